Context: an optimization exercise on an open-source flow, tuned for small area, a short achievable clock period and few clock cycles per item. The choices shown serve that exercise and are no tape-out recipe.
The RTL was checked by simulation tests, not by an equivalence proof against the original design.
The runs stand in the order in which they began. Some may have run side by side, so a run need not build on the results above it, and the first need not be the original design.
Not every run is shown, and edits may drop behaviour that the tests do not exercise.

[run.sh]
#!/bin/bash
# synth_recipe.tcl (not shown) runs the flow's synth.tcl, then flattens the netlist and writes it again
# the make line also repeats each setting of config.mk as NAME=value (left out here)
make -C /OpenROAD-flow-scripts/flow DESIGN_CONFIG=/design/flow/config.mk WORK_HOME=/design/flow/orfs CLKGATE_MAP_FILE= SYNTH_SCRIPT=/design/flow/synth_recipe.tcl finish
[config.mk]
export PLATFORM = sky130hd
export DESIGN_NAME = Multiplier
export DESIGN_NICKNAME = Multiplier
export VERILOG_FILES = /design/flow/design.v
export SDC_FILE = /design/flow/constraint.sdc
export NUM_CORES = 4
export LEC_CHECK = 0
export CAP_MARGIN = 20
export CORE_MARGIN = 2
export CORE_UTILIZATION = 40
export SLEW_MARGIN = 20
[constraint.sdc]
create_clock -name core_clock -period 5.0 [get_ports {Clock}]
set_input_delay 1.0000 -clock core_clock [delete_from_list [all_inputs] [get_ports {Clock}]]
set_output_delay 1.0000 -clock core_clock [all_outputs]
set_load 0.01 [all_outputs]
[design.v]
module DataPath
(
	input wire b_sel,
	input wire a_sel,
	input wire add_sel,
	input wire prod_sel,
	input wire [31:0]Data_A,
	input wire [31:0]Data_B,
	input wire Shift_Enable,
	input wire Clock,
	input wire Reset,
	output reg [63:0]Prod,
	output wire oB_LSB
);
wire [31:0]Mux_B_Out;
wire [31:0]Reg_B_Out;
wire [31:0]Shifted_B;
assign	oB_LSB= Reg_B_Out[0];
assign  Shifted_B = Reg_B_Out >>1;
MUX #(32) Mux_B
(
	.Select(b_sel),
	.Data_A(Shifted_B),
	.Data_B(Data_B),
	.Out(Mux_B_Out)
);
FFD #(32) Reg_B
(
	.Clock(Clock),
	.Reset(Reset),
	.Enable(1'b1),
	.D(Mux_B_Out),
	.Q(Reg_B_Out)
);
wire [63:0]Mux_A_Out;
wire [63:0]Reg_A_Out;
wire [63:0]Shifted_A;
wire [63:0]A_64_Bits;
assign  Shifted_A = {32'b0,Reg_A_Out} <<1;
assign  A_64_Bits = {32'b0,Data_A} ;
MUX #(64) Mux_A
(
	.Select(a_sel),
	.Data_A(Shifted_A),
	.Data_B(A_64_Bits),
	.Out(Mux_A_Out)
);
FFD #(64) Reg_A
(
	.Clock(Clock),
	.Reset(Reset),
	.Enable(1'b1),
	.D(Mux_A_Out),
	.Q(Reg_A_Out)
);
wire [63:0]Mux_Prod_Out;
wire [63:0]Add_Out;
wire [63:0]Sum_Prod;
MUX #(64) Mux_Prod1
(
	.Select(prod_sel),
	.Data_A(Sum_Prod),
	.Data_B(64'b0),
	.Out(Mux_Prod_Out)
);
wire [63:0]Product;
always @ (Product)
	Prod=Product;
FFD #(64) Reg_Prod
(
	.Clock(Clock),
	.Reset(Reset),
	.Enable(1'b1),
	.D(Mux_Prod_Out),
	.Q(Product)
);
ADDER Adder_Prod
(
	.Data_A(Reg_A_Out),
	.Data_B(Product),
	.Result(Add_Out)
);
MUX #(64) Mux_Prod0
(
	.Select(add_sel),
	.Data_A(Add_Out),
	.Data_B(Product),
	.Out(Sum_Prod)
);
endmodule
module MUX #(parameter SIZE=32)
(
	input wire Select,
	input wire [SIZE-1:0]Data_B,
	input wire [SIZE-1:0]Data_A,
	output reg [SIZE-1:0] Out
);
always @(*)
	begin
		if(Select==1)
			Out=Data_A;
		else
			Out=Data_B;
	end
endmodule
module FFD # ( parameter SIZE=32 )
(
	input wire				Clock,
	input wire				Reset,
	input wire				Enable,
	input wire [SIZE-1:0]	D,
	output reg [SIZE-1:0]	Q
);
always @ (posedge Clock) 
begin
	if ( Reset )
		Q <= 0;
	else
	begin	
		if (Enable) 
			Q <= D; 
	end	
end
endmodule
module ADDER
(
	input wire [63:0]Data_A,
	input wire [63:0]Data_B,
	output reg [63:0]Result
);
	always @(*)
		begin
			Result = Data_B + Data_A;
		end
endmodule
module control_Machine
  (
    input wire Clock,
    input wire Reset,
    input wire iLSB,
    input wire iValid_Data,
    input wire iAck,
    output reg oShift,
    output reg oA_Sel,
    output reg oB_Sel,
    output reg oProduct_Sel,
    output reg oAdd_Sel,
    output wire oReady,
    output wire oDone
  );
  reg [5:0] rCounter;
  reg [1:0] rCurrentState;
  reg [1:0] rNextState;
  reg rCountReset;
  assign oReady = (rCurrentState == 0);
  assign oDone  = (rCurrentState == 2);
  always @ ( posedge Clock )
    if (Reset)
      begin
        rCurrentState <= 0;
        rCounter <= 6'd0;
      end
    else
      begin
        rCurrentState <= rNextState;
        if (rCountReset)
          rCounter <= 6'd0;
        else
          rCounter <= rCounter + 6'd1;
      end
  always @ ( * )
    begin
      rNextState = rCurrentState;
      rCountReset = 1'b1;
      oShift = 1'b0;
      oA_Sel = 1'b0;
      oB_Sel = 1'b0;
      oProduct_Sel = 1'b0;
      oAdd_Sel = 1'b0;
      case (rCurrentState)
        0:
          begin
            if (iValid_Data)
              begin
                rNextState = 1;
                rCountReset = 1'b0;
              end
          end
        1:
          begin
            oA_Sel = 1'b1;
            oB_Sel = 1'b1;
            oProduct_Sel = 1'b1;
            oShift = 1'b1;
            oAdd_Sel = iLSB;
            if (rCounter < 6'd32)
              rCountReset = 1'b0;
            else
              rNextState = 2;
          end
        2:
          begin
            oA_Sel = 1'b1;
            oB_Sel = 1'b1;
            oProduct_Sel = 1'b1;
            if (iAck)
              rNextState = 0;
          end
        default:
          begin
            rNextState = 0;
          end
      endcase
    end
endmodule
module Multiplier
(
	input wire Clock,
	input wire Reset,
	input wire iValid_Data,
	input wire iAck,
	input wire [31:0] Data_A,
	input wire [31:0] Data_B,
	output wire oReady,
	output wire oDone,
	output wire [63:0] Prod
);
wire oShift, oA_Sel, oB_Sel, oProduct_Sel, oAdd_Sel, wiLSB;
control_Machine control1(.Clock(Clock), .Reset(Reset), .iLSB(wiLSB),
	.iValid_Data(iValid_Data), .iAck(iAck), .oShift(oShift), .oA_Sel(oA_Sel),
	.oB_Sel(oB_Sel), .oProduct_Sel(oProduct_Sel), .oAdd_Sel(oAdd_Sel),
	.oReady(oReady), .oDone(oDone));
DataPath data1(.add_sel(oAdd_Sel), .b_sel(oB_Sel), .a_sel(oA_Sel),
	.prod_sel(oProduct_Sel), .Data_A(Data_A), .Data_B(Data_B),
	.Shift_Enable(oShift), .Clock(Clock), .Reset(Reset), .Prod(Prod),
	.oB_LSB(wiLSB));
endmodule
==> metrics.cfg, run 1 <==
[clocking]
cts_buffers = 17
path_clk_slew_ps = 70
clock_sinks = 168
cts_resized = 0
cts_tree = done
htreeDepth = 4
clk_latency_ps = 440
clk_path_buf_depth = 2
cts_root_buffer = clkbuf_16
ctsHoldBuffers = 0
post_cts_buffers = 0

[synth]
yosysWarnings = 7
synth_area_leaders = dfxtp_1 35%, ha_1 8.8%, mux2i_1 6.8%
syn_inst = 1156
yosys_register_bits = 168
syn_nets = 1292
syn_area_um2 = 9510
ys_types = 66
synth_ff_type = dfxtp_1
yosysTopAreaCellShare_pct = 35.4
synth_top_area_cell = dfxtp_1
synth_edf_count = 0
yosysSeqAreaShare_pct = 35.4
ys_async_sr_fraction_pct = 0
syn_area_per_cell_um2 = 8.22

[run_status]
status = no timing/DRC/antenna violations

[global_route]
grt_usage_pct = 20.6
grt_pass1_wl_um = 41100
grt_pass1_vias = 8195
groute.layer.met1.usage_pct = 27.6
grt-ovfl-total = 0
grt_max_degree = 58
met3_usage_pct = 5.78
top_usage_layer = met2
grt_antenna_before_repair = 2
grt_use_met2_pct = 32.4

[sta]
hold_viol = 0
worst_pin_slew_ps = 964
rsz0062_at_grt = false
max_slew_margin_pct = 35.7
setup_viol = 0
fin_crit_ps = 3400
hold_ws_ps = 451
fmaxAchievable_mhz = 294
fin_crit_sh_pct = 68.1
finalSetupTns_ps = 0
slew_viol_final = 0
finClkSkew_ps = 11.7

[job]
cap_violations = 0

[worst_setup_path]
path_cells = ha_1 > fa_1 > a21o_1 > and4_1 > o2111ai_1 > a211oi_1 > a211oi_1 > o21ai_0 > a31oi_1 > xor2_1 > o21ai_0
critPathMaxFanout = 3
crit_arrival_ps = 3730
rr_worst_depth = 11
worst-r2r-setup-slack_ps = 1600
r2r-start = data1.Reg_Prod.Q[0]
r2r-end = data1.Reg_Prod.Q[56]
max_stage_delay_ps = 560
critPathSlowestCell = a211oi_1
end_kind = flop
critical_path_class = reg -> reg
critPathTopFamily = compound AO/OA/AOI/OAI gates
cp-start-kind = flop
critPathRequiredTime_ps = 5330
crit_buf_inv = 0

[worst_hold_path]
hold_depth = 1
min_path_type = reg -> reg
min_to = control1.rCounter[0]
min_from = control1.rCounter[0]

[route]
vias = 8383
via_per_inst = 5.27
drt_iter0_drc = 457
antenna_left = 0
wl_um = 25100
post_drt_wl_per_cell_um = 15.8
first_pass_iters = 6
drc = 0

[die]
coreArea_um2 = 23400
die-area_um2 = 25000
die_w_um = 158
pin_count = 134
die_height_um = 158
start_util_pct = 40.6
core.rowCount = 56

[pwr]
total_power_mw = 4.16
leakagePower_nw = 4.63
vdd_ir_drop_max_mv = 0.214
p_per_area_nw_per_um2 = 355

[finish]
fillers = 2308
final_cell_mix = 168 x dfxtp_1, 144 x nand2_1, 132 x clkdlybuf4s50_1
drive_gt1_share_pct = 4.41
mostFrequentLayoutCell = dfxtp_1
postLayoutCoreUtil_pct = 50.0
final_nets = 1392
synthToLayoutAreaGrowth_pct = 23.0
design_area_um2 = 11700

[place]
portBuffers = 133
place_area_um2 = 11100
dp_hpwl_um = 18600
gp_congestion = 0.884

[cells in the mapped netlist (12+ instances only)]
cell type,count
xor2_1,25
clkbuf_1,36
dfxtp_1,168
nor3_1,13
o21bai_1,18
nor2_1,132
xnor2_1,28
inv_1,26
nand2_1,144
nand4_1,21
o21ai_0,57
buf_2,12
a211oi_1,16
ha_1,67
mux2i_1,65
and2_1,38
nand3_1,21
a21oi_1,126
a21o_1,25
[cells by family after synthesis]
| family | share of synthesized area (%) |
|---|---|
| muxes | 6.84 |
| buffers and inverters | 3.65 |
| and+or+nand+nor | 19.7 |
| xor gates and xnor gates | 4.88 |
| DFF | 35.4 |
| adders and majority gates | 9.03 |
| AOI/OAI and AO/OA | 20.5 |
[sequential cells by signal, indices dropped and copies added, names as in the netlist]
| signal | flops |
|---|---|
| data1.Reg_B.Q | 32 |
| control1.rCurrentState | 2 |
| data1.Reg_Prod.Q | 64 |
| control1.rCounter | 6 |
| data1.Reg_A.Q | 64 |
[metal layers]
metal	share of wire (%)	wire (µm)	vias to the layer above
met5	0	0	-
met4	1.3	319	0
met3	6.7	1680	22
met2	44	11000	198
met1	48	12100	3858
li1	-	-	4305
[stage by stage]
stage | setup slack, ps | instances
finish | 1600 | 1590
detailed placement | 1610 | 1556
global placement | 1660 | 1556
floorplan | 2170 | 1156
global route | 1380 | 1588
CTS | 1570 | 1588
[area by class of cell]
cell class / count / area (µm²) / share of cell area (%)
diodes: 2 / 5.00 / 0.0428
clock buffers: 17 / 425 / 3.64
clock inverters: 15 / 200 / 1.71
inverters: 26 / 97.6 / 0.834
multi-input cells: 901 / 5810 / 49.7
flip-flops and latches: 168 / 3360 / 28.8
well taps: 319 / 399 / 3.41
repair buffers: 142 / 1390 / 11.9
[power breakdown]
part	internal [mW]	switching, mW
logic	0.516	0.686
registers	1.49	0.0746
clock network	0.730	0.656
total	2.74	1.42
[worst max-delay path by stage]
stage / cells after the start / slack (ps) / to / startpoint
after floorplan: 11 / 2170 / data1.Reg_Prod.Q[56] / data1.Reg_Prod.Q[0]
after global placement: 11 / 1660 / data1.Reg_Prod.Q[56] / data1.Reg_Prod.Q[0]
after detailed placement: 11 / 1610 / data1.Reg_Prod.Q[56] / data1.Reg_Prod.Q[0]
after CTS: 11 / 1570 / data1.Reg_Prod.Q[56] / data1.Reg_Prod.Q[0]
after global routing: 11 / 1380 / data1.Reg_Prod.Q[56] / data1.Reg_Prod.Q[0]
final: 11 / 1600 / data1.Reg_Prod.Q[56] / data1.Reg_Prod.Q[0]
Testbench counts, summed over its fixed seeds: cycles 54,400, items 1,600.
## Run 2: large edit since run 1, in outline
design.v: 237 -> 4771 lines; modules unchanged: 0
  DataPath: edited, 90 -> 4685 lines, shown in part
  FullAdder: new, 4 lines
  HalfAdder: new, 4 lines
  HalfAdderX: new, 4 lines
  Aoi21: new, 3 lines
  Oai21: new, 3 lines
  Nand2: new, 3 lines
  Nor2: new, 3 lines
  Xor2: new, 3 lines
  Xnor2: new, 3 lines
  BoothEnc: new, 4 lines
  BoothSel: new, 5 lines
  BoothAoi: new, 3 lines
  BoothXor: new, 3 lines
  control_Machine: edited, 80 -> 22 lines
  Multiplier: edited, 22 -> 19 lines
  removed: MUX, FFD, ADDER
==> module DataPath, changes in run 2, first 106 of 4771 lines <==
@@ -1,90 +1,4685 @@
 module DataPath
 (
-	input wire b_sel,
-	input wire a_sel,
-	input wire add_sel,
-	input wire prod_sel,
-	input wire [31:0]Data_A,
-	input wire [31:0]Data_B,
-	input wire Shift_Enable,
 	input wire Clock,
-	input wire Reset,
-	output reg [63:0]Prod,
-	output wire oB_LSB
-);
-wire [31:0]Mux_B_Out;
-wire [31:0]Reg_B_Out;
-wire [31:0]Shifted_B;
-assign	oB_LSB= Reg_B_Out[0];
-assign  Shifted_B = Reg_B_Out >>1;
-MUX #(32) Mux_B
-(
-	.Select(b_sel),
-	.Data_A(Shifted_B),
-	.Data_B(Data_B),
-	.Out(Mux_B_Out)
-);
-FFD #(32) Reg_B
-(
-	.Clock(Clock),
-	.Reset(Reset),
-	.Enable(1'b1),
-	.D(Mux_B_Out),
-	.Q(Reg_B_Out)
-);
-wire [63:0]Mux_A_Out;
-wire [63:0]Reg_A_Out;
-wire [63:0]Shifted_A;
-wire [63:0]A_64_Bits;
-assign  Shifted_A = {32'b0,Reg_A_Out} <<1;
-assign  A_64_Bits = {32'b0,Data_A} ;
-MUX #(64) Mux_A
-(
-	.Select(a_sel),
-	.Data_A(Shifted_A),
-	.Data_B(A_64_Bits),
-	.Out(Mux_A_Out)
-);
-FFD #(64) Reg_A
-(
-	.Clock(Clock),
-	.Reset(Reset),
-	.Enable(1'b1),
-	.D(Mux_A_Out),
-	.Q(Reg_A_Out)
-);
-wire [63:0]Mux_Prod_Out;
-wire [63:0]Add_Out;
-wire [63:0]Sum_Prod;
-MUX #(64) Mux_Prod1
-(
-	.Select(prod_sel),
-	.Data_A(Sum_Prod),
-	.Data_B(64'b0),
-	.Out(Mux_Prod_Out)
-);
-wire [63:0]Product;
-always @ (Product)
-	Prod=Product;
-FFD #(64) Reg_Prod
-(
-	.Clock(Clock),
-	.Reset(Reset),
-	.Enable(1'b1),
-	.D(Mux_Prod_Out),
-	.Q(Product)
-);
-ADDER Adder_Prod
-(
-	.Data_A(Reg_A_Out),
-	.Data_B(Product),
-	.Result(Add_Out)
-);
-MUX #(64) Mux_Prod0
-(
-	.Select(add_sel),
-	.Data_A(Add_Out),
-	.Data_B(Product),
-	.Out(Sum_Prod)
+	input wire Load,
+	input wire [31:0] Data_A,
+	input wire [31:0] Data_B,
+	output wire [63:0] Prod
 );
+wire bo1;
+wire bt1;
+wire bo2;
+wire bt2;
+wire pp1;
+wire pp2;
+wire pp3;
+wire pp4;
+wire pp5;
+wire pp6;
+wire pp7;
+wire pp8;
==> module FullAdder as of run 2 <==
module FullAdder (input wire iA, input wire iB, input wire iC, output wire oS, output wire oC);
assign oS = iA ^ iB ^ iC;
assign oC = (iA & iB) | (iA & iC) | (iB & iC);
endmodule
==> module HalfAdder as of run 2 <==
module HalfAdder (input wire iA, input wire iB, output wire oS, output wire oC);
assign oS = iA ^ iB;
assign oC = iA & iB;
endmodule
==> module HalfAdderX as of run 2 <==
module HalfAdderX (input wire iA, input wire iB, output wire oS, output wire oC);
assign oS = ~(iA ^ iB);
assign oC = iA | iB;
endmodule
==> module Aoi21 as of run 2 <==
module Aoi21 (input wire iA1, input wire iA2, input wire iB1, output wire oY);
assign oY = ~(iB1 | (iA1 & iA2));
endmodule
==> module Oai21 as of run 2 <==
module Oai21 (input wire iA1, input wire iA2, input wire iB1, output wire oY);
assign oY = ~(iB1 & (iA1 | iA2));
endmodule
==> module Nand2 as of run 2 <==
module Nand2 (input wire iA, input wire iB, output wire oY);
assign oY = ~(iA & iB);
endmodule
==> module Nor2 as of run 2 <==
module Nor2 (input wire iA, input wire iB, output wire oY);
assign oY = ~(iA | iB);
endmodule
==> module Xor2 as of run 2 <==
module Xor2 (input wire iA, input wire iB, output wire oY);
assign oY = iA ^ iB;
endmodule
==> module Xnor2 as of run 2 <==
module Xnor2 (input wire iA, input wire iB, output wire oY);
assign oY = ~(iA ^ iB);
endmodule
==> module BoothEnc as of run 2 <==
module BoothEnc (input wire iB2, input wire iB1, input wire iB0, output wire oOne, output wire oTwo);
assign oOne = iB1 ^ iB0;
assign oTwo = (iB2 & ~iB1 & ~iB0) | (~iB2 & iB1 & iB0);
endmodule
==> module BoothSel as of run 2 <==
module BoothSel (input wire iOne, input wire iTwo, input wire iNeg, input wire iA1, input wire iA0, output wire oP);
wire wSelN;
BoothAoi u_aoi (.iOne(iOne), .iTwo(iTwo), .iA1(iA1), .iA0(iA0), .oN(wSelN));
BoothXor u_xor (.iN(wSelN), .iNeg(iNeg), .oP(oP));
endmodule
==> module BoothAoi as of run 2 <==
module BoothAoi (input wire iOne, input wire iTwo, input wire iA1, input wire iA0, output wire oN);
assign oN = (iOne & iA1) | (iTwo & iA0);
endmodule
==> module BoothXor as of run 2 <==
module BoothXor (input wire iN, input wire iNeg, output wire oP);
assign oP = iN ^ iNeg;
endmodule
==> module control_Machine as of run 2 <==
module control_Machine
  (
    input wire Clock,
    input wire Reset,
    input wire iValid_Data,
    input wire iAck,
    output wire oLoad,
    output wire oReady,
    output wire oDone
  );
  reg rFull;
  assign oDone  = rFull;
  assign oReady = ~rFull | iAck;
  assign oLoad  = iValid_Data & oReady & ~Reset;
  always @ ( posedge Clock )
    if (Reset)
      rFull <= 1'b0;
    else if (oLoad)
      rFull <= 1'b1;
    else if (iAck)
      rFull <= 1'b0;
endmodule
==> module Multiplier as of run 2 <==
module Multiplier
(
	input wire Clock,
	input wire Reset,
	input wire iValid_Data,
	input wire iAck,
	input wire [31:0] Data_A,
	input wire [31:0] Data_B,
	output wire oReady,
	output wire oDone,
	output wire [63:0] Prod
);
wire wLoad;
control_Machine control1(.Clock(Clock), .Reset(Reset),
	.iValid_Data(iValid_Data), .iAck(iAck), .oLoad(wLoad),
	.oReady(oReady), .oDone(oDone));
DataPath data1(.Clock(Clock), .Load(wLoad), .Data_A(Data_A), .Data_B(Data_B),
	.Prod(Prod));
endmodule
removed: run.sh
==> flow/run.sh (new file) <==
#!/bin/bash
# The standard layout (standard.sh, standard synthesis included), except that the
# port buffers ORFS inserts at global placement are buf_2 cells instead of its default
# delay-cell choice, so the resizer can size them like any other buffer.
set -euo pipefail
bash standard.sh "BUFFER_PORTS_ARGS=-buffer_cell sky130_fd_sc_hd__buf_2" finish > flow_make.log 2>&1
==> standard.sh (new file) <==
#!/bin/bash
# synth_recipe.tcl (not shown) runs the flow's synth.tcl, then flattens the netlist and writes it again
# the make line also repeats each setting of config.mk as NAME=value (left out here)
make -C /OpenROAD-flow-scripts/flow DESIGN_CONFIG=/design/flow/config.mk WORK_HOME=/design/flow/orfs CLKGATE_MAP_FILE= SYNTH_SCRIPT=/design/flow/synth_recipe.tcl "${@:-finish}"
--- a/config.mk
+++ b/config.mk
@@ -7,5 +7,8 @@
 export LEC_CHECK = 0
 export CAP_MARGIN = 20
 export CORE_MARGIN = 2
-export CORE_UTILIZATION = 40
+export CORE_UTILIZATION = 55
+export SETUP_SLACK_MARGIN = 0.5
 export SLEW_MARGIN = 20
+export SYNTH_HIERARCHICAL = 1
+export SYNTH_MINIMUM_KEEP_SIZE = 0
==> run 2 against run 1 <==
  * Register-to-register slack better by 1600 ps
  * Global-route usage is 18 points higher
  * Setup slack worse by 1100 ps
  * Critical path type is now reg -> out
==> metrics.cfg, run 2 <==
[finish]
fillers = 4526  ; was 2308
final_cell_mix = 540 x xor2_1, 496 x a22o_1, 454 x fa_1  ; was 168 x dfxtp_1, 144 x nand2_1, 132 x clkdlybuf4s50_1
final_nets = 3717  ; was 1392
design_area_um2 = 35400  ; was 11700 µm²
antenna_cells_inserted = 0  ; was 2
drive_gt1_share_pct = 23.9  ; was 4.41%
synthToLayoutAreaGrowth_pct = 15.7  ; was 23.0%
seq_area_um2 = 4670  ; was 3360 µm²
multi_input_comb_area_um2 = 26100  ; was 5810 µm²
postLayoutCoreUtil_pct = 64.3  ; was 50.0%
mostFrequentLayoutCell = xor2_1  ; was dfxtp_1

[synth]
yosysSeqAreaShare_pct = 15.3  ; was 35.4%
ys_async_sr_fraction_pct = 0  ; unchanged
synth_area_leaders = fa_1 30%, xor2_1 16%, edfxtp_1 15%  ; was dfxtp_1 35%, ha_1 8.8%, mux2i_1 6.8%
syn_area_um2 = 30600  ; was 9510 µm²
ys_types = 25  ; was 66
synth_ff_type = edfxtp_1  ; was dfxtp_1
syn_nets = 3448  ; was 1292
synth_top_area_cell = fa_1  ; was dfxtp_1
synth_edf_count = 155  ; was 0
yosysWarnings = 8  ; was 7
syn_inst = 2774  ; was 1156
synth_commonest_cells = 568 x xor2_1, 496 x a22o_1, 463 x fa_1, 208 x nand2_1, 166 x a21oi_2  ; was 168 x dfxtp_1, 144 x nand2_1, 132 x nor2_1, 126 x a21oi_1, 67 x ha_1
yosysTopAreaCellShare_pct = 30.3  ; was 35.4%
synth.most_common_cell = xor2_1  ; was dfxtp_1
yosys_register_bits = 156  ; was 168
syn_area_per_cell_um2 = 11.0  ; was 8.22 µm²

[die]
die_height_um = 240  ; was 158 µm
core.rowCount = 86  ; was 56
pin_count = 134  ; unchanged
coreArea_um2 = 55100  ; was 23400 µm²
die_w_um = 240  ; was 158 µm
start_util_pct = 55.6  ; was 40.6%
die-area_um2 = 57600  ; was 25000 µm²

[global_route]
grt_antenna_before_repair = 2  ; unchanged
grt_usage_pct = 38.4  ; was 20.6%
grt-ovfl-total = 0  ; unchanged
grt_max_degree = 63  ; was 58
grt_pass1_vias = 26500  ; was 8195
grt_pass1_wl_um = 164000  ; was 41100 µm

[sta]
fin_crit_sh_pct = 90.7  ; was 68.1%
finClkSkew_ps = 5.90  ; was 11.7 ps
fmaxAchievable_mhz = 220  ; was 294 MHz
setup_viol = 0  ; unchanged
fin_crit_ps = 4540  ; was 3400 ps
slew_viol_final = 0  ; unchanged
hold_viol = 0  ; unchanged
max_slew_margin_pct = 40.4  ; was 35.7%
worst_pin_slew_ps = 893  ; was 964 ps
rsz0062_at_grt = true  ; was false

[clocking]
cts_root_buffer = clkbuf_16  ; unchanged
htreeDepth = 4  ; unchanged
clk_latency_ps = 440  ; about the same
cts_buffers = 17  ; unchanged
cts_tree = done  ; unchanged
path_clk_slew_ps = 60  ; was 70 ps
ctsHoldBuffers = 0  ; unchanged
clock_sinks = 156  ; was 168
clk_path_buf_depth = 2  ; unchanged

[worst_setup_path]
critPathMaxFanout = 4  ; was 3
cp-start-kind = flop  ; unchanged
crit_arrival_ps = 3540  ; was 3730 ps
critical_path_class = reg -> out  ; was reg -> reg
critPathRequiredTime_ps = 4000  ; was 5330 ps
worst-r2r-setup-slack_ps = 3210  ; was 1600 ps
end_kind = primary output  ; was flop

[run_status]
status = no timing/DRC/antenna violations  ; unchanged

[route]
drc = 0  ; unchanged
vias = 25100  ; was 8383
post_drt_wl_per_cell_um = 28.6  ; was 15.8 µm
first_pass_iters = 6  ; unchanged
drt_iter0_drc = 2812  ; was 457
wl_um = 109000  ; was 25100 µm
via_per_inst = 6.60  ; was 5.27
antenna_left = 0  ; unchanged

[job]
cap_violations = 0  ; unchanged

[worst_hold_path]
min_path_type = reg -> reg  ; unchanged

[place]
gp_congestion = 0.987  ; was 0.884
dp_hpwl_um = 83000  ; was 18600 µm
place_area_um2 = 33600  ; was 11100 µm²
portBuffers = 133  ; unchanged

## run 2: cells by family (layout without fill, tap and decap cells)
kind of cell,after synthesis,in the layout,share of synthesized area [%]
simple gates,380,380,5.24
buf+inv,171,453,3.03
fa+ha+maj,606,606,36.1
xor+xnor,620,620,17.7
flops,156,156,15.3
compound gates,841,841,22.6
## run 2: worst paths after layout
| check | startpoint | end | depth (start not counted) |
|---|---|---|---|
| max | data1.r0_32 | Prod[52] | 11 |
| min | control1.rFull | control1.rFull | 2 |
| max reg2reg | control1.rFull | data1.r0_24 | 4 |
| min reg2reg | control1.rFull | control1.rFull | 2 |
## run 2: final cells by class
type	count	share of cell area [%]
multi-input cells	2447	73.7
well taps	748	2.64
inverters	99	1.05
flip-flops and latches	156	13.2
clock buffers	17	1.20
clock inverters	15	0.498
repair buffers	322	7.66
## run 2: per-layer routing
layer  share of wire, %  vias to the layer above  wire, µm  track usage, %
met1                 40                    12700     43500            53.3
li1                   -                    10400         -               -
met3                 12                      340     12800            9.39
met4                4.1                        2      4460            13.9
met5              0.012                        -        13               0
met2                 44                     1703     48100            58.9
## run 2: through the flow
| step | setup TNS [ps] | cells | hold slack [ps] | worst slack, ps |
|---|---|---|---|---|
| 2_1_floorplan | -80490 | 2774 | 545 | -519 |
| 3_3_place_gp | -206 | 3757 | 489 | -134 |
| 3_5_place_dp | -3.52 | 3758 | 520 | -3.52 |
| 4_1_cts | 0 | 3797 | 529 | 481 |
| 5_1_grt | 0 | 3804 | 543 | 353 |
| 6_report | 0 | 3804 | 520 | 463 |
## run 2: critical path: stages, from the launching register on
cell      delay, ps
edfxtp_1        400
fa_1            560
fa_1            460
ha_4            350
nand2_1         170
nor2_4          180
nand2_1         170
o21ai_2         250
a21oi_2          70
o21ai_1         120
xor2_1          210
buf_2           160
## run 2: timing repair
| item | 4_1_cts | 5_1_grt |
|---|---|---|
| pin swaps | 30 | 25 |
| cloned | 0 | 0 |
| gates resized for setup | 130 | 117 |
| setup buffers | 7 | 7 |
| endpoints found under the setup margin | 36 | 72 |
## run 2: modules after synthesis, one instance, submodules excluded, excerpt
module	flip-flops and latches	area [µm²]
Nand2	0	3.75
HalfAdder	0	12.5
control_Machine	1	55.1
BoothAoi	0	8.76
FullAdder	0	20.0
Xor2	0	8.76
HalfAdderX	0	27.5
BoothEnc	0	31.3
Oai21	0	5.00
Testbench counts for the RTL of run 2, summed over its fixed seeds: cycles 1,608, items 1,600.
Power of run 2 is not shown: the default activity estimate is doubtful for this run.
## Run 3: large edit since run 2, in outline
design.v: 4771 -> 4869 lines; modules unchanged: 15
  DataPath: edited, 4685 -> 4783 lines, shown in part
==> module DataPath, changes in run 3, first 144 of 1443 lines <==
@@ -10,6 +10,10 @@
 wire bt1;
 wire bo2;
 wire bt2;
+wire bo3;
+wire bt3;
+wire bo4;
+wire bt4;
 wire pp1;
 wire pp2;
 wire pp3;
@@ -43,10 +47,14 @@
 wire pp31;
 wire pp32;
 wire pp33;
-wire bo3;
-wire bt3;
-wire bo4;
-wire bt4;
+wire bo5;
+wire bt5;
+wire bo6;
+wire bt6;
+wire bo7;
+wire bt7;
+wire bo8;
+wire bt8;
 wire pp34;
 wire pp35;
 wire pp36;
@@ -80,10 +88,14 @@
 wire pp64;
 wire pp65;
 wire pp66;
-wire bo5;
-wire bt5;
-wire bo6;
-wire bt6;
+wire bo9;
+wire bt9;
+wire bo10;
+wire bt10;
+wire bo11;
+wire bt11;
+wire bo12;
+wire bt12;
 wire pp67;
 wire pp68;
 wire pp69;
@@ -117,10 +129,14 @@
 wire pp97;
 wire pp98;
 wire pp99;
-wire bo7;
-wire bt7;
-wire bo8;
-wire bt8;
+wire bo13;
+wire bt13;
+wire bo14;
+wire bt14;
+wire bo15;
+wire bt15;
+wire bo16;
+wire bt16;
 wire pp100;
 wire pp101;
 wire pp102;
@@ -154,10 +170,14 @@
 wire pp130;
 wire pp131;
 wire pp132;
-wire bo9;
-wire bt9;
-wire bo10;
-wire bt10;
+wire bo17;
+wire bt17;
+wire bo18;
+wire bt18;
+wire bo19;
+wire bt19;
+wire bo20;
+wire bt20;
 wire pp133;
 wire pp134;
 wire pp135;
@@ -191,10 +211,14 @@
 wire pp163;
 wire pp164;
 wire pp165;
-wire bo11;
-wire bt11;
-wire bo12;
-wire bt12;
+wire bo21;
+wire bt21;
+wire bo22;
+wire bt22;
+wire bo23;
+wire bt23;
+wire bo24;
+wire bt24;
 wire pp166;
 wire pp167;
 wire pp168;
@@ -228,10 +252,14 @@
 wire pp196;
 wire pp197;
 wire pp198;
-wire bo13;
-wire bt13;
-wire bo14;
-wire bt14;
+wire bo25;
+wire bt25;
+wire bo26;
+wire bt26;
+wire bo27;
+wire bt27;
+wire bo28;
+wire bt28;
 wire pp199;
 wire pp200;
 wire pp201;
@@ -265,10 +293,14 @@
 wire pp229;
 wire pp230;
 wire pp231;
-wire bo15;
-wire bt15;
-wire bo16;
-wire bt16;
+wire bo29;
+wire bt29;
+wire bo30;
+wire bt30;
+wire bo31;
+wire bt31;
+wire bo32;
+wire bt32;
 wire pp232;
 wire pp233;
 wire pp234;
--- a/config.mk
+++ b/config.mk
@@ -7,7 +7,7 @@
 export LEC_CHECK = 0
 export CAP_MARGIN = 20
 export CORE_MARGIN = 2
-export CORE_UTILIZATION = 55
+export CORE_UTILIZATION = 65
 export SETUP_SLACK_MARGIN = 0.5
 export SLEW_MARGIN = 20
 export SYNTH_HIERARCHICAL = 1
==> run 3 against run 2 <==
  * Count of clock-buffer cells in the layout up 1
  * Still clean
  * Synthesized cell count up 4.3%
  * Largest cell class unchanged
  * Final cell count up 0.42%
  * Setup slack worse by 60 ps
  * Clock skew up 2.8 ps
  * Wire length down 0.12%
==> metrics.cfg, run 3 <==
[clocking]
cts_buffers = 17  ; unchanged
cts_tree = done  ; unchanged
clock_sinks = 156  ; unchanged
path_clk_slew_ps = 70  ; was 60 ps
htreeDepth = 4  ; unchanged
clk_latency_ps = 450  ; was 440 ps
clk_path_buf_depth = 2  ; unchanged
cts_root_buffer = clkbuf_16  ; unchanged

[sta]
hold_viol = 0  ; unchanged
fin_crit_ps = 4600  ; was 4540 ps
setup_slack_ps = 403  ; was 463 ps
fin_crit_sh_pct = 91.9  ; was 90.7%
max_slew_margin_pct = 33.9  ; was 40.4%
setup_viol = 0  ; unchanged
worst_pin_slew_ps = 991  ; was 893 ps
finClkSkew_ps = 8.73  ; was 5.90 ps
slew_viol_final = 0  ; unchanged
fmaxAchievable_mhz = 218  ; was 220 MHz
rsz0062_at_grt = true  ; unchanged

[place]
pre_cts_ws_ps = -16.3  ; was -3.52 ps
dp_hpwl_um = 84900  ; was 83000 µm
portBuffers = 133  ; unchanged
gp_congestion = 1.04  ; was 0.987

[synth]
yosys_register_bits = 156  ; unchanged
syn_area_um2 = 31600  ; was 30600 µm²
synth_commonest_cells = 598 x xor2_1, 496 x a22o_1, 463 x fa_1, 238 x nand2_1, 166 x a21oi_2  ; was 568 x xor2_1, 496 x a22o_1, 463 x fa_1, 208 x nand2_1, 166 x a21oi_2
ys_async_sr_fraction_pct = 0  ; unchanged
yosysWarnings = 8  ; unchanged
yosysSeqAreaShare_pct = 14.8  ; was 15.3%
yosysTopAreaCellShare_pct = 29.4  ; was 30.3%
ys_types = 25  ; unchanged
syn_nets = 3568  ; was 3448
synth_top_area_cell = fa_1  ; unchanged
syn_area_per_cell_um2 = 10.9  ; was 11.0 µm²
syn_inst = 2894  ; was 2774
synth_area_leaders = fa_1 29%, xor2_1 17%, edfxtp_1 15%  ; was fa_1 30%, xor2_1 16%, edfxtp_1 15%
synth_ff_type = edfxtp_1  ; unchanged
synth_edf_count = 155  ; unchanged
synth.most_common_cell = xor2_1  ; unchanged

[worst_setup_path]
crit_arrival_ps = 3600  ; was 3540 ps
crit_start = data1.r0_41  ; was data1.r0_32
worst-r2r-setup-slack_ps = 2930  ; was 3210 ps
critPathCapture = Prod[56]  ; was Prod[52]
r2r-start = control1.rFull  ; unchanged
rr_worst_depth = 3  ; was 4
critPathRequiredTime_ps = 4000  ; about the same
r2r-end = data1.r1_53  ; was data1.r0_24
cp-start-kind = flop  ; unchanged
end_kind = primary output  ; unchanged
critPathMaxFanout = 4  ; unchanged
critical_path_class = reg -> out  ; unchanged

[die]
die_height_um = 224  ; was 240 µm
pin_count = 134  ; unchanged
core.rowCount = 80  ; was 86
die-area_um2 = 50300  ; was 57600 µm²
start_util_pct = 65.9  ; was 55.6%
die_w_um = 224  ; was 240 µm
coreArea_um2 = 47800  ; was 55100 µm²

[finish]
synthToLayoutAreaGrowth_pct = 15.7  ; about the same
final_nets = 3867  ; was 3717
mostFrequentLayoutCell = xor2_1  ; unchanged
antenna_cells_inserted = 0  ; unchanged
fillers = 3200  ; was 4526
drive_gt1_share_pct = 25.7  ; was 23.9%
final_cell_mix = 572 x xor2_1, 496 x a22o_1, 456 x fa_1  ; was 540 x xor2_1, 496 x a22o_1, 454 x fa_1

[route]
post_drt_wl_per_cell_um = 28.5  ; was 28.6 µm
vias = 26400  ; was 25100
drt_iter0_drc = 3537  ; was 2812
first_pass_iters = 8  ; was 6
drc = 0  ; unchanged
via_per_inst = 6.90  ; was 6.60
antenna_left = 0  ; unchanged
wl_um = 109000  ; about the same

[global_route]
grt-ovfl-total = 0  ; unchanged
grt_antenna_before_repair = 2  ; unchanged
grt_max_degree = 73  ; was 63
grt_pass1_vias = 26700  ; was 26500
grt_pass1_wl_um = 160000  ; was 164000 µm
grt_usage_pct = 42.7  ; was 38.4%

[worst_hold_path]
min_path_type = reg -> reg  ; unchanged

[job]
cap_violations = 0  ; unchanged

[run_status]
status = no timing/DRC/antenna violations  ; unchanged

run 3: cell types whose count changed after synthesis:
cell      change
nand2_1      +30
nand2b_1     +30
o22ai_2      +30
xor2_1       +30
run 3: per-module statistics from Yosys, one instance, submodules excluded, a selection:
module / area [µm²] / times used
BoothEnc: 31.3 / 60
control_Machine: 55.1 / 1
Nor2: 3.75 / 106
Xnor2: 8.76 / 21
HalfAdderX: 27.5 / 16
Xor2: 8.76 / 42
BoothXor: 8.76 / 496
DataPath: 5940 / 1
Oai21: 5.00 / 147
BoothAoi: 8.76 / 496
Aoi21: 8.76 / 166
FullAdder: 20.0 / 463
HalfAdder: 12.5 / 127
Nand2: 3.75 / 148
run 3: worst min-delay path by stage:
stage,start,end,slack (ps),depth (start not counted)
floorplan,control1.rFull,control1.rFull,540,2
global placement,control1.rFull,control1.rFull,490,2
detailed placement,control1.rFull,control1.rFull,500,2
CTS,control1.rFull,control1.rFull,510,2
global route,control1.rFull,control1.rFull,530,2
finish,control1.rFull,control1.rFull,510,2
run 3: metal layers:
layer	vias up	part of all wire, %	track usage (%)
met5	-	0.096	0
met4	4	4.6	16.2
met3	351	13	10.9
met2	2046	44	65.6
met1	13100	38	58.8
li1	10900	-	-
run 3: timing repair:
item / in CTS / in global routing
endpoints found under the setup margin: 43 / 93
gates cloned: 0 / 2
pin swaps: 17 / 40
gates resized for setup: 145 / 179
endpoints found under the hold margin: 0 / 0
hold buffers: 0 / 0
setup buffers: 2 / 21
run 3: worst max-delay path: stages (launching register included):
cell and delay (ps):
edfxtp_1 400, fa_1 580, fa_1 480, ha_4 340, nand2_2 130, nor2_4 160, nand2_1 180, nor2_2 190
nand2_1 90, o21ai_2 220, xor2_1 220, buf_2 170
run 3: cell type report:
cell class,instances,area (µm²),share of cell area (%)
inverters,99,372,1.02
repair buffers,352,2720,7.46
multi-input cells,2567,27400,75.0
flip-flops and latches,156,4670,12.8
clock buffers,18,429,1.18
well taps,615,769,2.11
clock inverters,13,166,0.456
run 3: per-stage QoR:
stage / hold WS [ps] / std cells / TNS [ps] / util, % / instance area [µm²]
after global placement: 488 / 3764 / 0 / 71.6 / 34200
final: 507 / 3820 / 0 / 76.3 / 36500
after CTS: 511 / 3797 / 0 / 74.0 / 35400
after detailed placement: 502 / 3764 / -16.3 / 71.6 / 34200
after global routing: 534 / 3820 / 0 / 76.3 / 36500
after floorplan: 545 / 2894 / -80490 / - / 31600
run 3: cell families (layout without fill, tap and decap cells):
group | count (synthesis) | after routing | share of synthesized area [%]
AOI/OAI and AO/OA | 871 | 871 | 23.1
xor gates and xnor gates | 650 | 650 | 18.0
adders and majority gates | 606 | 606 | 35.0
buffers and inverters | 171 | 482 | 2.94
DFF | 156 | 156 | 14.8
and+or+nand+nor | 440 | 440 | 6.04
Testbench counts for the RTL of run 3, summed over its fixed seeds: cycles 1,608, items 1,600.
Power of run 3 is not shown: the default activity estimate is doubtful for this run.
--- run 4: outline of the changes from run 3 ---
design.v: 4869 -> 4334 lines; modules unchanged: 12
  DataPath: edited, 4783 -> 4248 lines, shown in part
  BoothEncN: new, 4 lines
  BoothSel: edited, 5 -> 5 lines
  BoothOai: new, 3 lines
  removed: BoothEnc, BoothAoi
==> module DataPath, changes in run 4, first 145 of 5817 lines <==
@@ -6,14 +6,42 @@
 	input wire [31:0] Data_B,
 	output wire [63:0] Prod
 );
+wire an1;
+wire an2;
+wire an3;
+wire an4;
+wire an5;
+wire an6;
+wire an7;
+wire an8;
+wire an9;
+wire an10;
+wire an11;
+wire an12;
+wire an13;
+wire an14;
+wire an15;
+wire an16;
+wire an17;
+wire an18;
+wire an19;
+wire an20;
+wire an21;
+wire an22;
+wire an23;
+wire an24;
+wire an25;
+wire an26;
+wire an27;
+wire an28;
+wire an29;
+wire an30;
+wire an31;
+wire an32;
 wire bo1;
 wire bt1;
 wire bo2;
 wire bt2;
-wire bo3;
-wire bt3;
-wire bo4;
-wire bt4;
 wire pp1;
 wire pp2;
 wire pp3;
@@ -47,14 +75,10 @@
 wire pp31;
 wire pp32;
 wire pp33;
-wire bo5;
-wire bt5;
-wire bo6;
-wire bt6;
-wire bo7;
-wire bt7;
-wire bo8;
-wire bt8;
+wire bo3;
+wire bt3;
+wire bo4;
+wire bt4;
 wire pp34;
 wire pp35;
 wire pp36;
@@ -88,14 +112,10 @@
 wire pp64;
 wire pp65;
 wire pp66;
-wire bo9;
-wire bt9;
-wire bo10;
-wire bt10;
-wire bo11;
-wire bt11;
-wire bo12;
-wire bt12;
+wire bo5;
+wire bt5;
+wire bo6;
+wire bt6;
 wire pp67;
 wire pp68;
 wire pp69;
@@ -129,14 +149,10 @@
 wire pp97;
 wire pp98;
 wire pp99;
-wire bo13;
-wire bt13;
-wire bo14;
-wire bt14;
-wire bo15;
-wire bt15;
-wire bo16;
-wire bt16;
+wire bo7;
+wire bt7;
+wire bo8;
+wire bt8;
 wire pp100;
 wire pp101;
 wire pp102;
@@ -170,14 +186,10 @@
 wire pp130;
 wire pp131;
 wire pp132;
-wire bo17;
-wire bt17;
-wire bo18;
-wire bt18;
-wire bo19;
-wire bt19;
-wire bo20;
-wire bt20;
+wire bo9;
+wire bt9;
+wire bo10;
+wire bt10;
 wire pp133;
 wire pp134;
 wire pp135;
@@ -211,14 +223,10 @@
 wire pp163;
 wire pp164;
 wire pp165;
-wire bo21;
-wire bt21;
-wire bo22;
-wire bt22;
-wire bo23;
-wire bt23;
-wire bo24;
-wire bt24;
+wire bo11;
+wire bt11;
+wire bo12;
+wire bt12;
 wire pp166;
 wire pp167;
 wire pp168;
@@ -252,14 +260,10 @@
 wire pp196;
 wire pp197;
==> module BoothEncN as of run 4 <==
module BoothEncN (input wire iB2, input wire iB1, input wire iB0, output wire oOneN, output wire oTwoN);
assign oOneN = ~(iB1 ^ iB0);
assign oTwoN = ~((iB2 & ~iB1 & ~iB0) | (~iB2 & iB1 & iB0));
endmodule
==> module BoothSel as of run 4 <==
module BoothSel (input wire iOneN, input wire iTwoN, input wire iNeg, input wire iA1N, input wire iA0N, output wire oP);
wire wSel;
BoothOai u_oai (.iOneN(iOneN), .iTwoN(iTwoN), .iA1N(iA1N), .iA0N(iA0N), .oY(wSel));
BoothXor u_xor (.iN(wSel), .iNeg(iNeg), .oP(oP));
endmodule
==> module BoothOai as of run 4 <==
module BoothOai (input wire iOneN, input wire iTwoN, input wire iA1N, input wire iA0N, output wire oY);
assign oY = ~((iOneN | iA1N) & (iTwoN | iA0N));
endmodule
--- a/config.mk
+++ b/config.mk
@@ -7,7 +7,7 @@
 export LEC_CHECK = 0
 export CAP_MARGIN = 20
 export CORE_MARGIN = 2
-export CORE_UTILIZATION = 65
+export CORE_UTILIZATION = 55
 export SETUP_SLACK_MARGIN = 0.5
 export SLEW_MARGIN = 20
 export SYNTH_HIERARCHICAL = 1
==> run 4 against run 3 <==
  * Count of clock-buffer cells in the layout is 1 higher
  * Synthesized area is 8.5% lower
  * Fmax is 2.7% higher
  * Clock skew is 2.8 ps higher
  * Synthesized cell count is 12% lower
  * Largest cell class unchanged
  * Highest routed layer is now met4
  * Utilization is 13 points lower
  * Still clean
==> metrics.cfg, run 4 <==
[route]
wl_um = 105000  ; was 109000 µm
vias = 23500  ; was 26400
drt_iter0_drc = 2997  ; was 3537
drc = 0  ; unchanged
antenna_left = 0  ; unchanged
post_drt_wl_per_cell_um = 29.7  ; was 28.5 µm
via_per_inst = 6.67  ; was 6.90
first_pass_iters = 6  ; was 8

[global_route]
grt_pass1_vias = 24000  ; was 26700
grt_max_degree = 98  ; was 73
grt_pass1_wl_um = 156000  ; was 160000 µm
grt-ovfl-total = 0  ; unchanged
grt_usage_pct = 39.3  ; was 42.7%
grt_antenna_before_repair = 2  ; unchanged

[synth]
syn_inst = 2560  ; was 2894
synth_commonest_cells = 517 x xor2_1, 496 x o22ai_1, 464 x fa_1, 187 x edfxtp_1, 143 x a21oi_2  ; was 598 x xor2_1, 496 x a22o_1, 463 x fa_1, 238 x nand2_1, 166 x a21oi_2
yosysSeqAreaShare_pct = 19.5  ; was 14.8%
syn_area_per_cell_um2 = 11.3  ; was 10.9 µm²
yosysWarnings = 8  ; unchanged
synth_ff_type = edfxtp_1  ; unchanged
syn_area_um2 = 28900  ; was 31600 µm²
yosysTopAreaCellShare_pct = 32.2  ; was 29.4%
ys_async_sr_fraction_pct = 0  ; unchanged
synth_area_leaders = fa_1 32%, edfxtp_1 19%, xor2_1 16%  ; was fa_1 29%, xor2_1 17%, edfxtp_1 15%
synth_top_area_cell = fa_1  ; unchanged
synth.most_common_cell = xor2_1  ; unchanged
yosys_register_bits = 188  ; was 156
ys_types = 22  ; was 25
syn_nets = 3217  ; was 3568
synth_edf_count = 187  ; was 155

[clocking]
path_clk_slew_ps = 70  ; about the same
clk_latency_ps = 490  ; was 450 ps
cts_root_buffer = clkbuf_16  ; unchanged
clk_path_buf_depth = 2  ; unchanged
cts_tree = done  ; unchanged
clock_sinks = 188  ; was 156
cts_buffers = 17  ; unchanged
htreeDepth = 4  ; unchanged

[die]
coreArea_um2 = 51600  ; was 47800 µm²
die_w_um = 233  ; was 224 µm
die-area_um2 = 54300  ; was 50300 µm²
die_height_um = 233  ; was 224 µm
pin_count = 134  ; unchanged
core.rowCount = 83  ; was 80
start_util_pct = 55.9  ; was 65.9%

[worst_setup_path]
critical_path_class = in -> reg  ; was reg -> out
r2r-start = control1.rFull  ; unchanged
critPathRequiredTime_ps = 5190  ; was 4000 ps
end_kind = flop  ; was primary output
critPathMaxFanout = 11  ; was 4
crit_start = Data_B[23]  ; was data1.r0_41
cp-start-kind = input pin  ; was flop
crit_arrival_ps = 4670  ; was 3600 ps

[sta]
hold_viol = 0  ; unchanged
slew_viol_final = 0  ; unchanged
fin_crit_sh_pct = 89.6  ; was 91.9%
finClkSkew_ps = 11.6  ; was 8.73 ps
fmaxAchievable_mhz = 223  ; was 218 MHz
max_slew_margin_pct = 34.6  ; was 33.9%
setup_viol = 0  ; unchanged
rsz0062_at_grt = true  ; unchanged
fin_crit_ps = 4480  ; was 4600 ps
worst_pin_slew_ps = 981  ; was 991 ps

[place]
gp_congestion = 0.990  ; was 1.04
dp_hpwl_um = 81600  ; was 84900 µm
place_area_um2 = 31400  ; was 34200 µm²
portBuffers = 133  ; unchanged

[job]
cap_violations = 0  ; unchanged

[worst_hold_path]
min_path_type = reg -> reg  ; unchanged
min_from = control1.rFull  ; unchanged

[run_status]
status = no timing/DRC/antenna violations  ; unchanged

[finish]
synthToLayoutAreaGrowth_pct = 14.0  ; was 15.7%
design_area_um2 = 32900  ; was 36500 µm²
final_nets = 3489  ; was 3867
mostFrequentLayoutCell = xor2_1  ; unchanged
drive_gt1_share_pct = 22.2  ; was 25.7%
final_cell_mix = 515 x xor2_1, 496 x o22ai_1, 462 x fa_1  ; was 572 x xor2_1, 496 x a22o_1, 456 x fa_1

==> run 4: cell type report <==
class | count | area (µm²)
Fill cell | 4193 | 18700
Inverter | 130 | 492
Clock inverter | 12 | 139
Multi-Input combinational cell | 2173 | 23100
Tap cell | 680 | 851
Sequential cell | 188 | 5640
Antenna cell | 1 | 2.50
Clock buffer | 19 | 433
Timing Repair Buffer | 322 | 2210
==> run 4: worst max-delay path: stages <==
cell and delay [ps]:
buf_2 200, xnor2_2 630, buf_4 290, nor2b_1 70, xnor2_1 460, fa_1 520, fa_1 510, fa_1 430
fa_1 540
==> run 4: metrics by stage <==
step,worst slack [ps],util (%),cells,hold WS [ps],setup TNS [ps]
final,522,63.8,3525,517,0
after global routing,469,63.8,3525,542,0
after CTS,408,62.5,3519,519,0
after detailed placement,-2.52,60.8,3484,508,-2.52
after global placement,82.6,60.8,3484,489,0
after floorplan,-1320,-,2560,545,-247450
==> run 4: logic make-up after synthesis <==
kind of cell	Yosys count	synth area share, %
flip-flops	188	19.5
buffers and inverters	199	3.49
adder cells (fa/ha/maj)	589	37.6
XOR/XNOR	620	18.8
AO/OA/AOI/OAI	713	16.4
AND/OR/NAND/NOR	251	4.18
==> run 4: modules after synthesis, one instance, submodules excluded, excerpt <==
module	area, µm²	flops+latches	copies in the design	cells
Aoi21	8.76	0	113	1
BoothEncN	30.0	0	30	4
BoothOai	6.26	0	496	1
BoothXor	8.76	0	496	1
FullAdder	20.0	0	464	1
HalfAdder	12.5	0	109	1
HalfAdderX	27.5	0	16	5
Nor2	3.75	0	52	1
Oai21	5.00	0	72	1
Xnor2	8.76	0	42	1
Xor2	8.76	0	21	1
control_Machine	55.1	1	1	5
==> run 4: final timing paths <==
| path | endpoint | slack, ps | cells past startpoint |
|---|---|---|---|
| setup / recovery | data1.r1_26 | 520 | 9 |
| hold / removal | control1.rFull | 520 | 2 |
| setup reg to reg | data1.r0_43 | 3380 | 3 |
| hold reg to reg | control1.rFull | 520 | 2 |
==> run 4: repair_timing <==
action	in CTS	in global routing
buffers inserted	4	5
endpoints found under the setup margin	36	54
gates resized for setup	60	116
hold buffers	0	0
pin swaps	2	21
==> run 4: per-layer routing <==
metal / up-vias / track usage, % / share of wire [%]
met1: 11900 / 55.1 / 39
met3: 273 / 11.1 / 13
met4: 0 / 15.2 / 4.3
met2: 1722 / 57.9 / 43
met5: - / 0 / 0
li1: 9653 / - / -
Testbench counts for the RTL of run 4, summed over its fixed seeds: cycles 1,608, items 1,600.
Power of run 4 is not shown: the default activity estimate is doubtful for this run.
==> run 5: changes to the inputs <==
--- a/config.mk
+++ b/config.mk
@@ -8,7 +8,7 @@
 export CAP_MARGIN = 20
 export CORE_MARGIN = 2
 export CORE_UTILIZATION = 55
-export SETUP_SLACK_MARGIN = 0.5
+export SETUP_SLACK_MARGIN = 0.25
 export SLEW_MARGIN = 20
 export SYNTH_HIERARCHICAL = 1
 export SYNTH_MINIMUM_KEEP_SIZE = 0
==> run 5 against run 4 <==
  * Sequential cell count stayed put
  * Critical path depth is 2 higher
  * Final cell count is 0.11% higher
  * Global-route usage is 0.065 points higher
  * Register-to-register slack worse by 320 ps
  * Utilization is 1.6 points lower
  * Sequential share of layout area is 0.44 points higher
  * Worst hold slack worse by 3.2 ps
  * Synthesized cell count stayed put
==> metrics.cfg, run 5 <==
[route]
wl_um = 104000  ; was 105000 µm
routed-wl-met2_um = 45900  ; was 45400 µm
highest_layer = met5  ; was met4
drt_iter0_drc = 2741  ; was 2997
drc = 0  ; unchanged
first_pass_iters = 6  ; unchanged
antenna_left = 0  ; unchanged
drt-met1-wl_um = 41600  ; was 41100 µm
vias = 23500  ; about the same
post_drt_wl_per_cell_um = 29.6  ; was 29.7 µm
via_per_inst = 6.65  ; was 6.67
routed-wl-met3_um = 12300  ; was 13600 µm

[finish]
drive_gt1_share_pct = 18.6  ; was 22.2%
synthToLayoutAreaGrowth_pct = 11.2  ; was 14.0%
final_cell_mix = 517 x xor2_1, 496 x o22ai_1, 464 x fa_1  ; was 515 x xor2_1, 496 x o22ai_1, 462 x fa_1
mostFrequentLayoutCell = xor2_1  ; unchanged
final_nets = 3492  ; was 3489

[sta]
fin_crit_sh_pct = 93.7  ; was 89.6%
fin_crit_ps = 4680  ; was 4480 ps
finalSetupTns_ps = 0  ; unchanged
hold_viol = 0  ; unchanged
finClkSkew_ps = 13.8  ; was 11.6 ps
setup_slack_ps = 315  ; was 522 ps
worst_pin_slew_ps = 998  ; was 981 ps
max_slew_margin_pct = 33.5  ; was 34.6%
setup_viol = 0  ; unchanged
slew_viol_final = 0  ; unchanged
rsz0062_at_grt = true  ; unchanged
fmaxAchievable_mhz = 213  ; was 223 MHz

[clocking]
cts_root_buffer = clkbuf_16  ; unchanged
clk_path_buf_depth = 2  ; unchanged
cts_tree = done  ; unchanged
cts_buffers = 17  ; unchanged
clk_latency_ps = 510  ; was 490 ps
htreeDepth = 4  ; unchanged
path_clk_slew_ps = 90  ; was 70 ps
ctsHoldBuffers = 0  ; unchanged
clock_sinks = 188  ; unchanged

[worst_setup_path]
rr_worst_depth = 3  ; unchanged
crit_arrival_ps = 3680  ; was 4670 ps
worst-r2r-setup-slack_ps = 3060  ; was 3380 ps
end_kind = primary output  ; was flop
critPathMaxFanout = 3  ; was 11
cp-start-kind = flop  ; was input pin
critPathRequiredTime_ps = 4000  ; was 5190 ps
critical_path_class = reg -> out  ; was in -> reg

[synth]
syn_area_per_cell_um2 = 11.3  ; unchanged
syn_nets = 3217  ; unchanged
syn_area_um2 = 28900  ; unchanged
synthMuxAreaShare_pct = 0  ; unchanged
ys_types = 22  ; unchanged
synthAdderAreaFrac_pct = 37.6  ; unchanged
synth_edf_count = 187  ; unchanged
syn_inst = 2560  ; unchanged
synth_commonest_cells = 517 x xor2_1, 496 x o22ai_1, 464 x fa_1, 187 x edfxtp_1, 143 x a21oi_2  ; unchanged
synth_top_area_cell = fa_1  ; unchanged
synth_ff_type = edfxtp_1  ; unchanged
yosysTopAreaCellShare_pct = 32.2  ; unchanged
synth_area_leaders = fa_1 32%, edfxtp_1 19%, xor2_1 16%  ; unchanged
synth_compound_area_share_pct = 16.4  ; unchanged
yosysWarnings = 8  ; unchanged
ys_async_sr_fraction_pct = 0  ; unchanged
synth_top_family_by_area = adder cells  ; unchanged
synth.most_common_cell = xor2_1  ; unchanged
yosys_register_bits = 188  ; unchanged
yosys.area_share.simple_pct = 4.18  ; unchanged
yosysSeqAreaShare_pct = 19.5  ; unchanged
synth_xor_area_share_pct = 18.8  ; unchanged

[die]
coreArea_um2 = 51600  ; unchanged
die_height_um = 233  ; unchanged
core.rowCount = 83  ; unchanged
start_util_pct = 55.9  ; unchanged
die_w_um = 233  ; unchanged
die-area_um2 = 54300  ; unchanged
pin_count = 134  ; unchanged

[global_route]
grt-ovfl-total = 0  ; unchanged
grt_usage_pct = 39.3  ; about the same
grt_pass1_vias = 23800  ; was 24000
grt_pass1_wl_um = 154000  ; was 156000 µm
grt_antenna_before_repair = 2  ; unchanged
grt_max_degree = 90  ; was 98

[place]
gp_congestion = 1.02  ; was 0.990
dp_hpwl_um = 80900  ; was 81600 µm
portBuffers = 133  ; unchanged
pre_cts_ws_ps = 93.2  ; was -2.52 ps

[worst_hold_path]
min_path_type = reg -> reg  ; unchanged
hold_depth = 2  ; unchanged

[job]
cap_violations = 0  ; unchanged

[run_status]
status = no timing/DRC/antenna violations  ; unchanged

[run 5: cell counts after synthesis]
No cell type changed its count.
[run 5: kinds of logic after synthesis]
group,count (synthesis)
and+or+nand+nor,251
xor gates and xnor gates,620
AOI/OAI and AO/OA,713
adders and majority gates,589
DFF,188
buffers and inverters,199
[run 5: metrics by stage]
stage | hold slack (ps) | std cells | utilization, % | cell area [µm²]
2_1_floorplan | 545 | 2560 | - | 28900
3_3_place_gp | 488 | 3495 | 60.8 | 31400
3_5_place_dp | 509 | 3495 | 60.8 | 31400
4_1_cts | 520 | 3527 | 62.0 | 32000
5_1_grt | 535 | 3529 | 62.2 | 32100
6_report | 514 | 3529 | 62.2 | 32100
[run 5: critical path, cell delays in order (launching register included)]
cell and delay, ps:
edfxtp_1 440, fa_1 540, ha_1 370, nand2_1 210, nor2_2 250, nand2_1 120
nor2_1 230, nand2_1 100, o21ai_2 300, a21oi_2 100, xnor2_1 310, buf_2 200
[run 5: Yosys stat by module, one instance, submodules excluded, a selection]
| module | copies in the design | cells inside | flops+latches |
|---|---|---|---|
| Aoi21 | 113 | 1 | 0 |
| BoothEncN | 30 | 4 | 0 |
| BoothOai | 496 | 1 | 0 |
| BoothXor | 496 | 1 | 0 |
| FullAdder | 464 | 1 | 0 |
| HalfAdder | 109 | 1 | 0 |
| HalfAdderX | 16 | 5 | 0 |
| Nand2 | 73 | 1 | 0 |
| Nor2 | 52 | 1 | 0 |
| Oai21 | 72 | 1 | 0 |
| Xnor2 | 42 | 1 | 0 |
| Xor2 | 21 | 1 | 0 |
| control_Machine | 1 | 5 | 1 |
[run 5: layout make-up]
type | count | area (µm²)
clock inverters | 11 | 136
repair buffers | 325 | 2180
inverters | 130 | 488
well taps | 680 | 851
flip-flops and latches | 188 | 5640
multi-input cells | 2173 | 22300
diodes | 1 | 2.50
clock buffers | 21 | 450
fillers | 4276 | 19500
[run 5: per-layer routing]
| metal | track usage [%] | vias up |
|---|---|---|
| li1 | - | 9686 |
| met5 | 1.75 | - |
| met1 | 54.3 | 11800 |
| met2 | 59.2 | 1650 |
| met3 | 10.3 | 305 |
| met4 | 15.7 | 4 |
[run 5: final timing paths]
kind	start	to
max	data1.r0_23	Prod[39]
min	control1.rFull	control1.rFull
max reg2reg	control1.rFull	data1.r0_41
min reg2reg	control1.rFull	control1.rFull
[run 5: timing repair]
action / CTS / global route
gates resized for setup: 9 / 18
buffers inserted: 0 / 1
setup endpoints to repair: 9 / 28
pin swaps: 0 / 0
Power of run 5 is not shown: the default activity estimate is doubtful for this run.
## Run 6: large edit since run 5, in outline
design.v: 4334 -> 4321 lines; modules unchanged: 15
  DataPath: edited, 4248 -> 4235 lines, shown in part
==> module DataPath, changes in run 6, first 150 of 2420 lines <==
@@ -710,126 +710,86 @@
 wire fc15;
 wire fs16;
 wire fc16;
-wire iv1;
-wire xs1;
-wire xc1;
+wire hs9;
+wire hc9;
 wire fs17;
 wire fc17;
 wire fs18;
 wire fc18;
 wire fs19;
 wire fc19;
-wire hs9;
-wire hc9;
-wire xs2;
-wire xc2;
 wire fs20;
 wire fc20;
+wire hs10;
+wire hc10;
 wire fs21;
 wire fc21;
 wire fs22;
 wire fc22;
-wire hs10;
-wire hc10;
-wire iv2;
 wire fs23;
 wire fc23;
 wire fs24;
 wire fc24;
 wire fs25;
 wire fc25;
+wire hs11;
+wire hc11;
 wire fs26;
 wire fc26;
-wire xs3;
-wire xc3;
 wire fs27;
 wire fc27;
 wire fs28;
 wire fc28;
-wire hs11;
-wire hc11;
-wire iv3;
 wire fs29;
 wire fc29;
 wire fs30;
 wire fc30;
+wire hs12;
+wire hc12;
 wire fs31;
 wire fc31;
-wire xs4;
-wire xc4;
 wire fs32;
 wire fc32;
-wire hs12;
-wire hc12;
-wire iv4;
 wire fs33;
 wire fc33;
 wire fs34;
 wire fc34;
-wire xs5;
-wire xc5;
-wire hs13;
-wire hc13;
-wire iv5;
 wire fs35;
 wire fc35;
-wire hs14;
-wire hc14;
-wire iv6;
-wire iv7;
-wire iv8;
-wire iv9;
-wire iv10;
-wire iv11;
-wire iv12;
-wire iv13;
-wire iv14;
-wire iv15;
-wire iv16;
-wire hs15;
-wire hc15;
-wire hs16;
-wire hc16;
 wire fs36;
 wire fc36;
-wire hs17;
-wire hc17;
+wire hs13;
+wire hc13;
 wire fs37;
 wire fc37;
-wire hs18;
-wire hc18;
 wire fs38;
 wire fc38;
 wire fs39;
 wire fc39;
-wire hs19;
-wire hc19;
 wire fs40;
 wire fc40;
 wire fs41;
 wire fc41;
-wire hs20;
-wire hc20;
 wire fs42;
 wire fc42;
+wire hs14;
+wire hc14;
 wire fs43;
 wire fc43;
 wire fs44;
 wire fc44;
-wire hs21;
-wire hc21;
 wire fs45;
 wire fc45;
 wire fs46;
 wire fc46;
 wire fs47;
 wire fc47;
-wire hs22;
-wire hc22;
 wire fs48;
 wire fc48;
 wire fs49;
 wire fc49;
+wire hs15;
+wire hc15;
 wire fs50;
 wire fc50;
 wire fs51;
@@ -844,6 +804,8 @@
 wire fc55;
 wire fs56;
 wire fc56;
+wire hs16;
+wire hc16;
 wire fs57;
 wire fc57;
 wire fs58;
--- a/config.mk
+++ b/config.mk
@@ -8,7 +8,7 @@
 export CAP_MARGIN = 20
 export CORE_MARGIN = 2
 export CORE_UTILIZATION = 55
-export SETUP_SLACK_MARGIN = 0.25
+export SETUP_SLACK_MARGIN = 0.5
 export SLEW_MARGIN = 20
 export SYNTH_HIERARCHICAL = 1
 export SYNTH_MINIMUM_KEEP_SIZE = 0
==> run 6 against run 5 <==
  * Still clean on timing, DRC and antenna
  * Final cell count down 0.51%
  * Via count rose by 0.86%
  * Die area decreased by 2.6%
  * Utilization up 3.8 points
  * Sequential cell count is 32 lower
  * Sequential share of layout area decreased by 3.5 points
  * Synthesized area fell by 2.6%
  * Fmax up 0.98%
  * Final area increased by 3.4%
  * Critical path depth increased by 4
  * Synthesized cell count is 0.59% lower
  * Non-clock buffer count rose by 6
==> metrics.cfg, run 6 <==
[place]
place_area_um2 = 31200  ; was 31400 µm²
gp_congestion = 0.972  ; was 1.02
portBuffers = 133  ; unchanged
dp_hpwl_um = 77200  ; was 80900 µm

[route]
antenna_left = 0  ; unchanged
routed-wl-met2_um = 44800  ; was 45900 µm
post_drt_wl_per_cell_um = 30.3  ; was 29.6 µm
routed-wl-met3_um = 17000  ; was 12300 µm
drc = 0  ; unchanged
first_pass_iters = 7  ; was 6
vias = 23700  ; was 23500
wl_um = 106000  ; was 104000 µm
highest_layer = met5  ; unchanged
drt_iter0_drc = 3219  ; was 2741
via_per_inst = 6.74  ; was 6.65
drt-met1-wl_um = 40000  ; was 41600 µm

[sta]
worst_pin_slew_ps = 834  ; was 998 ps
max_slew_margin_pct = 44.3  ; was 33.5%
setup_viol = 0  ; unchanged
finClkSkew_ps = 14.1  ; was 13.8 ps
hold_ws_ps = 506  ; was 514 ps
hold_viol = 0  ; unchanged
fmaxAchievable_mhz = 216  ; was 213 MHz
finalSetupTns_ps = 0  ; unchanged
slew_viol_final = 0  ; unchanged
fin_crit_ps = 4640  ; was 4680 ps
rsz0062_at_grt = true  ; unchanged
fin_crit_sh_pct = 92.8  ; was 93.7%

[worst_setup_path]
crit_arrival_ps = 3640  ; was 3680 ps
critical_path_class = reg -> out  ; unchanged
end_kind = primary output  ; unchanged
critPathMaxFanout = 3  ; unchanged
cp-start-kind = flop  ; unchanged
critPathRequiredTime_ps = 4000  ; about the same

[finish]
postLayoutCoreUtil_pct = 66.0  ; was 62.2%
final_cell_mix = 514 x xor2_1, 496 x o22ai_1, 443 x fa_1  ; was 517 x xor2_1, 496 x o22ai_1, 464 x fa_1
design_area_um2 = 33200  ; was 32100 µm²
antenna_cells_inserted = 0  ; was 1
drive_gt1_share_pct = 24.0  ; was 18.6%
final_nets = 3500  ; was 3492
mostFrequentLayoutCell = xor2_1  ; unchanged
synthToLayoutAreaGrowth_pct = 18.0  ; was 11.2%

[clocking]
clk_latency_ps = 470  ; was 510 ps
clk_path_buf_depth = 2  ; unchanged
path_clk_slew_ps = 70  ; was 90 ps
cts_buffers = 17  ; unchanged
htreeDepth = 4  ; unchanged
cts_root_buffer = clkbuf_16  ; unchanged
clock_sinks = 156  ; was 188
cts_tree = done  ; unchanged
ctsHoldBuffers = 0  ; unchanged

[die]
die_height_um = 230  ; was 233 µm
core.rowCount = 82  ; was 83
start_util_pct = 55.9  ; about the same
die_w_um = 230  ; was 233 µm
coreArea_um2 = 50300  ; was 51600 µm²
pin_count = 134  ; unchanged
die-area_um2 = 52900  ; was 54300 µm²

[synth]
yosysTopAreaCellShare_pct = 33.0  ; was 32.2%
synth_ff_type = edfxtp_1  ; unchanged
synth_top_area_cell = fa_1  ; unchanged
syn_inst = 2545  ; was 2560
syn_nets = 3219  ; was 3217
ys_types = 22  ; unchanged
synth.most_common_cell = xor2_1  ; unchanged
ys_async_sr_fraction_pct = 0  ; unchanged
yosys_register_bits = 156  ; was 188
yosysWarnings = 8  ; unchanged
synth_area_leaders = fa_1 33%, edfxtp_1 17%, xor2_1 16%  ; was fa_1 32%, edfxtp_1 19%, xor2_1 16%
syn_area_per_cell_um2 = 11.0  ; was 11.3 µm²
synth_edf_count = 155  ; was 187
synth_commonest_cells = 517 x xor2_1, 496 x o22ai_1, 463 x fa_1, 155 x edfxtp_1  ; was 517 x xor2_1, 496 x o22ai_1, 464 x fa_1, 187 x edfxtp_1, 143 x a21oi_2
syn_area_um2 = 28100  ; was 28900 µm²
yosysSeqAreaShare_pct = 16.6  ; was 19.5%

[global_route]
grt_usage_pct = 40.6  ; was 39.3%
grt_max_degree = 82  ; was 90
grt-ovfl-total = 0  ; unchanged
grt_pass1_wl_um = 158000  ; was 154000 µm
grt_pass1_vias = 24400  ; was 23800
grt_antenna_before_repair = 1  ; was 2

[job]
cap_violations = 0  ; unchanged

[run_status]
status = no timing/DRC/antenna violations  ; unchanged

[worst_hold_path]
min_path_type = reg -> reg  ; unchanged

-- run 6: cell types whose count changed in the layout (fill, tap and decap cells not counted), sizes merged --
cell,before,now
bufinv,2,0
edfxtp,187,155
diode,1,0
clkinv,2,6
ha,125,143
inv,133,134
buf,325,328
fa,464,463
-- run 6: worst max-delay path: stages, from the launching register on --
cell	delay, ps
edfxtp_1	380
ha_2	210
ha_4	160
fa_2	580
ha_4	230
a21oi_4	160
buf_12	140
buf_6	100
o21ai_4	70
a21oi_4	210
o21ai_4	110
a21oi_4	250
inv_2	70
a21oi_2	170
xnor2_2	150
buf_2	170
-- run 6: repair_timing --
item,in CTS,in global routing
setup endpoints to repair,39,63
pin swaps,45,75
gates resized for setup,151,86
buffers inserted,18,12
-- run 6: Yosys stat by module (local to each module, per instance), excerpt --
module      flops+latches  cells inside
BoothEncN               0             4
BoothOai                0             1
BoothXor                0             1
DataPath              155           385
FullAdder               0             1
HalfAdderX              0             5
Nand2                   0             1
Nor2                    0             1
Oai21                   0             1
Xnor2                   0             1
Xor2                    0             1
-- run 6: area by class of cell --
class                      instances  area (µm²)
multi-input combinational       2190       23700
fill                            3942       17100
sequential                       156        4670
timing repair buffer             331        2850
tap                              672         841
inverter                         130         499
clock buffer                      18         439
clock inverter                    14         130
-- run 6: metal layers --
layer,up-vias,GRT usage (%)
li1,9613,-
met1,11700,55.2
met2,1956,58.4
met3,357,16.7
met4,4,14.4
met5,-,0.919
-- run 6: logic make-up (layout without fill, tap and decap cells) --
| logic type | count (synthesis) | in the layout | share of synthesized area [%] |
|---|---|---|---|
| flip-flops | 156 | 156 | 16.6 |
| AO/OA/AOI/OAI | 713 | 713 | 16.8 |
| buffers and inverters | 199 | 493 | 3.58 |
| XOR/XNOR | 620 | 620 | 19.3 |
| AND/OR/NAND/NOR | 251 | 251 | 4.29 |
| adder cells (fa/ha/maj) | 606 | 606 | 39.4 |
-- run 6: per-stage QoR --
stage	cells	worst slack [ps]
after global placement	3449	-14.2
after floorplan	2545	-519
after detailed placement	3449	-7.95
final	3511	361
after CTS	3499	393
after global routing	3511	262
-- run 6: final timing paths --
kind	endpoint	slack (ps)	start	depth (start not counted)
worst max-delay path	Prod[29]	360	data1.r1_23	15
worst min-delay path	control1.rFull	510	control1.rFull	2
worst max register to register	data1.r0_49	3010	control1.rFull	3
worst min register to register	control1.rFull	510	control1.rFull	2
Testbench counts for the RTL of run 6, summed over its fixed seeds: cycles 1,608, items 1,600.
Power of run 6 is not shown: the default activity estimate is doubtful for this run.
## Run 7: large edit since run 6, in outline
design.v: 4321 -> 4285 lines; modules unchanged: 15
  DataPath: edited, 4235 -> 4199 lines, shown in part
==> module DataPath, changes in run 7, first 140 of 3701 lines <==
@@ -40,8 +40,6 @@
 wire an32;
 wire bo1;
 wire bt1;
-wire bo2;
-wire bt2;
 wire pp1;
 wire pp2;
 wire pp3;
@@ -75,10 +73,8 @@
 wire pp31;
 wire pp32;
 wire pp33;
-wire bo3;
-wire bt3;
-wire bo4;
-wire bt4;
+wire bo2;
+wire bt2;
 wire pp34;
 wire pp35;
 wire pp36;
@@ -112,10 +108,8 @@
 wire pp64;
 wire pp65;
 wire pp66;
-wire bo5;
-wire bt5;
-wire bo6;
-wire bt6;
+wire bo3;
+wire bt3;
 wire pp67;
 wire pp68;
 wire pp69;
@@ -149,10 +143,8 @@
 wire pp97;
 wire pp98;
 wire pp99;
-wire bo7;
-wire bt7;
-wire bo8;
-wire bt8;
+wire bo4;
+wire bt4;
 wire pp100;
 wire pp101;
 wire pp102;
@@ -186,10 +178,8 @@
 wire pp130;
 wire pp131;
 wire pp132;
-wire bo9;
-wire bt9;
-wire bo10;
-wire bt10;
+wire bo5;
+wire bt5;
 wire pp133;
 wire pp134;
 wire pp135;
@@ -223,10 +213,8 @@
 wire pp163;
 wire pp164;
 wire pp165;
-wire bo11;
-wire bt11;
-wire bo12;
-wire bt12;
+wire bo6;
+wire bt6;
 wire pp166;
 wire pp167;
 wire pp168;
@@ -260,10 +248,8 @@
 wire pp196;
 wire pp197;
 wire pp198;
-wire bo13;
-wire bt13;
-wire bo14;
-wire bt14;
+wire bo7;
+wire bt7;
 wire pp199;
 wire pp200;
 wire pp201;
@@ -297,10 +283,8 @@
 wire pp229;
 wire pp230;
 wire pp231;
-wire bo15;
-wire bt15;
-wire bo16;
-wire bt16;
+wire bo8;
+wire bt8;
 wire pp232;
 wire pp233;
 wire pp234;
@@ -334,10 +318,8 @@
 wire pp262;
 wire pp263;
 wire pp264;
-wire bo17;
-wire bt17;
-wire bo18;
-wire bt18;
+wire bo9;
+wire bt9;
 wire pp265;
 wire pp266;
 wire pp267;
@@ -371,10 +353,8 @@
 wire pp295;
 wire pp296;
 wire pp297;
-wire bo19;
-wire bt19;
-wire bo20;
-wire bt20;
+wire bo10;
+wire bt10;
 wire pp298;
 wire pp299;
 wire pp300;
@@ -408,10 +388,8 @@
 wire pp328;
 wire pp329;
 wire pp330;
-wire bo21;
-wire bt21;
-wire bo22;
-wire bt22;
+wire bo11;
+wire bt11;
 wire pp331;
 wire pp332;
 wire pp333;
@@ -445,10 +423,8 @@
==> run 7 against run 6 <==
  * Still clean
  * Die area is 1.1% higher
  * Sequential cell count increased by 32
  * Sequential share of layout area increased by 3.0 points
  * Via count fell by 1.0%
  * Clock skew fell by 1.3 ps
  * Utilization is 1.6 points lower
  * Synthesized area increased by 1.1%
  * Register-to-register slack lost 30 ps
  * Final area fell by 0.60%
  * Wire length increased by 3.2%
  * Final cell count is 1.4% lower
  * Critical path type unchanged
  * Largest cell class unchanged
==> metrics.cfg, run 7 <==
[run_status]
status = no timing/DRC/antenna violations  ; unchanged

[synth]
synth_edf_count = 187  ; was 155
yosys.area_share.simple_pct = 3.59  ; was 4.29%
synth_area_leaders = fa_1 33%, edfxtp_1 20%, xor2_1 16%  ; was fa_1 33%, edfxtp_1 17%, xor2_1 16%
syn_area_um2 = 28400  ; was 28100 µm²
synth_top_area_cell = fa_1  ; unchanged
yosysWarnings = 8  ; unchanged
synthMuxAreaShare_pct = 0  ; unchanged
synth_ff_type = edfxtp_1  ; unchanged
synth_xor_area_share_pct = 18.7  ; was 19.3%
synth_top_family_by_area = adder cells  ; unchanged
syn_area_per_cell_um2 = 11.4  ; was 11.0 µm²
yosys_register_bits = 188  ; was 156
ys_types = 22  ; unchanged
yosysTopAreaCellShare_pct = 32.7  ; was 33.0%
syn_inst = 2500  ; was 2545
syn_nets = 3157  ; was 3219
synth.most_common_cell = xor2_1  ; unchanged
synth_compound_area_share_pct = 16.2  ; was 16.8%
yosysSeqAreaShare_pct = 19.8  ; was 16.6%
ys_async_sr_fraction_pct = 0  ; unchanged
synthAdderAreaFrac_pct = 38.2  ; was 39.4%
synth_commonest_cells = 517 x xor2_1, 496 x o22ai_1, 464 x fa_1, 187 x edfxtp_1, 129 x inv_1  ; was 517 x xor2_1, 496 x o22ai_1, 463 x fa_1, 155 x edfxtp_1

[worst_setup_path]
critPathMaxFanout = 3  ; unchanged
worst-r2r-setup-slack_ps = 2980  ; was 3010 ps
crit_arrival_ps = 3480  ; was 3640 ps
critical_path_class = reg -> out  ; unchanged
critPathRequiredTime_ps = 4000  ; about the same
rr_worst_depth = 4  ; was 3
cp-start-kind = flop  ; unchanged
end_kind = primary output  ; unchanged

[route]
vias = 23400  ; was 23700
first_pass_iters = 9  ; was 7
via_per_inst = 6.77  ; was 6.74
antenna_left = 0  ; unchanged
drc = 0  ; unchanged
drt_iter0_drc = 3063  ; was 3219
post_drt_wl_per_cell_um = 31.7  ; was 30.3 µm
wl_um = 110000  ; was 106000 µm

[finish]
layoutNonFillerInstCount = 3462  ; was 3511
synthToLayoutAreaGrowth_pct = 16.1  ; was 18.0%
drive_gt1_share_pct = 21.9  ; was 24.0%
final_nets = 3423  ; was 3500
mostFrequentLayoutCell = xor2_1  ; unchanged
final_cell_mix = 517 x xor2_1, 493 x o22ai_1, 460 x fa_1  ; was 514 x xor2_1, 496 x o22ai_1, 443 x fa_1

[sta]
slew_viol_final = 0  ; unchanged
fin_crit_sh_pct = 89.6  ; was 92.8%
fmaxAchievable_mhz = 223  ; was 216 MHz
hold_ws_ps = 510  ; was 506 ps
max_slew_margin_pct = 32.0  ; was 44.3%
rsz0062_at_grt = true  ; unchanged
hold_viol = 0  ; unchanged
finClkSkew_ps = 12.9  ; was 14.1 ps
fin_crit_ps = 4480  ; was 4640 ps
worst_pin_slew_ps = 1020  ; was 834 ps
setup_viol = 0  ; unchanged

[place]
gp_congestion = 0.951  ; was 0.972
placed_cells = 3406  ; was 3449
dp_hpwl_um = 78000  ; was 77200 µm
portBuffers = 133  ; unchanged

[global_route]
grt_max_degree = 188  ; was 82
grt_antenna_before_repair = 9  ; was 1
grt_pass1_vias = 24400  ; about the same
grt_usage_pct = 41.6  ; was 40.6%
grt_pass1_wl_um = 160000  ; was 158000 µm
grt-ovfl-total = 0  ; unchanged

[clocking]
clock_sinks = 188  ; was 156
clk_path_buf_depth = 2  ; unchanged
cts_root_buffer = clkbuf_16  ; unchanged
htreeDepth = 4  ; unchanged
clk_latency_ps = 500  ; was 470 ps
path_clk_slew_ps = 90  ; was 70 ps
cts_tree = done  ; unchanged
cts_buffers = 17  ; unchanged

[die]
pin_count = 134  ; unchanged
die-area_um2 = 53500  ; was 52900 µm²
start_util_pct = 55.5  ; was 55.9%
coreArea_um2 = 51200  ; was 50300 µm²
core.rowCount = 83  ; was 82
die_w_um = 231  ; was 230 µm
die_height_um = 231  ; was 230 µm

[worst_hold_path]
min_path_type = reg -> reg  ; unchanged
hold_depth = 2  ; unchanged

[job]
cap_violations = 0  ; unchanged

## run 7: cell types whose count changed after synthesis, sizes merged
cell    before  now
a21oi      145  130
and3b       30   15
edfxtp     155  187
fa         463  464
ha         143  125
nor2       114   99
xnor2      103   88
## run 7: kinds of logic (layout without fill, tap and decap cells)
kind of cell,after synthesis,after routing
DFF,188,188
adders and majority gates,589,589
AOI/OAI and AO/OA,698,698
and+or+nand+nor,221,221
buffers and inverters,199,478
other,0,3
xor gates and xnor gates,605,605
## run 7: worst paths after layout
kind,start,to
max,data1.r1_25,Prod[43]
min,control1.rFull,control1.rFull
max reg2reg,control1.rFull,data1.r2_44
min reg2reg,control1.rFull,control1.rFull
## run 7: per-module statistics from Yosys (local to each module, per instance), a selection
module      cells  copies in the design  cell area (µm²)  flops+latches
DataPath      417                     1             6990            187
BoothEncN       4                    15             30.0              0
HalfAdderX      5                    16             27.5              0
FullAdder       1                   464             20.0              0
HalfAdder       1                   109             12.5              0
BoothXor        1                   496             8.76              0
Aoi21           1                   113             8.76              0
Xor2            1                    21             8.76              0
Xnor2           1                    42             8.76              0
BoothOai        1                   496             6.26              0
Oai21           1                    72             5.00              0
Nand2           1                    73             3.75              0
Nor2            1                    52             3.75              0
## run 7: timing repair
item,CTS,global route
setup buffers,12,8
endpoints found under the setup margin,41,36
hold buffers,0,0
gates resized for setup,73,83
gates cloned,0,0
pin swaps,8,7
## run 7: worst max-delay path, stage by stage, from the launching register on
cell      delay (ps)
edfxtp_1         490
fa_1             500
ha_1             410
nand2_2          150
nor2_4           180
nand2_1          150
nor2_2           190
nand2_1           80
o21ai_1          140
buf_4            220
a21oi_2           90
xnor2_1          200
buf_2            170
## run 7: layout make-up
type	instances	area, µm²
Tap cell	680	851
Inverter	130	492
Clock inverter	14	165
Timing Repair Buffer	316	2550
Sequential cell	188	5640
Antenna cell	3	7.51
Clock buffer	18	439
Fill cell	4056	18200
Multi-Input combinational cell	2113	22800
## run 7: through the flow
| step | util (%) | setup slack, ps | TNS, ps | instance area, µm² |
|---|---|---|---|---|
| finish | 64.4 | 521 | 0 | 33000 |
| global route | 64.4 | 426 | 0 | 33000 |
| CTS | 63.4 | 468 | 0 | 32400 |
| detailed placement | 61.3 | -59.6 | -59.6 | 31400 |
| global placement | 61.3 | 68.7 | 0 | 31400 |
| floorplan | - | -1320 | -247450 | 28800 |
## run 7: layer usage
| metal | up-vias | share of wire (%) | GRT usage, % |
|---|---|---|---|
| li1 | 9451 | - | - |
| met1 | 11800 | 38 | 55.9 |
| met2 | 1849 | 44 | 61.6 |
| met3 | 342 | 13 | 12.2 |
| met4 | 2 | 5.0 | 20.6 |
| met5 | - | 0.045 | 0.735 |
Testbench counts for the RTL of run 7, summed over its fixed seeds: cycles 1,608, items 1,600.
Power of run 7 is not shown: the default activity estimate is doubtful for this run.
==> run 8: changes to the inputs <==
--- a/config.mk
+++ b/config.mk
@@ -7,7 +7,7 @@
 export LEC_CHECK = 0
 export CAP_MARGIN = 20
 export CORE_MARGIN = 2
-export CORE_UTILIZATION = 55
+export CORE_UTILIZATION = 68
 export SETUP_SLACK_MARGIN = 0.5
 export SLEW_MARGIN = 20
 export SYNTH_HIERARCHICAL = 1
==> run 8 against run 7 <==
  * Largest cell class unchanged
  * Highest routed layer unchanged
  * Synthesized cell count did not move
  * Setup slack got worse by 380 ps
  * Critical path type unchanged
  * Worst hold slack improved by 39 ps
==> metrics.cfg, run 8 <==
[worst_setup_path]
max_stage_delay_ps = 500  ; about the same
critPathRequiredTime_ps = 4000  ; about the same
cp-start-kind = flop  ; unchanged
path_cells = fa_1 > ha_1 > nand2_1 > nor2_2 > nand2_1 > nor2_1 > nand2_1 > o21ai_4 > a21oi_2 > xnor2_1 > buf_2  ; was fa_1 > ha_1 > nand2_2 > nor2_4 > nand2_1 > nor2_2 > nand2_1 > o21ai_1 > buf_4 > a21oi_2 > xnor2_1 > buf_2
crit_arrival_ps = 3850  ; was 3480 ps
critical_path.most_common_cell = nand2_1  ; unchanged
critPathSlowestCell = fa_1  ; unchanged
critPathMaxFanout = 3  ; unchanged
critical_path_class = reg -> out  ; unchanged
end_kind = primary output  ; unchanged

[job]
cap_violations = 0  ; unchanged

[synth]
yosysTopAreaCellShare_pct = 32.7  ; unchanged
yosysSeqAreaShare_pct = 19.8  ; unchanged
syn_area_per_cell_um2 = 11.4  ; unchanged
yosysWarnings = 8  ; unchanged
synth_top_area_cell = fa_1  ; unchanged
synth_edf_count = 187  ; unchanged
synth_ff_type = edfxtp_1  ; unchanged
synth_area_leaders = fa_1 33%, edfxtp_1 20%, xor2_1 16%  ; unchanged
ys_async_sr_fraction_pct = 0  ; unchanged
syn_inst = 2500  ; unchanged
synth_commonest_cells = 517 x xor2_1, 496 x o22ai_1, 464 x fa_1, 187 x edfxtp_1, 129 x inv_1  ; unchanged
syn_area_um2 = 28400  ; unchanged
ys_types = 22  ; unchanged
synth.most_common_cell = xor2_1  ; unchanged
yosys_register_bits = 188  ; unchanged
syn_nets = 3157  ; unchanged

[die]
die-area_um2 = 43400  ; was 53500 µm²
pin_count = 134  ; unchanged
coreArea_um2 = 41000  ; was 51200 µm²
core.rowCount = 74  ; was 83
die_height_um = 208  ; was 231 µm
start_util_pct = 69.3  ; was 55.5%
die_w_um = 208  ; was 231 µm

[place]
placed_cells = 3262  ; was 3406
gp_congestion = 1.00  ; was 0.951
dp_hpwl_um = 78400  ; was 78000 µm
portBuffers = 133  ; unchanged

[route]
drt_iter0_drc = 5008  ; was 3063
via_per_inst = 7.79  ; was 6.77
vias = 25900  ; was 23400
wl_um = 118000  ; was 110000 µm
post_drt_wl_per_cell_um = 35.3  ; was 31.7 µm
first_pass_iters = 14  ; was 9
antenna_left = 0  ; unchanged
drc = 0  ; unchanged

[worst_hold_path]
min_path_type = reg -> reg  ; unchanged

[clocking]
clock_sinks = 188  ; unchanged
htreeDepth = 4  ; unchanged
cts_buffers = 17  ; unchanged
clk_latency_ps = 500  ; about the same
clk_path_buf_depth = 2  ; unchanged
path_clk_slew_ps = 80  ; was 90 ps
cts_tree = done  ; unchanged
cts_root_buffer = clkbuf_16  ; unchanged
ctsHoldBuffers = 0  ; unchanged

[finish]
synthToLayoutAreaGrowth_pct = 15.6  ; was 16.1%
drive_gt1_share_pct = 22.2  ; was 21.9%
mostFrequentLayoutCell = xor2_1  ; unchanged
final_nets = 3431  ; was 3423
layoutNonFillerInstCount = 3328  ; was 3462
final_cell_mix = 517 x xor2_1, 493 x o22ai_1, 462 x fa_1  ; was 517 x xor2_1, 493 x o22ai_1, 460 x fa_1
fillers = 2399  ; was 4056

[global_route]
grt_usage_pct = 52.3  ; was 41.6%
grt_max_degree = 71  ; was 188
grt_pass1_vias = 26600  ; was 24400
grt_antenna_before_repair = 7  ; was 9
grt-ovfl-total = 0  ; unchanged
grt_pass1_wl_um = 166000  ; was 160000 µm

[sta]
setup_viol = 0  ; unchanged
finClkSkew_ps = 12.7  ; was 12.9 ps
worst_pin_slew_ps = 1040  ; was 1020 ps
fin_crit_ps = 4850  ; was 4480 ps
fmaxAchievable_mhz = 206  ; was 223 MHz
max_slew_margin_pct = 30.5  ; was 32.0%
hold_viol = 0  ; unchanged
fin_crit_sh_pct = 97.1  ; was 89.6%
rsz0062_at_grt = true  ; unchanged
slew_viol_final = 0  ; unchanged

[run_status]
status = no timing/DRC/antenna violations  ; unchanged

## run 8: changes by cell type in the layout (fill, tap and decap cells not counted), sizes merged
cell,change
clkbuf,+2
buf,+4
xnor2,+1
bufinv,+1
diode,+6
## run 8: cell families (layout without fill, tap and decap cells)
| family | after synthesis | after routing | share of synthesized area, % |
|---|---|---|---|
| adder cells (fa/ha/maj) | 589 | 589 | 38.2 |
| AND/OR/NAND/NOR | 221 | 221 | 3.59 |
| other | 0 | 9 | 0 |
| AO/OA/AOI/OAI | 698 | 698 | 16.2 |
| buffers and inverters | 199 | 485 | 3.54 |
| XOR/XNOR | 605 | 606 | 18.7 |
| flip-flops | 188 | 188 | 19.8 |
## run 8: layer usage
metal | vias to the layer above | part of all wire [%] | global-route usage, %
li1 | 9464 | - | -
met1 | 12200 | 30 | 63.8
met2 | 3157 | 41 | 75.0
met3 | 1099 | 18 | 22.6
met4 | 4 | 10 | 36.1
met5 | - | 0.043 | 0.556
## run 8: path summary, 6_finish.rpt
kind                   from             end  slack, ps  depth (start not counted)
max             data1.r0_47        Prod[51]        150                         11
min          control1.rFull  control1.rFull        550                          2
max reg2reg  control1.rFull     data1.r0_42       2870                          3
min reg2reg  control1.rFull  control1.rFull        550                          2
## run 8: final cells by class
cell class / instances / area, µm² / area share, %
multi-input cells: 2114 / 22900 / 69.9
flip-flops and latches: 188 / 5640 / 17.2
repair buffers: 323 / 2470 / 7.52
well taps: 532 / 666 / 2.03
inverters: 130 / 492 / 1.50
clock buffers: 17 / 425 / 1.30
clock inverters: 15 / 179 / 0.545
diodes: 9 / 22.5 / 0.0686
## run 8: critical path: cells and delay by family (launching register included)
| family | cells | cell delay, ps |
|---|---|---|
| and+or+nand+nor | 5 | 1230 |
| adders and majority gates | 2 | 870 |
| AOI/OAI and AO/OA | 2 | 430 |
| DFF | 1 | 420 |
| xor gates and xnor gates | 1 | 230 |
| buffers and inverters | 1 | 170 |
## run 8: modules after synthesis, one instance, submodules excluded, a selection
module           cell area [µm²]  copies in the design
HalfAdder                   12.5                   109
BoothOai                    6.26                   496
Oai21                       5.00                    72
Nor2                        3.75                    52
Xnor2                       8.76                    42
BoothXor                    8.76                   496
Aoi21                       8.76                   113
control_Machine             55.1                     1
Xor2                        8.76                    21
BoothEncN                   30.0                    15
DataPath                    6990                     1
Nand2                       3.75                    73
HalfAdderX                  27.5                    16
FullAdder                   20.0                   464
## run 8: repair_timing
item,CTS,global route
gates cloned,0,3
gates resized for setup,52,124
pin swaps,0,16
setup buffers,5,17
setup endpoints to repair,35,60
## run 8: stage by stage
step	utilization [%]	hold slack [ps]	worst slack (ps)	TNS [ps]	instance area, µm²
6_report	80.1	548	146	0	32800
5_1_grt	80.0	550	89.0	0	32800
3_3_place_gp	75.8	484	83.6	0	31100
2_1_floorplan	-	545	-1320	-247450	28800
4_1_cts	77.9	534	457	0	32000
3_5_place_dp	75.8	513	-4.32	-4.32	31100
Power of run 8 is not shown: the default activity estimate is doubtful for this run.
==> run 9: changes to the inputs <==
--- a/config.mk
+++ b/config.mk
@@ -7,8 +7,8 @@
 export LEC_CHECK = 0
 export CAP_MARGIN = 20
 export CORE_MARGIN = 2
-export CORE_UTILIZATION = 68
-export SETUP_SLACK_MARGIN = 0.5
+export CORE_UTILIZATION = 55
+export SETUP_SLACK_MARGIN = 0.35
 export SLEW_MARGIN = 20
 export SYNTH_HIERARCHICAL = 1
 export SYNTH_MINIMUM_KEEP_SIZE = 0
==> run 9 against run 8 <==
  * Sequential share of layout area rose by 0.32 points
  * Sequential cell count unchanged
  * Final area is 1.8% lower
  * Fmax up 6.0%
  * Global-route usage down 10 points
  * Non-clock buffer count down 35
  * Synthesized area unchanged
  * Final cell count rose by 3.2%
  * Worst hold slack worse by 16 ps
  * Count of clock-buffer cells in the layout increased by 1
  * Register-to-register slack better by 390 ps
  * Synthesized cell count is the same
==> metrics.cfg, run 9 <==
[route]
via_per_inst = 6.86  ; was 7.79
wl_um = 110000  ; was 118000 µm
drc = 0  ; unchanged
first_pass_iters = 6  ; was 14
antenna_left = 0  ; unchanged
post_drt_wl_per_cell_um = 31.9  ; was 35.3 µm
vias = 23600  ; was 25900
drt_iter0_drc = 3059  ; was 5008

[synth]
synth_top_area_cell = fa_1  ; unchanged
yosysSeqAreaShare_pct = 19.8  ; unchanged
yosysTopAreaCellShare_pct = 32.7  ; unchanged
yosysWarnings = 8  ; unchanged
yosys_register_bits = 188  ; unchanged
synth_edf_count = 187  ; unchanged
syn_area_per_cell_um2 = 11.4  ; unchanged
synth_commonest_cells = 517 x xor2_1, 496 x o22ai_1, 464 x fa_1, 187 x edfxtp_1, 129 x inv_1  ; unchanged
synth.most_common_cell = xor2_1  ; unchanged
syn_inst = 2500  ; unchanged
ys_async_sr_fraction_pct = 0  ; unchanged
syn_area_um2 = 28400  ; unchanged
synth_ff_type = edfxtp_1  ; unchanged
synth_area_leaders = fa_1 33%, edfxtp_1 20%, xor2_1 16%  ; unchanged
ys_types = 22  ; unchanged
syn_nets = 3157  ; unchanged

[global_route]
grt_pass1_wl_um = 162000  ; was 166000 µm
grt_usage_pct = 42.0  ; was 52.3%
top_usage_layer = met2  ; unchanged
grt_max_degree = 89  ; was 71
grt_pass1_vias = 24600  ; was 26600
groute.layer.met1.usage_pct = 55.9  ; was 63.8%
met3_usage_pct = 13.7  ; was 22.6%
grt-ovfl-total = 0  ; unchanged
grt_antenna_before_repair = 6  ; was 7
grt_use_met2_pct = 62.7  ; was 75.0%

[sta]
worst_pin_slew_ps = 822  ; was 1040 ps
max_slew_margin_pct = 45.2  ; was 30.5%
setup_viol = 0  ; unchanged
finClkSkew_ps = 12.8  ; was 12.7 ps
hold_viol = 0  ; unchanged
fin_crit_ps = 4580  ; was 4850 ps
slew_viol_final = 0  ; unchanged
setup_slack_ps = 422  ; was 146 ps
fmaxAchievable_mhz = 218  ; was 206 MHz
fin_crit_sh_pct = 91.6  ; was 97.1%
rsz0062_at_grt = true  ; unchanged

[finish]
fillers = 4183  ; was 2399
mostFrequentLayoutCell = xor2_1  ; unchanged
layoutNonFillerInstCount = 3435  ; was 3328
synthToLayoutAreaGrowth_pct = 13.5  ; was 15.6%
final_cell_mix = 517 x xor2_1, 496 x o22ai_1, 464 x fa_1  ; was 517 x xor2_1, 493 x o22ai_1, 462 x fa_1
multi_input_comb_area_um2 = 22300  ; was 22900 µm²
drive_gt1_share_pct = 19.3  ; was 22.2%
final_nets = 3395  ; was 3431
seq_area_um2 = 5640  ; unchanged

[clocking]
ctsHoldBuffers = 0  ; unchanged
clk_path_buf_depth = 2  ; unchanged
cts_tree = done  ; unchanged
htreeDepth = 4  ; unchanged
path_clk_slew_ps = 80  ; about the same
cts_root_buffer = clkbuf_16  ; unchanged
cts_buffers = 17  ; unchanged
clock_sinks = 188  ; unchanged
clk_latency_ps = 520  ; was 500 ps

[worst_setup_path]
critical_path_class = reg -> out  ; unchanged
r2r-end = data1.r0_37  ; was data1.r0_42
cp-start-kind = flop  ; unchanged
rr_worst_depth = 3  ; unchanged
worst-r2r-setup-slack_ps = 3260  ; was 2870 ps
end_kind = primary output  ; unchanged
crit_arrival_ps = 3580  ; was 3850 ps
r2r-start = control1.rFull  ; unchanged
critPathMaxFanout = 3  ; unchanged
critPathRequiredTime_ps = 4000  ; about the same

[die]
coreArea_um2 = 51200  ; was 41000 µm²
pin_count = 134  ; unchanged
core.rowCount = 83  ; was 74
die-area_um2 = 53500  ; was 43400 µm²
start_util_pct = 55.5  ; was 69.3%
die_w_um = 231  ; was 208 µm
die_height_um = 231  ; was 208 µm

[place]
placed_cells = 3395  ; was 3262
dp_hpwl_um = 76800  ; was 78400 µm
gp_congestion = 0.974  ; was 1.00
portBuffers = 133  ; unchanged
pre_cts_ws_ps = 108  ; was -4.32 ps

[worst_hold_path]
min_from = control1.rFull  ; unchanged
hold_depth = 2  ; unchanged
min_to = control1.rFull  ; unchanged
min_path_type = reg -> reg  ; unchanged

[run_status]
status = no timing/DRC/antenna violations  ; unchanged

[job]
cap_violations = 0  ; unchanged

## run 9: worst max path at each step
stage	from	end	slack (ps)
6_report	data1.r0_41	Prod[43]	420
5_1_grt	data1.r0_41	Prod[43]	310
4_1_cts	data1.r0_25	Prod[43]	340
3_5_place_dp	Data_B[17]	data1.r2_33	110
3_3_place_gp	Data_B[17]	data1.r2_31	140
2_1_floorplan	iAck	data1.r0_0	-1320
## run 9: what timing repair did
| item | 4_1_cts | 5_1_grt |
|---|---|---|
| setup endpoints to repair | 27 | 32 |
| pin swaps | 1 | 3 |
| buffers inserted | 0 | 4 |
| resized for setup | 28 | 58 |
## run 9: cells by family after synthesis
family	count (synthesis)	share of synthesized area, %
AOI/OAI and AO/OA	698	16.2
xor gates and xnor gates	605	18.7
adders and majority gates	589	38.2
buffers and inverters	199	3.54
DFF	188	19.8
and+or+nand+nor	221	3.59
## run 9: worst max-delay path: stages (launching register included)
cell and delay [ps]:
edfxtp_1 400, fa_1 590, ha_2 340, a21oi_4 400, o21ai_2 160, a21oi_2 180
o21ai_2 100, a21oi_2 100, o21ai_1 80, buf_4 190, a21oi_2 180, xnor2_2 160
buf_2 170
## run 9: through the flow
stage               setup TNS, ps  utilization (%)  instance area (µm²)  hold slack, ps
floorplan                 -247450                -                28600             545
global placement                0             61.0                31200             485
detailed placement              0             61.0                31200             523
CTS                             0             62.4                31900             534
global route                    0             63.0                32200             547
finish                          0             63.0                32200             532
## run 9: cell type report
cell class | instances | area share, %
Inverter | 130 | 1.52
Multi-Input combinational cell | 2113 | 69.2
Clock buffer | 18 | 1.36
Clock inverter | 14 | 0.497
Sequential cell | 188 | 17.5
Tap cell | 680 | 2.64
Antenna cell | 4 | 0.0310
Timing Repair Buffer | 288 | 7.23
## run 9: modules after synthesis (local to each module, per instance), excerpt
module / times used / cells inside / area, µm² / flip-flops and latches
Aoi21: 113 / 1 / 8.76 / 0
BoothEncN: 15 / 4 / 30.0 / 0
BoothOai: 496 / 1 / 6.26 / 0
BoothXor: 496 / 1 / 8.76 / 0
FullAdder: 464 / 1 / 20.0 / 0
HalfAdder: 109 / 1 / 12.5 / 0
HalfAdderX: 16 / 5 / 27.5 / 0
Nand2: 73 / 1 / 3.75 / 0
Nor2: 52 / 1 / 3.75 / 0
Oai21: 72 / 1 / 5.00 / 0
Xnor2: 42 / 1 / 8.76 / 0
Xor2: 21 / 1 / 8.76 / 0
control_Machine: 1 / 5 / 55.1 / 1
## run 9: routing by layer
layer,up-vias,wire length [µm],share of wire [%]
li1,9397,-,-
met5,-,0,0
met3,389,14900,14
met2,1942,48200,44
met1,11800,40700,37
met4,0,5790,5.3
Power of run 9 is not shown: the default activity estimate is doubtful for this run.
==> run 10: changes to the inputs <==
--- a/config.mk
+++ b/config.mk
@@ -7,7 +7,7 @@
 export LEC_CHECK = 0
 export CAP_MARGIN = 20
 export CORE_MARGIN = 2
-export CORE_UTILIZATION = 55
+export CORE_UTILIZATION = 45
 export SETUP_SLACK_MARGIN = 0.35
 export SLEW_MARGIN = 20
 export SYNTH_HIERARCHICAL = 1
==> run 10 against run 9 <==
  * Still clean on timing, DRC and antenna
  * Synthesized area unchanged
  * Count of clock-buffer cells in the layout down 1
  * First-iteration DRC count down 10%
  * Via count down 0.39%
  * Register-to-register slack worse by 180 ps
  * Clock skew down 0.81 ps
  * Critical path type unchanged
  * Largest cell class unchanged
==> metrics.cfg, run 10 <==
[route]
vias = 23500  ; was 23600
antenna_left = 0  ; unchanged
drt_iter0_drc = 2752  ; was 3059
via_per_inst = 6.48  ; was 6.86
first_pass_iters = 6  ; unchanged
drc = 0  ; unchanged
post_drt_wl_per_cell_um = 30.2  ; was 31.9 µm
wl_um = 109000  ; was 110000 µm

[die]
die_height_um = 255  ; was 231 µm
coreArea_um2 = 62700  ; was 51200 µm²
core.rowCount = 92  ; was 83
start_util_pct = 45.3  ; was 55.5%
pin_count = 134  ; unchanged
die-area_um2 = 65200  ; was 53500 µm²
die_w_um = 255  ; was 231 µm

[sta]
setup_slack_ps = 383  ; was 422 ps
rsz0062_at_grt = true  ; unchanged
max_slew_margin_pct = 18.8  ; was 45.2%
worst_pin_slew_ps = 1210  ; was 822 ps
slew_viol_final = 0  ; unchanged
finalSetupTns_ps = 0  ; unchanged
hold_viol = 0  ; unchanged
finClkSkew_ps = 12.0  ; was 12.8 ps
fmaxAchievable_mhz = 217  ; was 218 MHz
fin_crit_ps = 4620  ; was 4580 ps
fin_crit_sh_pct = 92.3  ; was 91.6%
setup_viol = 0  ; unchanged

[worst_hold_path]
min_path_type = reg -> reg  ; unchanged

[clocking]
path_clk_slew_ps = 80  ; about the same
cts_buffers = 17  ; unchanged
cts_root_buffer = clkbuf_16  ; unchanged
ctsHoldBuffers = 0  ; unchanged
cts_tree = done  ; unchanged
clk_path_buf_depth = 2  ; unchanged
clk_latency_ps = 520  ; about the same
clock_sinks = 188  ; unchanged
htreeDepth = 4  ; unchanged

[finish]
drive_gt1_share_pct = 20.2  ; was 19.3%
seq_area_um2 = 5640  ; unchanged
fillers = 5592  ; was 4183
mostFrequentLayoutCell = xor2_1  ; unchanged
synthToLayoutAreaGrowth_pct = 14.3  ; was 13.5%
final_nets = 3420  ; was 3395
multi_input_comb_area_um2 = 22400  ; was 22300 µm²
final_cell_mix = 516 x xor2_1, 496 x o22ai_1, 464 x fa_1  ; was 517 x xor2_1, 496 x o22ai_1, 464 x fa_1

[global_route]
grt_pass1_wl_um = 162000  ; about the same
grt_usage_pct = 34.4  ; was 42.0%
grt_max_degree = 104  ; was 89
grt_pass1_vias = 24700  ; was 24600
grt-ovfl-total = 0  ; unchanged
grt_antenna_before_repair = 5  ; was 6

[place]
portBuffers = 133  ; unchanged
dp_hpwl_um = 80100  ; was 76800 µm
pre_cts_ws_ps = -203  ; was 108 ps
gp_congestion = 0.993  ; was 0.974

[synth]
synth_commonest_cells = 517 x xor2_1, 496 x o22ai_1, 464 x fa_1, 187 x edfxtp_1, 129 x inv_1  ; unchanged
syn_nets = 3157  ; unchanged
synth_top_area_cell = fa_1  ; unchanged
yosysTopAreaCellShare_pct = 32.7  ; unchanged
syn_inst = 2500  ; unchanged
syn_area_um2 = 28400  ; unchanged
synth_area_leaders = fa_1 33%, edfxtp_1 20%, xor2_1 16%  ; unchanged
syn_area_per_cell_um2 = 11.4  ; unchanged
ys_types = 22  ; unchanged
yosys_register_bits = 188  ; unchanged
synth_edf_count = 187  ; unchanged
synth_ff_type = edfxtp_1  ; unchanged
synth.most_common_cell = xor2_1  ; unchanged
ys_async_sr_fraction_pct = 0  ; unchanged
yosysWarnings = 8  ; unchanged
yosysSeqAreaShare_pct = 19.8  ; unchanged

[job]
cap_violations = 0  ; unchanged

[worst_setup_path]
end_kind = primary output  ; unchanged
critPathRequiredTime_ps = 4000  ; about the same
critPathMaxFanout = 3  ; unchanged
crit_arrival_ps = 3620  ; was 3580 ps
cp-start-kind = flop  ; unchanged
critical_path_class = reg -> out  ; unchanged

[run_status]
status = no timing/DRC/antenna violations  ; unchanged

==> run 10: cell types whose count changed in the layout (fill, tap and decap cells not counted), moves of 3 or more <==
cell / delta
buf_4: +42
buf_12: -17
nor2_2: +6
nor2_1: -4
clkinv_4: -3
clkinv_8: +3
inv_8: -3
o21ai_4: +3
==> run 10: final cells by class <==
cell class / count / area share [%]
Clock inverter: 15 / 0.582
Inverter: 130 / 1.51
Multi-Input combinational cell: 2113 / 68.9
Clock buffer: 17 / 1.31
Timing Repair Buffer: 313 / 7.10
Antenna cell: 2 / 0.0154
Tap cell: 846 / 3.26
Sequential cell: 188 / 17.4
==> run 10: final timing paths <==
check,from,endpoint,slack [ps],cells past startpoint
setup / recovery,data1.r0_17,Prod[35],380,11
hold reg to reg,control1.rFull,control1.rFull,510,2
setup reg to reg,control1.rFull,data1.r2_43,3080,3
hold / removal,control1.rFull,control1.rFull,510,2
==> run 10: worst max-delay path, cell delays in order, from the launching register on <==
cell	delay, ps
edfxtp_1	410
fa_1	500
ha_1	360
nand2_1	250
nor2_2	250
nand2_1	120
nor2_1	230
nand2_1	130
o21ai_4	240
a21oi_2	110
xnor2_2	310
buf_2	200
==> run 10: cell families (layout without fill, tap and decap cells) <==
group | count (synthesis) | in the layout | synth area share (%)
flops | 188 | 188 | 19.8
compound gates | 698 | 698 | 16.2
simple gates | 221 | 221 | 3.59
other cells | 0 | 2 | 0
buf+inv | 199 | 475 | 3.54
fa+ha+maj | 589 | 589 | 38.2
xor+xnor | 605 | 605 | 18.7
==> run 10: per-module statistics from Yosys (local to each module, per instance), excerpt <==
module           cells inside  times used  cell area (µm²)
BoothOai                    1         496             6.26
HalfAdder                   1         109             12.5
Nand2                       1          73             3.75
BoothXor                    1         496             8.76
Xor2                        1          21             8.76
control_Machine             5           1             55.1
Oai21                       1          72             5.00
Xnor2                       1          42             8.76
BoothEncN                   4          15             30.0
Nor2                        1          52             3.75
HalfAdderX                  5          16             27.5
FullAdder                   1         464             20.0
Aoi21                       1         113             8.76
DataPath                  417           1             6990
==> run 10: repair_timing <==
action / 4_1_cts / 5_1_grt
pin swaps: 0 / 6
gates resized for setup: 32 / 57
endpoints found under the hold margin: 0 / 0
setup buffers: 2 / 6
setup endpoints to repair: 25 / 37
==> run 10: metrics by stage <==
step | hold slack, ps | util [%] | instances | cell area [µm²]
5_1_grt | 542 | 51.7 | 3623 | 32500
2_1_floorplan | 545 | - | 2500 | 28600
4_1_cts | 510 | 51.2 | 3616 | 32100
3_5_place_dp | 498 | 49.9 | 3582 | 31300
3_3_place_gp | 485 | 49.9 | 3582 | 31300
6_report | 513 | 51.7 | 3624 | 32500
==> run 10: layer usage <==
layer  track usage [%]  share of wire (%)  up-vias  routed length [µm]
met5                 0             0.0064        -                   7
met4              19.2                6.2        2                6830
met3              10.1                 12      415               13200
met2              51.4                 44     1795               48100
met1              44.8                 38    11800               41300
li1                  -                  -     9449                   -
Power of run 10 is not shown: the default activity estimate is doubtful for this run.
==> run 11: changes to the inputs <==
--- a/design.v
+++ b/design.v
@@ -1824,11 +1824,13 @@
 wire cg62;
 wire cp63;
 wire cg63;
+wire ci1;
 wire cs1;
+wire ci2;
 wire ca1;
 wire cq1;
 wire cs2;
-wire ci1;
+wire ci3;
 wire cx1;
 wire cs3;
 wire cx2;
@@ -1843,7 +1845,7 @@
 wire cq4;
 wire cx7;
 wire cs6;
-wire ci2;
+wire ci4;
 wire cx8;
 wire cs7;
 wire cx9;
@@ -1852,7 +1854,7 @@
 wire cq6;
 wire cx11;
 wire cs8;
-wire ci3;
+wire ci5;
 wire cx12;
 wire cs9;
 wire cx13;
@@ -1871,7 +1873,7 @@
 wire cq11;
 wire cx20;
 wire cq12;
-wire ci4;
+wire ci6;
 wire cx21;
 wire cs12;
 wire cx22;
@@ -1906,7 +1908,7 @@
 wire cq22;
 wire cx37;
 wire cs18;
-wire ci5;
+wire ci7;
 wire cx38;
 wire cs19;
 wire cx39;
@@ -1919,7 +1921,7 @@
 wire cq26;
 wire cx43;
 wire cs20;
-wire ci6;
+wire ci8;
 wire cx44;
 wire cs21;
 wire cx45;
@@ -1932,7 +1934,7 @@
 wire cq30;
 wire cx49;
 wire cs22;
-wire ci7;
+wire ci9;
 wire cx50;
 wire cs23;
 wire cx51;
@@ -1945,7 +1947,7 @@
 wire cq34;
 wire cx55;
 wire cs24;
-wire ci8;
+wire ci10;
 wire cx56;
 wire cs25;
 wire cx57;
@@ -1958,7 +1960,7 @@
 wire cq38;
 wire cx61;
 wire cs26;
-wire ci9;
+wire ci11;
 wire cx62;
 wire cs27;
 wire cx63;
@@ -1971,7 +1973,7 @@
 wire cq42;
 wire cx67;
 wire cs28;
-wire ci10;
+wire ci12;
 wire cx68;
 wire cs29;
 wire cx69;
@@ -1984,7 +1986,7 @@
 wire cq46;
 wire cx73;
 wire cs30;
-wire ci11;
+wire ci13;
 wire cx74;
 wire cs31;
 wire cx75;
@@ -1997,7 +1999,7 @@
 wire cq50;
 wire cx79;
 wire cs32;
-wire ci12;
+wire ci14;
 wire cx80;
 wire cs33;
 wire cx81;
@@ -2066,7 +2068,7 @@
 wire cq74;
 wire cx113;
 wire cq75;
-wire ci13;
+wire ci15;
 wire cx114;
 wire cs42;
 wire cx115;
@@ -2081,7 +2083,7 @@
 wire cq79;
 wire cx120;
 wire cq80;
-wire ci14;
+wire ci16;
 wire cx121;
 wire cs44;
 wire cx122;
@@ -2096,7 +2098,7 @@
 wire cq84;
 wire cx127;
 wire cq85;
-wire ci15;
+wire ci17;
 wire cx128;
 wire cs46;
 wire cx129;
@@ -2111,7 +2113,7 @@
 wire cq89;
 wire cx134;
 wire cq90;
-wire ci16;
+wire ci18;
 wire cx135;
 wire cs48;
 wire cx136;
@@ -2515,22 +2517,24 @@
 assign iv14 = ~Data_B[27];
 assign iv15 = ~Data_B[29];
 assign iv16 = ~Data_B[31];
-assign ci1 = ~ca1;
-assign ci2 = ~cx7;
-assign ci3 = ~cx11;
-assign ci4 = ~cx3;
-assign ci5 = ~cx37;
-assign ci6 = ~cx43;
-assign ci7 = ~cx49;
-assign ci8 = ~cx55;
-assign ci9 = ~cx61;
-assign ci10 = ~cx67;
-assign ci11 = ~cx73;
-assign ci12 = ~cx79;
-assign ci13 = ~cx16;
-assign ci14 = ~cx21;
-assign ci15 = ~cx26;
-assign ci16 = ~cx31;
+assign ci1 = ~cp1;
+assign ci2 = ~r0_1;
+assign ci3 = ~ca1;
+assign ci4 = ~cx7;
+assign ci5 = ~cx11;
+assign ci6 = ~cx3;
+assign ci7 = ~cx37;
+assign ci8 = ~cx43;
+assign ci9 = ~cx49;
+assign ci10 = ~cx55;
+assign ci11 = ~cx61;
+assign ci12 = ~cx67;
+assign ci13 = ~cx73;
+assign ci14 = ~cx79;
+assign ci15 = ~cx16;
+assign ci16 = ~cx21;
+assign ci17 = ~cx26;
+assign ci18 = ~cx31;
 BoothSel u_pp2 (.iOneN(bo1), .iTwoN(bt1), .iNeg(Data_B[1]), .iA1N(an2), .iA0N(an1), .oP(pp2));
 BoothSel u_pp3 (.iOneN(bo1), .iTwoN(bt1), .iNeg(Data_B[1]), .iA1N(an3), .iA0N(an2), .oP(pp3));
 BoothSel u_pp4 (.iOneN(bo1), .iTwoN(bt1), .iNeg(Data_B[1]), .iA1N(an4), .iA0N(an3), .oP(pp4));
@@ -3568,442 +3572,505 @@
 FullAdder u_fs463 (.iA(r0_61), .iB(r1_61), .iC(r2_61), .oS(fs463), .oC(fc463));
 HalfAdderX u_xs16 (.iA(r0_62), .iB(r1_62), .oS(xs16), .oC(xc16));
 FullAdder u_fs464 (.iA(r0_63), .iB(r1_63), .iC(r2_63), .oS(fs464), .oC(fc464));
-HalfAdder u_cp1 (.iA(r0_0), .iB(r1_0), .oS(cp1), .oC(cg1));
-HalfAdder u_cp2 (.iA(r2_2), .iB(hs45), .oS(cp2), .oC(cg2));
-HalfAdder u_cp3 (.iA(hc45), .iB(hs46), .oS(cp3), .oC(cg3));
-HalfAdder u_cp4 (.iA(hc46), .iB(fs406), .oS(cp4), .oC(cg4));
-HalfAdder u_cp5 (.iA(fc406), .iB(fs407), .oS(cp5), .oC(cg5));
-HalfAdder u_cp6 (.iA(fc407), .iB(fs408), .oS(cp6), .oC(cg6));
-HalfAdder u_cp7 (.iA(fc408), .iB(fs409), .oS(cp7), .oC(cg7));
-HalfAdder u_cp8 (.iA(fc409), .iB(fs410), .oS(cp8), .oC(cg8));
-HalfAdder u_cp9 (.iA(fc410), .iB(fs411), .oS(cp9), .oC(cg9));
-HalfAdder u_cp10 (.iA(fc411), .iB(fs412), .oS(cp10), .oC(cg10));
-HalfAdder u_cp11 (.iA(fc412), .iB(fs413), .oS(cp11), .oC(cg11));
-HalfAdder u_cp12 (.iA(fc413), .iB(fs414), .oS(cp12), .oC(cg12));
-HalfAdder u_cp13 (.iA(fc414), .iB(fs415), .oS(cp13), .oC(cg13));
-HalfAdder u_cp14 (.iA(fc415), .iB(fs416), .oS(cp14), .oC(cg14));
-HalfAdder u_cp15 (.iA(fc416), .iB(fs417), .oS(cp15), .oC(cg15));
-HalfAdder u_cp16 (.iA(fc417), .iB(fs418), .oS(cp16), .oC(cg16));
-HalfAdder u_cp17 (.iA(fc418), .iB(fs419), .oS(cp17), .oC(cg17));
-HalfAdder u_cp18 (.iA(fc419), .iB(fs420), .oS(cp18), .oC(cg18));
-HalfAdder u_cp19 (.iA(fc420), .iB(fs421), .oS(cp19), .oC(cg19));
-HalfAdder u_cp20 (.iA(fc421), .iB(fs422), .oS(cp20), .oC(cg20));
-HalfAdder u_cp21 (.iA(fc422), .iB(fs423), .oS(cp21), .oC(cg21));
-HalfAdder u_cp22 (.iA(fc423), .iB(fs424), .oS(cp22), .oC(cg22));
-HalfAdder u_cp23 (.iA(fc424), .iB(fs425), .oS(cp23), .oC(cg23));
-HalfAdder u_cp24 (.iA(fc425), .iB(fs426), .oS(cp24), .oC(cg24));
-HalfAdder u_cp25 (.iA(fc426), .iB(fs427), .oS(cp25), .oC(cg25));
-HalfAdder u_cp26 (.iA(fc427), .iB(fs428), .oS(cp26), .oC(cg26));
-HalfAdder u_cp27 (.iA(fc428), .iB(fs429), .oS(cp27), .oC(cg27));
-HalfAdder u_cp28 (.iA(fc429), .iB(fs430), .oS(cp28), .oC(cg28));
-HalfAdder u_cp29 (.iA(fc430), .iB(fs431), .oS(cp29), .oC(cg29));
-HalfAdder u_cp30 (.iA(fc431), .iB(fs432), .oS(cp30), .oC(cg30));
-HalfAdder u_cp31 (.iA(fc432), .iB(fs433), .oS(cp31), .oC(cg31));
-HalfAdder u_cp32 (.iA(fc433), .iB(fs434), .oS(cp32), .oC(cg32));
-HalfAdder u_cp33 (.iA(fc434), .iB(fs435), .oS(cp33), .oC(cg33));
-HalfAdder u_cp34 (.iA(fc435), .iB(fs436), .oS(cp34), .oC(cg34));
-HalfAdder u_cp35 (.iA(fc436), .iB(fs437), .oS(cp35), .oC(cg35));
-HalfAdder u_cp36 (.iA(fc437), .iB(fs438), .oS(cp36), .oC(cg36));
-HalfAdder u_cp37 (.iA(fc438), .iB(fs439), .oS(cp37), .oC(cg37));
-HalfAdder u_cp38 (.iA(fc439), .iB(fs440), .oS(cp38), .oC(cg38));
-HalfAdder u_cp39 (.iA(fc440), .iB(fs441), .oS(cp39), .oC(cg39));
-HalfAdder u_cp40 (.iA(fc441), .iB(fs442), .oS(cp40), .oC(cg40));
-HalfAdder u_cp41 (.iA(fc442), .iB(fs443), .oS(cp41), .oC(cg41));
-HalfAdder u_cp42 (.iA(fc443), .iB(fs444), .oS(cp42), .oC(cg42));
-HalfAdder u_cp43 (.iA(fc444), .iB(fs445), .oS(cp43), .oC(cg43));
-HalfAdder u_cp44 (.iA(fc445), .iB(fs446), .oS(cp44), .oC(cg44));
-HalfAdder u_cp45 (.iA(fc446), .iB(fs447), .oS(cp45), .oC(cg45));
-HalfAdder u_cp46 (.iA(fc447), .iB(fs448), .oS(cp46), .oC(cg46));
-HalfAdder u_cp47 (.iA(fc448), .iB(fs449), .oS(cp47), .oC(cg47));
-HalfAdder u_cp48 (.iA(fc449), .iB(fs450), .oS(cp48), .oC(cg48));
-HalfAdder u_cp49 (.iA(fc450), .iB(fs451), .oS(cp49), .oC(cg49));
-HalfAdder u_cp50 (.iA(fc451), .iB(fs452), .oS(cp50), .oC(cg50));
-HalfAdder u_cp51 (.iA(fc452), .iB(fs453), .oS(cp51), .oC(cg51));
-HalfAdder u_cp52 (.iA(fc453), .iB(fs454), .oS(cp52), .oC(cg52));
-HalfAdder u_cp53 (.iA(fc454), .iB(fs455), .oS(cp53), .oC(cg53));
-HalfAdder u_cp54 (.iA(fc455), .iB(fs456), .oS(cp54), .oC(cg54));
-HalfAdder u_cp55 (.iA(fc456), .iB(fs457), .oS(cp55), .oC(cg55));
-HalfAdder u_cp56 (.iA(fc457), .iB(fs458), .oS(cp56), .oC(cg56));
-HalfAdder u_cp57 (.iA(fc458), .iB(fs459), .oS(cp57), .oC(cg57));
-HalfAdder u_cp58 (.iA(fc459), .iB(fs460), .oS(cp58), .oC(cg58));
-HalfAdder u_cp59 (.iA(fc460), .iB(fs461), .oS(cp59), .oC(cg59));
-HalfAdder u_cp60 (.iA(fc461), .iB(fs462), .oS(cp60), .oC(cg60));
-HalfAdder u_cp61 (.iA(fc462), .iB(fs463), .oS(cp61), .oC(cg61));
-HalfAdder u_cp62 (.iA(xs16), .iB(fc463), .oS(cp62), .oC(cg62));
-HalfAdder u_cp63 (.iA(xc16), .iB(fs464), .oS(cp63), .oC(cg63));
-Xor2 u_cs1 (.iA(r0_1), .iB(cg1), .oY(cs1));
-Nand2 u_ca1 (.iA(r0_1), .iB(cg1), .oY(ca1));
-Nand2 u_cq1 (.iA(r0_1), .iB(cp1), .oY(cq1));
+Xnor2 u_cp1 (.iA(r0_0), .iB(r1_0), .oY(cp1));
+Nand2 u_cg1 (.iA(r0_0), .iB(r1_0), .oY(cg1));
+Xnor2 u_cp2 (.iA(r2_2), .iB(hs45), .oY(cp2));
+Nand2 u_cg2 (.iA(r2_2), .iB(hs45), .oY(cg2));
+Xnor2 u_cp3 (.iA(hc45), .iB(hs46), .oY(cp3));
+Nand2 u_cg3 (.iA(hc45), .iB(hs46), .oY(cg3));
+Xnor2 u_cp4 (.iA(hc46), .iB(fs406), .oY(cp4));
+Nand2 u_cg4 (.iA(hc46), .iB(fs406), .oY(cg4));
+Xnor2 u_cp5 (.iA(fc406), .iB(fs407), .oY(cp5));
+Nand2 u_cg5 (.iA(fc406), .iB(fs407), .oY(cg5));
+Xnor2 u_cp6 (.iA(fc407), .iB(fs408), .oY(cp6));
+Nand2 u_cg6 (.iA(fc407), .iB(fs408), .oY(cg6));
+Xnor2 u_cp7 (.iA(fc408), .iB(fs409), .oY(cp7));
+Nand2 u_cg7 (.iA(fc408), .iB(fs409), .oY(cg7));
+Xnor2 u_cp8 (.iA(fc409), .iB(fs410), .oY(cp8));
+Nand2 u_cg8 (.iA(fc409), .iB(fs410), .oY(cg8));
+Xnor2 u_cp9 (.iA(fc410), .iB(fs411), .oY(cp9));
+Nand2 u_cg9 (.iA(fc410), .iB(fs411), .oY(cg9));
+Xnor2 u_cp10 (.iA(fc411), .iB(fs412), .oY(cp10));
+Nand2 u_cg10 (.iA(fc411), .iB(fs412), .oY(cg10));
+Xnor2 u_cp11 (.iA(fc412), .iB(fs413), .oY(cp11));
+Nand2 u_cg11 (.iA(fc412), .iB(fs413), .oY(cg11));
+Xnor2 u_cp12 (.iA(fc413), .iB(fs414), .oY(cp12));
+Nand2 u_cg12 (.iA(fc413), .iB(fs414), .oY(cg12));
+Xnor2 u_cp13 (.iA(fc414), .iB(fs415), .oY(cp13));
+Nand2 u_cg13 (.iA(fc414), .iB(fs415), .oY(cg13));
+Xnor2 u_cp14 (.iA(fc415), .iB(fs416), .oY(cp14));
+Nand2 u_cg14 (.iA(fc415), .iB(fs416), .oY(cg14));
+Xnor2 u_cp15 (.iA(fc416), .iB(fs417), .oY(cp15));
+Nand2 u_cg15 (.iA(fc416), .iB(fs417), .oY(cg15));
+Xnor2 u_cp16 (.iA(fc417), .iB(fs418), .oY(cp16));
+Nand2 u_cg16 (.iA(fc417), .iB(fs418), .oY(cg16));
+Xnor2 u_cp17 (.iA(fc418), .iB(fs419), .oY(cp17));
+Nand2 u_cg17 (.iA(fc418), .iB(fs419), .oY(cg17));
+Xnor2 u_cp18 (.iA(fc419), .iB(fs420), .oY(cp18));
+Nand2 u_cg18 (.iA(fc419), .iB(fs420), .oY(cg18));
+Xnor2 u_cp19 (.iA(fc420), .iB(fs421), .oY(cp19));
+Nand2 u_cg19 (.iA(fc420), .iB(fs421), .oY(cg19));
+Xnor2 u_cp20 (.iA(fc421), .iB(fs422), .oY(cp20));
+Nand2 u_cg20 (.iA(fc421), .iB(fs422), .oY(cg20));
+Xnor2 u_cp21 (.iA(fc422), .iB(fs423), .oY(cp21));
+Nand2 u_cg21 (.iA(fc422), .iB(fs423), .oY(cg21));
+Xnor2 u_cp22 (.iA(fc423), .iB(fs424), .oY(cp22));
+Nand2 u_cg22 (.iA(fc423), .iB(fs424), .oY(cg22));
+Xnor2 u_cp23 (.iA(fc424), .iB(fs425), .oY(cp23));
+Nand2 u_cg23 (.iA(fc424), .iB(fs425), .oY(cg23));
+Xnor2 u_cp24 (.iA(fc425), .iB(fs426), .oY(cp24));
+Nand2 u_cg24 (.iA(fc425), .iB(fs426), .oY(cg24));
+Xnor2 u_cp25 (.iA(fc426), .iB(fs427), .oY(cp25));
+Nand2 u_cg25 (.iA(fc426), .iB(fs427), .oY(cg25));
+Xnor2 u_cp26 (.iA(fc427), .iB(fs428), .oY(cp26));
+Nand2 u_cg26 (.iA(fc427), .iB(fs428), .oY(cg26));
+Xnor2 u_cp27 (.iA(fc428), .iB(fs429), .oY(cp27));
+Nand2 u_cg27 (.iA(fc428), .iB(fs429), .oY(cg27));
+Xnor2 u_cp28 (.iA(fc429), .iB(fs430), .oY(cp28));
+Nand2 u_cg28 (.iA(fc429), .iB(fs430), .oY(cg28));
+Xnor2 u_cp29 (.iA(fc430), .iB(fs431), .oY(cp29));
+Nand2 u_cg29 (.iA(fc430), .iB(fs431), .oY(cg29));
+Xnor2 u_cp30 (.iA(fc431), .iB(fs432), .oY(cp30));
+Nand2 u_cg30 (.iA(fc431), .iB(fs432), .oY(cg30));
+Xnor2 u_cp31 (.iA(fc432), .iB(fs433), .oY(cp31));
+Nand2 u_cg31 (.iA(fc432), .iB(fs433), .oY(cg31));
+Xnor2 u_cp32 (.iA(fc433), .iB(fs434), .oY(cp32));
+Nand2 u_cg32 (.iA(fc433), .iB(fs434), .oY(cg32));
+Xnor2 u_cp33 (.iA(fc434), .iB(fs435), .oY(cp33));
+Nand2 u_cg33 (.iA(fc434), .iB(fs435), .oY(cg33));
+Xnor2 u_cp34 (.iA(fc435), .iB(fs436), .oY(cp34));
+Nand2 u_cg34 (.iA(fc435), .iB(fs436), .oY(cg34));
+Xnor2 u_cp35 (.iA(fc436), .iB(fs437), .oY(cp35));
+Nand2 u_cg35 (.iA(fc436), .iB(fs437), .oY(cg35));
+Xnor2 u_cp36 (.iA(fc437), .iB(fs438), .oY(cp36));
+Nand2 u_cg36 (.iA(fc437), .iB(fs438), .oY(cg36));
+Xnor2 u_cp37 (.iA(fc438), .iB(fs439), .oY(cp37));
+Nand2 u_cg37 (.iA(fc438), .iB(fs439), .oY(cg37));
+Xnor2 u_cp38 (.iA(fc439), .iB(fs440), .oY(cp38));
+Nand2 u_cg38 (.iA(fc439), .iB(fs440), .oY(cg38));
+Xnor2 u_cp39 (.iA(fc440), .iB(fs441), .oY(cp39));
+Nand2 u_cg39 (.iA(fc440), .iB(fs441), .oY(cg39));
+Xnor2 u_cp40 (.iA(fc441), .iB(fs442), .oY(cp40));
+Nand2 u_cg40 (.iA(fc441), .iB(fs442), .oY(cg40));
+Xnor2 u_cp41 (.iA(fc442), .iB(fs443), .oY(cp41));
+Nand2 u_cg41 (.iA(fc442), .iB(fs443), .oY(cg41));
+Xnor2 u_cp42 (.iA(fc443), .iB(fs444), .oY(cp42));
+Nand2 u_cg42 (.iA(fc443), .iB(fs444), .oY(cg42));
+Xnor2 u_cp43 (.iA(fc444), .iB(fs445), .oY(cp43));
+Nand2 u_cg43 (.iA(fc444), .iB(fs445), .oY(cg43));
+Xnor2 u_cp44 (.iA(fc445), .iB(fs446), .oY(cp44));
+Nand2 u_cg44 (.iA(fc445), .iB(fs446), .oY(cg44));
+Xnor2 u_cp45 (.iA(fc446), .iB(fs447), .oY(cp45));
+Nand2 u_cg45 (.iA(fc446), .iB(fs447), .oY(cg45));
+Xnor2 u_cp46 (.iA(fc447), .iB(fs448), .oY(cp46));
+Nand2 u_cg46 (.iA(fc447), .iB(fs448), .oY(cg46));
+Xnor2 u_cp47 (.iA(fc448), .iB(fs449), .oY(cp47));
+Nand2 u_cg47 (.iA(fc448), .iB(fs449), .oY(cg47));
+Xnor2 u_cp48 (.iA(fc449), .iB(fs450), .oY(cp48));
+Nand2 u_cg48 (.iA(fc449), .iB(fs450), .oY(cg48));
+Xnor2 u_cp49 (.iA(fc450), .iB(fs451), .oY(cp49));
+Nand2 u_cg49 (.iA(fc450), .iB(fs451), .oY(cg49));
+Xnor2 u_cp50 (.iA(fc451), .iB(fs452), .oY(cp50));
+Nand2 u_cg50 (.iA(fc451), .iB(fs452), .oY(cg50));
+Xnor2 u_cp51 (.iA(fc452), .iB(fs453), .oY(cp51));
+Nand2 u_cg51 (.iA(fc452), .iB(fs453), .oY(cg51));
+Xnor2 u_cp52 (.iA(fc453), .iB(fs454), .oY(cp52));
+Nand2 u_cg52 (.iA(fc453), .iB(fs454), .oY(cg52));
+Xnor2 u_cp53 (.iA(fc454), .iB(fs455), .oY(cp53));
+Nand2 u_cg53 (.iA(fc454), .iB(fs455), .oY(cg53));
+Xnor2 u_cp54 (.iA(fc455), .iB(fs456), .oY(cp54));
+Nand2 u_cg54 (.iA(fc455), .iB(fs456), .oY(cg54));
+Xnor2 u_cp55 (.iA(fc456), .iB(fs457), .oY(cp55));
+Nand2 u_cg55 (.iA(fc456), .iB(fs457), .oY(cg55));
+Xnor2 u_cp56 (.iA(fc457), .iB(fs458), .oY(cp56));
+Nand2 u_cg56 (.iA(fc457), .iB(fs458), .oY(cg56));
+Xnor2 u_cp57 (.iA(fc458), .iB(fs459), .oY(cp57));
+Nand2 u_cg57 (.iA(fc458), .iB(fs459), .oY(cg57));
+Xnor2 u_cp58 (.iA(fc459), .iB(fs460), .oY(cp58));
+Nand2 u_cg58 (.iA(fc459), .iB(fs460), .oY(cg58));
+Xnor2 u_cp59 (.iA(fc460), .iB(fs461), .oY(cp59));
+Nand2 u_cg59 (.iA(fc460), .iB(fs461), .oY(cg59));
+Xnor2 u_cp60 (.iA(fc461), .iB(fs462), .oY(cp60));
+Nand2 u_cg60 (.iA(fc461), .iB(fs462), .oY(cg60));
+Xnor2 u_cp61 (.iA(fc462), .iB(fs463), .oY(cp61));
+Nand2 u_cg61 (.iA(fc462), .iB(fs463), .oY(cg61));
+Xnor2 u_cp62 (.iA(xs16), .iB(fc463), .oY(cp62));
+Nand2 u_cg62 (.iA(xs16), .iB(fc463), .oY(cg62));
+Xnor2 u_cp63 (.iA(xc16), .iB(fs464), .oY(cp63));
+Nand2 u_cg63 (.iA(xc16), .iB(fs464), .oY(cg63));
+Xnor2 u_cs1 (.iA(r0_1), .iB(cg1), .oY(cs1));
+Nor2 u_ca1 (.iA(ci2), .iB(cg1), .oY(ca1));
+Nor2 u_cq1 (.iA(ci2), .iB(cp1), .oY(cq1));
 Xnor2 u_cs2 (.iA(cp2), .iB(ca1), .oY(cs2));
-Aoi21 u_cx1 (.iA1(cp2), .iA2(ci1), .iB1(cg2), .oY(cx1));
+Oai21 u_cx1 (.iA1(cp2), .iA2(ci3), .iB1(cg2), .oY(cx1));
 Xnor2 u_cs3 (.iA(cp3), .iB(cx1), .oY(cs3));
-Aoi21 u_cx2 (.iA1(cp3), .iA2(cg2), .iB1(cg3), .oY(cx2));
-Nand2 u_cq2 (.iA(cp3), .iB(cp2), .oY(cq2));
-Oai21 u_cx3 (.iA1(cq2), .iA2(ca1), .iB1(cx2), .oY(cx3));
+Oai21 u_cx2 (.iA1(cp3), .iA2(cg2), .iB1(cg3), .oY(cx2));
+Nor2 u_cq2 (.iA(cp3), .iB(cp2), .oY(cq2));
+Aoi21 u_cx3 (.iA1(cq2), .iA2(ca1), .iB1(cx2), .oY(cx3));
 Xor2 u_cs4 (.iA(cp4), .iB(cx3), .oY(cs4));
-Aoi21 u_cx4 (.iA1(cp4), .iA2(cx3), .iB1(cg4), .oY(cx4));
+Oai21 u_cx4 (.iA1(cp4), .iA2(cx3), .iB1(cg4), .oY(cx4));
 Xnor2 u_cs5 (.iA(cp5), .iB(cx4), .oY(cs5));
-Aoi21 u_cx5 (.iA1(cp5), .iA2(cg4), .iB1(cg5), .oY(cx5));
-Nand2 u_cq3 (.iA(cp5), .iB(cp4), .oY(cq3));
-Oai21 u_cx6 (.iA1(cq3), .iA2(cx2), .iB1(cx5), .oY(cx6));
-Nor2 u_cq4 (.iA(cq3), .iB(cq2), .oY(cq4));
-Aoi21 u_cx7 (.iA1(cq4), .iA2(ci1), .iB1(cx6), .oY(cx7));
+Oai21 u_cx5 (.iA1(cp5), .iA2(cg4), .iB1(cg5), .oY(cx5));
+Nor2 u_cq3 (.iA(cp5), .iB(cp4), .oY(cq3));
+Aoi21 u_cx6 (.iA1(cq3), .iA2(cx2), .iB1(cx5), .oY(cx6));
+Nand2 u_cq4 (.iA(cq3), .iB(cq2), .oY(cq4));
+Oai21 u_cx7 (.iA1(cq4), .iA2(ci3), .iB1(cx6), .oY(cx7));
 Xnor2 u_cs6 (.iA(cp6), .iB(cx7), .oY(cs6));
-Aoi21 u_cx8 (.iA1(cp6), .iA2(ci2), .iB1(cg6), .oY(cx8));
+Oai21 u_cx8 (.iA1(cp6), .iA2(ci4), .iB1(cg6), .oY(cx8));
 Xnor2 u_cs7 (.iA(cp7), .iB(cx8), .oY(cs7));
-Aoi21 u_cx9 (.iA1(cp7), .iA2(cg6), .iB1(cg7), .oY(cx9));
-Nand2 u_cq5 (.iA(cp7), .iB(cp6), .oY(cq5));
-Oai21 u_cx10 (.iA1(cq5), .iA2(cx5), .iB1(cx9), .oY(cx10));
-Nor2 u_cq6 (.iA(cq5), .iB(cq3), .oY(cq6));
-Aoi21 u_cx11 (.iA1(cq6), .iA2(cx3), .iB1(cx10), .oY(cx11));
+Oai21 u_cx9 (.iA1(cp7), .iA2(cg6), .iB1(cg7), .oY(cx9));
+Nor2 u_cq5 (.iA(cp7), .iB(cp6), .oY(cq5));
+Aoi21 u_cx10 (.iA1(cq5), .iA2(cx5), .iB1(cx9), .oY(cx10));
+Nand2 u_cq6 (.iA(cq5), .iB(cq3), .oY(cq6));
+Oai21 u_cx11 (.iA1(cq6), .iA2(cx3), .iB1(cx10), .oY(cx11));
 Xnor2 u_cs8 (.iA(cp8), .iB(cx11), .oY(cs8));
-Aoi21 u_cx12 (.iA1(cp8), .iA2(ci3), .iB1(cg8), .oY(cx12));
+Oai21 u_cx12 (.iA1(cp8), .iA2(ci5), .iB1(cg8), .oY(cx12));
 Xnor2 u_cs9 (.iA(cp9), .iB(cx12), .oY(cs9));
-Aoi21 u_cx13 (.iA1(cp9), .iA2(cg8), .iB1(cg9), .oY(cx13));
-Nand2 u_cq7 (.iA(cp9), .iB(cp8), .oY(cq7));
-Oai21 u_cx14 (.iA1(cq7), .iA2(cx9), .iB1(cx13), .oY(cx14));
-Nor2 u_cq8 (.iA(cq7), .iB(cq5), .oY(cq8));
-Aoi21 u_cx15 (.iA1(cq8), .iA2(cx6), .iB1(cx14), .oY(cx15));
-Nand2 u_cq9 (.iA(cq8), .iB(cq4), .oY(cq9));
-Oai21 u_cx16 (.iA1(cq9), .iA2(ca1), .iB1(cx15), .oY(cx16));
+Oai21 u_cx13 (.iA1(cp9), .iA2(cg8), .iB1(cg9), .oY(cx13));
+Nor2 u_cq7 (.iA(cp9), .iB(cp8), .oY(cq7));
+Aoi21 u_cx14 (.iA1(cq7), .iA2(cx9), .iB1(cx13), .oY(cx14));
+Nand2 u_cq8 (.iA(cq7), .iB(cq5), .oY(cq8));
+Oai21 u_cx15 (.iA1(cq8), .iA2(cx6), .iB1(cx14), .oY(cx15));
+Nor2 u_cq9 (.iA(cq8), .iB(cq4), .oY(cq9));
+Aoi21 u_cx16 (.iA1(cq9), .iA2(ca1), .iB1(cx15), .oY(cx16));
 Xor2 u_cs10 (.iA(cp10), .iB(cx16), .oY(cs10));
-Aoi21 u_cx17 (.iA1(cp10), .iA2(cx16), .iB1(cg10), .oY(cx17));
+Oai21 u_cx17 (.iA1(cp10), .iA2(cx16), .iB1(cg10), .oY(cx17));
 Xnor2 u_cs11 (.iA(cp11), .iB(cx17), .oY(cs11));
-Aoi21 u_cx18 (.iA1(cp11), .iA2(cg10), .iB1(cg11), .oY(cx18));
-Nand2 u_cq10 (.iA(cp11), .iB(cp10), .oY(cq10));
-Oai21 u_cx19 (.iA1(cq10), .iA2(cx13), .iB1(cx18), .oY(cx19));
-Nor2 u_cq11 (.iA(cq10), .iB(cq7), .oY(cq11));
-Aoi21 u_cx20 (.iA1(cq11), .iA2(cx10), .iB1(cx19), .oY(cx20));
-Nand2 u_cq12 (.iA(cq11), .iB(cq6), .oY(cq12));
-Oai21 u_cx21 (.iA1(cq12), .iA2(ci4), .iB1(cx20), .oY(cx21));
+Oai21 u_cx18 (.iA1(cp11), .iA2(cg10), .iB1(cg11), .oY(cx18));
+Nor2 u_cq10 (.iA(cp11), .iB(cp10), .oY(cq10));
+Aoi21 u_cx19 (.iA1(cq10), .iA2(cx13), .iB1(cx18), .oY(cx19));
+Nand2 u_cq11 (.iA(cq10), .iB(cq7), .oY(cq11));
+Oai21 u_cx20 (.iA1(cq11), .iA2(cx10), .iB1(cx19), .oY(cx20));
+Nor2 u_cq12 (.iA(cq11), .iB(cq6), .oY(cq12));
+Aoi21 u_cx21 (.iA1(cq12), .iA2(ci6), .iB1(cx20), .oY(cx21));
 Xor2 u_cs12 (.iA(cp12), .iB(cx21), .oY(cs12));
-Aoi21 u_cx22 (.iA1(cp12), .iA2(cx21), .iB1(cg12), .oY(cx22));
+Oai21 u_cx22 (.iA1(cp12), .iA2(cx21), .iB1(cg12), .oY(cx22));
 Xnor2 u_cs13 (.iA(cp13), .iB(cx22), .oY(cs13));
-Aoi21 u_cx23 (.iA1(cp13), .iA2(cg12), .iB1(cg13), .oY(cx23));
-Nand2 u_cq13 (.iA(cp13), .iB(cp12), .oY(cq13));
-Oai21 u_cx24 (.iA1(cq13), .iA2(cx18), .iB1(cx23), .oY(cx24));
-Nor2 u_cq14 (.iA(cq13), .iB(cq10), .oY(cq14));
-Aoi21 u_cx25 (.iA1(cq14), .iA2(cx14), .iB1(cx24), .oY(cx25));
-Nand2 u_cq15 (.iA(cq14), .iB(cq8), .oY(cq15));
-Oai21 u_cx26 (.iA1(cq15), .iA2(cx7), .iB1(cx25), .oY(cx26));
+Oai21 u_cx23 (.iA1(cp13), .iA2(cg12), .iB1(cg13), .oY(cx23));
+Nor2 u_cq13 (.iA(cp13), .iB(cp12), .oY(cq13));
+Aoi21 u_cx24 (.iA1(cq13), .iA2(cx18), .iB1(cx23), .oY(cx24));
+Nand2 u_cq14 (.iA(cq13), .iB(cq10), .oY(cq14));
+Oai21 u_cx25 (.iA1(cq14), .iA2(cx14), .iB1(cx24), .oY(cx25));
+Nor2 u_cq15 (.iA(cq14), .iB(cq8), .oY(cq15));
+Aoi21 u_cx26 (.iA1(cq15), .iA2(cx7), .iB1(cx25), .oY(cx26));
 Xor2 u_cs14 (.iA(cp14), .iB(cx26), .oY(cs14));
-Aoi21 u_cx27 (.iA1(cp14), .iA2(cx26), .iB1(cg14), .oY(cx27));
+Oai21 u_cx27 (.iA1(cp14), .iA2(cx26), .iB1(cg14), .oY(cx27));
 Xnor2 u_cs15 (.iA(cp15), .iB(cx27), .oY(cs15));
-Aoi21 u_cx28 (.iA1(cp15), .iA2(cg14), .iB1(cg15), .oY(cx28));
-Nand2 u_cq16 (.iA(cp15), .iB(cp14), .oY(cq16));
-Oai21 u_cx29 (.iA1(cq16), .iA2(cx23), .iB1(cx28), .oY(cx29));
-Nor2 u_cq17 (.iA(cq16), .iB(cq13), .oY(cq17));
-Aoi21 u_cx30 (.iA1(cq17), .iA2(cx19), .iB1(cx29), .oY(cx30));
-Nand2 u_cq18 (.iA(cq17), .iB(cq11), .oY(cq18));
-Oai21 u_cx31 (.iA1(cq18), .iA2(cx11), .iB1(cx30), .oY(cx31));
+Oai21 u_cx28 (.iA1(cp15), .iA2(cg14), .iB1(cg15), .oY(cx28));
+Nor2 u_cq16 (.iA(cp15), .iB(cp14), .oY(cq16));
+Aoi21 u_cx29 (.iA1(cq16), .iA2(cx23), .iB1(cx28), .oY(cx29));
+Nand2 u_cq17 (.iA(cq16), .iB(cq13), .oY(cq17));
+Oai21 u_cx30 (.iA1(cq17), .iA2(cx19), .iB1(cx29), .oY(cx30));
+Nor2 u_cq18 (.iA(cq17), .iB(cq11), .oY(cq18));
+Aoi21 u_cx31 (.iA1(cq18), .iA2(cx11), .iB1(cx30), .oY(cx31));
 Xor2 u_cs16 (.iA(cp16), .iB(cx31), .oY(cs16));
-Aoi21 u_cx32 (.iA1(cp16), .iA2(cx31), .iB1(cg16), .oY(cx32));
+Oai21 u_cx32 (.iA1(cp16), .iA2(cx31), .iB1(cg16), .oY(cx32));
 Xnor2 u_cs17 (.iA(cp17), .iB(cx32), .oY(cs17));
-Aoi21 u_cx33 (.iA1(cp17), .iA2(cg16), .iB1(cg17), .oY(cx33));
-Nand2 u_cq19 (.iA(cp17), .iB(cp16), .oY(cq19));
-Oai21 u_cx34 (.iA1(cq19), .iA2(cx28), .iB1(cx33), .oY(cx34));
-Nor2 u_cq20 (.iA(cq19), .iB(cq16), .oY(cq20));
-Aoi21 u_cx35 (.iA1(cq20), .iA2(cx24), .iB1(cx34), .oY(cx35));
-Nand2 u_cq21 (.iA(cq20), .iB(cq14), .oY(cq21));
-Oai21 u_cx36 (.iA1(cq21), .iA2(cx15), .iB1(cx35), .oY(cx36));
-Nor2 u_cq22 (.iA(cq21), .iB(cq9), .oY(cq22));
-Aoi21 u_cx37 (.iA1(cq22), .iA2(ci1), .iB1(cx36), .oY(cx37));
+Oai21 u_cx33 (.iA1(cp17), .iA2(cg16), .iB1(cg17), .oY(cx33));
+Nor2 u_cq19 (.iA(cp17), .iB(cp16), .oY(cq19));
+Aoi21 u_cx34 (.iA1(cq19), .iA2(cx28), .iB1(cx33), .oY(cx34));
+Nand2 u_cq20 (.iA(cq19), .iB(cq16), .oY(cq20));
+Oai21 u_cx35 (.iA1(cq20), .iA2(cx24), .iB1(cx34), .oY(cx35));
+Nor2 u_cq21 (.iA(cq20), .iB(cq14), .oY(cq21));
+Aoi21 u_cx36 (.iA1(cq21), .iA2(cx15), .iB1(cx35), .oY(cx36));
+Nand2 u_cq22 (.iA(cq21), .iB(cq9), .oY(cq22));
+Oai21 u_cx37 (.iA1(cq22), .iA2(ci3), .iB1(cx36), .oY(cx37));
 Xnor2 u_cs18 (.iA(cp18), .iB(cx37), .oY(cs18));
-Aoi21 u_cx38 (.iA1(cp18), .iA2(ci5), .iB1(cg18), .oY(cx38));
+Oai21 u_cx38 (.iA1(cp18), .iA2(ci7), .iB1(cg18), .oY(cx38));
 Xnor2 u_cs19 (.iA(cp19), .iB(cx38), .oY(cs19));
-Aoi21 u_cx39 (.iA1(cp19), .iA2(cg18), .iB1(cg19), .oY(cx39));
-Nand2 u_cq23 (.iA(cp19), .iB(cp18), .oY(cq23));
-Oai21 u_cx40 (.iA1(cq23), .iA2(cx33), .iB1(cx39), .oY(cx40));
-Nor2 u_cq24 (.iA(cq23), .iB(cq19), .oY(cq24));
-Aoi21 u_cx41 (.iA1(cq24), .iA2(cx29), .iB1(cx40), .oY(cx41));
-Nand2 u_cq25 (.iA(cq24), .iB(cq17), .oY(cq25));
-Oai21 u_cx42 (.iA1(cq25), .iA2(cx20), .iB1(cx41), .oY(cx42));
-Nor2 u_cq26 (.iA(cq25), .iB(cq12), .oY(cq26));
-Aoi21 u_cx43 (.iA1(cq26), .iA2(cx3), .iB1(cx42), .oY(cx43));
+Oai21 u_cx39 (.iA1(cp19), .iA2(cg18), .iB1(cg19), .oY(cx39));
+Nor2 u_cq23 (.iA(cp19), .iB(cp18), .oY(cq23));
+Aoi21 u_cx40 (.iA1(cq23), .iA2(cx33), .iB1(cx39), .oY(cx40));
+Nand2 u_cq24 (.iA(cq23), .iB(cq19), .oY(cq24));
+Oai21 u_cx41 (.iA1(cq24), .iA2(cx29), .iB1(cx40), .oY(cx41));
+Nor2 u_cq25 (.iA(cq24), .iB(cq17), .oY(cq25));
+Aoi21 u_cx42 (.iA1(cq25), .iA2(cx20), .iB1(cx41), .oY(cx42));
+Nand2 u_cq26 (.iA(cq25), .iB(cq12), .oY(cq26));
+Oai21 u_cx43 (.iA1(cq26), .iA2(cx3), .iB1(cx42), .oY(cx43));
 Xnor2 u_cs20 (.iA(cp20), .iB(cx43), .oY(cs20));
-Aoi21 u_cx44 (.iA1(cp20), .iA2(ci6), .iB1(cg20), .oY(cx44));
+Oai21 u_cx44 (.iA1(cp20), .iA2(ci8), .iB1(cg20), .oY(cx44));
 Xnor2 u_cs21 (.iA(cp21), .iB(cx44), .oY(cs21));
-Aoi21 u_cx45 (.iA1(cp21), .iA2(cg20), .iB1(cg21), .oY(cx45));
-Nand2 u_cq27 (.iA(cp21), .iB(cp20), .oY(cq27));
-Oai21 u_cx46 (.iA1(cq27), .iA2(cx39), .iB1(cx45), .oY(cx46));
-Nor2 u_cq28 (.iA(cq27), .iB(cq23), .oY(cq28));
-Aoi21 u_cx47 (.iA1(cq28), .iA2(cx34), .iB1(cx46), .oY(cx47));
-Nand2 u_cq29 (.iA(cq28), .iB(cq20), .oY(cq29));
-Oai21 u_cx48 (.iA1(cq29), .iA2(cx25), .iB1(cx47), .oY(cx48));
-Nor2 u_cq30 (.iA(cq29), .iB(cq15), .oY(cq30));
-Aoi21 u_cx49 (.iA1(cq30), .iA2(ci2), .iB1(cx48), .oY(cx49));
+Oai21 u_cx45 (.iA1(cp21), .iA2(cg20), .iB1(cg21), .oY(cx45));
+Nor2 u_cq27 (.iA(cp21), .iB(cp20), .oY(cq27));
+Aoi21 u_cx46 (.iA1(cq27), .iA2(cx39), .iB1(cx45), .oY(cx46));
+Nand2 u_cq28 (.iA(cq27), .iB(cq23), .oY(cq28));
+Oai21 u_cx47 (.iA1(cq28), .iA2(cx34), .iB1(cx46), .oY(cx47));
+Nor2 u_cq29 (.iA(cq28), .iB(cq20), .oY(cq29));
+Aoi21 u_cx48 (.iA1(cq29), .iA2(cx25), .iB1(cx47), .oY(cx48));
+Nand2 u_cq30 (.iA(cq29), .iB(cq15), .oY(cq30));
+Oai21 u_cx49 (.iA1(cq30), .iA2(ci4), .iB1(cx48), .oY(cx49));
 Xnor2 u_cs22 (.iA(cp22), .iB(cx49), .oY(cs22));
-Aoi21 u_cx50 (.iA1(cp22), .iA2(ci7), .iB1(cg22), .oY(cx50));
+Oai21 u_cx50 (.iA1(cp22), .iA2(ci9), .iB1(cg22), .oY(cx50));
 Xnor2 u_cs23 (.iA(cp23), .iB(cx50), .oY(cs23));
-Aoi21 u_cx51 (.iA1(cp23), .iA2(cg22), .iB1(cg23), .oY(cx51));
-Nand2 u_cq31 (.iA(cp23), .iB(cp22), .oY(cq31));
-Oai21 u_cx52 (.iA1(cq31), .iA2(cx45), .iB1(cx51), .oY(cx52));
-Nor2 u_cq32 (.iA(cq31), .iB(cq27), .oY(cq32));
-Aoi21 u_cx53 (.iA1(cq32), .iA2(cx40), .iB1(cx52), .oY(cx53));
-Nand2 u_cq33 (.iA(cq32), .iB(cq24), .oY(cq33));
-Oai21 u_cx54 (.iA1(cq33), .iA2(cx30), .iB1(cx53), .oY(cx54));
-Nor2 u_cq34 (.iA(cq33), .iB(cq18), .oY(cq34));
-Aoi21 u_cx55 (.iA1(cq34), .iA2(ci3), .iB1(cx54), .oY(cx55));
+Oai21 u_cx51 (.iA1(cp23), .iA2(cg22), .iB1(cg23), .oY(cx51));
+Nor2 u_cq31 (.iA(cp23), .iB(cp22), .oY(cq31));
+Aoi21 u_cx52 (.iA1(cq31), .iA2(cx45), .iB1(cx51), .oY(cx52));
+Nand2 u_cq32 (.iA(cq31), .iB(cq27), .oY(cq32));
+Oai21 u_cx53 (.iA1(cq32), .iA2(cx40), .iB1(cx52), .oY(cx53));
+Nor2 u_cq33 (.iA(cq32), .iB(cq24), .oY(cq33));
+Aoi21 u_cx54 (.iA1(cq33), .iA2(cx30), .iB1(cx53), .oY(cx54));
+Nand2 u_cq34 (.iA(cq33), .iB(cq18), .oY(cq34));
+Oai21 u_cx55 (.iA1(cq34), .iA2(ci5), .iB1(cx54), .oY(cx55));
 Xnor2 u_cs24 (.iA(cp24), .iB(cx55), .oY(cs24));
-Aoi21 u_cx56 (.iA1(cp24), .iA2(ci8), .iB1(cg24), .oY(cx56));
+Oai21 u_cx56 (.iA1(cp24), .iA2(ci10), .iB1(cg24), .oY(cx56));
 Xnor2 u_cs25 (.iA(cp25), .iB(cx56), .oY(cs25));
-Aoi21 u_cx57 (.iA1(cp25), .iA2(cg24), .iB1(cg25), .oY(cx57));
-Nand2 u_cq35 (.iA(cp25), .iB(cp24), .oY(cq35));
-Oai21 u_cx58 (.iA1(cq35), .iA2(cx51), .iB1(cx57), .oY(cx58));
-Nor2 u_cq36 (.iA(cq35), .iB(cq31), .oY(cq36));
-Aoi21 u_cx59 (.iA1(cq36), .iA2(cx46), .iB1(cx58), .oY(cx59));
-Nand2 u_cq37 (.iA(cq36), .iB(cq28), .oY(cq37));
-Oai21 u_cx60 (.iA1(cq37), .iA2(cx35), .iB1(cx59), .oY(cx60));
-Nor2 u_cq38 (.iA(cq37), .iB(cq21), .oY(cq38));
-Aoi21 u_cx61 (.iA1(cq38), .iA2(cx16), .iB1(cx60), .oY(cx61));
+Oai21 u_cx57 (.iA1(cp25), .iA2(cg24), .iB1(cg25), .oY(cx57));
+Nor2 u_cq35 (.iA(cp25), .iB(cp24), .oY(cq35));
+Aoi21 u_cx58 (.iA1(cq35), .iA2(cx51), .iB1(cx57), .oY(cx58));
+Nand2 u_cq36 (.iA(cq35), .iB(cq31), .oY(cq36));
+Oai21 u_cx59 (.iA1(cq36), .iA2(cx46), .iB1(cx58), .oY(cx59));
+Nor2 u_cq37 (.iA(cq36), .iB(cq28), .oY(cq37));
+Aoi21 u_cx60 (.iA1(cq37), .iA2(cx35), .iB1(cx59), .oY(cx60));
+Nand2 u_cq38 (.iA(cq37), .iB(cq21), .oY(cq38));
+Oai21 u_cx61 (.iA1(cq38), .iA2(cx16), .iB1(cx60), .oY(cx61));
 Xnor2 u_cs26 (.iA(cp26), .iB(cx61), .oY(cs26));
-Aoi21 u_cx62 (.iA1(cp26), .iA2(ci9), .iB1(cg26), .oY(cx62));
+Oai21 u_cx62 (.iA1(cp26), .iA2(ci11), .iB1(cg26), .oY(cx62));
 Xnor2 u_cs27 (.iA(cp27), .iB(cx62), .oY(cs27));
-Aoi21 u_cx63 (.iA1(cp27), .iA2(cg26), .iB1(cg27), .oY(cx63));
-Nand2 u_cq39 (.iA(cp27), .iB(cp26), .oY(cq39));
-Oai21 u_cx64 (.iA1(cq39), .iA2(cx57), .iB1(cx63), .oY(cx64));
-Nor2 u_cq40 (.iA(cq39), .iB(cq35), .oY(cq40));
-Aoi21 u_cx65 (.iA1(cq40), .iA2(cx52), .iB1(cx64), .oY(cx65));
-Nand2 u_cq41 (.iA(cq40), .iB(cq32), .oY(cq41));
-Oai21 u_cx66 (.iA1(cq41), .iA2(cx41), .iB1(cx65), .oY(cx66));
-Nor2 u_cq42 (.iA(cq41), .iB(cq25), .oY(cq42));
-Aoi21 u_cx67 (.iA1(cq42), .iA2(cx21), .iB1(cx66), .oY(cx67));
+Oai21 u_cx63 (.iA1(cp27), .iA2(cg26), .iB1(cg27), .oY(cx63));
+Nor2 u_cq39 (.iA(cp27), .iB(cp26), .oY(cq39));
+Aoi21 u_cx64 (.iA1(cq39), .iA2(cx57), .iB1(cx63), .oY(cx64));
+Nand2 u_cq40 (.iA(cq39), .iB(cq35), .oY(cq40));
+Oai21 u_cx65 (.iA1(cq40), .iA2(cx52), .iB1(cx64), .oY(cx65));
+Nor2 u_cq41 (.iA(cq40), .iB(cq32), .oY(cq41));
+Aoi21 u_cx66 (.iA1(cq41), .iA2(cx41), .iB1(cx65), .oY(cx66));
+Nand2 u_cq42 (.iA(cq41), .iB(cq25), .oY(cq42));
+Oai21 u_cx67 (.iA1(cq42), .iA2(cx21), .iB1(cx66), .oY(cx67));
 Xnor2 u_cs28 (.iA(cp28), .iB(cx67), .oY(cs28));
-Aoi21 u_cx68 (.iA1(cp28), .iA2(ci10), .iB1(cg28), .oY(cx68));
+Oai21 u_cx68 (.iA1(cp28), .iA2(ci12), .iB1(cg28), .oY(cx68));
 Xnor2 u_cs29 (.iA(cp29), .iB(cx68), .oY(cs29));
-Aoi21 u_cx69 (.iA1(cp29), .iA2(cg28), .iB1(cg29), .oY(cx69));
-Nand2 u_cq43 (.iA(cp29), .iB(cp28), .oY(cq43));
-Oai21 u_cx70 (.iA1(cq43), .iA2(cx63), .iB1(cx69), .oY(cx70));
-Nor2 u_cq44 (.iA(cq43), .iB(cq39), .oY(cq44));
-Aoi21 u_cx71 (.iA1(cq44), .iA2(cx58), .iB1(cx70), .oY(cx71));
-Nand2 u_cq45 (.iA(cq44), .iB(cq36), .oY(cq45));
-Oai21 u_cx72 (.iA1(cq45), .iA2(cx47), .iB1(cx71), .oY(cx72));
-Nor2 u_cq46 (.iA(cq45), .iB(cq29), .oY(cq46));
-Aoi21 u_cx73 (.iA1(cq46), .iA2(cx26), .iB1(cx72), .oY(cx73));
+Oai21 u_cx69 (.iA1(cp29), .iA2(cg28), .iB1(cg29), .oY(cx69));
+Nor2 u_cq43 (.iA(cp29), .iB(cp28), .oY(cq43));
+Aoi21 u_cx70 (.iA1(cq43), .iA2(cx63), .iB1(cx69), .oY(cx70));
+Nand2 u_cq44 (.iA(cq43), .iB(cq39), .oY(cq44));
+Oai21 u_cx71 (.iA1(cq44), .iA2(cx58), .iB1(cx70), .oY(cx71));
+Nor2 u_cq45 (.iA(cq44), .iB(cq36), .oY(cq45));
+Aoi21 u_cx72 (.iA1(cq45), .iA2(cx47), .iB1(cx71), .oY(cx72));
+Nand2 u_cq46 (.iA(cq45), .iB(cq29), .oY(cq46));
+Oai21 u_cx73 (.iA1(cq46), .iA2(cx26), .iB1(cx72), .oY(cx73));
 Xnor2 u_cs30 (.iA(cp30), .iB(cx73), .oY(cs30));
-Aoi21 u_cx74 (.iA1(cp30), .iA2(ci11), .iB1(cg30), .oY(cx74));
+Oai21 u_cx74 (.iA1(cp30), .iA2(ci13), .iB1(cg30), .oY(cx74));
 Xnor2 u_cs31 (.iA(cp31), .iB(cx74), .oY(cs31));
-Aoi21 u_cx75 (.iA1(cp31), .iA2(cg30), .iB1(cg31), .oY(cx75));
-Nand2 u_cq47 (.iA(cp31), .iB(cp30), .oY(cq47));
-Oai21 u_cx76 (.iA1(cq47), .iA2(cx69), .iB1(cx75), .oY(cx76));
-Nor2 u_cq48 (.iA(cq47), .iB(cq43), .oY(cq48));
-Aoi21 u_cx77 (.iA1(cq48), .iA2(cx64), .iB1(cx76), .oY(cx77));
-Nand2 u_cq49 (.iA(cq48), .iB(cq40), .oY(cq49));
-Oai21 u_cx78 (.iA1(cq49), .iA2(cx53), .iB1(cx77), .oY(cx78));
-Nor2 u_cq50 (.iA(cq49), .iB(cq33), .oY(cq50));
-Aoi21 u_cx79 (.iA1(cq50), .iA2(cx31), .iB1(cx78), .oY(cx79));
+Oai21 u_cx75 (.iA1(cp31), .iA2(cg30), .iB1(cg31), .oY(cx75));
+Nor2 u_cq47 (.iA(cp31), .iB(cp30), .oY(cq47));
+Aoi21 u_cx76 (.iA1(cq47), .iA2(cx69), .iB1(cx75), .oY(cx76));
+Nand2 u_cq48 (.iA(cq47), .iB(cq43), .oY(cq48));
+Oai21 u_cx77 (.iA1(cq48), .iA2(cx64), .iB1(cx76), .oY(cx77));
+Nor2 u_cq49 (.iA(cq48), .iB(cq40), .oY(cq49));
+Aoi21 u_cx78 (.iA1(cq49), .iA2(cx53), .iB1(cx77), .oY(cx78));
+Nand2 u_cq50 (.iA(cq49), .iB(cq33), .oY(cq50));
+Oai21 u_cx79 (.iA1(cq50), .iA2(cx31), .iB1(cx78), .oY(cx79));
 Xnor2 u_cs32 (.iA(cp32), .iB(cx79), .oY(cs32));
-Aoi21 u_cx80 (.iA1(cp32), .iA2(ci12), .iB1(cg32), .oY(cx80));
+Oai21 u_cx80 (.iA1(cp32), .iA2(ci14), .iB1(cg32), .oY(cx80));
 Xnor2 u_cs33 (.iA(cp33), .iB(cx80), .oY(cs33));
-Aoi21 u_cx81 (.iA1(cp33), .iA2(cg32), .iB1(cg33), .oY(cx81));
-Nand2 u_cq51 (.iA(cp33), .iB(cp32), .oY(cq51));
-Oai21 u_cx82 (.iA1(cq51), .iA2(cx75), .iB1(cx81), .oY(cx82));
-Nor2 u_cq52 (.iA(cq51), .iB(cq47), .oY(cq52));
-Aoi21 u_cx83 (.iA1(cq52), .iA2(cx70), .iB1(cx82), .oY(cx83));
-Nand2 u_cq53 (.iA(cq52), .iB(cq44), .oY(cq53));
-Oai21 u_cx84 (.iA1(cq53), .iA2(cx59), .iB1(cx83), .oY(cx84));
-Nor2 u_cq54 (.iA(cq53), .iB(cq37), .oY(cq54));
-Aoi21 u_cx85 (.iA1(cq54), .iA2(cx36), .iB1(cx84), .oY(cx85));
-Nand2 u_cq55 (.iA(cq54), .iB(cq22), .oY(cq55));
-Oai21 u_cx86 (.iA1(cq55), .iA2(ca1), .iB1(cx85), .oY(cx86));
+Oai21 u_cx81 (.iA1(cp33), .iA2(cg32), .iB1(cg33), .oY(cx81));
+Nor2 u_cq51 (.iA(cp33), .iB(cp32), .oY(cq51));
+Aoi21 u_cx82 (.iA1(cq51), .iA2(cx75), .iB1(cx81), .oY(cx82));
+Nand2 u_cq52 (.iA(cq51), .iB(cq47), .oY(cq52));
+Oai21 u_cx83 (.iA1(cq52), .iA2(cx70), .iB1(cx82), .oY(cx83));
+Nor2 u_cq53 (.iA(cq52), .iB(cq44), .oY(cq53));
+Aoi21 u_cx84 (.iA1(cq53), .iA2(cx59), .iB1(cx83), .oY(cx84));
+Nand2 u_cq54 (.iA(cq53), .iB(cq37), .oY(cq54));
+Oai21 u_cx85 (.iA1(cq54), .iA2(cx36), .iB1(cx84), .oY(cx85));
+Nor2 u_cq55 (.iA(cq54), .iB(cq22), .oY(cq55));
+Aoi21 u_cx86 (.iA1(cq55), .iA2(ca1), .iB1(cx85), .oY(cx86));
 Xor2 u_cs34 (.iA(cp34), .iB(cx86), .oY(cs34));
-Aoi21 u_cx87 (.iA1(cp34), .iA2(cx86), .iB1(cg34), .oY(cx87));
+Oai21 u_cx87 (.iA1(cp34), .iA2(cx86), .iB1(cg34), .oY(cx87));
 Xnor2 u_cs35 (.iA(cp35), .iB(cx87), .oY(cs35));
-Aoi21 u_cx88 (.iA1(cp35), .iA2(cg34), .iB1(cg35), .oY(cx88));
-Nand2 u_cq56 (.iA(cp35), .iB(cp34), .oY(cq56));
-Oai21 u_cx89 (.iA1(cq56), .iA2(cx81), .iB1(cx88), .oY(cx89));
-Nor2 u_cq57 (.iA(cq56), .iB(cq51), .oY(cq57));
-Aoi21 u_cx90 (.iA1(cq57), .iA2(cx76), .iB1(cx89), .oY(cx90));
-Nand2 u_cq58 (.iA(cq57), .iB(cq48), .oY(cq58));
-Oai21 u_cx91 (.iA1(cq58), .iA2(cx65), .iB1(cx90), .oY(cx91));
-Nor2 u_cq59 (.iA(cq58), .iB(cq41), .oY(cq59));
-Aoi21 u_cx92 (.iA1(cq59), .iA2(cx42), .iB1(cx91), .oY(cx92));
-Nand2 u_cq60 (.iA(cq59), .iB(cq26), .oY(cq60));
-Oai21 u_cx93 (.iA1(cq60), .iA2(ci4), .iB1(cx92), .oY(cx93));
+Oai21 u_cx88 (.iA1(cp35), .iA2(cg34), .iB1(cg35), .oY(cx88));
+Nor2 u_cq56 (.iA(cp35), .iB(cp34), .oY(cq56));
+Aoi21 u_cx89 (.iA1(cq56), .iA2(cx81), .iB1(cx88), .oY(cx89));
+Nand2 u_cq57 (.iA(cq56), .iB(cq51), .oY(cq57));
+Oai21 u_cx90 (.iA1(cq57), .iA2(cx76), .iB1(cx89), .oY(cx90));
+Nor2 u_cq58 (.iA(cq57), .iB(cq48), .oY(cq58));
+Aoi21 u_cx91 (.iA1(cq58), .iA2(cx65), .iB1(cx90), .oY(cx91));
+Nand2 u_cq59 (.iA(cq58), .iB(cq41), .oY(cq59));
+Oai21 u_cx92 (.iA1(cq59), .iA2(cx42), .iB1(cx91), .oY(cx92));
+Nor2 u_cq60 (.iA(cq59), .iB(cq26), .oY(cq60));
+Aoi21 u_cx93 (.iA1(cq60), .iA2(ci6), .iB1(cx92), .oY(cx93));
 Xor2 u_cs36 (.iA(cp36), .iB(cx93), .oY(cs36));
-Aoi21 u_cx94 (.iA1(cp36), .iA2(cx93), .iB1(cg36), .oY(cx94));
+Oai21 u_cx94 (.iA1(cp36), .iA2(cx93), .iB1(cg36), .oY(cx94));
 Xnor2 u_cs37 (.iA(cp37), .iB(cx94), .oY(cs37));
-Aoi21 u_cx95 (.iA1(cp37), .iA2(cg36), .iB1(cg37), .oY(cx95));
-Nand2 u_cq61 (.iA(cp37), .iB(cp36), .oY(cq61));
-Oai21 u_cx96 (.iA1(cq61), .iA2(cx88), .iB1(cx95), .oY(cx96));
-Nor2 u_cq62 (.iA(cq61), .iB(cq56), .oY(cq62));
-Aoi21 u_cx97 (.iA1(cq62), .iA2(cx82), .iB1(cx96), .oY(cx97));
-Nand2 u_cq63 (.iA(cq62), .iB(cq52), .oY(cq63));
-Oai21 u_cx98 (.iA1(cq63), .iA2(cx71), .iB1(cx97), .oY(cx98));
-Nor2 u_cq64 (.iA(cq63), .iB(cq45), .oY(cq64));
-Aoi21 u_cx99 (.iA1(cq64), .iA2(cx48), .iB1(cx98), .oY(cx99));
-Nand2 u_cq65 (.iA(cq64), .iB(cq30), .oY(cq65));
-Oai21 u_cx100 (.iA1(cq65), .iA2(cx7), .iB1(cx99), .oY(cx100));
+Oai21 u_cx95 (.iA1(cp37), .iA2(cg36), .iB1(cg37), .oY(cx95));
+Nor2 u_cq61 (.iA(cp37), .iB(cp36), .oY(cq61));
+Aoi21 u_cx96 (.iA1(cq61), .iA2(cx88), .iB1(cx95), .oY(cx96));
+Nand2 u_cq62 (.iA(cq61), .iB(cq56), .oY(cq62));
+Oai21 u_cx97 (.iA1(cq62), .iA2(cx82), .iB1(cx96), .oY(cx97));
+Nor2 u_cq63 (.iA(cq62), .iB(cq52), .oY(cq63));
+Aoi21 u_cx98 (.iA1(cq63), .iA2(cx71), .iB1(cx97), .oY(cx98));
+Nand2 u_cq64 (.iA(cq63), .iB(cq45), .oY(cq64));
+Oai21 u_cx99 (.iA1(cq64), .iA2(cx48), .iB1(cx98), .oY(cx99));
+Nor2 u_cq65 (.iA(cq64), .iB(cq30), .oY(cq65));
+Aoi21 u_cx100 (.iA1(cq65), .iA2(cx7), .iB1(cx99), .oY(cx100));
 Xor2 u_cs38 (.iA(cp38), .iB(cx100), .oY(cs38));
-Aoi21 u_cx101 (.iA1(cp38), .iA2(cx100), .iB1(cg38), .oY(cx101));
+Oai21 u_cx101 (.iA1(cp38), .iA2(cx100), .iB1(cg38), .oY(cx101));
 Xnor2 u_cs39 (.iA(cp39), .iB(cx101), .oY(cs39));
-Aoi21 u_cx102 (.iA1(cp39), .iA2(cg38), .iB1(cg39), .oY(cx102));
-Nand2 u_cq66 (.iA(cp39), .iB(cp38), .oY(cq66));
-Oai21 u_cx103 (.iA1(cq66), .iA2(cx95), .iB1(cx102), .oY(cx103));
-Nor2 u_cq67 (.iA(cq66), .iB(cq61), .oY(cq67));
-Aoi21 u_cx104 (.iA1(cq67), .iA2(cx89), .iB1(cx103), .oY(cx104));
-Nand2 u_cq68 (.iA(cq67), .iB(cq57), .oY(cq68));
-Oai21 u_cx105 (.iA1(cq68), .iA2(cx77), .iB1(cx104), .oY(cx105));
-Nor2 u_cq69 (.iA(cq68), .iB(cq49), .oY(cq69));
-Aoi21 u_cx106 (.iA1(cq69), .iA2(cx54), .iB1(cx105), .oY(cx106));
-Nand2 u_cq70 (.iA(cq69), .iB(cq34), .oY(cq70));
-Oai21 u_cx107 (.iA1(cq70), .iA2(cx11), .iB1(cx106), .oY(cx107));
+Oai21 u_cx102 (.iA1(cp39), .iA2(cg38), .iB1(cg39), .oY(cx102));
+Nor2 u_cq66 (.iA(cp39), .iB(cp38), .oY(cq66));
+Aoi21 u_cx103 (.iA1(cq66), .iA2(cx95), .iB1(cx102), .oY(cx103));
+Nand2 u_cq67 (.iA(cq66), .iB(cq61), .oY(cq67));
+Oai21 u_cx104 (.iA1(cq67), .iA2(cx89), .iB1(cx103), .oY(cx104));
+Nor2 u_cq68 (.iA(cq67), .iB(cq57), .oY(cq68));
+Aoi21 u_cx105 (.iA1(cq68), .iA2(cx77), .iB1(cx104), .oY(cx105));
+Nand2 u_cq69 (.iA(cq68), .iB(cq49), .oY(cq69));
+Oai21 u_cx106 (.iA1(cq69), .iA2(cx54), .iB1(cx105), .oY(cx106));
+Nor2 u_cq70 (.iA(cq69), .iB(cq34), .oY(cq70));
+Aoi21 u_cx107 (.iA1(cq70), .iA2(cx11), .iB1(cx106), .oY(cx107));
 Xor2 u_cs40 (.iA(cp40), .iB(cx107), .oY(cs40));
-Aoi21 u_cx108 (.iA1(cp40), .iA2(cx107), .iB1(cg40), .oY(cx108));
+Oai21 u_cx108 (.iA1(cp40), .iA2(cx107), .iB1(cg40), .oY(cx108));
 Xnor2 u_cs41 (.iA(cp41), .iB(cx108), .oY(cs41));
-Aoi21 u_cx109 (.iA1(cp41), .iA2(cg40), .iB1(cg41), .oY(cx109));
-Nand2 u_cq71 (.iA(cp41), .iB(cp40), .oY(cq71));
-Oai21 u_cx110 (.iA1(cq71), .iA2(cx102), .iB1(cx109), .oY(cx110));
-Nor2 u_cq72 (.iA(cq71), .iB(cq66), .oY(cq72));
-Aoi21 u_cx111 (.iA1(cq72), .iA2(cx96), .iB1(cx110), .oY(cx111));
-Nand2 u_cq73 (.iA(cq72), .iB(cq62), .oY(cq73));
-Oai21 u_cx112 (.iA1(cq73), .iA2(cx83), .iB1(cx111), .oY(cx112));
-Nor2 u_cq74 (.iA(cq73), .iB(cq53), .oY(cq74));
-Aoi21 u_cx113 (.iA1(cq74), .iA2(cx60), .iB1(cx112), .oY(cx113));
-Nand2 u_cq75 (.iA(cq74), .iB(cq38), .oY(cq75));
-Oai21 u_cx114 (.iA1(cq75), .iA2(ci13), .iB1(cx113), .oY(cx114));
+Oai21 u_cx109 (.iA1(cp41), .iA2(cg40), .iB1(cg41), .oY(cx109));
+Nor2 u_cq71 (.iA(cp41), .iB(cp40), .oY(cq71));
+Aoi21 u_cx110 (.iA1(cq71), .iA2(cx102), .iB1(cx109), .oY(cx110));
+Nand2 u_cq72 (.iA(cq71), .iB(cq66), .oY(cq72));
+Oai21 u_cx111 (.iA1(cq72), .iA2(cx96), .iB1(cx110), .oY(cx111));
+Nor2 u_cq73 (.iA(cq72), .iB(cq62), .oY(cq73));
+Aoi21 u_cx112 (.iA1(cq73), .iA2(cx83), .iB1(cx111), .oY(cx112));
+Nand2 u_cq74 (.iA(cq73), .iB(cq53), .oY(cq74));
+Oai21 u_cx113 (.iA1(cq74), .iA2(cx60), .iB1(cx112), .oY(cx113));
+Nor2 u_cq75 (.iA(cq74), .iB(cq38), .oY(cq75));
+Aoi21 u_cx114 (.iA1(cq75), .iA2(ci15), .iB1(cx113), .oY(cx114));
 Xor2 u_cs42 (.iA(cp42), .iB(cx114), .oY(cs42));
-Aoi21 u_cx115 (.iA1(cp42), .iA2(cx114), .iB1(cg42), .oY(cx115));
+Oai21 u_cx115 (.iA1(cp42), .iA2(cx114), .iB1(cg42), .oY(cx115));
 Xnor2 u_cs43 (.iA(cp43), .iB(cx115), .oY(cs43));
-Aoi21 u_cx116 (.iA1(cp43), .iA2(cg42), .iB1(cg43), .oY(cx116));
-Nand2 u_cq76 (.iA(cp43), .iB(cp42), .oY(cq76));
-Oai21 u_cx117 (.iA1(cq76), .iA2(cx109), .iB1(cx116), .oY(cx117));
-Nor2 u_cq77 (.iA(cq76), .iB(cq71), .oY(cq77));
-Aoi21 u_cx118 (.iA1(cq77), .iA2(cx103), .iB1(cx117), .oY(cx118));
-Nand2 u_cq78 (.iA(cq77), .iB(cq67), .oY(cq78));
-Oai21 u_cx119 (.iA1(cq78), .iA2(cx90), .iB1(cx118), .oY(cx119));
-Nor2 u_cq79 (.iA(cq78), .iB(cq58), .oY(cq79));
-Aoi21 u_cx120 (.iA1(cq79), .iA2(cx66), .iB1(cx119), .oY(cx120));
-Nand2 u_cq80 (.iA(cq79), .iB(cq42), .oY(cq80));
-Oai21 u_cx121 (.iA1(cq80), .iA2(ci14), .iB1(cx120), .oY(cx121));
+Oai21 u_cx116 (.iA1(cp43), .iA2(cg42), .iB1(cg43), .oY(cx116));
+Nor2 u_cq76 (.iA(cp43), .iB(cp42), .oY(cq76));
+Aoi21 u_cx117 (.iA1(cq76), .iA2(cx109), .iB1(cx116), .oY(cx117));
+Nand2 u_cq77 (.iA(cq76), .iB(cq71), .oY(cq77));
+Oai21 u_cx118 (.iA1(cq77), .iA2(cx103), .iB1(cx117), .oY(cx118));
+Nor2 u_cq78 (.iA(cq77), .iB(cq67), .oY(cq78));
+Aoi21 u_cx119 (.iA1(cq78), .iA2(cx90), .iB1(cx118), .oY(cx119));
+Nand2 u_cq79 (.iA(cq78), .iB(cq58), .oY(cq79));
+Oai21 u_cx120 (.iA1(cq79), .iA2(cx66), .iB1(cx119), .oY(cx120));
+Nor2 u_cq80 (.iA(cq79), .iB(cq42), .oY(cq80));
+Aoi21 u_cx121 (.iA1(cq80), .iA2(ci16), .iB1(cx120), .oY(cx121));
 Xor2 u_cs44 (.iA(cp44), .iB(cx121), .oY(cs44));
-Aoi21 u_cx122 (.iA1(cp44), .iA2(cx121), .iB1(cg44), .oY(cx122));
+Oai21 u_cx122 (.iA1(cp44), .iA2(cx121), .iB1(cg44), .oY(cx122));
 Xnor2 u_cs45 (.iA(cp45), .iB(cx122), .oY(cs45));
-Aoi21 u_cx123 (.iA1(cp45), .iA2(cg44), .iB1(cg45), .oY(cx123));
-Nand2 u_cq81 (.iA(cp45), .iB(cp44), .oY(cq81));
-Oai21 u_cx124 (.iA1(cq81), .iA2(cx116), .iB1(cx123), .oY(cx124));
-Nor2 u_cq82 (.iA(cq81), .iB(cq76), .oY(cq82));
-Aoi21 u_cx125 (.iA1(cq82), .iA2(cx110), .iB1(cx124), .oY(cx125));
-Nand2 u_cq83 (.iA(cq82), .iB(cq72), .oY(cq83));
-Oai21 u_cx126 (.iA1(cq83), .iA2(cx97), .iB1(cx125), .oY(cx126));
-Nor2 u_cq84 (.iA(cq83), .iB(cq63), .oY(cq84));
-Aoi21 u_cx127 (.iA1(cq84), .iA2(cx72), .iB1(cx126), .oY(cx127));
-Nand2 u_cq85 (.iA(cq84), .iB(cq46), .oY(cq85));
-Oai21 u_cx128 (.iA1(cq85), .iA2(ci15), .iB1(cx127), .oY(cx128));
+Oai21 u_cx123 (.iA1(cp45), .iA2(cg44), .iB1(cg45), .oY(cx123));
+Nor2 u_cq81 (.iA(cp45), .iB(cp44), .oY(cq81));
+Aoi21 u_cx124 (.iA1(cq81), .iA2(cx116), .iB1(cx123), .oY(cx124));
+Nand2 u_cq82 (.iA(cq81), .iB(cq76), .oY(cq82));
+Oai21 u_cx125 (.iA1(cq82), .iA2(cx110), .iB1(cx124), .oY(cx125));
+Nor2 u_cq83 (.iA(cq82), .iB(cq72), .oY(cq83));
+Aoi21 u_cx126 (.iA1(cq83), .iA2(cx97), .iB1(cx125), .oY(cx126));
+Nand2 u_cq84 (.iA(cq83), .iB(cq63), .oY(cq84));
+Oai21 u_cx127 (.iA1(cq84), .iA2(cx72), .iB1(cx126), .oY(cx127));
+Nor2 u_cq85 (.iA(cq84), .iB(cq46), .oY(cq85));
+Aoi21 u_cx128 (.iA1(cq85), .iA2(ci17), .iB1(cx127), .oY(cx128));
 Xor2 u_cs46 (.iA(cp46), .iB(cx128), .oY(cs46));
-Aoi21 u_cx129 (.iA1(cp46), .iA2(cx128), .iB1(cg46), .oY(cx129));
+Oai21 u_cx129 (.iA1(cp46), .iA2(cx128), .iB1(cg46), .oY(cx129));
 Xnor2 u_cs47 (.iA(cp47), .iB(cx129), .oY(cs47));
-Aoi21 u_cx130 (.iA1(cp47), .iA2(cg46), .iB1(cg47), .oY(cx130));
-Nand2 u_cq86 (.iA(cp47), .iB(cp46), .oY(cq86));
-Oai21 u_cx131 (.iA1(cq86), .iA2(cx123), .iB1(cx130), .oY(cx131));
-Nor2 u_cq87 (.iA(cq86), .iB(cq81), .oY(cq87));
-Aoi21 u_cx132 (.iA1(cq87), .iA2(cx117), .iB1(cx131), .oY(cx132));
-Nand2 u_cq88 (.iA(cq87), .iB(cq77), .oY(cq88));
-Oai21 u_cx133 (.iA1(cq88), .iA2(cx104), .iB1(cx132), .oY(cx133));
-Nor2 u_cq89 (.iA(cq88), .iB(cq68), .oY(cq89));
-Aoi21 u_cx134 (.iA1(cq89), .iA2(cx78), .iB1(cx133), .oY(cx134));
-Nand2 u_cq90 (.iA(cq89), .iB(cq50), .oY(cq90));
-Oai21 u_cx135 (.iA1(cq90), .iA2(ci16), .iB1(cx134), .oY(cx135));
+Oai21 u_cx130 (.iA1(cp47), .iA2(cg46), .iB1(cg47), .oY(cx130));
+Nor2 u_cq86 (.iA(cp47), .iB(cp46), .oY(cq86));
+Aoi21 u_cx131 (.iA1(cq86), .iA2(cx123), .iB1(cx130), .oY(cx131));
+Nand2 u_cq87 (.iA(cq86), .iB(cq81), .oY(cq87));
+Oai21 u_cx132 (.iA1(cq87), .iA2(cx117), .iB1(cx131), .oY(cx132));
+Nor2 u_cq88 (.iA(cq87), .iB(cq77), .oY(cq88));
+Aoi21 u_cx133 (.iA1(cq88), .iA2(cx104), .iB1(cx132), .oY(cx133));
+Nand2 u_cq89 (.iA(cq88), .iB(cq68), .oY(cq89));
+Oai21 u_cx134 (.iA1(cq89), .iA2(cx78), .iB1(cx133), .oY(cx134));
+Nor2 u_cq90 (.iA(cq89), .iB(cq50), .oY(cq90));
+Aoi21 u_cx135 (.iA1(cq90), .iA2(ci18), .iB1(cx134), .oY(cx135));
 Xor2 u_cs48 (.iA(cp48), .iB(cx135), .oY(cs48));
-Aoi21 u_cx136 (.iA1(cp48), .iA2(cx135), .iB1(cg48), .oY(cx136));
+Oai21 u_cx136 (.iA1(cp48), .iA2(cx135), .iB1(cg48), .oY(cx136));
 Xnor2 u_cs49 (.iA(cp49), .iB(cx136), .oY(cs49));
-Aoi21 u_cx137 (.iA1(cp49), .iA2(cg48), .iB1(cg49), .oY(cx137));
-Nand2 u_cq91 (.iA(cp49), .iB(cp48), .oY(cq91));
-Oai21 u_cx138 (.iA1(cq91), .iA2(cx130), .iB1(cx137), .oY(cx138));
-Nor2 u_cq92 (.iA(cq91), .iB(cq86), .oY(cq92));
-Aoi21 u_cx139 (.iA1(cq92), .iA2(cx124), .iB1(cx138), .oY(cx139));
-Nand2 u_cq93 (.iA(cq92), .iB(cq82), .oY(cq93));
-Oai21 u_cx140 (.iA1(cq93), .iA2(cx111), .iB1(cx139), .oY(cx140));
-Nor2 u_cq94 (.iA(cq93), .iB(cq73), .oY(cq94));
-Aoi21 u_cx141 (.iA1(cq94), .iA2(cx84), .iB1(cx140), .oY(cx141));
-Nand2 u_cq95 (.iA(cq94), .iB(cq54), .oY(cq95));
-Oai21 u_cx142 (.iA1(cq95), .iA2(cx37), .iB1(cx141), .oY(cx142));
+Oai21 u_cx137 (.iA1(cp49), .iA2(cg48), .iB1(cg49), .oY(cx137));
+Nor2 u_cq91 (.iA(cp49), .iB(cp48), .oY(cq91));
+Aoi21 u_cx138 (.iA1(cq91), .iA2(cx130), .iB1(cx137), .oY(cx138));
+Nand2 u_cq92 (.iA(cq91), .iB(cq86), .oY(cq92));
+Oai21 u_cx139 (.iA1(cq92), .iA2(cx124), .iB1(cx138), .oY(cx139));
+Nor2 u_cq93 (.iA(cq92), .iB(cq82), .oY(cq93));
+Aoi21 u_cx140 (.iA1(cq93), .iA2(cx111), .iB1(cx139), .oY(cx140));
+Nand2 u_cq94 (.iA(cq93), .iB(cq73), .oY(cq94));
+Oai21 u_cx141 (.iA1(cq94), .iA2(cx84), .iB1(cx140), .oY(cx141));
+Nor2 u_cq95 (.iA(cq94), .iB(cq54), .oY(cq95));
+Aoi21 u_cx142 (.iA1(cq95), .iA2(cx37), .iB1(cx141), .oY(cx142));
 Xor2 u_cs50 (.iA(cp50), .iB(cx142), .oY(cs50));
-Aoi21 u_cx143 (.iA1(cp50), .iA2(cx142), .iB1(cg50), .oY(cx143));
+Oai21 u_cx143 (.iA1(cp50), .iA2(cx142), .iB1(cg50), .oY(cx143));
 Xnor2 u_cs51 (.iA(cp51), .iB(cx143), .oY(cs51));
-Aoi21 u_cx144 (.iA1(cp51), .iA2(cg50), .iB1(cg51), .oY(cx144));
-Nand2 u_cq96 (.iA(cp51), .iB(cp50), .oY(cq96));
-Oai21 u_cx145 (.iA1(cq96), .iA2(cx137), .iB1(cx144), .oY(cx145));
-Nor2 u_cq97 (.iA(cq96), .iB(cq91), .oY(cq97));
-Aoi21 u_cx146 (.iA1(cq97), .iA2(cx131), .iB1(cx145), .oY(cx146));
-Nand2 u_cq98 (.iA(cq97), .iB(cq87), .oY(cq98));
-Oai21 u_cx147 (.iA1(cq98), .iA2(cx118), .iB1(cx146), .oY(cx147));
-Nor2 u_cq99 (.iA(cq98), .iB(cq78), .oY(cq99));
-Aoi21 u_cx148 (.iA1(cq99), .iA2(cx91), .iB1(cx147), .oY(cx148));
-Nand2 u_cq100 (.iA(cq99), .iB(cq59), .oY(cq100));
-Oai21 u_cx149 (.iA1(cq100), .iA2(cx43), .iB1(cx148), .oY(cx149));
+Oai21 u_cx144 (.iA1(cp51), .iA2(cg50), .iB1(cg51), .oY(cx144));
+Nor2 u_cq96 (.iA(cp51), .iB(cp50), .oY(cq96));
+Aoi21 u_cx145 (.iA1(cq96), .iA2(cx137), .iB1(cx144), .oY(cx145));
+Nand2 u_cq97 (.iA(cq96), .iB(cq91), .oY(cq97));
+Oai21 u_cx146 (.iA1(cq97), .iA2(cx131), .iB1(cx145), .oY(cx146));
+Nor2 u_cq98 (.iA(cq97), .iB(cq87), .oY(cq98));
+Aoi21 u_cx147 (.iA1(cq98), .iA2(cx118), .iB1(cx146), .oY(cx147));
+Nand2 u_cq99 (.iA(cq98), .iB(cq78), .oY(cq99));
+Oai21 u_cx148 (.iA1(cq99), .iA2(cx91), .iB1(cx147), .oY(cx148));
+Nor2 u_cq100 (.iA(cq99), .iB(cq59), .oY(cq100));
+Aoi21 u_cx149 (.iA1(cq100), .iA2(cx43), .iB1(cx148), .oY(cx149));
 Xor2 u_cs52 (.iA(cp52), .iB(cx149), .oY(cs52));
-Aoi21 u_cx150 (.iA1(cp52), .iA2(cx149), .iB1(cg52), .oY(cx150));
+Oai21 u_cx150 (.iA1(cp52), .iA2(cx149), .iB1(cg52), .oY(cx150));
 Xnor2 u_cs53 (.iA(cp53), .iB(cx150), .oY(cs53));
-Aoi21 u_cx151 (.iA1(cp53), .iA2(cg52), .iB1(cg53), .oY(cx151));
-Nand2 u_cq101 (.iA(cp53), .iB(cp52), .oY(cq101));
-Oai21 u_cx152 (.iA1(cq101), .iA2(cx144), .iB1(cx151), .oY(cx152));
-Nor2 u_cq102 (.iA(cq101), .iB(cq96), .oY(cq102));
-Aoi21 u_cx153 (.iA1(cq102), .iA2(cx138), .iB1(cx152), .oY(cx153));
-Nand2 u_cq103 (.iA(cq102), .iB(cq92), .oY(cq103));
-Oai21 u_cx154 (.iA1(cq103), .iA2(cx125), .iB1(cx153), .oY(cx154));
-Nor2 u_cq104 (.iA(cq103), .iB(cq83), .oY(cq104));
-Aoi21 u_cx155 (.iA1(cq104), .iA2(cx98), .iB1(cx154), .oY(cx155));
-Nand2 u_cq105 (.iA(cq104), .iB(cq64), .oY(cq105));
-Oai21 u_cx156 (.iA1(cq105), .iA2(cx49), .iB1(cx155), .oY(cx156));
+Oai21 u_cx151 (.iA1(cp53), .iA2(cg52), .iB1(cg53), .oY(cx151));
+Nor2 u_cq101 (.iA(cp53), .iB(cp52), .oY(cq101));
+Aoi21 u_cx152 (.iA1(cq101), .iA2(cx144), .iB1(cx151), .oY(cx152));
+Nand2 u_cq102 (.iA(cq101), .iB(cq96), .oY(cq102));
+Oai21 u_cx153 (.iA1(cq102), .iA2(cx138), .iB1(cx152), .oY(cx153));
+Nor2 u_cq103 (.iA(cq102), .iB(cq92), .oY(cq103));
+Aoi21 u_cx154 (.iA1(cq103), .iA2(cx125), .iB1(cx153), .oY(cx154));
+Nand2 u_cq104 (.iA(cq103), .iB(cq83), .oY(cq104));
+Oai21 u_cx155 (.iA1(cq104), .iA2(cx98), .iB1(cx154), .oY(cx155));
+Nor2 u_cq105 (.iA(cq104), .iB(cq64), .oY(cq105));
+Aoi21 u_cx156 (.iA1(cq105), .iA2(cx49), .iB1(cx155), .oY(cx156));
 Xor2 u_cs54 (.iA(cp54), .iB(cx156), .oY(cs54));
-Aoi21 u_cx157 (.iA1(cp54), .iA2(cx156), .iB1(cg54), .oY(cx157));
+Oai21 u_cx157 (.iA1(cp54), .iA2(cx156), .iB1(cg54), .oY(cx157));
 Xnor2 u_cs55 (.iA(cp55), .iB(cx157), .oY(cs55));
-Aoi21 u_cx158 (.iA1(cp55), .iA2(cg54), .iB1(cg55), .oY(cx158));
-Nand2 u_cq106 (.iA(cp55), .iB(cp54), .oY(cq106));
-Oai21 u_cx159 (.iA1(cq106), .iA2(cx151), .iB1(cx158), .oY(cx159));
-Nor2 u_cq107 (.iA(cq106), .iB(cq101), .oY(cq107));
-Aoi21 u_cx160 (.iA1(cq107), .iA2(cx145), .iB1(cx159), .oY(cx160));
-Nand2 u_cq108 (.iA(cq107), .iB(cq97), .oY(cq108));
-Oai21 u_cx161 (.iA1(cq108), .iA2(cx132), .iB1(cx160), .oY(cx161));
-Nor2 u_cq109 (.iA(cq108), .iB(cq88), .oY(cq109));
-Aoi21 u_cx162 (.iA1(cq109), .iA2(cx105), .iB1(cx161), .oY(cx162));
-Nand2 u_cq110 (.iA(cq109), .iB(cq69), .oY(cq110));
-Oai21 u_cx163 (.iA1(cq110), .iA2(cx55), .iB1(cx162), .oY(cx163));
+Oai21 u_cx158 (.iA1(cp55), .iA2(cg54), .iB1(cg55), .oY(cx158));
+Nor2 u_cq106 (.iA(cp55), .iB(cp54), .oY(cq106));
+Aoi21 u_cx159 (.iA1(cq106), .iA2(cx151), .iB1(cx158), .oY(cx159));
+Nand2 u_cq107 (.iA(cq106), .iB(cq101), .oY(cq107));
+Oai21 u_cx160 (.iA1(cq107), .iA2(cx145), .iB1(cx159), .oY(cx160));
+Nor2 u_cq108 (.iA(cq107), .iB(cq97), .oY(cq108));
+Aoi21 u_cx161 (.iA1(cq108), .iA2(cx132), .iB1(cx160), .oY(cx161));
+Nand2 u_cq109 (.iA(cq108), .iB(cq88), .oY(cq109));
+Oai21 u_cx162 (.iA1(cq109), .iA2(cx105), .iB1(cx161), .oY(cx162));
+Nor2 u_cq110 (.iA(cq109), .iB(cq69), .oY(cq110));
+Aoi21 u_cx163 (.iA1(cq110), .iA2(cx55), .iB1(cx162), .oY(cx163));
 Xor2 u_cs56 (.iA(cp56), .iB(cx163), .oY(cs56));
-Aoi21 u_cx164 (.iA1(cp56), .iA2(cx163), .iB1(cg56), .oY(cx164));
+Oai21 u_cx164 (.iA1(cp56), .iA2(cx163), .iB1(cg56), .oY(cx164));
 Xnor2 u_cs57 (.iA(cp57), .iB(cx164), .oY(cs57));
-Aoi21 u_cx165 (.iA1(cp57), .iA2(cg56), .iB1(cg57), .oY(cx165));
-Nand2 u_cq111 (.iA(cp57), .iB(cp56), .oY(cq111));
-Oai21 u_cx166 (.iA1(cq111), .iA2(cx158), .iB1(cx165), .oY(cx166));
-Nor2 u_cq112 (.iA(cq111), .iB(cq106), .oY(cq112));
-Aoi21 u_cx167 (.iA1(cq112), .iA2(cx152), .iB1(cx166), .oY(cx167));
-Nand2 u_cq113 (.iA(cq112), .iB(cq102), .oY(cq113));
-Oai21 u_cx168 (.iA1(cq113), .iA2(cx139), .iB1(cx167), .oY(cx168));
-Nor2 u_cq114 (.iA(cq113), .iB(cq93), .oY(cq114));
-Aoi21 u_cx169 (.iA1(cq114), .iA2(cx112), .iB1(cx168), .oY(cx169));
-Nand2 u_cq115 (.iA(cq114), .iB(cq74), .oY(cq115));
-Oai21 u_cx170 (.iA1(cq115), .iA2(cx61), .iB1(cx169), .oY(cx170));
+Oai21 u_cx165 (.iA1(cp57), .iA2(cg56), .iB1(cg57), .oY(cx165));
+Nor2 u_cq111 (.iA(cp57), .iB(cp56), .oY(cq111));
+Aoi21 u_cx166 (.iA1(cq111), .iA2(cx158), .iB1(cx165), .oY(cx166));
+Nand2 u_cq112 (.iA(cq111), .iB(cq106), .oY(cq112));
+Oai21 u_cx167 (.iA1(cq112), .iA2(cx152), .iB1(cx166), .oY(cx167));
+Nor2 u_cq113 (.iA(cq112), .iB(cq102), .oY(cq113));
+Aoi21 u_cx168 (.iA1(cq113), .iA2(cx139), .iB1(cx167), .oY(cx168));
+Nand2 u_cq114 (.iA(cq113), .iB(cq93), .oY(cq114));
+Oai21 u_cx169 (.iA1(cq114), .iA2(cx112), .iB1(cx168), .oY(cx169));
+Nor2 u_cq115 (.iA(cq114), .iB(cq74), .oY(cq115));
+Aoi21 u_cx170 (.iA1(cq115), .iA2(cx61), .iB1(cx169), .oY(cx170));
 Xor2 u_cs58 (.iA(cp58), .iB(cx170), .oY(cs58));
-Aoi21 u_cx171 (.iA1(cp58), .iA2(cx170), .iB1(cg58), .oY(cx171));
+Oai21 u_cx171 (.iA1(cp58), .iA2(cx170), .iB1(cg58), .oY(cx171));
 Xnor2 u_cs59 (.iA(cp59), .iB(cx171), .oY(cs59));
-Aoi21 u_cx172 (.iA1(cp59), .iA2(cg58), .iB1(cg59), .oY(cx172));
-Nand2 u_cq116 (.iA(cp59), .iB(cp58), .oY(cq116));
-Oai21 u_cx173 (.iA1(cq116), .iA2(cx165), .iB1(cx172), .oY(cx173));
-Nor2 u_cq117 (.iA(cq116), .iB(cq111), .oY(cq117));
-Aoi21 u_cx174 (.iA1(cq117), .iA2(cx159), .iB1(cx173), .oY(cx174));
-Nand2 u_cq118 (.iA(cq117), .iB(cq107), .oY(cq118));
-Oai21 u_cx175 (.iA1(cq118), .iA2(cx146), .iB1(cx174), .oY(cx175));
-Nor2 u_cq119 (.iA(cq118), .iB(cq98), .oY(cq119));
-Aoi21 u_cx176 (.iA1(cq119), .iA2(cx119), .iB1(cx175), .oY(cx176));
-Nand2 u_cq120 (.iA(cq119), .iB(cq79), .oY(cq120));
-Oai21 u_cx177 (.iA1(cq120), .iA2(cx67), .iB1(cx176), .oY(cx177));
+Oai21 u_cx172 (.iA1(cp59), .iA2(cg58), .iB1(cg59), .oY(cx172));
+Nor2 u_cq116 (.iA(cp59), .iB(cp58), .oY(cq116));
+Aoi21 u_cx173 (.iA1(cq116), .iA2(cx165), .iB1(cx172), .oY(cx173));
+Nand2 u_cq117 (.iA(cq116), .iB(cq111), .oY(cq117));
+Oai21 u_cx174 (.iA1(cq117), .iA2(cx159), .iB1(cx173), .oY(cx174));
+Nor2 u_cq118 (.iA(cq117), .iB(cq107), .oY(cq118));
+Aoi21 u_cx175 (.iA1(cq118), .iA2(cx146), .iB1(cx174), .oY(cx175));
+Nand2 u_cq119 (.iA(cq118), .iB(cq98), .oY(cq119));
+Oai21 u_cx176 (.iA1(cq119), .iA2(cx119), .iB1(cx175), .oY(cx176));
+Nor2 u_cq120 (.iA(cq119), .iB(cq79), .oY(cq120));
+Aoi21 u_cx177 (.iA1(cq120), .iA2(cx67), .iB1(cx176), .oY(cx177));
 Xor2 u_cs60 (.iA(cp60), .iB(cx177), .oY(cs60));
-Aoi21 u_cx178 (.iA1(cp60), .iA2(cx177), .iB1(cg60), .oY(cx178));
+Oai21 u_cx178 (.iA1(cp60), .iA2(cx177), .iB1(cg60), .oY(cx178));
 Xnor2 u_cs61 (.iA(cp61), .iB(cx178), .oY(cs61));
-Aoi21 u_cx179 (.iA1(cp61), .iA2(cg60), .iB1(cg61), .oY(cx179));
-Nand2 u_cq121 (.iA(cp61), .iB(cp60), .oY(cq121));
-Oai21 u_cx180 (.iA1(cq121), .iA2(cx172), .iB1(cx179), .oY(cx180));
-Nor2 u_cq122 (.iA(cq121), .iB(cq116), .oY(cq122));
-Aoi21 u_cx181 (.iA1(cq122), .iA2(cx166), .iB1(cx180), .oY(cx181));
-Nand2 u_cq123 (.iA(cq122), .iB(cq112), .oY(cq123));
-Oai21 u_cx182 (.iA1(cq123), .iA2(cx153), .iB1(cx181), .oY(cx182));
-Nor2 u_cq124 (.iA(cq123), .iB(cq103), .oY(cq124));
-Aoi21 u_cx183 (.iA1(cq124), .iA2(cx126), .iB1(cx182), .oY(cx183));
-Nand2 u_cq125 (.iA(cq124), .iB(cq84), .oY(cq125));
-Oai21 u_cx184 (.iA1(cq125), .iA2(cx73), .iB1(cx183), .oY(cx184));
+Oai21 u_cx179 (.iA1(cp61), .iA2(cg60), .iB1(cg61), .oY(cx179));
+Nor2 u_cq121 (.iA(cp61), .iB(cp60), .oY(cq121));
+Aoi21 u_cx180 (.iA1(cq121), .iA2(cx172), .iB1(cx179), .oY(cx180));
+Nand2 u_cq122 (.iA(cq121), .iB(cq116), .oY(cq122));
+Oai21 u_cx181 (.iA1(cq122), .iA2(cx166), .iB1(cx180), .oY(cx181));
+Nor2 u_cq123 (.iA(cq122), .iB(cq112), .oY(cq123));
+Aoi21 u_cx182 (.iA1(cq123), .iA2(cx153), .iB1(cx181), .oY(cx182));
+Nand2 u_cq124 (.iA(cq123), .iB(cq103), .oY(cq124));
+Oai21 u_cx183 (.iA1(cq124), .iA2(cx126), .iB1(cx182), .oY(cx183));
+Nor2 u_cq125 (.iA(cq124), .iB(cq84), .oY(cq125));
+Aoi21 u_cx184 (.iA1(cq125), .iA2(cx73), .iB1(cx183), .oY(cx184));
 Xor2 u_cs62 (.iA(cp62), .iB(cx184), .oY(cs62));
-Aoi21 u_cx185 (.iA1(cp62), .iA2(cx184), .iB1(cg62), .oY(cx185));
+Oai21 u_cx185 (.iA1(cp62), .iA2(cx184), .iB1(cg62), .oY(cx185));
 Xnor2 u_cs63 (.iA(cp63), .iB(cx185), .oY(cs63));
 always @(posedge Clock)
 	if (Load) begin
@@ -4195,7 +4262,7 @@
 		r1_63 <= pq32;
 		r2_63 <= hc44;
 	end
-assign Prod = {cs63, cs62, cs61, cs60, cs59, cs58, cs57, cs56, cs55, cs54, cs53, cs52, cs51, cs50, cs49, cs48, cs47, cs46, cs45, cs44, cs43, cs42, cs41, cs40, cs39, cs38, cs37, cs36, cs35, cs34, cs33, cs32, cs31, cs30, cs29, cs28, cs27, cs26, cs25, cs24, cs23, cs22, cs21, cs20, cs19, cs18, cs17, cs16, cs15, cs14, cs13, cs12, cs11, cs10, cs9, cs8, cs7, cs6, cs5, cs4, cs3, cs2, cs1, cp1};
+assign Prod = {cs63, cs62, cs61, cs60, cs59, cs58, cs57, cs56, cs55, cs54, cs53, cs52, cs51, cs50, cs49, cs48, cs47, cs46, cs45, cs44, cs43, cs42, cs41, cs40, cs39, cs38, cs37, cs36, cs35, cs34, cs33, cs32, cs31, cs30, cs29, cs28, cs27, cs26, cs25, cs24, cs23, cs22, cs21, cs20, cs19, cs18, cs17, cs16, cs15, cs14, cs13, cs12, cs11, cs10, cs9, cs8, cs7, cs6, cs5, cs4, cs3, cs2, cs1, ci1};
 endmodule
 module FullAdder (input wire iA, input wire iB, input wire iC, output wire oS, output wire oC);
 assign oS = iA ^ iB ^ iC;
--- a/config.mk
+++ b/config.mk
@@ -7,7 +7,7 @@
 export LEC_CHECK = 0
 export CAP_MARGIN = 20
 export CORE_MARGIN = 2
-export CORE_UTILIZATION = 45
+export CORE_UTILIZATION = 55
 export SETUP_SLACK_MARGIN = 0.35
 export SLEW_MARGIN = 20
 export SYNTH_HIERARCHICAL = 1
==> run 11 against run 10 <==
  * Still clean on timing, DRC and antenna
  * Synthesized cell count increased by 2.6%
  * Non-clock buffer count decreased by 20
  * Register-to-register slack got worse by 100 ps
  * Critical path type unchanged
  * Largest cell class unchanged
  * Highest routed layer is now met4
==> metrics.cfg, run 11 <==
[run_status]
status = no timing/DRC/antenna violations  ; unchanged

[sta]
worst_pin_slew_ps = 1010  ; was 1210 ps
finalSetupTns_ps = 0  ; unchanged
slew_viol_final = 0  ; unchanged
fmaxAchievable_mhz = 217  ; about the same
hold_viol = 0  ; unchanged
fin_crit_sh_pct = 92.3  ; about the same
max_slew_margin_pct = 32.6  ; was 18.8%
finClkSkew_ps = 13.0  ; was 12.0 ps
rsz0062_at_grt = true  ; unchanged
setup_viol = 0  ; unchanged
fin_crit_ps = 4620  ; about the same
hold_ws_ps = 508  ; was 513 ps

[place]
portBuffers = 133  ; unchanged
dp_hpwl_um = 77000  ; was 80100 µm
gp_congestion = 0.985  ; was 0.993
placed_cells = 3463  ; was 3582

[clocking]
cts_buffers = 17  ; unchanged
clock_sinks = 188  ; unchanged
path_clk_slew_ps = 80  ; about the same
cts_root_buffer = clkbuf_16  ; unchanged
clk_path_buf_depth = 2  ; unchanged
cts_tree = done  ; unchanged
ctsHoldBuffers = 0  ; unchanged
clk_latency_ps = 500  ; was 520 ps
htreeDepth = 4  ; unchanged

[synth]
yosys_register_bits = 188  ; unchanged
synth.most_common_cell = xor2_1  ; unchanged
synth_top_area_cell = fa_1  ; unchanged
syn_nets = 3158  ; was 3157
ys_async_sr_fraction_pct = 0  ; unchanged
syn_area_per_cell_um2 = 11.0  ; was 11.4 µm²
syn_area_um2 = 28300  ; was 28400 µm²
ys_types = 22  ; unchanged
yosysTopAreaCellShare_pct = 32.9  ; was 32.7%
yosysWarnings = 8  ; unchanged
synth_area_leaders = fa_1 33%, edfxtp_1 20%, xor2_1 16%  ; unchanged
syn_inst = 2564  ; was 2500
synth_ff_type = edfxtp_1  ; unchanged
yosysSeqAreaShare_pct = 19.9  ; was 19.8%
synth_commonest_cells = 516 x xor2_1, 496 x o22ai_1, 464 x fa_1, 187 x edfxtp_1, 152 x xnor2_1  ; was 517 x xor2_1, 496 x o22ai_1, 464 x fa_1, 187 x edfxtp_1, 129 x inv_1
synth_edf_count = 187  ; unchanged

[worst_hold_path]
min_path_type = reg -> reg  ; unchanged
min_from = control1.rFull  ; unchanged

[finish]
final_cell_mix = 516 x xor2_1, 496 x o22ai_1, 462 x fa_1  ; was 516 x xor2_1, 496 x o22ai_1, 464 x fa_1
layoutNonFillerInstCount = 3501  ; was 3624
synthToLayoutAreaGrowth_pct = 13.5  ; was 14.3%
postLayoutCoreUtil_pct = 62.8  ; was 51.7%
mostFrequentLayoutCell = xor2_1  ; unchanged
final_nets = 3401  ; was 3420
drive_gt1_share_pct = 17.2  ; was 20.2%

[die]
core.rowCount = 83  ; was 92
die-area_um2 = 53200  ; was 65200 µm²
start_util_pct = 55.3  ; was 45.3%
die_height_um = 231  ; was 255 µm
pin_count = 134  ; unchanged
coreArea_um2 = 51100  ; was 62700 µm²
die_w_um = 231  ; was 255 µm

[route]
vias = 23600  ; was 23500
drc = 0  ; unchanged
via_per_inst = 6.74  ; was 6.48
wl_um = 109000  ; about the same
post_drt_wl_per_cell_um = 31.1  ; was 30.2 µm
drt_iter0_drc = 2867  ; was 2752
antenna_left = 0  ; unchanged
first_pass_iters = 8  ; was 6

[job]
cap_violations = 0  ; unchanged

[worst_setup_path]
critPathRequiredTime_ps = 4000  ; about the same
end_kind = primary output  ; unchanged
cp-start-kind = flop  ; unchanged
crit_start = data1.r0_37  ; was data1.r0_17
r2r-start = control1.rFull  ; unchanged
crit_arrival_ps = 3620  ; about the same
critPathMaxFanout = 3  ; unchanged
critical_path_class = reg -> out  ; unchanged

[global_route]
grt_usage_pct = 42.0  ; was 34.4%
grt_pass1_wl_um = 162000  ; about the same
grt_pass1_vias = 24900  ; was 24700
grt-ovfl-total = 0  ; unchanged
grt_antenna_before_repair = 4  ; was 5
grt_max_degree = 188  ; was 104

run 11: cell types whose count changed after synthesis, sizes merged:
cell / delta
nand2: +41
xor2: -1
ha: -63
nor2: +21
inv: +2
xnor2: +64
o21ai: +41
a21oi: -41
run 11: through the flow:
stage                     setup WS, ps  instance area (µm²)
after floorplan                  -1320                28400
after global placement            77.2                31000
after detailed placement          15.1                31000
after CTS                          303                31700
after global routing               317                32100
final                              384                32100
run 11: path summary, 6_finish.rpt:
kind,slack (ps),depth (start not counted),endpoint
worst max-delay path,380,11,Prod[39]
worst min-delay path,510,2,control1.rFull
worst max register to register,2980,4,data1.r0_43
worst min register to register,510,2,control1.rFull
run 11: what timing repair did:
action,in CTS,in global routing
gates resized for setup,30,45
endpoints found under the setup margin,34,27
setup buffers,0,4
pin swaps,1,5
cloned,0,0
run 11: logic make-up (layout without fill, tap and decap cells):
| logic type | after synthesis | in the layout | synth area share (%) |
|---|---|---|---|
| other cells | 0 | 1 | 0 |
| simple gates | 283 | 283 | 4.43 |
| fa+ha+maj | 526 | 526 | 35.6 |
| buf+inv | 201 | 457 | 3.59 |
| compound gates | 698 | 698 | 15.7 |
| xor+xnor | 668 | 668 | 20.7 |
| flops | 188 | 188 | 19.9 |
run 11: worst max-delay path: stages (launching register included):
cell,delay (ps)
edfxtp_1,400
fa_1,620
xnor2_2,280
o21ai_1,210
a21oi_2,230
o21ai_1,160
a21oi_2,170
o21ai_1,120
a21oi_4,290
o21ai_1,170
xnor2_2,270
buf_2,180
run 11: routing by layer:
metal  wire length (µm)  track usage, %
met2              46800            61.6
met5                  0               0
met1              40800            56.7
met3              14900            13.3
met4               6230            19.9
run 11: layout make-up:
type	instances	area (µm²)
Antenna cell	1	2.50
Clock buffer	17	425
Clock inverter	15	184
Fill cell	4240	19000
Inverter	132	499
Multi-Input combinational cell	2175	22200
Sequential cell	188	5640
Tap cell	680	851
Timing Repair Buffer	293	2260
run 11: per-module statistics from Yosys (local to each module, per instance), excerpt:
module	flops+latches	cell area [µm²]	copies in the design
BoothEncN	0	30.0	15
BoothOai	0	6.26	496
DataPath	187	7000	1
FullAdder	0	20.0	464
HalfAdder	0	12.5	46
HalfAdderX	0	27.5	16
Nand2	0	3.75	114
Oai21	0	5.00	113
Xnor2	0	8.76	106
Testbench counts for the RTL of run 11, summed over its fixed seeds: cycles 1,608, items 1,600.
Power of run 11 is not shown: the default activity estimate is doubtful for this run.
==> run 12: changes to the inputs <==
--- a/config.mk
+++ b/config.mk
@@ -5,10 +5,10 @@
 export SDC_FILE = /design/flow/constraint.sdc
 export NUM_CORES = 4
 export LEC_CHECK = 0
-export CAP_MARGIN = 20
+export CAP_MARGIN = 5
 export CORE_MARGIN = 2
 export CORE_UTILIZATION = 55
 export SETUP_SLACK_MARGIN = 0.35
-export SLEW_MARGIN = 20
+export SLEW_MARGIN = 5
 export SYNTH_HIERARCHICAL = 1
 export SYNTH_MINIMUM_KEEP_SIZE = 0
==> run 12 against run 11 <==
  * Still clean on timing, DRC and antenna
  * Fmax about the same
  * Setup slack improved by 2.7 ps
  * Wire length fell by 0.30%
  * Die area did not move
  * Register-to-register slack improved by 50 ps
  * Clock skew up 1.5 ps
  * Critical path depth unchanged
  * Synthesized area stayed put
  * Global-route usage stayed put
  * Via count barely moved
  * Final cell count is essentially flat
==> metrics.cfg, run 12 <==
[clocking]
cts_buffers = 17  ; unchanged
cts_root_buffer = clkbuf_16  ; unchanged
ctsHoldBuffers = 0  ; unchanged
clk_latency_ps = 500  ; about the same
clock_sinks = 188  ; unchanged
clk_path_buf_depth = 2  ; unchanged
htreeDepth = 4  ; unchanged
cts_tree = done  ; unchanged
path_clk_slew_ps = 80  ; about the same

[sta]
slew_viol_final = 0  ; unchanged
hold_viol = 0  ; unchanged
setup_viol = 0  ; unchanged
finalSetupTns_ps = 0  ; unchanged
fin_crit_sh_pct = 92.3  ; about the same
finClkSkew_ps = 14.5  ; was 13.0 ps
rsz0062_at_grt = true  ; unchanged
fmaxAchievable_mhz = 217  ; about the same
max_slew_margin_pct = 18.0  ; was 32.6%
worst_pin_slew_ps = 1230  ; was 1010 ps
fin_crit_ps = 4610  ; was 4620 ps

[route]
drc = 0  ; unchanged
drt_iter0_drc = 2681  ; was 2867
vias = 23600  ; about the same
via_per_inst = 6.73  ; was 6.74
first_pass_iters = 6  ; was 8
wl_um = 108000  ; was 109000 µm
antenna_left = 0  ; unchanged
post_drt_wl_per_cell_um = 31.0  ; was 31.1 µm

[place]
gp_congestion = 0.985  ; unchanged
place_area_um2 = 31000  ; unchanged
portBuffers = 133  ; unchanged
dp_hpwl_um = 77000  ; unchanged

[global_route]
grt_max_degree = 188  ; unchanged
grt_pass1_wl_um = 162000  ; unchanged
grt-ovfl-total = 0  ; unchanged
grt_usage_pct = 42.0  ; unchanged
grt_pass1_vias = 24900  ; unchanged
grt_antenna_before_repair = 4  ; unchanged

[worst_hold_path]
min_path_type = reg -> reg  ; unchanged

[finish]
drive_gt1_share_pct = 17.2  ; about the same
final_nets = 3400  ; was 3401
synthToLayoutAreaGrowth_pct = 13.4  ; was 13.5%
final_cell_mix = 516 x xor2_1, 496 x o22ai_1, 462 x fa_1  ; unchanged
design_area_um2 = 32000  ; was 32100 µm²
mostFrequentLayoutCell = xor2_1  ; unchanged

[synth]
ys_async_sr_fraction_pct = 0  ; unchanged
synth_commonest_cells = 516 x xor2_1, 496 x o22ai_1, 464 x fa_1, 187 x edfxtp_1, 152 x xnor2_1  ; unchanged
yosysSeqAreaShare_pct = 19.9  ; unchanged
synth_xor_area_share_pct = 20.7  ; unchanged
synth_compound_area_share_pct = 15.7  ; unchanged
synth_area_leaders = fa_1 33%, edfxtp_1 20%, xor2_1 16%  ; unchanged
synth.most_common_cell = xor2_1  ; unchanged
yosys_register_bits = 188  ; unchanged
yosysTopAreaCellShare_pct = 32.9  ; unchanged
synth_ff_type = edfxtp_1  ; unchanged
syn_area_per_cell_um2 = 11.0  ; unchanged
ys_types = 22  ; unchanged
yosys.area_share.simple_pct = 4.43  ; unchanged
synth_top_area_cell = fa_1  ; unchanged
synth_edf_count = 187  ; unchanged
syn_nets = 3158  ; unchanged
synthAdderAreaFrac_pct = 35.6  ; unchanged
syn_inst = 2564  ; unchanged
yosysWarnings = 8  ; unchanged
syn_area_um2 = 28300  ; unchanged
synthMuxAreaShare_pct = 0  ; unchanged
synth_top_family_by_area = adder cells  ; unchanged

[die]
die_height_um = 231  ; unchanged
die-area_um2 = 53200  ; unchanged
die_w_um = 231  ; unchanged
start_util_pct = 55.3  ; unchanged
core.rowCount = 83  ; unchanged
coreArea_um2 = 51100  ; unchanged
pin_count = 134  ; unchanged

[worst_setup_path]
critPathTopFamily = compound AO/OA/AOI/OAI gates  ; unchanged
critPathMaxFanout = 3  ; unchanged
critPathRequiredTime_ps = 4000  ; about the same
critical_path_class = reg -> out  ; unchanged
crit_buf_inv = 1  ; unchanged
end_kind = primary output  ; unchanged
path_cells = fa_1 > xnor2_2 > o21ai_1 > a21oi_2 > o21ai_1 > a21oi_2 > o21ai_1 > a21oi_4 > o21ai_1 > xnor2_2 > buf_2  ; unchanged
cp-start-kind = flop  ; unchanged
critical_path.most_common_cell = o21ai_1  ; unchanged
max_stage_delay_ps = 620  ; about the same
crit_arrival_ps = 3610  ; was 3620 ps
critPathSlowestCell = fa_1  ; unchanged

[run_status]
status = no timing/DRC/antenna violations  ; unchanged

[job]
cap_violations = 0  ; unchanged

==> run 12: through the flow <==
stage	utilization (%)	worst slack, ps	cells	hold slack, ps
final	62.7	386	3500	508
after global routing	62.7	317	3500	528
after CTS	62.1	303	3495	509
after detailed placement	60.6	15.1	3463	498
after global placement	60.6	77.2	3463	486
after floorplan	-	-1320	2564	545
==> run 12: worst min-delay path, stage by stage (launching register included) <==
cell	delay, ps
dfxtp_1	340
nand2b_4	80
a21oi_1	60
==> run 12: final timing paths <==
check / startpoint / endpoint / slack [ps] / depth (start not counted)
worst min-delay path: control1.rFull / control1.rFull / 510 / 2
worst max register to register: control1.rFull / data1.r0_43 / 3030 / 3
worst min register to register: control1.rFull / control1.rFull / 510 / 2
worst max-delay path: data1.r0_37 / Prod[39] / 390 / 11
==> run 12: layout make-up <==
cell class | count | area (µm²)
Antenna cell | 1 | 2.50
Clock buffer | 17 | 425
Clock inverter | 15 | 184
Fill cell | 4243 | 19000
Inverter | 132 | 499
Multi-Input combinational cell | 2175 | 22200
Sequential cell | 188 | 5640
Tap cell | 680 | 851
Timing Repair Buffer | 292 | 2230
==> run 12: cells by family (layout without fill, tap and decap cells) <==
logic type,count (synthesis),count (layout)
compound gates,698,698
xor+xnor,668,668
fa+ha+maj,526,526
buf+inv,201,456
flops,188,188
other cells,0,1
simple gates,283,283
==> run 12: timing repair <==
action                                  4_1_cts  5_1_grt
gates resized for setup                      30       45
pin swaps                                     1        5
endpoints found under the hold margin         0        0
endpoints found under the setup margin       34       27
setup buffers                                 0        4
==> run 12: per-module statistics from Yosys (local to each module, per instance), a selection <==
module	times used	flops+latches	area (µm²)
control_Machine	1	1	55.1
BoothEncN	15	0	30.0
HalfAdderX	16	0	27.5
FullAdder	464	0	20.0
HalfAdder	46	0	12.5
BoothXor	496	0	8.76
Aoi21	72	0	8.76
Xnor2	106	0	8.76
Xor2	20	0	8.76
BoothOai	496	0	6.26
Oai21	113	0	5.00
Nand2	114	0	3.75
Nor2	73	0	3.75
==> run 12: per-layer routing <==
metal	track usage (%)	vias up	part of all wire, %
met5	0	-	0
met4	19.9	0	5.4
met3	13.3	380	14
met2	61.6	1896	43
met1	56.7	11800	38
li1	-	9527	-
Power of run 12 is not shown: the default activity estimate is doubtful for this run.
==> run 13: changes to the inputs <==
==> config.mk (replaced) <==
export PLATFORM = sky130hd
export DESIGN_NAME = Multiplier
export DESIGN_NICKNAME = Multiplier
export VERILOG_FILES = /design/flow/design.v
export SDC_FILE = /design/flow/constraint.sdc
export NUM_CORES = 4
export LEC_CHECK = 0
export CAP_MARGIN = 20
export CORE_MARGIN = 2
export CORE_UTILIZATION = 55
export SETUP_SLACK_MARGIN = 0.15
export SLEW_MARGIN = 20
export SYNTH_HIERARCHICAL = 1
export SYNTH_MINIMUM_KEEP_SIZE = 0
==> run 13 against run 12 <==
  * Register-to-register slack better by 230 ps
  * Worst hold slack is essentially flat
  * Final cell count up 0.37%
  * First-iteration DRC count rose by 29%
  * Synthesized cell count unchanged
  * Final area is 1.2% lower
  * Wire length is 1.5% lower
  * Sequential cell count unchanged
  * Via count grew 0.79%
  * Critical endpoint is now Prod[37]
  * Largest cell class unchanged
==> metrics.cfg, run 13 <==
[place]
pre_cts_ws_ps = -3.33  ; was 15.1 ps
place_area_um2 = 30900  ; was 31000 µm²
gp_congestion = 0.989  ; was 0.985
dp_hpwl_um = 78900  ; was 77000 µm
portBuffers = 133  ; unchanged

[synth]
yosys_register_bits = 188  ; unchanged
yosysWarnings = 8  ; unchanged
yosysTopAreaCellShare_pct = 32.9  ; unchanged
synth.most_common_cell = xor2_1  ; unchanged
synth_ff_type = edfxtp_1  ; unchanged
synth_top_area_cell = fa_1  ; unchanged
syn_inst = 2564  ; unchanged
ys_types = 22  ; unchanged
ys_async_sr_fraction_pct = 0  ; unchanged
syn_area_um2 = 28300  ; unchanged
syn_area_per_cell_um2 = 11.0  ; unchanged
syn_nets = 3158  ; unchanged
synth_area_leaders = fa_1 33%, edfxtp_1 20%, xor2_1 16%  ; unchanged
synth_edf_count = 187  ; unchanged
yosysSeqAreaShare_pct = 19.9  ; unchanged
synth_commonest_cells = 516 x xor2_1, 496 x o22ai_1, 464 x fa_1, 187 x edfxtp_1, 152 x xnor2_1  ; unchanged

[finish]
final_cell_mix = 516 x xor2_1, 496 x o22ai_1, 464 x fa_1  ; was 516 x xor2_1, 496 x o22ai_1, 462 x fa_1
design_area_um2 = 31700  ; was 32000 µm²
drive_gt1_share_pct = 16.2  ; was 17.2%
final_nets = 3413  ; was 3400
postLayoutCoreUtil_pct = 61.9  ; was 62.7%
mostFrequentLayoutCell = xor2_1  ; unchanged
synthToLayoutAreaGrowth_pct = 12.0  ; was 13.4%

[clocking]
clock_sinks = 188  ; unchanged
cts_tree = done  ; unchanged
path_clk_slew_ps = 90  ; was 80 ps
clk_latency_ps = 510  ; was 500 ps
htreeDepth = 4  ; unchanged
cts_root_buffer = clkbuf_16  ; unchanged
clk_path_buf_depth = 2  ; unchanged
cts_buffers = 17  ; unchanged

[worst_setup_path]
path_cells = fa_1 > xnor2_2 > o21ai_2 > a21oi_2 > o21ai_1 > a21oi_2 > o21ai_1 > a21oi_2 > o21ai_1 > xnor2_1 > buf_2  ; was fa_1 > xnor2_2 > o21ai_1 > a21oi_2 > o21ai_1 > a21oi_2 > o21ai_1 > a21oi_4 > o21ai_1 > xnor2_2 > buf_2
cp-start-kind = flop  ; unchanged
max_stage_delay_ps = 550  ; was 620 ps
critPathRequiredTime_ps = 4000  ; about the same
critPathSlowestCell = fa_1  ; unchanged
crit_arrival_ps = 3790  ; was 3610 ps
critical_path_class = reg -> out  ; unchanged
critPathTopFamily = compound AO/OA/AOI/OAI gates  ; unchanged
critPathMaxFanout = 3  ; unchanged
end_kind = primary output  ; unchanged
crit_buf_inv = 1  ; unchanged

[sta]
setup_slack_ps = 205  ; was 386 ps
fin_crit_ps = 4790  ; was 4610 ps
rsz0062_at_grt = true  ; unchanged
fmaxAchievable_mhz = 209  ; was 217 MHz
hold_ws_ps = 509  ; was 508 ps
setup_viol = 0  ; unchanged
fin_crit_sh_pct = 95.9  ; was 92.3%
hold_viol = 0  ; unchanged
worst_pin_slew_ps = 1080  ; was 1230 ps
max_slew_margin_pct = 27.8  ; was 18.0%
slew_viol_final = 0  ; unchanged
finClkSkew_ps = 11.1  ; was 14.5 ps

[job]
cap_violations = 0  ; unchanged

[die]
die_height_um = 231  ; unchanged
die-area_um2 = 53200  ; unchanged
die_w_um = 231  ; unchanged
start_util_pct = 55.3  ; unchanged
coreArea_um2 = 51100  ; unchanged
pin_count = 134  ; unchanged
core.rowCount = 83  ; unchanged

[global_route]
grt_pass1_vias = 24500  ; was 24900
grt_antenna_before_repair = 3  ; was 4
grt-ovfl-total = 0  ; unchanged
grt_usage_pct = 41.2  ; was 42.0%
grt_max_degree = 52  ; was 188
grt_pass1_wl_um = 159000  ; was 162000 µm

[route]
first_pass_iters = 6  ; unchanged
via_per_inst = 6.76  ; was 6.73
drt_iter0_drc = 3457  ; was 2681
post_drt_wl_per_cell_um = 30.4  ; was 31.0 µm
drc = 0  ; unchanged
antenna_left = 0  ; unchanged
vias = 23700  ; was 23600
wl_um = 107000  ; was 108000 µm

[worst_hold_path]
min_path_type = reg -> reg  ; unchanged

[run_status]
status = no timing/DRC/antenna violations  ; unchanged

-- run 13: cell counts after synthesis --
Identical to the previous run, type by type.
-- run 13: layer usage --
layer  GRT usage (%)  vias to the layer above  share of wire, %
met2            59.1                     1938                42
met1            56.2                    11800                38
met5           0.276                        -                 0
met4            21.5                        0               6.3
met3            12.8                      427                13
li1                -                     9559                 -
-- run 13: cells by family (layout without fill, tap and decap cells) --
kind of cell,after synthesis,count (layout),synth area share (%)
AND/OR/NAND/NOR,283,283,4.43
AO/OA/AOI/OAI,698,698,15.7
buffers and inverters,201,469,3.59
XOR/XNOR,668,668,20.7
other,0,1,0
adder cells (fa/ha/maj),526,526,35.6
flip-flops,188,188,19.9
-- run 13: timing repair --
item                                    4_1_cts  5_1_grt
buffers inserted                              0        0
gates resized for setup                       3       19
endpoints found under the setup margin        7       17
hold buffers                                  0        0
hold endpoints to repair                      0        0
-- run 13: cell type report --
cell class              count  area [µm²]
inverters                 132         495
flip-flops and latches    188        5640
repair buffers            305        2250
well taps                 680         851
multi-input cells        2175       21800
clock buffers              18         429
fillers                  4310       19400
clock inverters            14         149
diodes                      1        2.50
-- run 13: per-module statistics from Yosys, one instance, submodules excluded, excerpt --
module	cells inside	area, µm²	times used
FullAdder	1	20.0	464
BoothOai	1	6.26	496
Nor2	1	3.75	73
Nand2	1	3.75	114
control_Machine	5	55.1	1
DataPath	419	7000	1
Xor2	1	8.76	20
-- run 13: path summary, 6_finish.rpt --
kind | from | endpoint | slack [ps] | depth (start not counted)
worst min register to register | control1.rFull | control1.rFull | 510 | 2
worst max register to register | control1.rFull | data1.r0_37 | 3260 | 4
worst min-delay path | control1.rFull | control1.rFull | 510 | 2
worst max-delay path | data1.r0_25 | Prod[37] | 210 | 11
-- run 13: metrics by stage --
step / cells / setup TNS (ps)
floorplan: 2564 / -247450
global placement: 3479 / 0
detailed placement: 3479 / -3.78
CTS: 3511 / 0
global route: 3513 / 0
finish: 3513 / 0
-- run 13: worst reg2reg max path: cells and delay by family (launching register included) --
| kind | cells | cell delay, ps |
|---|---|---|
| DFF | 1 | 340 |
| and+or+nand+nor | 2 | 450 |
| buffers and inverters | 2 | 560 |
Power of run 13 is not shown: the default activity estimate is doubtful for this run.
--- run 14: outline of the changes from run 13 ---
design.v: 4352 -> 4799 lines; modules unchanged: 15
  DataPath: edited, 4266 -> 4713 lines, shown in part
==> module DataPath, changes in run 14, first 152 of 2097 lines <==
@@ -1824,13 +1824,12 @@
 wire cg62;
 wire cp63;
 wire cg63;
-wire ci1;
 wire cs1;
-wire ci2;
 wire ca1;
-wire cq1;
 wire cs2;
-wire ci3;
+wire cq1;
+wire ci1;
+wire ci2;
 wire cx1;
 wire cs3;
 wire cx2;
@@ -1838,383 +1837,639 @@
 wire cx3;
 wire cs4;
 wire cx4;
-wire cs5;
-wire cx5;
 wire cq3;
-wire cx6;
+wire cx5;
 wire cq4;
+wire cx6;
+wire cs5;
 wire cx7;
-wire cs6;
-wire ci4;
+wire cq5;
 wire cx8;
-wire cs7;
+wire cq6;
+wire ci3;
 wire cx9;
-wire cq5;
+wire cs6;
 wire cx10;
-wire cq6;
+wire cq7;
 wire cx11;
-wire cs8;
-wire ci5;
+wire cq8;
 wire cx12;
-wire cs9;
+wire cs7;
 wire cx13;
-wire cq7;
+wire cq9;
 wire cx14;
-wire cq8;
+wire cq10;
 wire cx15;
-wire cq9;
+wire cs8;
 wire cx16;
-wire cs10;
+wire cq11;
 wire cx17;
-wire cs11;
+wire cq12;
 wire cx18;
-wire cq10;
+wire cq13;
 wire cx19;
-wire cq11;
+wire cs9;
 wire cx20;
-wire cq12;
-wire ci6;
+wire cq14;
 wire cx21;
-wire cs12;
+wire cq15;
 wire cx22;
-wire cs13;
+wire cq16;
 wire cx23;
-wire cq13;
+wire cs10;
 wire cx24;
-wire cq14;
+wire cq17;
 wire cx25;
-wire cq15;
+wire cq18;
 wire cx26;
-wire cs14;
+wire cq19;
+wire ci4;
 wire cx27;
-wire cs15;
+wire cs11;
 wire cx28;
-wire cq16;
+wire cq20;
 wire cx29;
-wire cq17;
+wire cq21;
 wire cx30;
-wire cq18;
+wire cq22;
+wire ci5;
 wire cx31;
-wire cs16;
+wire cs12;
 wire cx32;
-wire cs17;
+wire cq23;
 wire cx33;
-wire cq19;
+wire cq24;
 wire cx34;
-wire cq20;
+wire cq25;
 wire cx35;
-wire cq21;
+wire cs13;
 wire cx36;
-wire cq22;
+wire cq26;
 wire cx37;
-wire cs18;
-wire ci7;
+wire cq27;
 wire cx38;
-wire cs19;
+wire cq28;
 wire cx39;
-wire cq23;
+wire cs14;
 wire cx40;
-wire cq24;
+wire cq29;
 wire cx41;
-wire cq25;
+wire cq30;
 wire cx42;
-wire cq26;
+wire cq31;
 wire cx43;
-wire cs20;
-wire ci8;
+wire cs15;
 wire cx44;
-wire cs21;
+wire cq32;
 wire cx45;
--- a/config.mk
+++ b/config.mk
@@ -8,7 +8,7 @@
 export CAP_MARGIN = 20
 export CORE_MARGIN = 2
 export CORE_UTILIZATION = 55
-export SETUP_SLACK_MARGIN = 0.15
+export SETUP_SLACK_MARGIN = 0.35
 export SLEW_MARGIN = 20
 export SYNTH_HIERARCHICAL = 1
 export SYNTH_MINIMUM_KEEP_SIZE = 0
==> run 14 against run 13 <==
  * Largest cell class unchanged
  * Global-route usage increased by 0.81 points
  * Die area grew 5.1%
  * Non-clock buffer count shrank 2
  * Register-to-register slack lost 390 ps
  * Final cell count grew 5.9%
  * Synthesized cell count rose by 7.6%
  * Highest routed layer is now met5
==> metrics.cfg, run 14 <==
[clocking]
cts_tree = done  ; unchanged
path_clk_slew_ps = 80  ; was 90 ps
clk_latency_ps = 480  ; was 510 ps
cts_root_buffer = clkbuf_16  ; unchanged
clock_sinks = 188  ; unchanged
post_cts_buffers = 0  ; unchanged
clk_path_buf_depth = 2  ; unchanged
cts_buffers = 17  ; unchanged
htreeDepth = 4  ; unchanged

[finish]
drive_gt1_share_pct = 18.6  ; was 16.2%
design_area_um2 = 33100  ; was 31700 µm²
final_nets = 3668  ; was 3413
fillers = 4531  ; was 4310
mostFrequentLayoutCell = xor2_1  ; unchanged
final_cell_mix = 538 x xor2_1, 496 x o22ai_1, 463 x fa_1  ; was 516 x xor2_1, 496 x o22ai_1, 464 x fa_1
synthToLayoutAreaGrowth_pct = 11.4  ; was 12.0%

[die]
core.rowCount = 85  ; was 83
start_util_pct = 55.5  ; was 55.3%
die-area_um2 = 55900  ; was 53200 µm²
pin_count = 134  ; unchanged
die_height_um = 237  ; was 231 µm
coreArea_um2 = 53600  ; was 51100 µm²
die_w_um = 237  ; was 231 µm

[global_route]
grt_pass1_vias = 26500  ; was 24500
grt_usage_pct = 42.0  ; was 41.2%
grt_pass1_wl_um = 172000  ; was 159000 µm
grt_max_degree = 99  ; was 52
grt_antenna_before_repair = 4  ; was 3
grt-ovfl-total = 0  ; unchanged

[worst_setup_path]
end_kind = primary output  ; unchanged
max_stage_delay_ps = 520  ; was 550 ps
critPathTopFamily = adder cells  ; was compound AO/OA/AOI/OAI gates
r2r-start = control1.rFull  ; unchanged
cp-start-kind = flop  ; unchanged
critPathSlowestCell = fa_1  ; unchanged
crit_cells = 10  ; was 11
crit_buf_inv = 1  ; unchanged
path_cells = fa_1 > ha_1 > nand2_1 > nor2_1 > nand2_1 > nor2_1 > nand2_1 > o21ai_1 > xor2_1 > buf_2  ; was fa_1 > xnor2_2 > o21ai_2 > a21oi_2 > o21ai_1 > a21oi_2 > o21ai_1 > a21oi_2 > o21ai_1 > xnor2_1 > buf_2
r2r-end = data1.r0_60  ; was data1.r0_37
critical_path.most_common_cell = nand2_1
critPathMaxFanout = 4  ; was 3
worst-r2r-setup-slack_ps = 2870  ; was 3260 ps
critical_path_class = reg -> out  ; unchanged
critPathRequiredTime_ps = 4000  ; about the same
crit_arrival_ps = 3590  ; was 3790 ps
rr_worst_depth = 3  ; was 4

[place]
gp_congestion = 0.971  ; was 0.989
dp_hpwl_um = 86800  ; was 78900 µm
portBuffers = 133  ; unchanged
place_area_um2 = 32500  ; was 30900 µm²

[sta]
fin_crit_ps = 4590  ; was 4790 ps
setup_viol = 0  ; unchanged
fin_crit_sh_pct = 91.7  ; was 95.9%
rsz0062_at_grt = true  ; unchanged
max_slew_margin_pct = 25.2  ; was 27.8%
hold_viol = 0  ; unchanged
fmaxAchievable_mhz = 218  ; was 209 MHz
finClkSkew_ps = 12.1  ; was 11.1 ps
worst_pin_slew_ps = 1120  ; was 1080 ps
slew_viol_final = 0  ; unchanged

[worst_hold_path]
min_to = control1.rFull  ; unchanged
hold_depth = 2  ; unchanged
min_from = control1.rFull  ; unchanged
min_path_type = reg -> reg  ; unchanged

[route]
vias = 25600  ; was 23700
antenna_left = 0  ; unchanged
post_drt_wl_per_cell_um = 31.1  ; was 30.4 µm
first_pass_iters = 6  ; unchanged
wl_um = 116000  ; was 107000 µm
drt_iter0_drc = 3061  ; was 3457
via_per_inst = 6.87  ; was 6.76
drc = 0  ; unchanged

[synth]
synth_edf_count = 187  ; unchanged
syn_inst = 2758  ; was 2564
syn_nets = 3415  ; was 3158
yosysWarnings = 8  ; unchanged
ys_async_sr_fraction_pct = 0  ; unchanged
syn_area_per_cell_um2 = 10.8  ; was 11.0 µm²
synth.most_common_cell = xor2_1  ; unchanged
yosys_register_bits = 188  ; unchanged
synth_commonest_cells = 538 x xor2_1, 496 x o22ai_1, 464 x fa_1, 187 x edfxtp_1, 181 x a21oi_2  ; was 516 x xor2_1, 496 x o22ai_1, 464 x fa_1, 187 x edfxtp_1, 152 x xnor2_1
synth_ff_type = edfxtp_1  ; unchanged
yosysTopAreaCellShare_pct = 31.2  ; was 32.9%
synth_top_area_cell = fa_1  ; unchanged
yosysSeqAreaShare_pct = 19.0  ; was 19.9%
synth_area_leaders = fa_1 31%, edfxtp_1 19%, xor2_1 16%  ; was fa_1 33%, edfxtp_1 20%, xor2_1 16%
ys_types = 22  ; unchanged
syn_area_um2 = 29700  ; was 28300 µm²

[run_status]
status = no timing/DRC/antenna violations  ; unchanged

[job]
cap_violations = 0  ; unchanged

## run 14: cell types whose count changed after synthesis
cell / change
a21oi_2: +94
ha_1: +63
inv_1: -1
nand2_1: +34
nor2_1: +33
o21ai_1: +34
xnor2_1: -85
xor2_1: +22
## run 14: tightest hold or removal path, stage by stage, from the launching register on
cell	delay (ps)
dfxtp_1	340
nand2b_4	80
a21oi_1	60
## run 14: per-stage QoR
| step | worst slack, ps | TNS [ps] | std cells | hold slack, ps | utilization (%) |
|---|---|---|---|---|---|
| after global routing | 283 | 0 | 3722 | 539 | 61.8 |
| final | 413 | 0 | 3722 | 521 | 61.8 |
| after global placement | -7.25 | -7.25 | 3688 | 486 | 60.6 |
| after CTS | 401 | 0 | 3720 | 523 | 61.6 |
| after detailed placement | -70.7 | -276 | 3688 | 511 | 60.6 |
| after floorplan | -1320 | -247450 | 2758 | 545 | - |
## run 14: timing repair
| item | in CTS | in global routing |
|---|---|---|
| endpoints found under the hold margin | 0 | 0 |
| hold buffers | 0 | 0 |
| resized for setup | 7 | 22 |
| setup endpoints to repair | 6 | 23 |
## run 14: final cells by class
class / instances / area [µm²] / area share, %
clock buffers: 18 / 429 / 1.30
diodes: 2 / 5.00 / 0.0151
inverters: 131 / 495 / 1.50
well taps: 696 / 871 / 2.63
repair buffers: 303 / 2190 / 6.62
clock inverters: 14 / 123 / 0.370
flip-flops and latches: 188 / 5640 / 17.0
multi-input cells: 2370 / 23400 / 70.6
## run 14: logic make-up after synthesis
logic type,share of synthesized area [%]
XOR/XNOR,17.8
buffers and inverters,3.40
AO/OA/AOI/OAI,18.3
flip-flops,19.0
AND/OR/NAND/NOR,5.05
adder cells (fa/ha/maj),36.5
## run 14: worst max-delay path by stage
stage | to | slack [ps] | start
2_1_floorplan | data1.r0_0 | -1320 | iAck
3_3_place_gp | data1.r2_36 | -7 | Data_B[14]
3_5_place_dp | data1.r2_36 | -70 | Data_B[14]
4_1_cts | Prod[42] | 400 | data1.r0_36
5_1_grt | Prod[50] | 280 | data1.r1_25
6_report | Prod[48] | 410 | data1.r1_40
## run 14: metal layers
| metal | wire length (µm) | up-vias | GRT usage [%] |
|---|---|---|---|
| li1 | - | 10300 | - |
| met1 | 43200 | 12800 | 55.4 |
| met2 | 51200 | 2053 | 63.5 |
| met3 | 14800 | 430 | 11.8 |
| met4 | 6720 | 2 | 21.8 |
| met5 | 9 | - | 0 |
## run 14: per-module statistics from Yosys, one instance, submodules excluded, excerpt
module / copies in the design / cells / flip-flops and latches / cell area, µm²
Nand2: 148 / 1 / 0 / 3.75
Xnor2: 21 / 1 / 0 / 8.76
Aoi21: 166 / 1 / 0 / 8.76
Nor2: 106 / 1 / 0 / 3.75
HalfAdder: 109 / 1 / 0 / 12.5
Oai21: 147 / 1 / 0 / 5.00
control_Machine: 1 / 5 / 1 / 55.1
HalfAdderX: 16 / 5 / 0 / 27.5
BoothEncN: 15 / 4 / 0 / 30.0
Testbench counts for the RTL of run 14, summed over its fixed seeds: cycles 1,608, items 1,600.
Power of run 14 is not shown: the default activity estimate is doubtful for this run.
==> run 15: too many edits to list; what changed since run 14 <==
design.v: 4799 -> 4370 lines; modules unchanged: 15
  DataPath: edited, 4713 -> 4284 lines, shown in part
==> module DataPath, changes in run 15, first 148 of 2436 lines <==
@@ -1576,8 +1576,6 @@
 wire hc44;
 wire hs45;
 wire hc45;
-wire hs46;
-wire hc46;
 wire fs406;
 wire fc406;
 wire fs407;
@@ -1604,8 +1602,14 @@
 wire fc417;
 wire fs418;
 wire fc418;
+wire xs16;
+wire xc16;
 wire fs419;
 wire fc419;
+wire hs46;
+wire hc46;
+wire hs47;
+wire hc47;
 wire fs420;
 wire fc420;
 wire fs421;
@@ -1694,10 +1698,38 @@
 wire fc462;
 wire fs463;
 wire fc463;
-wire xs16;
-wire xc16;
-wire fs464;
-wire fc464;
+wire hs48;
+wire hc48;
+wire hs49;
+wire hc49;
+wire hs50;
+wire hc50;
+wire hs51;
+wire hc51;
+wire hs52;
+wire hc52;
+wire hs53;
+wire hc53;
+wire hs54;
+wire hc54;
+wire hs55;
+wire hc55;
+wire hs56;
+wire hc56;
+wire hs57;
+wire hc57;
+wire hs58;
+wire hc58;
+wire hs59;
+wire hc59;
+wire hs60;
+wire hc60;
+wire hs61;
+wire hc61;
+wire hs62;
+wire hc62;
+wire hs63;
+wire hc63;
 wire cp1;
 wire cg1;
 wire cp2;
@@ -1824,12 +1856,13 @@
 wire cg62;
 wire cp63;
 wire cg63;
+wire ci1;
 wire cs1;
+wire ci2;
 wire ca1;
-wire cs2;
 wire cq1;
-wire ci1;
-wire ci2;
+wire cs2;
+wire ci3;
 wire cx1;
 wire cs3;
 wire cx2;
@@ -1837,639 +1870,383 @@
 wire cx3;
 wire cs4;
 wire cx4;
-wire cq3;
+wire cs5;
 wire cx5;
-wire cq4;
+wire cq3;
 wire cx6;
-wire cs5;
+wire cq4;
 wire cx7;
-wire cq5;
+wire cs6;
+wire ci4;
 wire cx8;
-wire cq6;
-wire ci3;
+wire cs7;
 wire cx9;
-wire cs6;
+wire cq5;
 wire cx10;
-wire cq7;
+wire cq6;
 wire cx11;
-wire cq8;
+wire cs8;
+wire ci5;
 wire cx12;
-wire cs7;
+wire cs9;
 wire cx13;
-wire cq9;
+wire cq7;
 wire cx14;
-wire cq10;
+wire cq8;
 wire cx15;
-wire cs8;
+wire cq9;
 wire cx16;
-wire cq11;
+wire cs10;
 wire cx17;
-wire cq12;
+wire cs11;
 wire cx18;
-wire cq13;
+wire cq10;
 wire cx19;
-wire cs9;
+wire cq11;
 wire cx20;
-wire cq14;
+wire cq12;
+wire ci6;
 wire cx21;
-wire cq15;
+wire cs12;
 wire cx22;
-wire cq16;
+wire cs13;
==> run 15 against run 14 <==
  * Still clean
  * Synthesized cell count down 7.0%
  * Critical path depth rose by 1
  * Die area is 5.7% lower
  * Count of clock-buffer cells in the layout unchanged
  * Synthesized area shrank 5.8%
  * Register-to-register slack better by 100 ps
  * Final cell count is 6.4% lower
  * First-iteration DRC count is 4.4% lower
  * Critical path type unchanged
  * Critical endpoint is now Prod[39]
  * Highest routed layer is now met4
==> metrics.cfg, run 15 <==
[run_status]
status = no timing/DRC/antenna violations  ; unchanged

[finish]
multi_input_comb_area_um2 = 22400  ; was 23400 µm²
design_area_um2 = 31900  ; was 33100 µm²
drive_gt1_share_pct = 16.8  ; was 18.6%
final_nets = 3406  ; was 3668
synthToLayoutAreaGrowth_pct = 13.8  ; was 11.4%
fillers = 4085  ; was 4531
seq_area_um2 = 5180  ; was 5640 µm²
final_cell_mix = 516 x xor2_1, 496 x o22ai_1, 462 x fa_1  ; was 538 x xor2_1, 496 x o22ai_1, 463 x fa_1
mostFrequentLayoutCell = xor2_1  ; unchanged

[sta]
hold_ws_ps = 508  ; was 521 ps
rsz0062_at_grt = true  ; unchanged
slew_viol_final = 0  ; unchanged
max_slew_margin_pct = 36.1  ; was 25.2%
finClkSkew_ps = 16.1  ; was 12.1 ps
fin_crit_ps = 4600  ; was 4590 ps
setup_viol = 0  ; unchanged
fin_crit_sh_pct = 92.0  ; was 91.7%
hold_viol = 0  ; unchanged
worst_pin_slew_ps = 953  ; was 1120 ps
fmaxAchievable_mhz = 217  ; was 218 MHz

[synth]
ys_async_sr_fraction_pct = 0  ; unchanged
syn_inst = 2565  ; was 2758
synth_area_leaders = fa_1 33%, edfxtp_1 18%, xor2_1 16%  ; was fa_1 31%, edfxtp_1 19%, xor2_1 16%
synth_edf_count = 172  ; was 187
synth_ff_type = edfxtp_1  ; unchanged
yosys_register_bits = 173  ; was 188
synth_top_area_cell = fa_1  ; unchanged
syn_nets = 3175  ; was 3415
ys_types = 22  ; unchanged
syn_area_um2 = 28000  ; was 29700 µm²
yosysSeqAreaShare_pct = 18.5  ; was 19.0%
synth_commonest_cells = 516 x xor2_1, 496 x o22ai_1, 463 x fa_1, 172 x edfxtp_1, 152 x xnor2_1  ; was 538 x xor2_1, 496 x o22ai_1, 464 x fa_1, 187 x edfxtp_1, 181 x a21oi_2
synth.most_common_cell = xor2_1  ; unchanged
yosysTopAreaCellShare_pct = 33.1  ; was 31.2%
yosysWarnings = 8  ; unchanged
syn_area_per_cell_um2 = 10.9  ; was 10.8 µm²

[global_route]
grt_pass1_wl_um = 161000  ; was 172000 µm
grt_pass1_vias = 25100  ; was 26500
grt_usage_pct = 42.1  ; was 42.0%
grt_antenna_before_repair = 5  ; was 4
grt_max_degree = 95  ; was 99
grt-ovfl-total = 0  ; unchanged

[worst_setup_path]
critPathRequiredTime_ps = 4000  ; about the same
end_kind = primary output  ; unchanged
critPathMaxFanout = 3  ; was 4
r2r-start = control1.rFull  ; unchanged
critical_path.most_common_cell = o21ai_1  ; was nand2_1
critPathTopFamily = compound AO/OA/AOI/OAI gates  ; was adder cells
crit_start = data1.r0_35  ; was data1.r1_40
critical_path_class = reg -> out  ; unchanged
critPathSlowestCell = fa_1  ; unchanged
path_cells = fa_1 > xnor2_4 > o21ai_1 > a21oi_2 > o21ai_1 > a21oi_2 > o21ai_1 > a21oi_4 > o21ai_1 > xnor2_1 > buf_2  ; was fa_1 > ha_1 > nand2_1 > nor2_1 > nand2_1 > nor2_1 > nand2_1 > o21ai_1 > xor2_1 > buf_2
cp-start-kind = flop  ; unchanged
max_stage_delay_ps = 700  ; was 520 ps
crit_arrival_ps = 3600  ; was 3590 ps
crit_buf_inv = 1  ; unchanged

[clocking]
clk_latency_ps = 500  ; was 480 ps
clk_path_buf_depth = 2  ; unchanged
clock_sinks = 173  ; was 188
htreeDepth = 4  ; unchanged
cts_buffers = 17  ; unchanged
path_clk_slew_ps = 80  ; about the same
cts_root_buffer = clkbuf_16  ; unchanged
cts_tree = done  ; unchanged
ctsHoldBuffers = 0  ; unchanged

[die]
start_util_pct = 55.8  ; was 55.5%
core.rowCount = 82  ; was 85
die_w_um = 230  ; was 237 µm
coreArea_um2 = 50200  ; was 53600 µm²
die_height_um = 230  ; was 237 µm
pin_count = 134  ; unchanged
die-area_um2 = 52700  ; was 55900 µm²

[place]
gp_congestion = 1.00  ; was 0.971
dp_hpwl_um = 76600  ; was 86800 µm
portBuffers = 133  ; unchanged
place_area_um2 = 30800  ; was 32500 µm²

[job]
cap_violations = 0  ; unchanged

[route]
drt_iter0_drc = 2925  ; was 3061
vias = 23700  ; was 25600
drc = 0  ; unchanged
post_drt_wl_per_cell_um = 31.2  ; was 31.1 µm
antenna_left = 0  ; unchanged
wl_um = 109000  ; was 116000 µm
via_per_inst = 6.79  ; was 6.87
first_pass_iters = 6  ; unchanged

[worst_hold_path]
min_from = control1.rFull  ; unchanged
min_path_type = reg -> reg  ; unchanged

run 15: cell types whose count changed after synthesis, moves of 15 or more:
cell      delta
ha_1        -46
o21ai_1     -34
nand2_1     -34
a21oi_2     -94
edfxtp_1    -15
nor2_1      -33
xor2_1      -22
xnor2_1     +85
run 15: path summary, 6_finish.rpt:
kind,to,slack [ps],cells after the start
max reg2reg,data1.r0_44,2970,3
min,control1.rFull,510,2
max,Prod[39],400,11
min reg2reg,control1.rFull,510,2
run 15: timing repair:
item,4_1_cts,5_1_grt
gates resized for setup,22,50
setup endpoints to repair,30,34
setup buffers,2,7
pin swaps,1,6
run 15: routing by layer:
layer | share of wire, % | track usage, % | up-vias
li1 | - | - | 9523
met3 | 13 | 14.4 | 477
met1 | 36 | 52.4 | 11800
met5 | 0 | 0 | -
met2 | 45 | 64.3 | 1864
met4 | 6.5 | 24.1 | 0
run 15: cell families (layout without fill, tap and decap cells):
group,count (synthesis),after routing,share of synthesized area (%)
AOI/OAI and AO/OA,698,698,15.9
xor gates and xnor gates,668,668,20.9
adders and majority gates,542,542,36.6
buffers and inverters,201,445,3.62
DFF,173,173,18.5
other,0,2,0
and+or+nand+nor,283,283,4.47
run 15: worst register-to-register path, delay by kind of cell (launching register included):
| family | cells | cell delay, ps |
|---|---|---|
| AND/OR/NAND/NOR | 2 | 720 |
| buffers and inverters | 1 | 460 |
| flip-flops | 1 | 340 |
run 15: through the flow:
stage	setup WS (ps)	TNS [ps]	util (%)	instances
floorplan	-946	-162780	-	2565
global route	254	0	63.5	3483
global placement	14.9	0	61.4	3440
CTS	255	0	62.8	3474
detailed placement	-39.0	-40.5	61.4	3440
finish	400	0	63.5	3483
run 15: cell type report:
type | count | share of cell area [%]
repair buffers | 281 | 7.54
flip-flops and latches | 173 | 16.3
clock buffers | 18 | 1.35
inverters | 132 | 1.57
diodes | 2 | 0.0157
multi-input cells | 2191 | 70.2
clock inverters | 14 | 0.420
well taps | 672 | 2.64
run 15: per-module statistics from Yosys, one instance, submodules excluded, excerpt:
module / copies in the design / cells / area [µm²] / flops+latches
Xnor2: 106 / 1 / 8.76 / 0
Aoi21: 72 / 1 / 8.76 / 0
DataPath: 1 / 404 / 6550 / 172
Nand2: 114 / 1 / 3.75 / 0
BoothEncN: 15 / 4 / 30.0 / 0
HalfAdderX: 16 / 5 / 27.5 / 0
BoothOai: 496 / 1 / 6.26 / 0
HalfAdder: 63 / 1 / 12.5 / 0
control_Machine: 1 / 5 / 55.1 / 1
Nor2: 73 / 1 / 3.75 / 0
FullAdder: 463 / 1 / 20.0 / 0
Xor2: 20 / 1 / 8.76 / 0
BoothXor: 496 / 1 / 8.76 / 0
Oai21: 113 / 1 / 5.00 / 0
Testbench counts for the RTL of run 15, summed over its fixed seeds: cycles 1,608, items 1,600.
Power of run 15 is not shown: the default activity estimate is doubtful for this run.
==> run 16: changes to the inputs <==
--- a/design.v
+++ b/design.v
@@ -1610,92 +1610,136 @@
 wire hc46;
 wire hs47;
 wire hc47;
+wire ft1;
 wire fs420;
 wire fc420;
+wire ft2;
 wire fs421;
 wire fc421;
+wire ft3;
 wire fs422;
 wire fc422;
+wire ft4;
 wire fs423;
 wire fc423;
+wire ft5;
 wire fs424;
 wire fc424;
+wire ft6;
 wire fs425;
 wire fc425;
+wire ft7;
 wire fs426;
 wire fc426;
+wire ft8;
 wire fs427;
 wire fc427;
+wire ft9;
 wire fs428;
 wire fc428;
+wire ft10;
 wire fs429;
 wire fc429;
+wire ft11;
 wire fs430;
 wire fc430;
+wire ft12;
 wire fs431;
 wire fc431;
+wire ft13;
 wire fs432;
 wire fc432;
+wire ft14;
 wire fs433;
 wire fc433;
+wire ft15;
 wire fs434;
 wire fc434;
+wire ft16;
 wire fs435;
 wire fc435;
+wire ft17;
 wire fs436;
 wire fc436;
+wire ft18;
 wire fs437;
 wire fc437;
+wire ft19;
 wire fs438;
 wire fc438;
+wire ft20;
 wire fs439;
 wire fc439;
+wire ft21;
 wire fs440;
 wire fc440;
+wire ft22;
 wire fs441;
 wire fc441;
+wire ft23;
 wire fs442;
 wire fc442;
+wire ft24;
 wire fs443;
 wire fc443;
+wire ft25;
 wire fs444;
 wire fc444;
+wire ft26;
 wire fs445;
 wire fc445;
+wire ft27;
 wire fs446;
 wire fc446;
+wire ft28;
 wire fs447;
 wire fc447;
+wire ft29;
 wire fs448;
 wire fc448;
+wire ft30;
 wire fs449;
 wire fc449;
+wire ft31;
 wire fs450;
 wire fc450;
+wire ft32;
 wire fs451;
 wire fc451;
+wire ft33;
 wire fs452;
 wire fc452;
+wire ft34;
 wire fs453;
 wire fc453;
+wire ft35;
 wire fs454;
 wire fc454;
+wire ft36;
 wire fs455;
 wire fc455;
+wire ft37;
 wire fs456;
 wire fc456;
+wire ft38;
 wire fs457;
 wire fc457;
+wire ft39;
 wire fs458;
 wire fc458;
+wire ft40;
 wire fs459;
 wire fc459;
+wire ft41;
 wire fs460;
 wire fc460;
+wire ft42;
 wire fs461;
 wire fc461;
+wire ft43;
 wire fs462;
 wire fc462;
+wire ft44;
 wire fs463;
 wire fc463;
 wire hs48;
@@ -3545,50 +3589,138 @@
 FullAdder u_fs419 (.iA(iv16), .iB(pq32), .iC(hc44), .oS(fs419), .oC(fc419));
 HalfAdder u_hs46 (.iA(r0_2), .iB(r1_2), .oS(hs46), .oC(hc46));
 HalfAdder u_hs47 (.iA(r0_3), .iB(r1_3), .oS(hs47), .oC(hc47));
-FullAdder u_fs420 (.iA(r0_4), .iB(r1_4), .iC(r2_4), .oS(fs420), .oC(fc420));
-FullAdder u_fs421 (.iA(r0_5), .iB(r1_5), .iC(r2_5), .oS(fs421), .oC(fc421));
-FullAdder u_fs422 (.iA(r0_6), .iB(r1_6), .iC(r2_6), .oS(fs422), .oC(fc422));
-FullAdder u_fs423 (.iA(r0_7), .iB(r1_7), .iC(r2_7), .oS(fs423), .oC(fc423));
-FullAdder u_fs424 (.iA(r0_8), .iB(r1_8), .iC(r2_8), .oS(fs424), .oC(fc424));
-FullAdder u_fs425 (.iA(r0_9), .iB(r1_9), .iC(r2_9), .oS(fs425), .oC(fc425));
-FullAdder u_fs426 (.iA(r0_10), .iB(r1_10), .iC(r2_10), .oS(fs426), .oC(fc426));
-FullAdder u_fs427 (.iA(r0_11), .iB(r1_11), .iC(r2_11), .oS(fs427), .oC(fc427));
-FullAdder u_fs428 (.iA(r0_12), .iB(r1_12), .iC(r2_12), .oS(fs428), .oC(fc428));
-FullAdder u_fs429 (.iA(r0_13), .iB(r1_13), .iC(r2_13), .oS(fs429), .oC(fc429));
-FullAdder u_fs430 (.iA(r0_14), .iB(r1_14), .iC(r2_14), .oS(fs430), .oC(fc430));
-FullAdder u_fs431 (.iA(r0_15), .iB(r1_15), .iC(r2_15), .oS(fs431), .oC(fc431));
-FullAdder u_fs432 (.iA(r0_16), .iB(r1_16), .iC(r2_16), .oS(fs432), .oC(fc432));
-FullAdder u_fs433 (.iA(r0_17), .iB(r1_17), .iC(r2_17), .oS(fs433), .oC(fc433));
-FullAdder u_fs434 (.iA(r0_18), .iB(r1_18), .iC(r2_18), .oS(fs434), .oC(fc434));
-FullAdder u_fs435 (.iA(r0_19), .iB(r1_19), .iC(r2_19), .oS(fs435), .oC(fc435));
-FullAdder u_fs436 (.iA(r0_20), .iB(r1_20), .iC(r2_20), .oS(fs436), .oC(fc436));
-FullAdder u_fs437 (.iA(r0_21), .iB(r1_21), .iC(r2_21), .oS(fs437), .oC(fc437));
-FullAdder u_fs438 (.iA(r0_22), .iB(r1_22), .iC(r2_22), .oS(fs438), .oC(fc438));
-FullAdder u_fs439 (.iA(r0_23), .iB(r1_23), .iC(r2_23), .oS(fs439), .oC(fc439));
-FullAdder u_fs440 (.iA(r0_24), .iB(r1_24), .iC(r2_24), .oS(fs440), .oC(fc440));
-FullAdder u_fs441 (.iA(r0_25), .iB(r1_25), .iC(r2_25), .oS(fs441), .oC(fc441));
-FullAdder u_fs442 (.iA(r0_26), .iB(r1_26), .iC(r2_26), .oS(fs442), .oC(fc442));
-FullAdder u_fs443 (.iA(r0_27), .iB(r1_27), .iC(r2_27), .oS(fs443), .oC(fc443));
-FullAdder u_fs444 (.iA(r0_28), .iB(r1_28), .iC(r2_28), .oS(fs444), .oC(fc444));
-FullAdder u_fs445 (.iA(r0_29), .iB(r1_29), .iC(r2_29), .oS(fs445), .oC(fc445));
-FullAdder u_fs446 (.iA(r0_30), .iB(r1_30), .iC(r2_30), .oS(fs446), .oC(fc446));
-FullAdder u_fs447 (.iA(r0_31), .iB(r1_31), .iC(r2_31), .oS(fs447), .oC(fc447));
-FullAdder u_fs448 (.iA(r0_32), .iB(r1_32), .iC(r2_32), .oS(fs448), .oC(fc448));
-FullAdder u_fs449 (.iA(r0_33), .iB(r1_33), .iC(r2_33), .oS(fs449), .oC(fc449));
-FullAdder u_fs450 (.iA(r0_34), .iB(r1_34), .iC(r2_34), .oS(fs450), .oC(fc450));
-FullAdder u_fs451 (.iA(r0_35), .iB(r1_35), .iC(r2_35), .oS(fs451), .oC(fc451));
-FullAdder u_fs452 (.iA(r0_36), .iB(r1_36), .iC(r2_36), .oS(fs452), .oC(fc452));
-FullAdder u_fs453 (.iA(r0_37), .iB(r1_37), .iC(r2_37), .oS(fs453), .oC(fc453));
-FullAdder u_fs454 (.iA(r0_38), .iB(r1_38), .iC(r2_38), .oS(fs454), .oC(fc454));
-FullAdder u_fs455 (.iA(r0_39), .iB(r1_39), .iC(r2_39), .oS(fs455), .oC(fc455));
-FullAdder u_fs456 (.iA(r0_40), .iB(r1_40), .iC(r2_40), .oS(fs456), .oC(fc456));
-FullAdder u_fs457 (.iA(r0_41), .iB(r1_41), .iC(r2_41), .oS(fs457), .oC(fc457));
-FullAdder u_fs458 (.iA(r0_42), .iB(r1_42), .iC(r2_42), .oS(fs458), .oC(fc458));
-FullAdder u_fs459 (.iA(r0_43), .iB(r1_43), .iC(r2_43), .oS(fs459), .oC(fc459));
-FullAdder u_fs460 (.iA(r0_44), .iB(r1_44), .iC(r2_44), .oS(fs460), .oC(fc460));
-FullAdder u_fs461 (.iA(r0_45), .iB(r1_45), .iC(r2_45), .oS(fs461), .oC(fc461));
-FullAdder u_fs462 (.iA(r0_46), .iB(r1_46), .iC(r2_46), .oS(fs462), .oC(fc462));
-FullAdder u_fs463 (.iA(r0_47), .iB(r1_47), .iC(r2_47), .oS(fs463), .oC(fc463));
+Xor2 u_ft1 (.iA(r0_4), .iB(r1_4), .oY(ft1));
+Xor2 u_fs420 (.iA(ft1), .iB(r2_4), .oY(fs420));
+Maj3 u_fc420 (.iA(r0_4), .iB(r1_4), .iC(r2_4), .oY(fc420));
+Xor2 u_ft2 (.iA(r0_5), .iB(r1_5), .oY(ft2));
+Xor2 u_fs421 (.iA(ft2), .iB(r2_5), .oY(fs421));
+Maj3 u_fc421 (.iA(r0_5), .iB(r1_5), .iC(r2_5), .oY(fc421));
+Xor2 u_ft3 (.iA(r0_6), .iB(r1_6), .oY(ft3));
+Xor2 u_fs422 (.iA(ft3), .iB(r2_6), .oY(fs422));
+Maj3 u_fc422 (.iA(r0_6), .iB(r1_6), .iC(r2_6), .oY(fc422));
+Xor2 u_ft4 (.iA(r0_7), .iB(r1_7), .oY(ft4));
+Xor2 u_fs423 (.iA(ft4), .iB(r2_7), .oY(fs423));
+Maj3 u_fc423 (.iA(r0_7), .iB(r1_7), .iC(r2_7), .oY(fc423));
+Xor2 u_ft5 (.iA(r0_8), .iB(r1_8), .oY(ft5));
+Xor2 u_fs424 (.iA(ft5), .iB(r2_8), .oY(fs424));
+Maj3 u_fc424 (.iA(r0_8), .iB(r1_8), .iC(r2_8), .oY(fc424));
+Xor2 u_ft6 (.iA(r0_9), .iB(r1_9), .oY(ft6));
+Xor2 u_fs425 (.iA(ft6), .iB(r2_9), .oY(fs425));
+Maj3 u_fc425 (.iA(r0_9), .iB(r1_9), .iC(r2_9), .oY(fc425));
+Xor2 u_ft7 (.iA(r0_10), .iB(r1_10), .oY(ft7));
+Xor2 u_fs426 (.iA(ft7), .iB(r2_10), .oY(fs426));
+Maj3 u_fc426 (.iA(r0_10), .iB(r1_10), .iC(r2_10), .oY(fc426));
+Xor2 u_ft8 (.iA(r0_11), .iB(r1_11), .oY(ft8));
+Xor2 u_fs427 (.iA(ft8), .iB(r2_11), .oY(fs427));
+Maj3 u_fc427 (.iA(r0_11), .iB(r1_11), .iC(r2_11), .oY(fc427));
+Xor2 u_ft9 (.iA(r0_12), .iB(r1_12), .oY(ft9));
+Xor2 u_fs428 (.iA(ft9), .iB(r2_12), .oY(fs428));
+Maj3 u_fc428 (.iA(r0_12), .iB(r1_12), .iC(r2_12), .oY(fc428));
+Xor2 u_ft10 (.iA(r0_13), .iB(r1_13), .oY(ft10));
+Xor2 u_fs429 (.iA(ft10), .iB(r2_13), .oY(fs429));
+Maj3 u_fc429 (.iA(r0_13), .iB(r1_13), .iC(r2_13), .oY(fc429));
+Xor2 u_ft11 (.iA(r0_14), .iB(r1_14), .oY(ft11));
+Xor2 u_fs430 (.iA(ft11), .iB(r2_14), .oY(fs430));
+Maj3 u_fc430 (.iA(r0_14), .iB(r1_14), .iC(r2_14), .oY(fc430));
+Xor2 u_ft12 (.iA(r0_15), .iB(r1_15), .oY(ft12));
+Xor2 u_fs431 (.iA(ft12), .iB(r2_15), .oY(fs431));
+Maj3 u_fc431 (.iA(r0_15), .iB(r1_15), .iC(r2_15), .oY(fc431));
+Xor2 u_ft13 (.iA(r0_16), .iB(r1_16), .oY(ft13));
+Xor2 u_fs432 (.iA(ft13), .iB(r2_16), .oY(fs432));
+Maj3 u_fc432 (.iA(r0_16), .iB(r1_16), .iC(r2_16), .oY(fc432));
+Xor2 u_ft14 (.iA(r0_17), .iB(r1_17), .oY(ft14));
+Xor2 u_fs433 (.iA(ft14), .iB(r2_17), .oY(fs433));
+Maj3 u_fc433 (.iA(r0_17), .iB(r1_17), .iC(r2_17), .oY(fc433));
+Xor2 u_ft15 (.iA(r0_18), .iB(r1_18), .oY(ft15));
+Xor2 u_fs434 (.iA(ft15), .iB(r2_18), .oY(fs434));
+Maj3 u_fc434 (.iA(r0_18), .iB(r1_18), .iC(r2_18), .oY(fc434));
+Xor2 u_ft16 (.iA(r0_19), .iB(r1_19), .oY(ft16));
+Xor2 u_fs435 (.iA(ft16), .iB(r2_19), .oY(fs435));
+Maj3 u_fc435 (.iA(r0_19), .iB(r1_19), .iC(r2_19), .oY(fc435));
+Xor2 u_ft17 (.iA(r0_20), .iB(r1_20), .oY(ft17));
+Xor2 u_fs436 (.iA(ft17), .iB(r2_20), .oY(fs436));
+Maj3 u_fc436 (.iA(r0_20), .iB(r1_20), .iC(r2_20), .oY(fc436));
+Xor2 u_ft18 (.iA(r0_21), .iB(r1_21), .oY(ft18));
+Xor2 u_fs437 (.iA(ft18), .iB(r2_21), .oY(fs437));
+Maj3 u_fc437 (.iA(r0_21), .iB(r1_21), .iC(r2_21), .oY(fc437));
+Xor2 u_ft19 (.iA(r0_22), .iB(r1_22), .oY(ft19));
+Xor2 u_fs438 (.iA(ft19), .iB(r2_22), .oY(fs438));
+Maj3 u_fc438 (.iA(r0_22), .iB(r1_22), .iC(r2_22), .oY(fc438));
+Xor2 u_ft20 (.iA(r0_23), .iB(r1_23), .oY(ft20));
+Xor2 u_fs439 (.iA(ft20), .iB(r2_23), .oY(fs439));
+Maj3 u_fc439 (.iA(r0_23), .iB(r1_23), .iC(r2_23), .oY(fc439));
+Xor2 u_ft21 (.iA(r0_24), .iB(r1_24), .oY(ft21));
+Xor2 u_fs440 (.iA(ft21), .iB(r2_24), .oY(fs440));
+Maj3 u_fc440 (.iA(r0_24), .iB(r1_24), .iC(r2_24), .oY(fc440));
+Xor2 u_ft22 (.iA(r0_25), .iB(r1_25), .oY(ft22));
+Xor2 u_fs441 (.iA(ft22), .iB(r2_25), .oY(fs441));
+Maj3 u_fc441 (.iA(r0_25), .iB(r1_25), .iC(r2_25), .oY(fc441));
+Xor2 u_ft23 (.iA(r0_26), .iB(r1_26), .oY(ft23));
+Xor2 u_fs442 (.iA(ft23), .iB(r2_26), .oY(fs442));
+Maj3 u_fc442 (.iA(r0_26), .iB(r1_26), .iC(r2_26), .oY(fc442));
+Xor2 u_ft24 (.iA(r0_27), .iB(r1_27), .oY(ft24));
+Xor2 u_fs443 (.iA(ft24), .iB(r2_27), .oY(fs443));
+Maj3 u_fc443 (.iA(r0_27), .iB(r1_27), .iC(r2_27), .oY(fc443));
+Xor2 u_ft25 (.iA(r0_28), .iB(r1_28), .oY(ft25));
+Xor2 u_fs444 (.iA(ft25), .iB(r2_28), .oY(fs444));
+Maj3 u_fc444 (.iA(r0_28), .iB(r1_28), .iC(r2_28), .oY(fc444));
+Xor2 u_ft26 (.iA(r0_29), .iB(r1_29), .oY(ft26));
+Xor2 u_fs445 (.iA(ft26), .iB(r2_29), .oY(fs445));
+Maj3 u_fc445 (.iA(r0_29), .iB(r1_29), .iC(r2_29), .oY(fc445));
+Xor2 u_ft27 (.iA(r0_30), .iB(r1_30), .oY(ft27));
+Xor2 u_fs446 (.iA(ft27), .iB(r2_30), .oY(fs446));
+Maj3 u_fc446 (.iA(r0_30), .iB(r1_30), .iC(r2_30), .oY(fc446));
+Xor2 u_ft28 (.iA(r0_31), .iB(r1_31), .oY(ft28));
+Xor2 u_fs447 (.iA(ft28), .iB(r2_31), .oY(fs447));
+Maj3 u_fc447 (.iA(r0_31), .iB(r1_31), .iC(r2_31), .oY(fc447));
+Xor2 u_ft29 (.iA(r0_32), .iB(r1_32), .oY(ft29));
+Xor2 u_fs448 (.iA(ft29), .iB(r2_32), .oY(fs448));
+Maj3 u_fc448 (.iA(r0_32), .iB(r1_32), .iC(r2_32), .oY(fc448));
+Xor2 u_ft30 (.iA(r0_33), .iB(r1_33), .oY(ft30));
+Xor2 u_fs449 (.iA(ft30), .iB(r2_33), .oY(fs449));
+Maj3 u_fc449 (.iA(r0_33), .iB(r1_33), .iC(r2_33), .oY(fc449));
+Xor2 u_ft31 (.iA(r0_34), .iB(r1_34), .oY(ft31));
+Xor2 u_fs450 (.iA(ft31), .iB(r2_34), .oY(fs450));
+Maj3 u_fc450 (.iA(r0_34), .iB(r1_34), .iC(r2_34), .oY(fc450));
+Xor2 u_ft32 (.iA(r0_35), .iB(r1_35), .oY(ft32));
+Xor2 u_fs451 (.iA(ft32), .iB(r2_35), .oY(fs451));
+Maj3 u_fc451 (.iA(r0_35), .iB(r1_35), .iC(r2_35), .oY(fc451));
+Xor2 u_ft33 (.iA(r0_36), .iB(r1_36), .oY(ft33));
+Xor2 u_fs452 (.iA(ft33), .iB(r2_36), .oY(fs452));
+Maj3 u_fc452 (.iA(r0_36), .iB(r1_36), .iC(r2_36), .oY(fc452));
+Xor2 u_ft34 (.iA(r0_37), .iB(r1_37), .oY(ft34));
+Xor2 u_fs453 (.iA(ft34), .iB(r2_37), .oY(fs453));
+Maj3 u_fc453 (.iA(r0_37), .iB(r1_37), .iC(r2_37), .oY(fc453));
+Xor2 u_ft35 (.iA(r0_38), .iB(r1_38), .oY(ft35));
+Xor2 u_fs454 (.iA(ft35), .iB(r2_38), .oY(fs454));
+Maj3 u_fc454 (.iA(r0_38), .iB(r1_38), .iC(r2_38), .oY(fc454));
+Xor2 u_ft36 (.iA(r0_39), .iB(r1_39), .oY(ft36));
+Xor2 u_fs455 (.iA(ft36), .iB(r2_39), .oY(fs455));
+Maj3 u_fc455 (.iA(r0_39), .iB(r1_39), .iC(r2_39), .oY(fc455));
+Xor2 u_ft37 (.iA(r0_40), .iB(r1_40), .oY(ft37));
+Xor2 u_fs456 (.iA(ft37), .iB(r2_40), .oY(fs456));
+Maj3 u_fc456 (.iA(r0_40), .iB(r1_40), .iC(r2_40), .oY(fc456));
+Xor2 u_ft38 (.iA(r0_41), .iB(r1_41), .oY(ft38));
+Xor2 u_fs457 (.iA(ft38), .iB(r2_41), .oY(fs457));
+Maj3 u_fc457 (.iA(r0_41), .iB(r1_41), .iC(r2_41), .oY(fc457));
+Xor2 u_ft39 (.iA(r0_42), .iB(r1_42), .oY(ft39));
+Xor2 u_fs458 (.iA(ft39), .iB(r2_42), .oY(fs458));
+Maj3 u_fc458 (.iA(r0_42), .iB(r1_42), .iC(r2_42), .oY(fc458));
+Xor2 u_ft40 (.iA(r0_43), .iB(r1_43), .oY(ft40));
+Xor2 u_fs459 (.iA(ft40), .iB(r2_43), .oY(fs459));
+Maj3 u_fc459 (.iA(r0_43), .iB(r1_43), .iC(r2_43), .oY(fc459));
+Xor2 u_ft41 (.iA(r0_44), .iB(r1_44), .oY(ft41));
+Xor2 u_fs460 (.iA(ft41), .iB(r2_44), .oY(fs460));
+Maj3 u_fc460 (.iA(r0_44), .iB(r1_44), .iC(r2_44), .oY(fc460));
+Xor2 u_ft42 (.iA(r0_45), .iB(r1_45), .oY(ft42));
+Xor2 u_fs461 (.iA(ft42), .iB(r2_45), .oY(fs461));
+Maj3 u_fc461 (.iA(r0_45), .iB(r1_45), .iC(r2_45), .oY(fc461));
+Xor2 u_ft43 (.iA(r0_46), .iB(r1_46), .oY(ft43));
+Xor2 u_fs462 (.iA(ft43), .iB(r2_46), .oY(fs462));
+Maj3 u_fc462 (.iA(r0_46), .iB(r1_46), .iC(r2_46), .oY(fc462));
+Xor2 u_ft44 (.iA(r0_47), .iB(r1_47), .oY(ft44));
+Xor2 u_fs463 (.iA(ft44), .iB(r2_47), .oY(fs463));
+Maj3 u_fc463 (.iA(r0_47), .iB(r1_47), .iC(r2_47), .oY(fc463));
 HalfAdder u_hs48 (.iA(r0_48), .iB(r1_48), .oS(hs48), .oC(hc48));
 HalfAdder u_hs49 (.iA(r0_49), .iB(r1_49), .oS(hs49), .oC(hc49));
 HalfAdder u_hs50 (.iA(r0_50), .iB(r1_50), .oS(hs50), .oC(hc50));
@@ -4312,6 +4444,9 @@
 module Xnor2 (input wire iA, input wire iB, output wire oY);
 assign oY = ~(iA ^ iB);
 endmodule
+module Maj3 (input wire iA, input wire iB, input wire iC, output wire oY);
+assign oY = (iA & iB) | (iA & iC) | (iB & iC);
+endmodule
 module BoothEncN (input wire iB2, input wire iB1, input wire iB0, output wire oOneN, output wire oTwoN);
 assign oOneN = ~(iB1 ^ iB0);
 assign oTwoN = ~((iB2 & ~iB1 & ~iB0) | (~iB2 & iB1 & iB0));
==> run 16 against run 15 <==
  * Utilization decreased by 0.83 points
  * Still clean
  * Sequential share of layout area shrank 0.12 points
  * Worst hold slack better by 6.8 ps
  * Critical endpoint is now Prod[35]
  * Critical path depth rose by 2
==> metrics.cfg, run 16 <==
[run_status]
status = no timing/DRC/antenna violations  ; unchanged

[worst_setup_path]
r2r-end = data1.r1_43  ; was data1.r0_44
rr_worst_depth = 3  ; unchanged
critPathMaxFanout = 3  ; unchanged
r2r-start = control1.rFull  ; unchanged
critPathRequiredTime_ps = 4000  ; about the same
max_stage_delay_ps = 430  ; was 700 ps
worst-r2r-setup-slack_ps = 2990  ; was 2970 ps
critPathSlowestCell = edfxtp_1  ; was fa_1
cp-start-kind = flop  ; unchanged
critical_path_class = reg -> out  ; unchanged
crit_arrival_ps = 3640  ; was 3600 ps
critical_path.most_common_cell = o21ai_1  ; unchanged
path_cells = xor2_1 > xor2_2 > buf_4 > xnor2_2 > o21ai_1 > a21oi_2 > o21ai_1 > a21oi_2 > o21ai_1 > a21oi_2 > o21ai_1 > xnor2_1 > buf_2  ; was fa_1 > xnor2_4 > o21ai_1 > a21oi_2 > o21ai_1 > a21oi_2 > o21ai_1 > a21oi_4 > o21ai_1 > xnor2_1 > buf_2
end_kind = primary output  ; unchanged

[route]
drt_iter0_drc = 3078  ; was 2925
vias = 24100  ; was 23700
via_per_inst = 6.72  ; was 6.79
antenna_left = 0  ; unchanged
post_drt_wl_per_cell_um = 30.5  ; was 31.2 µm
wl_um = 109000  ; about the same
first_pass_iters = 7  ; was 6
drc = 0  ; unchanged

[finish]
drive_gt1_share_pct = 17.5  ; was 16.8%
mostFrequentLayoutCell = xor2_1  ; unchanged
final_cell_mix = 597 x xor2_1, 496 x o22ai_1, 419 x fa_1  ; was 516 x xor2_1, 496 x o22ai_1, 462 x fa_1
synthToLayoutAreaGrowth_pct = 13.1  ; was 13.8%
final_nets = 3451  ; was 3406
layoutNonFillerInstCount = 3581  ; was 3483

[die]
core.rowCount = 83  ; was 82
start_util_pct = 55.4  ; was 55.8%
die-area_um2 = 53400  ; was 52700 µm²
pin_count = 134  ; unchanged
die_height_um = 231  ; was 230 µm
die_w_um = 231  ; was 230 µm
coreArea_um2 = 51200  ; was 50200 µm²

[synth]
syn_area_per_cell_um2 = 10.7  ; was 10.9 µm²
synth.most_common_cell = xor2_1  ; unchanged
yosysWarnings = 8  ; unchanged
synth_top_area_cell = fa_1  ; unchanged
yosysSeqAreaShare_pct = 18.3  ; was 18.5%
yosys_register_bits = 173  ; unchanged
synth_edf_count = 172  ; unchanged
synth_area_leaders = fa_1 30%, xor2_1 19%, edfxtp_1 18%  ; was fa_1 33%, edfxtp_1 18%, xor2_1 16%
syn_inst = 2653  ; was 2565
syn_area_um2 = 28400  ; was 28000 µm²
ys_async_sr_fraction_pct = 0  ; unchanged
synth_ff_type = edfxtp_1  ; unchanged
synth_commonest_cells = 604 x xor2_1, 496 x o22ai_1, 419 x fa_1, 172 x edfxtp_1, 152 x xnor2_1  ; was 516 x xor2_1, 496 x o22ai_1, 463 x fa_1, 172 x edfxtp_1, 152 x xnor2_1
yosysTopAreaCellShare_pct = 29.6  ; was 33.1%
syn_nets = 3219  ; was 3175
ys_types = 23  ; was 22

[place]
dp_hpwl_um = 76700  ; was 76600 µm
pre_cts_ws_ps = 120  ; was -39.0 ps
portBuffers = 133  ; unchanged
placed_cells = 3544  ; was 3440
gp_congestion = 0.953  ; was 1.00

[sta]
finClkSkew_ps = 12.0  ; was 16.1 ps
fin_crit_sh_pct = 92.9  ; was 92.0%
fmaxAchievable_mhz = 215  ; was 217 MHz
rsz0062_at_grt = true  ; unchanged
setup_viol = 0  ; unchanged
slew_viol_final = 0  ; unchanged
hold_viol = 0  ; unchanged
hold_ws_ps = 515  ; was 508 ps
worst_pin_slew_ps = 1030  ; was 953 ps
fin_crit_ps = 4640  ; was 4600 ps
setup_slack_ps = 356  ; was 400 ps
max_slew_margin_pct = 31.2  ; was 36.1%

[clocking]
cts_tree = done  ; unchanged
cts_root_buffer = clkbuf_16  ; unchanged
htreeDepth = 4  ; unchanged
clk_latency_ps = 520  ; was 500 ps
clk_path_buf_depth = 2  ; unchanged
cts_buffers = 17  ; unchanged
path_clk_slew_ps = 80  ; about the same
clock_sinks = 173  ; unchanged

[global_route]
grt_usage_pct = 41.6  ; was 42.1%
grt_max_degree = 51  ; was 95
grt-ovfl-total = 0  ; unchanged
grt_antenna_before_repair = 4  ; was 5
grt_pass1_wl_um = 161000  ; about the same
grt_pass1_vias = 24900  ; was 25100

[worst_hold_path]
hold_depth = 2  ; unchanged
min_from = control1.rFull  ; unchanged
min_to = control1.rFull  ; unchanged
min_path_type = reg -> reg  ; unchanged

[job]
cap_violations = 0  ; unchanged

## run 16: cell types whose count changed after synthesis
cell    delta
fa_1      -44
maj3_2    +44
xor2_1    +88
## run 16: metal layers
layer / share of wire (%) / track usage (%)
met5: 0 / 0
met4: 6.5 / 22.5
met3: 12 / 12.3
met2: 44 / 62.4
met1: 37 / 54.2
## run 16: worst max-delay path by stage
stage,startpoint,end
after floorplan,iAck,data1.r0_0
after global placement,Data_B[7],data1.r2_30
after detailed placement,Data_B[7],data1.r2_28
after CTS,data1.r1_18,Prod[23]
after global routing,data1.r1_23,Prod[39]
final,data1.r1_19,Prod[35]
## run 16: what timing repair did
item	CTS	global route
setup buffers	0	2
endpoints found under the setup margin	36	26
gates resized for setup	16	37
pin swaps	0	5
hold buffers	0	0
## run 16: logic make-up (layout without fill, tap and decap cells)
logic type / after synthesis / count (layout) / synth area share, %
buffers and inverters: 201 / 446 / 3.57
adder cells (fa/ha/maj): 542 / 542 / 34.8
other: 0 / 3 / 0
AO/OA/AOI/OAI: 698 / 698 / 15.6
flip-flops: 173 / 173 / 18.3
AND/OR/NAND/NOR: 283 / 283 / 4.41
XOR/XNOR: 756 / 756 / 23.3
## run 16: area by class of cell
class                      count  area (µm²)
antenna                        3        7.51
clock buffer                  17         425
clock inverter                15         176
fill                        4278       19100
inverter                     132         499
multi-input combinational   2279       22600
sequential                   173        5180
tap                          680         851
timing repair buffer         282        2310
## run 16: worst max-delay path, delay by kind of cell, from the launching register on
family	cells	cell delay, ps
compound gates	7	1320
xor+xnor	4	990
flops	1	430
buf+inv	2	380
## run 16: per-module statistics from Yosys, one instance, submodules excluded, excerpt
module           times used  flops+latches  area, µm²  cells
control_Machine           1              1       55.1      5
Nor2                     73              0       3.75      1
Oai21                   113              0       5.00      1
Xnor2                   106              0       8.76      1
FullAdder               419              0       20.0      1
Xor2                    108              0       8.76      1
Aoi21                    72              0       8.76      1
## run 16: per-stage QoR
step / setup TNS [ps] / cell area (µm²) / util, %
6_report: 0 / 32100 / 62.7
5_1_grt: 0 / 32100 / 62.7
4_1_cts: 0 / 31900 / 62.3
3_5_place_dp: 0 / 31200 / 60.9
3_3_place_gp: 0 / 31200 / 60.9
2_1_floorplan: -162780 / 28600 / -
Testbench counts for the RTL of run 16, summed over its fixed seeds: cycles 1,608, items 1,600.
Power of run 16 is not shown: the default activity estimate is doubtful for this run.

## afterwards: timing with drivers on the ports
Ports are ideal in the flow. The routed layouts listed here were re-timed in OpenROAD.
Step 1 sets driving cells, clkbuf_16 on the clock port and buf_2 on the other inputs (assumed; they add their load-dependent delay and slew).
Step 2, shift: input delay + t, output delay - t, t = (earliest + latest rising clock arrival at the registers) / 2. This alone moves slack from input paths to output paths.
a / b / c = ideal ports / drivers / drivers and shift; a / b = the first two.
run	shift t [ns]	setup slack, ns	worst setup path after step 2	clock arrival spread, ns	worst register clock-pin slew, ns
run 1	0.482	1.597 / 1.597 / 1.597	register to register	0.013 / 0.013	0.08 / 0.08
run 2	0.491	0.463 / 0.408 / 0.038	input to register	0.010 / 0.010	0.07 / 0.07
run 3	0.499	0.403 / 0.352 / 0.052	input to register	0.015 / 0.016	0.08 / 0.08
run 4	0.545	0.522 / 0.492 / -0.053	input to register	0.017 / 0.016	0.08 / 0.08
run 5	0.558	0.315 / 0.257 / -0.045	input to register	0.022 / 0.022	0.09 / 0.09
run 6	0.512	0.361 / 0.306 / 0.079	input to register	0.023 / 0.023	0.08 / 0.08
run 7	0.557	0.521 / 0.457 / 0.114	input to register	0.021 / 0.021	0.09 / 0.09
run 8	0.545	0.146 / 0.091 / -0.076	input to register	0.017 / 0.018	0.09 / 0.09
run 9	0.569	0.422 / 0.363 / 0.029	input to register	0.023 / 0.023	0.09 / 0.09
run 10	0.579	0.383 / 0.322 / -0.072	input to register	0.024 / 0.023	0.10 / 0.10
run 11	0.562	0.384 / 0.320 / -0.028	input to register	0.022 / 0.022	0.09 / 0.09
run 12	0.559	0.386 / 0.322 / -0.055	input to register	0.022 / 0.022	0.08 / 0.08
run 13	0.568	0.205 / 0.142 / -0.100	input to register	0.019 / 0.019	0.09 / 0.09
run 14	0.539	0.413 / 0.358 / -0.078	input to register	0.022 / 0.022	0.09 / 0.09
run 15	0.564	0.400 / 0.338 / 0.000	input to register	0.028 / 0.028	0.09 / 0.09
run 16	0.577	0.356 / 0.288 / 0.028	input to register	0.019 / 0.019	0.09 / 0.09
Met with ideal ports but missed after step 2: setup timing in 8 of these runs. For run 4, which loses most, drivers alone change the setup slack by -0.030 ns; drivers and shift together by -0.575 ns.
